From an optimization exercise on the open Yosys and OpenROAD flow, aimed at small area; shortcuts taken in it are not production practice. Where RTL was checked, it was by simulation tests only, not by an equivalence proof against the original. Order is by start time. A run may have started before the one above it ended, and the first run may already hold edits. The series may have gaps, and a smaller design here may also do less where the tests do not look. No functional check of the RTL was part of run 1. Power figures rest on the tool's default switching activity, not on a simulated workload.

## flow/run.sh

```bash
#!/bin/bash
# synth_recipe.tcl (not shown) runs the flow's synth.tcl, then flattens the netlist and writes it again
# the make line also repeats each setting of config.mk as NAME=value (left out here)
make -C /OpenROAD-flow-scripts/flow DESIGN_CONFIG=/design/flow/config.mk WORK_HOME=/design/flow/orfs CLKGATE_MAP_FILE= SYNTH_SCRIPT=/design/flow/synth_recipe.tcl finish
```

## flow/config.mk

```make
export PLATFORM = sky130hd
export DESIGN_NAME = ms53l
export DESIGN_NICKNAME = ms53l
export VERILOG_FILES = /design/flow/design.v
export SDC_FILE = /design/flow/constraint.sdc
export NUM_CORES = 4
export LEC_CHECK = 0
export CAP_MARGIN = 20
export CORE_MARGIN = 2
export CORE_UTILIZATION = 40
export SLEW_MARGIN = 20
```

## flow/constraint.sdc

```tcl
create_clock -name core_clock -period 10.0 [get_ports {clk}]
set_input_delay 2.0000 -clock core_clock [delete_from_list [all_inputs] [get_ports {clk}]]
set_output_delay 2.0000 -clock core_clock [all_outputs]
set_load 0.01 [all_outputs]
```

## flow/design.v

```verilog
module uart_recv(
    input			     clk,                   
    input              rst_n,                 
    input              uart_rxd,                  
    output  reg        uart_done,                 
    output  reg [7:0]  uart_data,                  
	 output      [15:0]  data_two_byte
    );
parameter  CLK_FREQ = 50000000;                 
parameter  UART_BPS = 9600;                     
localparam  BPS_CNT  = CLK_FREQ/UART_BPS;       
reg        uart_rxd_d0;
reg        uart_rxd_d1;
reg [15:0] clk_cnt;                               
reg [7:0]  rxdata;
reg [3:0]  rx_cnt;
reg        rx_flag;
wire       start_flag;
assign  start_flag = uart_rxd_d1 & (~uart_rxd_d0);    
always @(posedge clk or negedge rst_n) begin 
    if (!rst_n) begin 
        uart_rxd_d0 <= 1'b0;
        uart_rxd_d1 <= 1'b0;          
    end
    else begin
        uart_rxd_d0  <= uart_rxd;                   
        uart_rxd_d1  <= uart_rxd_d0;
    end   
end
always @(posedge clk or negedge rst_n) begin         
    if (!rst_n)                                  
        rx_flag <= 1'b0;
    else begin
        if(start_flag)                           
            rx_flag <= 1'b1;                     
        else if((rx_cnt == 4'd9) && (clk_cnt == BPS_CNT/2))
            rx_flag <= 1'b0;                     
        else
            rx_flag <= rx_flag;
    end
end
always @(posedge clk or negedge rst_n) begin         
    if (!rst_n)                             
        clk_cnt <= 16'd0;                                  
    else if ( rx_flag ) begin              
        if (clk_cnt < BPS_CNT - 1)
            clk_cnt <= clk_cnt + 1'b1;
        else
            clk_cnt <= 16'd0;              
    end
    else                              				
        clk_cnt <= 16'd0;						 
end
always @(posedge clk or negedge rst_n) begin         
    if (!rst_n)                             
        rx_cnt  <= 4'd0;
    else if ( rx_flag ) begin                 
        if (clk_cnt == BPS_CNT - 1)				 
            rx_cnt <= rx_cnt + 1'b1;			 
        else
            rx_cnt <= rx_cnt;       
    end
	 else
        rx_cnt  <= 4'd0;						 
end
always @(posedge clk or negedge rst_n) begin 
    if ( !rst_n)  
        rxdata <= 8'd0;                                     
    else if(rx_flag)                             
        if (clk_cnt == BPS_CNT/2) begin          
            case ( rx_cnt )
             4'd1 : rxdata[0] <= uart_rxd_d1;    
             4'd2 : rxdata[1] <= uart_rxd_d1;
             4'd3 : rxdata[2] <= uart_rxd_d1;
             4'd4 : rxdata[3] <= uart_rxd_d1;
             4'd5 : rxdata[4] <= uart_rxd_d1;
             4'd6 : rxdata[5] <= uart_rxd_d1;
             4'd7 : rxdata[6] <= uart_rxd_d1;
             4'd8 : rxdata[7] <= uart_rxd_d1;    
             default:;                                    
            endcase
        end
        else 
            rxdata <= rxdata;
    else
        rxdata <= 8'd0;
end
always @(posedge clk or negedge rst_n) begin        
    if (!rst_n) begin
        uart_data <= 8'd0;                               
        uart_done <= 1'b0;
    end
    else if(rx_cnt == 4'd9) begin                
        uart_data <= rxdata;                     
        uart_done <= 1'b1;                       
    end
    else begin
        uart_data <= 8'd0;                                   
        uart_done <= 1'b0; 
    end    
end
reg recv_done_d0;
reg recv_done_d1;
wire recv_done_flag;
assign recv_done_flag = (~recv_done_d1) & recv_done_d0;
always @(posedge clk or negedge rst_n) begin         
    if (!rst_n) begin
        recv_done_d0 <= 1'b0;                                  
        recv_done_d1 <= 1'b0;
    end                                                      
    else begin                                               
        recv_done_d0 <= uart_done;                               
        recv_done_d1 <= recv_done_d0;                            
    end
end
reg [3:0]  cnt_data;
reg [87:0] data_two_byte_reg;
always @(posedge clk or negedge rst_n) begin        
    if (!rst_n) begin
        cnt_data <= 4'd0;
    end
    else if(recv_done_flag) begin          
		  cnt_data <= cnt_data + 1'b1;
    end
    else if(cnt_data == 4'd12)
		  cnt_data <= 4'd0; 
end
always @(posedge clk or negedge rst_n) begin        
    if (!rst_n)
		data_two_byte_reg <= 8'd0;
	 else if(recv_done_flag)begin
	 case(cnt_data)
		4'd1 : data_two_byte_reg[7:0]   <= uart_data;
		4'd2 : data_two_byte_reg[15:8]  <= uart_data;
		4'd3 : data_two_byte_reg[23:16] <= uart_data;
		4'd4 : data_two_byte_reg[31:24] <= uart_data;
		4'd5 : data_two_byte_reg[39:32] <= uart_data;
		4'd6 : data_two_byte_reg[47:40] <= uart_data;
		4'd7 : data_two_byte_reg[55:48] <= uart_data;
		4'd8 : data_two_byte_reg[63:56] <= uart_data;
		4'd9 : data_two_byte_reg[71:64] <= uart_data;
		4'd10: data_two_byte_reg[79:72] <= uart_data;
		4'd11: data_two_byte_reg[87:80] <= uart_data;
		default : ;
	endcase
	end
end
assign data_two_byte = {data_two_byte_reg[63:56],data_two_byte_reg[71:64]};
endmodule	
module uart_send(
    input	           clk,            
    input              rst_n,           
    input              tx_en,             
    input       [ 7:0] tx_din,             
    output             uart_tx_busy,         
    output  reg        uart_txd              
    );
parameter  CLK_FREQ = 50000000;              
parameter  UART_BPS = 9600;                  
localparam  BPS_CNT  = CLK_FREQ/UART_BPS;    
reg [ 3:0] tx_cnt;
reg [ 7:0] tx_data;
reg        tx_flag;
wire       en_flag;
reg        uart_en_d0; 
reg        uart_en_d1;  
reg [15:0] clk_cnt;                            
assign uart_tx_busy = tx_flag;
assign en_flag = (~uart_en_d1) & uart_en_d0;
always @(posedge clk or negedge rst_n) begin         
    if (!rst_n) begin
        uart_en_d0 <= 1'b0;                                  
        uart_en_d1 <= 1'b0;
    end                                                      
    else begin                                               
        uart_en_d0 <= tx_en;                               
        uart_en_d1 <= uart_en_d0;                            
    end
end
always @(posedge clk or negedge rst_n) begin         
    if (!rst_n) begin                                  
        tx_flag <= 1'b0;
        tx_data <= 8'd0;
    end 
    else if (en_flag) begin                  
            tx_flag <= 1'b1;                 
            tx_data <= tx_din;             
        end
        else if ((tx_cnt == 4'd9) && (clk_cnt == BPS_CNT - (BPS_CNT/16))) begin                                       
            tx_flag <= 1'b0;                 
            tx_data <= 8'd0;
        end
        else begin
            tx_flag <= tx_flag;
            tx_data <= tx_data;
        end 
end
always @(posedge clk or negedge rst_n) begin         
    if (!rst_n)                             
        clk_cnt <= 16'd0;                                  
    else if (tx_flag) begin                  
        if (clk_cnt < BPS_CNT - 1)
            clk_cnt <= clk_cnt + 1'b1;
        else
            clk_cnt <= 16'd0;                
    end
    else                             
        clk_cnt <= 16'd0; 				         
end
always @(posedge clk or negedge rst_n) begin         
    if (!rst_n)                             
        tx_cnt <= 4'd0;
    else if (tx_flag) begin                
        if (clk_cnt == BPS_CNT - 1)			 
            tx_cnt <= tx_cnt + 1'b1;		 
        else
            tx_cnt <= tx_cnt;       
    end
    else                              
        tx_cnt  <= 4'd0;				     
end
always @(posedge clk or negedge rst_n) begin        
    if (!rst_n)  
        uart_txd <= 1'b1;        
    else if (tx_flag)
        case(tx_cnt)
            4'd0: uart_txd <= 1'b0;          
            4'd1: uart_txd <= tx_data[0];    
            4'd2: uart_txd <= tx_data[1];
            4'd3: uart_txd <= tx_data[2];
            4'd4: uart_txd <= tx_data[3];
            4'd5: uart_txd <= tx_data[4];
            4'd6: uart_txd <= tx_data[5];
            4'd7: uart_txd <= tx_data[6];
            4'd8: uart_txd <= tx_data[7];    
            4'd9: uart_txd <= 1'b1;          
            default: ;
        endcase
    else 
        uart_txd <= 1'b1;                    
end
endmodule	          
module reg_7Byte(
	input				clk,
	input				rst_n,
	input				flag_start,
	input            	tx_busy, 
    output reg       	tx_en,                  
    output reg  [7:0] 	tx_data
);
reg		start_en;
always @(posedge clk or negedge rst_n)begin
	if(!rst_n)
		start_en <= 1'b0;
	else if(cnt_data == 5'd11)
		start_en <= 1'b0;
	else if(flag_start)
		start_en <= 1'b1;
	else
		start_en <= start_en;
end
reg [15:0] cnt_give_pos;
always @(posedge clk or negedge rst_n)begin
	if(!rst_n)
		cnt_give_pos <= 16'd0;
	else 
		if(start_en) begin
			if(cnt_give_pos == 16'd4900)
				cnt_give_pos <= 16'd0;
			else
				cnt_give_pos <= cnt_give_pos + 1'b1;
		end
end
reg	give_en;
always @(posedge clk or negedge rst_n)begin
	if(!rst_n)
		give_en	<= 1'b0;
	else if(cnt_give_pos == 16'd4900)
		give_en <= 1'b1;
	else 
		give_en <= 1'b0;
end
reg [4:0]	cnt_data;
always @(posedge clk or negedge rst_n)begin
	if(!rst_n)begin
		cnt_data <= 4'b0;
	end
	else 
		if(start_en)begin
			if(give_en)begin
				cnt_data <= cnt_data + 1'b1;
			end
			else begin
				cnt_data <= cnt_data;
			end
		end
		else begin
			cnt_data <= 4'd0;
		end
end
reg [7:0] data_r;
always @(posedge clk or negedge rst_n)begin
	if(!rst_n)begin
		data_r <= 8'b0;
	end
	else case(cnt_data)
			4'd0  	: data_r <= 8'h51;	 
			4'd1		: data_r <= 8'h0B;	 
			4'd2    	: data_r <= 8'h00;	 
			4'd3		: data_r <= 8'h01;
			4'd4		: data_r <= 8'h00;	 
			4'd5		: data_r <= 8'h05;	 
			4'd6  	: data_r <= 8'h02;  	 
			4'd7  	: data_r <= 8'h00;	 
			4'd8  	: data_r <= 8'h64;
			4'd9		: data_r <= 8'h0D;	 
			4'd10		: data_r <= 8'h0A;
			default : ;
	endcase
end
reg tx_ready;
always @(posedge clk or negedge rst_n) begin         
    if (!rst_n) begin
        tx_ready  <= 1'b0; 
        tx_en   <= 1'b0;
        tx_data <= 8'd0;
    end                                                      
    else begin                                               
        if(give_en)begin                 
            tx_ready  <= 1'b1;                   
            tx_en   <= 1'b0;
            tx_data <= data_r;              
        end
        else if(tx_ready && (~tx_busy)) begin    
            tx_ready <= 1'b0;                    
            tx_en  <= 1'b1;                    
        end
    end
end
endmodule
module  bcd_8421
(
    input   wire            sys_clk     ,    
    input   wire            sys_rst_n   ,    
    input   wire    [19:0]  data        ,    
    output  reg     [3:0]   unit        ,    
    output  reg     [3:0]   ten         ,    
    output  reg     [3:0]   hun         ,    
    output  reg     [3:0]   tho         ,    
    output  reg     [3:0]   t_tho       ,    
    output  reg     [3:0]   h_hun            
);
reg     [4:0]   cnt_shift   ;    
reg     [43:0]  data_shift  ;    
reg             shift_flag  ;    
always@(posedge sys_clk or negedge sys_rst_n)
    if(sys_rst_n == 1'b0)
        cnt_shift   <=  5'd0;
    else    if((cnt_shift == 5'd21) && (shift_flag == 1'b1))
        cnt_shift   <=  5'd0;
    else    if(shift_flag == 1'b1)
        cnt_shift   <=  cnt_shift + 1'b1;
    else
        cnt_shift   <=  cnt_shift;
always@(posedge sys_clk or negedge sys_rst_n)
    if(sys_rst_n == 1'b0)
        data_shift  <=  44'b0;
    else    if(cnt_shift == 5'd0)
        data_shift  <=  {24'b0,data};
    else    if((cnt_shift <= 20) && (shift_flag == 1'b0))
        begin
            data_shift[23:20]   <=  (data_shift[23:20] > 4) ? (data_shift[23:20] + 2'd3) : (data_shift[23:20]);
            data_shift[27:24]   <=  (data_shift[27:24] > 4) ? (data_shift[27:24] + 2'd3) : (data_shift[27:24]);
            data_shift[31:28]   <=  (data_shift[31:28] > 4) ? (data_shift[31:28] + 2'd3) : (data_shift[31:28]);
            data_shift[35:32]   <=  (data_shift[35:32] > 4) ? (data_shift[35:32] + 2'd3) : (data_shift[35:32]);
            data_shift[39:36]   <=  (data_shift[39:36] > 4) ? (data_shift[39:36] + 2'd3) : (data_shift[39:36]);
            data_shift[43:40]   <=  (data_shift[43:40] > 4) ? (data_shift[43:40] + 2'd3) : (data_shift[43:40]);
        end
    else    if((cnt_shift <= 20) && (shift_flag == 1'b1))
        data_shift  <=  data_shift << 1;
    else
        data_shift  <=  data_shift;
always@(posedge sys_clk or negedge sys_rst_n)
    if(sys_rst_n == 1'b0)
        shift_flag  <=  1'b0;
    else
        shift_flag  <=  ~shift_flag;
always@(posedge sys_clk or negedge sys_rst_n)
    if(sys_rst_n == 1'b0)
        begin
            unit    <=  4'b0;
            ten     <=  4'b0;
            hun     <=  4'b0;
            tho     <=  4'b0;
            t_tho   <=  4'b0;
            h_hun   <=  4'b0;
        end
    else    if(cnt_shift == 5'd21)
        begin
            unit    <=  data_shift[23:20];
            ten     <=  data_shift[27:24];
            hun     <=  data_shift[31:28];
            tho     <=  data_shift[35:32];
            t_tho   <=  data_shift[39:36];
            h_hun   <=  data_shift[43:40];
        end
endmodule
module  seg_dynamic
(
    input   wire            sys_clk     ,  
    input   wire            sys_rst_n   ,  
    input   wire    [19:0]  data        ,  
    input   wire    [5:0]   point       ,  
    input   wire            seg_en      ,  
    input   wire            sign        ,  
    output  reg     [5:0]   sel         ,  
    output  reg     [7:0]   seg            
);
parameter   CNT_MAX =   16'd999;     
wire    [3:0]   unit        ;    
wire    [3:0]   ten         ;    
wire    [3:0]   hun         ;    
wire    [3:0]   tho         ;    
wire    [3:0]   t_tho       ;    
wire    [3:0]   h_hun       ;    
reg     [23:0]  data_reg    ;    
reg     [15:0]  cnt_1ms     ;    
reg             flag_1ms    ;    
reg     [2:0]   cnt_sel     ;    
reg     [5:0]   sel_reg     ;    
reg     [3:0]   data_disp   ;    
reg             dot_disp    ;    
 always@(posedge sys_clk or  negedge sys_rst_n)
    if(sys_rst_n == 1'b0)
        data_reg    <=  24'b0;
    else    if((h_hun) || (point[5]))
        data_reg    <=  {h_hun,t_tho,tho,hun,ten,unit};
    else    if(((t_tho) || (point[4])) && (sign == 1'b1)) 
        data_reg <= {4'd10,t_tho,tho,hun,ten,unit}; 
    else    if(((t_tho) || (point[4])) && (sign == 1'b0))
        data_reg <= {4'd11,t_tho,tho,hun,ten,unit}; 
    else    if(((tho) || (point[3])) && (sign == 1'b1))
        data_reg <= {4'd11,4'd10,tho,hun,ten,unit};
    else    if(((tho) || (point[3])) && (sign == 1'b0))
        data_reg <= {4'd11,4'd11,tho,hun,ten,unit};
    else    if(((hun) || (point[2])) && (sign == 1'b1))
        data_reg <= {4'd11,4'd11,4'd10,hun,ten,unit};
    else    if(((hun) || (point[2])) && (sign == 1'b0))
        data_reg <= {4'd11,4'd11,4'd11,hun,ten,unit};
    else    if(((ten) || (point[1])) && (sign == 1'b1))
        data_reg <= {4'd11,4'd11,4'd11,4'd10,ten,unit};
    else    if(((ten) || (point[1])) && (sign == 1'b0))
        data_reg <= {4'd11,4'd11,4'd11,4'd11,ten,unit};
    else    if(((unit) || (point[0])) && (sign == 1'b1))
        data_reg <= {4'd11,4'd11,4'd11,4'd11,4'd10,unit};
    else
        data_reg <= {4'd11,4'd11,4'd11,4'd11,4'd11,unit};
always@(posedge sys_clk or negedge sys_rst_n)
    if(sys_rst_n == 1'b0)
        cnt_1ms <=  16'd0;
    else    if(cnt_1ms == CNT_MAX)
        cnt_1ms <=  16'd0;
    else
        cnt_1ms <=  cnt_1ms + 1'b1;
always@(posedge sys_clk or negedge sys_rst_n)
    if(sys_rst_n == 1'b0)
        flag_1ms    <=  1'b0;
    else    if(cnt_1ms == CNT_MAX - 1'b1)
        flag_1ms    <=  1'b1;
    else
        flag_1ms    <=  1'b0;
always@(posedge sys_clk or negedge sys_rst_n)
    if(sys_rst_n == 1'b0)
        cnt_sel <=  3'd0;
    else    if((cnt_sel == 3'd5) && (flag_1ms == 1'b1))
        cnt_sel <=  3'd0;
    else    if(flag_1ms == 1'b1)
        cnt_sel <=  cnt_sel + 1'b1;
    else
        cnt_sel <=  cnt_sel;
always@(posedge sys_clk or negedge sys_rst_n)
    if(sys_rst_n == 1'b0)
        sel_reg <=  6'b000_000;
    else    if((cnt_sel == 3'd0) && (flag_1ms == 1'b1))
        sel_reg <=  6'b000_001;
    else    if(flag_1ms == 1'b1)
        sel_reg <=  sel_reg << 1;
    else
        sel_reg <=  sel_reg;
always@(posedge sys_clk or  negedge sys_rst_n)
    if(sys_rst_n == 1'b0)
        data_disp    <=  4'b0;
    else    if((seg_en == 1'b1) && (flag_1ms == 1'b1))
        case(cnt_sel)
        3'd0:   data_disp    <=  data_reg[3:0]  ;   
        3'd1:   data_disp    <=  data_reg[7:4]  ;   
        3'd2:   data_disp    <=  data_reg[11:8] ;   
        3'd3:   data_disp    <=  data_reg[15:12];   
        3'd4:   data_disp    <=  data_reg[19:16];   
        3'd5:   data_disp    <=  data_reg[23:20];   
        default:data_disp    <=  4'b0        ;
        endcase
    else
        data_disp   <=  data_disp;
always@(posedge sys_clk or negedge sys_rst_n)
    if(sys_rst_n == 1'b0)
        dot_disp    <=  1'b1;
    else    if(flag_1ms == 1'b1)
        dot_disp    <=  ~point[cnt_sel];
    else
        dot_disp    <=  dot_disp;
always@(posedge sys_clk or  negedge sys_rst_n)
    if(sys_rst_n == 1'b0)
        seg <=  8'b1111_1111;
    else    
        case(data_disp)
            4'd0  : seg  <=  {dot_disp,7'b100_0000};     
            4'd1  : seg  <=  {dot_disp,7'b111_1001};     
            4'd2  : seg  <=  {dot_disp,7'b010_0100};     
            4'd3  : seg  <=  {dot_disp,7'b011_0000};     
            4'd4  : seg  <=  {dot_disp,7'b001_1001};     
            4'd5  : seg  <=  {dot_disp,7'b001_0010};     
            4'd6  : seg  <=  {dot_disp,7'b000_0010};     
            4'd7  : seg  <=  {dot_disp,7'b111_1000};     
            4'd8  : seg  <=  {dot_disp,7'b000_0000};     
            4'd9  : seg  <=  {dot_disp,7'b001_0000};     
            4'd10 : seg  <=  8'b1011_1111          ;     
            4'd11 : seg  <=  8'b1111_1111          ;     
            default:seg  <=  8'b1100_0000;
        endcase
always@(posedge sys_clk or negedge sys_rst_n)
    if(sys_rst_n == 1'b0)
        sel <=  6'b000_000;
    else
        sel <=  sel_reg;
bcd_8421    bcd_8421_inst
(
    .sys_clk     (sys_clk  ),    
    .sys_rst_n   (sys_rst_n),    
    .data        (data     ),    
    .unit        (unit     ),    
    .ten         (ten      ),    
    .hun         (hun      ),    
    .tho         (tho      ),    
    .t_tho       (t_tho    ),    
    .h_hun       (h_hun    )     
);
endmodule
module  hc595_ctrl
(
    input   wire            sys_clk     ,    
    input   wire            sys_rst_n   ,    
    input   wire    [5:0]   sel         ,    
    input   wire    [7:0]   seg         ,    
    output  reg             stcp        ,    
    output  reg             shcp        ,    
    output  reg             ds          ,    
    output  wire            oe               
);
reg     [1:0]   cnt_4   ;    
reg     [3:0]   cnt_bit ;    
wire    [13:0]  data    ;    
assign  data = {seg[0],seg[1],seg[2],seg[3],seg[4],seg[5],seg[6],seg[7],sel};
assign oe = ~sys_rst_n;
always@(posedge sys_clk or  negedge sys_rst_n)
    if(sys_rst_n == 1'b0)
        cnt_4 <=  2'd0;
    else    if(cnt_4 == 2'd3)
        cnt_4 <=  2'd0;
    else
        cnt_4 <=  cnt_4 +   1'b1;
always@(posedge sys_clk or  negedge sys_rst_n)
    if(sys_rst_n == 1'b0)
        cnt_bit   <=  4'd0;
    else    if(cnt_4 == 2'd3 && cnt_bit == 4'd13)
        cnt_bit   <=  4'd0;
    else    if(cnt_4  ==  2'd3)
        cnt_bit   <=  cnt_bit   +   1'b1;
    else
        cnt_bit   <=  cnt_bit;
always@(posedge sys_clk or  negedge sys_rst_n)
    if(sys_rst_n == 1'b0)
        stcp    <=  1'b0;
    else    if(cnt_bit == 4'd13 && cnt_4 == 2'd3)
        stcp    <=  1'b1;
    else
        stcp    <=  1'b0;
always@(posedge sys_clk or  negedge sys_rst_n)
    if(sys_rst_n == 1'b0)
        shcp    <=  1'b0;
    else    if(cnt_4 >= 4'd2)
        shcp    <=  1'b1;
    else
        shcp    <=  1'b0;
always@(posedge sys_clk or  negedge sys_rst_n)
    if(sys_rst_n == 1'b0)
        ds  <=  1'b0;
    else    if(cnt_4 == 2'd0)
        ds  <=  data[cnt_bit];
    else
        ds  <=  ds;
endmodule
module  seg_595_dynamic
(
    input   wire            sys_clk     ,  
    input   wire            sys_rst_n   ,  
    input   wire    [19:0]  data        ,  
    input   wire    [5:0]   point       ,  
    input   wire            seg_en      ,  
    input   wire            sign        ,  
    output  wire            stcp        ,  
    output  wire            shcp        ,  
    output  wire            ds          ,  
    output  wire            oe             
);
wire    [5:0]   sel;     
wire    [7:0]   seg;     
seg_dynamic seg_dynamic_inst
(
    .sys_clk     (sys_clk  ),    
    .sys_rst_n   (sys_rst_n),    
    .data        (data     ),    
    .point       (point    ),    
    .seg_en      (seg_en   ),    
    .sign        (sign     ),    
    .sel         (sel      ),    
    .seg         (seg      )     
);
hc595_ctrl  hc595_ctrl_inst
(
    .sys_clk     (sys_clk  ),    
    .sys_rst_n   (sys_rst_n),    
    .sel         (sel      ),    
    .seg         (seg      ),    
    .stcp        (stcp     ),    
    .shcp        (shcp     ),    
    .ds          (ds       ),    
    .oe          (oe       )
);
endmodule
module ms53l(
	input			clk,
	input			rst_n,
	input			key_in,			 
	input			uart_rx,			 
	output		uart_tx,			 
	input			uart_rx_ms53l,
	output		uart_tx_ms531,
	 output  reg             led_out,
    output  wire            stcp        , 
    output  wire            shcp        , 
    output  wire            ds          , 
    output  wire            oe            
);
assign uart_tx = uart_rx_ms53l;
reg touch_key_dly1 ;  
reg touch_key_dly2 ;  
wire touch_en ;  
assign touch_en = touch_key_dly2 & (~touch_key_dly1);
always@(posedge clk or negedge rst_n) begin
	if(rst_n == 1'b0) begin
	 touch_key_dly1 <= 1'b0;
	 touch_key_dly2 <= 1'b0;
   end
   else begin
	 touch_key_dly1 <= key_in;
	 touch_key_dly2 <= touch_key_dly1;
   end
end
always@(posedge clk or negedge rst_n) begin
	if(rst_n == 1'b0)
		led_out <= 1'b1;
   else if(touch_en)
		led_out <= ~led_out;
end
wire       uart_recv_done;               
wire [7:0] uart_recv_data;               
wire       uart_send_en;                
wire [7:0] uart_send_data;              
wire       uart_tx_busy;                 
wire	[7:0]	data_ms53l;
wire [15:0] data_wire;
wire [15:0] data_two_byte_wire;
parameter  CLK_FREQ = 50000000;        
parameter  UART_BPS = 115200;    
uart_recv #(                          
    .CLK_FREQ       (CLK_FREQ),         
    .UART_BPS       (UART_BPS))        
u_uart_recv(                 
    .clk            (clk), 
    .rst_n          (rst_n),
    .uart_rxd       (uart_rx_ms53l),
    .uart_done      (uart_recv_done),
    .uart_data      (uart_recv_data),
	 .data_two_byte  (data_two_byte_wire)
    );
uart_send #(                          
    .CLK_FREQ       (CLK_FREQ),         
    .UART_BPS       (UART_BPS))         
u_uart_send(                 
    .clk            (clk),
    .rst_n          (rst_n),
    .tx_en          (uart_send_en),
    .tx_din         (uart_send_data),
    .uart_tx_busy   (uart_tx_busy),
    .uart_txd       (uart_tx_ms531)
    );
reg_7Byte reg_7Byte_u(
	.clk(clk),
	.rst_n(rst_n),
	.flag_start(touch_en),
	.tx_busy(uart_tx_busy), 
    .tx_en(uart_send_en),                  
    .tx_data(uart_send_data)
);
seg_595_dynamic    seg_595_dynamic_inst
(
    .sys_clk    (clk   		),   
    .sys_rst_n  (rst_n 		),   
	 .data       ({4'b0000,data_two_byte_wire}),
    .point      (6'b0      ),
    .seg_en     (1'b1      ),
    .sign       (1'b0      ),
    .stcp       (stcp      ),   
    .shcp       (shcp      ),   
    .ds         (ds        ),   
    .oe         (oe        )
);
endmodule
```

==> results of run 1 <==
==> kinds of logic after synthesis <==
family,share of synthesized area [%]
simple gates,16.1
xor+xnor,3.28
compound gates,12.7
fa+ha+maj,4.79
buf+inv,3.91
flops,54.9
mux,4.23
other cells,0.0575
==> power by group through the flow <==
stage / clock network, mW / registers, mW / logic [mW]
3_5_place_dp: 0 / 1.22 / 0.0824
5_1_grt: 1.37 / 1.20 / 0.0931
3_3_place_gp: 0 / 1.22 / 0.0803
4_1_cts: 1.32 / 1.20 / 0.0830
2_1_floorplan: 0 / 1.22 / 0.0436
6_report: 1.28 / 1.20 / 0.0802
==> worst register-to-register path, delay by kind of cell (launching register included) <==
family / cells / cell delay (ns)
AOI/OAI and AO/OA: 3 / 0.71
DFF: 1 / 0.85
buffers and inverters: 2 / 0.94
==> through the flow <==
step	area [sq um]	hold WS, ns	worst slack, ns
finish	14800	0.347	4.92
global route	14800	0.365	4.74
CTS	14800	0.350	4.81
detailed placement	13600	0.338	4.82
global placement	13600	0.334	4.83
floorplan	13100	0.331	5.88
==> area by class of cell <==
class                           count  area [sq um]  share of cell area, %
Sequential cell                   286          7170                   48.6
Multi-Input combinational cell    841          5450                   36.9
Clock buffer                       51          1030                   6.95
Tap cell                          442           553                   3.75
Inverter                           65           244                   1.65
Timing Repair Buffer               18           165                   1.12
Clock inverter                     10           154                   1.04
==> metal layers <==
layer / GRT usage [%] / part of all wire, % / up-vias
li1: - / - / 4356
met1: 20.0 / 48 / 4377
met2: 24.4 / 47 / 110
met3: 2.65 / 3.4 / 37
met4: 4.29 / 1.8 / 0
met5: 0 / 0 / -
==> cell usage in the layout (no fill, tap or decap), types with 27 or more instances in the layout <==
master	n
dfrtp_1	276
clkbuf_16	35
a21oi_1	29
o21ai_0	87
nor2_1	115
xnor2_1	35
inv_1	65
nand3_1	58
nand2_1	118
ha_1	50
a22o_1	27
==> synth_stat cells (all sizes together), types with 12 or more instances <==
cell    count  area share (%)
nor2      115             3.3
buf        12            0.52
a22o       27             1.8
nand3      58             2.2
nand4      15            0.72
a31oi      22             1.1
mux2i      17             1.3
o21ai     101             3.9
nand2b     22             1.1
nor4       12            0.69
ha         50             4.8
inv        65             1.9
dfrtp     276              53
nand2     118             3.4
xnor2      35             2.3
nor3       14            0.61
clkbuf     53             1.5
a21oi      29             1.1
xor2       14            0.94
o22ai      15            0.72
mux2       28             2.4
==> path summary, 6_finish.rpt <==
kind	startpoint	to	slack, ns	depth (start not counted)
setup / recovery	rst_n	oe	4.92	3
hold / removal	u_uart_recv.uart_done$_DFF_PN0_	u_uart_recv.recv_done_d0$_DFF_PN0_	0.35	0
setup reg to reg	flip-flop	flip-flop	7.39	5
hold reg to reg	u_uart_recv.uart_done$_DFF_PN0_	u_uart_recv.recv_done_d0$_DFF_PN0_	0.35	0
max in group asynchronous	rst_n	reg_7Byte_u.cnt_give_pos[4]$_DFFE_PN0P_	6.60	3
min in group asynchronous	rst_n	seg_595_dynamic_inst.seg_dynamic_inst.cnt_1ms[13]$_DFF_PN0_	1.49	1
==> flow_summary.yaml, run 1 <==
status:
  outcome: "timing/DRC/antenna clean"
clock_tree:
  htree_levels: 2
  numClockSinks: 286
  cts_made_buffers: 34
  clkTransAtPathRegs_ns: 0.05
  cts_resized: 0
  clk_path_buf_depth: 3
  cts_tree: "yes"
  clk_latency_ns: 0.50
  cts_setup_buffers: 0
  clock_tree.root_cell: "clkbuf_16"
  postCtsHoldBufs: 0
sta:
  fin_skew_ns: 0.0135
  slew-limit-headroom_pct: 34.4
  setup_tns_ns: 0
  finalHoldViolCount: 0
  setup_viol: 0
  fin_crit_ns: 5.08
  fmaxAchievable_ghz: 0.197
  worst_slew_pin_slew_ns: 0.983
  maxSlewViolCount: 0
  fin_crit_sh_pct: 50.8
  rsz0062_at_grt: "false"
die:
  die-area_sq_mm: 0.0341
  coreArea_sq_mm: 0.0324
  io-pin-count: 12
  die_w_microns: 185
  rows: 66
  fp.dieH_microns: 185
  initial_core_util_pct: 40.4
pwr:
  pwr-share-seq_pct: 47.0
  p_sw_mw: 0.536
  p_leak_nw: 6.60
  swShare_pct: 21.0
  intPower_mw: 2.02
  power_mw: 2.56
  p_clk_share_pct: 49.9
  combPwrFrac_pct: 3.1
  p_per_area_mw_per_mm2: 173
  peakVddDrop_mv: 0.104
critical_path:
  cp-start-kind: "primary input"
  cp_slowest_cell: "clkdlybuf4s50_1"
  cp_cell_sequence: "buf_8, inv_1, clkdlybuf4s50_1"
  worst-path-buf-inv: 3
  arrival_ns: 3.08
  slowest_delay_ns: 0.50
  crit_family: "buffers and inverters"
  end_kind: "output port"
  crit_type: "in -> out"
  cp_max_fo: 94
  critPathRequiredTime_ns: 8.00
job:
  drv_cap: 0
place:
  dp.cells: 1652
  port_buffers: 10
  gp_congestion: 0.792
  dp.final_hpwl_microns: 15400
synthesis:
  synth_cell_type_count: 73
  ys_seq_area_share_pct: 54.9
  synth_flop_cell: "dfrtp_1"
  synth_edf_count: 0
  syn_inst: 1244
  ys_ff_latch: 286
  avgSynthCellArea_sq_um: 10.5
  ys_warn_count: 7
  async_flop_share_pct: 100
  syn_area_sq_mm: 0.0131
finish:
  area_delta_synth_final_pct: 12.9
  final_net_count: 1301
  fillers: 3024
  fin_cells: 1713
  antenna_cells: 0
  fin_util_pct: 45.6
  drive_gt1_share_pct: 8.73
drt:
  vias: 8880
  first_pass_iters: 6
  routedWlPerCell_microns: 14.0
  routed_wl_microns: 24000
  drtAntennaViolNets: 0
  drc_errors: 0
  vias_per_cell: 5.18
  drt_iter0_markers: 541
grt:
  grt_pass1_vias: 8783
  grt_overflow_total: 0
  grt_pass1_wl_microns: 42400
  antenna_found_initial: 0
  grt_max_degree: 95
  grt.total_usage_pct: 14.8
min_path:
  hp-class: "reg -> reg"
==> inputs of run 2 (changes only) <==
==> flow/design.v (replaced) <==
module ms53l(
    input       clk,
    input       rst_n,
    input       key_in,
    input       uart_rx,
    output      uart_tx,
    input       uart_rx_ms53l,
    output      uart_tx_ms531,
    output reg  led_out,
    output wire stcp,
    output wire shcp,
    output wire ds,
    output wire oe
);
assign uart_tx = uart_rx_ms53l;
assign oe      = ~rst_n;
reg key_d1, key_d2;
wire touch = key_d2 & ~key_d1;
always @(posedge clk or negedge rst_n)
    if (!rst_n) begin
        key_d1  <= 1'b0;
        key_d2  <= 1'b0;
        led_out <= 1'b1;
    end else begin
        key_d1  <= key_in;
        key_d2  <= key_d1;
        if (touch) led_out <= ~led_out;
    end
reg        snd_en;       
reg [12:0] gap_cnt;      
reg        give;         
reg [3:0]  byte_cnt;     
reg [8:0]  bit_cnt;      
reg [3:0]  bit_idx;      
always @(posedge clk or negedge rst_n)
    if (!rst_n) begin
        snd_en   <= 1'b0;
        gap_cnt  <= 13'd0;
        give     <= 1'b0;
        byte_cnt <= 4'd0;
    end else begin
        if (byte_cnt == 4'd11)
            snd_en <= 1'b0;
        else if (touch)
            snd_en <= 1'b1;
        if (snd_en)
            gap_cnt <= (gap_cnt == 13'd4900) ? 13'd0 : gap_cnt + 1'b1;
        give <= (gap_cnt == 13'd4900);
        if (!snd_en)
            byte_cnt <= 4'd0;
        else if (give)
            byte_cnt <= byte_cnt + 1'b1;
    end
always @(posedge clk or negedge rst_n)
    if (!rst_n) begin
        bit_cnt <= 9'd0;
        bit_idx <= 4'd9;
    end else if (give) begin
        bit_cnt <= 9'd0;
        bit_idx <= 4'd15;
    end else if (bit_idx != 4'd9) begin
        bit_cnt <= (bit_cnt == 9'd433) ? 9'd0 : bit_cnt + 1'b1;
        if (bit_cnt == 9'd3)
            bit_idx <= bit_idx + 1'b1;
    end
reg [7:0] tx_byte;
always @(*)
    case (byte_cnt)
        4'd1:    tx_byte = 8'h51;
        4'd2:    tx_byte = 8'h0B;
        4'd3:    tx_byte = 8'h00;
        4'd4:    tx_byte = 8'h01;
        4'd5:    tx_byte = 8'h00;
        4'd6:    tx_byte = 8'h05;
        4'd7:    tx_byte = 8'h02;
        4'd8:    tx_byte = 8'h00;
        4'd9:    tx_byte = 8'h64;
        4'd10:   tx_byte = 8'h0D;
        default: tx_byte = 8'h0A;
    endcase
reg tx_bit;
always @(*)
    case (bit_idx)
        4'd0:    tx_bit = 1'b0;
        4'd1:    tx_bit = tx_byte[0];
        4'd2:    tx_bit = tx_byte[1];
        4'd3:    tx_bit = tx_byte[2];
        4'd4:    tx_bit = tx_byte[3];
        4'd5:    tx_bit = tx_byte[4];
        4'd6:    tx_bit = tx_byte[5];
        4'd7:    tx_bit = tx_byte[6];
        4'd8:    tx_bit = tx_byte[7];
        default: tx_bit = 1'b1;
    endcase
assign uart_tx_ms531 = tx_bit;
reg       rxd_d0, rxd_d1;
reg       rx_flag;
reg [8:0] rx_clk;
reg [3:0] rx_cnt;
reg [7:0] rx_data;
reg [3:0] rx_bytes;      
reg [15:0] value;        
wire rx_start = rxd_d1 & ~rxd_d0;
wire rx_done  = (rx_cnt == 4'd9) && (rx_clk == 9'd2);
always @(posedge clk or negedge rst_n)
    if (!rst_n) begin
        rxd_d0  <= 1'b0;
        rxd_d1  <= 1'b0;
        rx_flag <= 1'b0;
        rx_clk  <= 9'd0;
        rx_cnt  <= 4'd0;
        rx_bytes <= 4'd0;
    end else begin
        rxd_d0 <= uart_rx_ms53l;
        rxd_d1 <= rxd_d0;
        if (rx_start)
            rx_flag <= 1'b1;
        else if ((rx_cnt == 4'd9) && (rx_clk == 9'd217))
            rx_flag <= 1'b0;
        if (rx_flag) begin
            rx_clk <= (rx_clk == 9'd433) ? 9'd0 : rx_clk + 1'b1;
            if (rx_clk == 9'd433)
                rx_cnt <= rx_cnt + 1'b1;
        end else begin
            rx_clk <= 9'd0;
            rx_cnt <= 4'd0;
        end
        if (rx_done)
            rx_bytes <= (rx_bytes == 4'd11) ? 4'd0 : rx_bytes + 1'b1;
    end
always @(posedge clk)
    if (rx_clk == 9'd217)
        rx_data <= {rxd_d1, rx_data[7:1]};
reg [1:0] ph;        
reg [3:0] bitn;      
reg [7:0] slot;      
reg [3:0] sub;       
reg       stcp_r, shcp_r;
always @(posedge clk or negedge rst_n)
    if (!rst_n) begin
        ph     <= 2'd0;
        bitn   <= 4'd13;
        slot   <= 8'd0;
        sub    <= 4'd0;
        stcp_r <= 1'b0;
        shcp_r <= 1'b0;
    end else begin
        ph <= ph + 1'b1;
        if (ph == 2'd0)
            bitn <= (bitn == 4'd13) ? 4'd0 : bitn + 1'b1;
        if (ph == 2'd3) begin
            slot <= (slot == 8'd249) ? 8'd0 : slot + 1'b1;
            sub  <= (sub == 4'd10) ? 4'd0 : sub + 1'b1;
        end
        stcp_r <= (bitn == 4'd13) && (ph == 2'd3);
        shcp_r <= ph[1];
    end
assign stcp = stcp_r;
assign shcp = shcp_r;
reg freeze, pend;
wire freeze_set = (sub == 4'd0) && (ph == 2'd0) && (slot >= 8'd228) && (slot <= 8'd238);
wire upd        = (slot == 8'd1) && (ph == 2'd0);
wire rx_wr      = rx_done && ((rx_bytes == 4'd8) || (rx_bytes == 4'd9));
wire we_hi      = !freeze && ((rx_done && rx_bytes == 4'd8) || (pend && rx_bytes == 4'd9));
wire we_lo      = !freeze && ((rx_done && rx_bytes == 4'd9) || (pend && rx_bytes == 4'd10));
always @(posedge clk or negedge rst_n)
    if (!rst_n) begin
        freeze <= 1'b0;
        pend   <= 1'b0;
        value  <= 16'd0;
    end else begin
        if (freeze_set)
            freeze <= 1'b1;
        else if (upd)
            freeze <= 1'b0;
        pend <= freeze & (pend | rx_wr);
        if (we_hi) value[15:8] <= rx_data;
        if (we_lo) value[7:0]  <= rx_data;
    end
reg [3:0] rm1, rm2, rm3, rm4;
reg [2:0] rm5;
wire first = (slot == 8'd247) && (ph == 2'd0);
wire [1:0] ord = {~slot[7] | (slot[3] & slot[0]), ~slot[0]};
wire vbit = value[~{ord, ph}];
function [4:0] dstep;    
    input [3:0] r;
    input       x;
    input       clr;
    reg   [3:0] re;
    reg   [3:0] m;
    reg         q;
    begin
        re = clr ? 4'd0 : r;
        q  = (re >= 4'd5);
        m  = q ? re - 4'd5 : re;
        dstep = {q, m[2:0], x};
    end
endfunction
wire [4:0] s1 = dstep(rm1, vbit,  first);
wire [4:0] s2 = dstep(rm2, s1[4], first);
wire [4:0] s3 = dstep(rm3, s2[4], first);
wire [4:0] s4 = dstep(rm4, s3[4], first);
always @(posedge clk) begin
    rm1 <= s1[3:0];
    rm2 <= s2[3:0];
    rm3 <= s3[3:0];
    rm4 <= s4[3:0];
    rm5 <= {rm5[1:0], s4[4]};
end
reg [2:0] dsel;      
reg [3:0] dval;      
wire z5 = (rm5 == 3'd0);
wire z4 = z5 & (rm4 == 4'd0);
wire z3 = z4 & (rm3 == 4'd0);
wire z2 = z3 & (rm2 == 4'd0);
wire [2:0] dnext = (dsel == 3'd5 || dsel == 3'd7) ? 3'd0 : dsel + 1'b1;
reg  [3:0] dnew;
always @(*)
    case (dnext)
        3'd0:    dnew = rm1;
        3'd1:    dnew = z2 ? 4'd11 : rm2;
        3'd2:    dnew = z3 ? 4'd11 : rm3;
        3'd3:    dnew = z4 ? 4'd11 : rm4;
        3'd4:    dnew = z5 ? 4'd11 : {1'b0, rm5};
        default: dnew = 4'd11;
    endcase
always @(posedge clk or negedge rst_n)
    if (!rst_n) begin
        dsel <= 3'd6;
        dval <= 4'd0;
    end else if (upd) begin
        dsel <= (dsel == 3'd6) ? 3'd7 : dnext;
        if (dsel != 3'd6)
            dval <= dnew;
    end
reg [6:0] segs;      
always @(*)
    case (dval)
        4'd0:    segs = 7'b100_0000;
        4'd1:    segs = 7'b111_1001;
        4'd2:    segs = 7'b010_0100;
        4'd3:    segs = 7'b011_0000;
        4'd4:    segs = 7'b001_1001;
        4'd5:    segs = 7'b001_0010;
        4'd6:    segs = 7'b000_0010;
        4'd7:    segs = 7'b111_1000;
        4'd8:    segs = 7'b000_0000;
        4'd9:    segs = 7'b001_0000;
        default: segs = 7'b111_1111;
    endcase
reg ds_w;
always @(*)
    case (bitn)
        4'd0, 4'd1, 4'd2, 4'd3, 4'd4, 4'd5: ds_w = (dsel == bitn[2:0]);
        4'd6:    ds_w = 1'b1;
        4'd7:    ds_w = segs[6];
        4'd8:    ds_w = segs[5];
        4'd9:    ds_w = segs[4];
        4'd10:   ds_w = segs[3];
        4'd11:   ds_w = segs[2];
        4'd12:   ds_w = segs[1];
        default: ds_w = segs[0];
    endcase
assign ds = ds_w;
endmodule
==> run 2 against run 1 <==
  * Count of clock-buffer cells in the layout decreased by 23
  * Critical path depth unchanged
  * Critical path type unchanged
  * Critical endpoint unchanged
  * Clock skew decreased by 0.0016 ns
  * First-iteration DRC count decreased by 49%
  * Fmax decreased by 0.25%
  * Flip-flop and latch count decreased by 159
==> flow_summary.yaml, run 2 <==
finish:
  top_regs: "value: 16 flops, gap_cnt: 13 flops"
  area_delta_synth_final_pct: 12.8
  multi_input_area_sq_mm: 0.00348
  final_cell_mix: "dfrtp_1 (92), nand2_1 (65), nor2_1 (65)"
  fillers: 1521
  final_net_count: 748
  antenna_cells: 0
  top_register: "value"
  drive_gt1_share_pct: 11.2
  largest_reg_flops: 16
  seqCellArea_sq_mm: 0.00313
  final_common_cell: "dfrtp_1"
critical_path:
  critPathLaunch: "rst_n"
  critPathRequiredTime_ns: 8.00
  cp_max_fo: 45
  rr_worst_depth: 12
  crit_type: "in -> out"
  cp-start-kind: "primary input"
  end_kind: "output port"
  arrival_ns: 3.09
  r2r_setup_slack_ns: 6.94
  r2r-start: "ph[0]$_DFF_PN0_"
  r2r_end: "rm4[2]$_DFF_P_"
  critPathCapture: "oe"
synthesis:
  syn_inst: 690
  synth_edf_count: 8
  ys_ff_latch: 127
  ys_warn_count: 1
  synth_cell_type_count: 76
  yosysMostFrequentCell: "dfrtp_1"
  syn_area_sq_mm: 0.00688
  ys_seq_area_share_pct: 45.5
  ys_top_cells_by_count: "dfrtp_1 (92), nand2_1 (65), nor2_1 (65)"
  yosysTopAreaCellShare_pct: 33.4
  avgSynthCellArea_sq_um: 9.98
  yosys-top-cells-area: "dfrtp_1 (33%), ha_1 (8.0%), dfxtp_1 (5.5%), o21ai_0 (3.7%), nand2_1 (3.5%)"
  async_flop_share_pct: 78.7
  synth_flop_cell: "dfrtp_1"
  synth_top_area_cell: "dfrtp_1"
grt:
  grt_pass1_vias: 5007
  grt_overflow_total: 0
  grt.total_usage_pct: 15.7
  grt_pass1_wl_microns: 23100
  antenna_found_initial: 0
  grt_max_degree: 58
sta:
  slew-limit-headroom_pct: 51.6
  holdWs_ns: 0.368
  setup_tns_ns: 0
  setup_viol: 0
  fin_crit_sh_pct: 50.9
  maxSlewViolCount: 0
  worst_slew_pin_slew_ns: 0.726
  fin_skew_ns: 0.0119
  fin_crit_ns: 5.09
  fmaxAchievable_ghz: 0.196
  rsz0062_at_grt: "false"
  finalHoldViolCount: 0
  setup_slack_ns: 4.91
drt:
  vias: 4994
  drt_iter0_markers: 277
  first_pass_iters: 6
  routedWlPerCell_microns: 14.2
  drc_errors: 0
  vias_per_cell: 5.36
  drtAntennaViolNets: 0
  routed_wl_microns: 13200
die:
  coreArea_sq_mm: 0.0167
  fp.dieH_microns: 135
  die-area_sq_mm: 0.0183
  initial_core_util_pct: 41.2
  io-pin-count: 12
  die_w_microns: 135
  rows: 47
min_path:
  hp-class: "reg -> reg"
clock_tree:
  cts_made_buffers: 17
  clk_path_buf_depth: 2
  clock_tree.root_cell: "clkbuf_16"
  numClockSinks: 127
  cts_tree: "yes"
  clkTransAtPathRegs_ns: 0.05
  cts_setup_buffers: 0
  cts_resized: 0
  clk_latency_ns: 0.42
  htree_levels: 4
  postCtsHoldBufs: 0
job:
  drv_cap: 0
place:
  gp_congestion: 0.846
  post-place-ws_ns: 4.87
  port_buffers: 10
  dp.final_hpwl_microns: 9160
pwr:
  p_clk_share_pct: 47.9
  combPwrFrac_pct: 7.4
  swShare_pct: 23.1
  peakVddDrop_mv: 0.127
  p_sw_mw: 0.302
  p_leak_nw: 3.46
  pwr-share-seq_pct: 44.7
  intPower_mw: 1.00
  p_per_area_mw_per_mm2: 168
status:
  outcome: "timing/DRC/antenna clean"
## run 2: cell count changes after synthesis, moves of 24 or more
cell      previous run  this run
a22o_1              27         3
clkbuf_1            53        13
dfrtp_1            276        92
inv_1               65        40
nand2_1            118        65
nand3_1             58        22
nor2_1             115        65
o21ai_0             87        51
## run 2: critical path: stages
cell and delay (ns):
buf_4 0.47, inv_1 0.08, clkdlybuf4s50_1 0.50
## run 2: layout make-up
cell class	instances	share of cell area (%)
clock buffers	28	6.80
flip-flops and latches	127	40.3
repair buffers	13	1.55
inverters	41	1.98
multi-input cells	499	44.8
clock inverters	4	0.935
well taps	220	3.54
## run 2: worst min path at each step
stage                     startpoint                to  slack (ns)  cells after the start
floorplan           key_d1$_DFF_PN0_  key_d2$_DFF_PN0_        0.35                      0
global placement    key_d1$_DFF_PN0_  key_d2$_DFF_PN0_        0.35                      0
detailed placement  rxd_d0$_DFF_PN0_  rxd_d1$_DFF_PN0_        0.36                      0
CTS                 rxd_d0$_DFF_PN0_  rxd_d1$_DFF_PN0_        0.37                      0
global route        key_d1$_DFF_PN0_  key_d2$_DFF_PN0_        0.38                      0
finish              key_d1$_DFF_PN0_  key_d2$_DFF_PN0_        0.37                      0
## run 2: metal layers
| layer | track usage, % | share of wire [%] | up-vias |
|---|---|---|---|
| met5 | 0 | 0 | - |
| met4 | 6.83 | 1.8 | 0 |
| met3 | 4.23 | 3.1 | 20 |
| met2 | 25.5 | 48 | 74 |
| met1 | 19.8 | 47 | 2439 |
| li1 | - | - | 2461 |
## run 2: cells by family (layout without fill, tap and decap cells)
kind of cell | count (synthesis) | in the layout | synth area share (%)
simple gates | 251 | 251 | 19.6
fa+ha+maj | 44 | 44 | 8.00
mux | 30 | 30 | 5.60
xor+xnor | 29 | 29 | 3.69
compound gates | 145 | 145 | 13.7
flops | 127 | 127 | 45.5
buf+inv | 64 | 86 | 3.89
## run 2: power groups by stage
stage	logic [mW]	registers, mW	clock network, mW
CTS	0.0993	0.584	0.639
detailed placement	0.0985	0.593	0
global route	0.113	0.589	0.664
global placement	0.0928	0.590	0
floorplan	0.0778	0.582	0
finish	0.0967	0.584	0.625
## run 2: through the flow
| stage | cells | instance area, sq um | power, mW | utilization, % |
|---|---|---|---|---|
| 2_1_floorplan | 690 | 6880 | 0.660 | - |
| 3_3_place_gp | 900 | 7160 | 0.683 | 42.9 |
| 3_5_place_dp | 900 | 7160 | 0.691 | 42.9 |
| 4_1_cts | 932 | 7760 | 1.32 | 46.5 |
| 5_1_grt | 932 | 7760 | 1.37 | 46.5 |
| 6_report | 932 | 7760 | 1.31 | 46.5 |
==> inputs of run 3 (changes only) <==
--- a/flow/config.mk
+++ b/flow/config.mk
@@ -8,4 +8,7 @@
 export CAP_MARGIN = 20
 export CORE_MARGIN = 2
 export CORE_UTILIZATION = 40
+export CTS_BUF_LIST = sky130_fd_sc_hd__clkbuf_4
+export CTS_CLUSTER_DIAMETER = 100
+export CTS_CLUSTER_SIZE = 50
 export SLEW_MARGIN = 20
==> run 3 against run 2 <==
  * Flip-flop and latch count is the same
  * Worst setup slack better by 0.0027 ns
  * Still clean on timing, DRC and antenna
  * Critical endpoint unchanged
  * Power fell by 20%
  * Die area did not move
==> flow_summary.yaml, run 3 <==
die:
  fp.dieH_microns: 135
  rows: 47
  coreArea_sq_mm: 0.0167
  initial_core_util_pct: 41.2
  io-pin-count: 12
  die-area_sq_mm: 0.0183
  die_w_microns: 135
critical_path:
  arrival_ns: 3.09
  cp_max_fo: 45
  end_kind: "output port"
  cp_cell_sequence: "buf_4, inv_1, clkdlybuf4s50_1"
  cp_slowest_cell: "clkdlybuf4s50_1"
  slowest_delay_ns: 0.50
  cp-start-kind: "primary input"
  crit_family: "buffers and inverters"
  worst-path-buf-inv: 3
  critPathRequiredTime_ns: 8.00
  crit_type: "in -> out"
sta:
  fin_skew_ns: 0.0202
  setup_tns_ns: 0
  slew-limit-headroom_pct: 51.8
  rsz0062_at_grt: "false"
  maxSlewViolCount: 0
  worst_slew_pin_slew_ns: 0.722
  fin_crit_ns: 5.09
  setup_viol: 0
  finalHoldViolCount: 0
  fin_crit_sh_pct: 50.9
  fmaxAchievable_ghz: 0.196
finish:
  antenna_cells: 0
  top_register: "value"
  design_area_sq_mm: 0.00745
  final_net_count: 748
  final_cell_mix: "dfrtp_1 (92), nand2_1 (65), nor2_1 (65)"
  final_common_cell: "dfrtp_1"
  drive_gt1_share_pct: 11.5
  largest_reg_flops: 16
  top_regs: "value: 16 flops, gap_cnt: 13 flops"
  area_delta_synth_final_pct: 8.31
grt:
  grt_max_degree: 58
  grt_pass1_vias: 4942
  antenna_found_initial: 0
  grt.total_usage_pct: 15.3
  grt_overflow_total: 0
  grt_pass1_wl_microns: 22700
synthesis:
  synth_flop_cell: "dfrtp_1"
  ys_warn_count: 1
  synth_cell_type_count: 76
  synth_top_area_cell: "dfrtp_1"
  ys_ff_latch: 127
  ys_seq_area_share_pct: 45.5
  syn_inst: 690
  yosysMostFrequentCell: "dfrtp_1"
  yosysTopAreaCellShare_pct: 33.4
  yosys-top-cells-area: "dfrtp_1 (33%), ha_1 (8.0%), dfxtp_1 (5.5%), o21ai_0 (3.7%), nand2_1 (3.5%)"
  syn_area_sq_mm: 0.00688
  synth_edf_count: 8
  ys_top_cells_by_count: "dfrtp_1 (92), nand2_1 (65), nor2_1 (65)"
  async_flop_share_pct: 78.7
  avgSynthCellArea_sq_um: 9.98
clock_tree:
  cts_resized: 0
  clk_latency_ns: 0.53
  htree_levels: 4
  clk_path_buf_depth: 2
  cts_tree: "yes"
  postCtsHoldBufs: 0
  numClockSinks: 127
  cts_made_buffers: 17
  clock_tree.root_cell: "clkbuf_4"
  cts_setup_buffers: 0
  clkTransAtPathRegs_ns: 0.10
drt:
  vias_per_cell: 5.38
  routed_wl_microns: 13000
  drc_errors: 0
  routedWlPerCell_microns: 13.9
  drt_iter0_markers: 325
  vias: 5011
  first_pass_iters: 5
  drtAntennaViolNets: 0
status:
  outcome: "timing/DRC/antenna clean"
place:
  dp.final_hpwl_microns: 9160
  gp_congestion: 0.846
  port_buffers: 10
  dpl_cell_area_sq_mm: 0.00716
job:
  drv_cap: 0
pwr:
  peakVddDrop_mv: 0.0664
  p_per_area_mw_per_mm2: 141
  p_leak_nw: 3.33
min_path:
  hp-class: "reg -> reg"
-- run 3: cell count changes in the layout (fill, tap and decap cells not counted), sizes merged --
cell and change:
clkbuf -5, clkinv +4, bufinv +1
-- run 3: final cells by class --
cell class | count | area, sq um
fill | 1571 | 9250
multi-input combinational | 499 | 3480
sequential | 127 | 3130
tap | 220 | 275
clock buffer | 23 | 173
inverter | 41 | 154
timing repair buffer | 13 | 120
clock inverter | 9 | 118
-- run 3: routing by layer --
metal,routed length (microns),up-vias,track usage (%)
li1,-,2459,-
met1,6170,2445,19.6
met2,6160,88,25.3
met3,412,19,3.82
met4,218,0,5.61
met5,0,-,0
-- run 3: cell families (layout without fill, tap and decap cells) --
logic type | after synthesis | in the layout | share of synthesized area, %
and+or+nand+nor | 251 | 251 | 19.6
DFF | 127 | 127 | 45.5
AOI/OAI and AO/OA | 145 | 145 | 13.7
buffers and inverters | 64 | 86 | 3.89
muxes | 30 | 30 | 5.60
adders and majority gates | 44 | 44 | 8.00
xor gates and xnor gates | 29 | 29 | 3.69
-- run 3: power by group --
group,internal (mW),switching [mW]
sequential,0.546,0.0371
combinational,0.0484,0.0484
clock,0.187,0.181
total,0.781,0.267
-- run 3: stage by stage --
step	util (%)	total power, mW	instances	setup slack [ns]	hold slack (ns)
after floorplan	-	0.660	690	5.88	0.346
after global placement	42.9	0.683	900	4.90	0.355
after detailed placement	42.9	0.691	900	4.87	0.359
after CTS	44.6	1.06	932	4.87	0.382
after global routing	44.6	1.11	932	4.77	0.391
final	44.6	1.05	932	4.91	0.380
-- run 3: worst paths after layout --
check / startpoint / end / slack (ns) / depth (start not counted)
worst min-delay path: rxd_d0$_DFF_PN0_ / rxd_d1$_DFF_PN0_ / 0.38 / 0
min in group asynchronous: rst_n / dval[3]$_DFFE_PN0P_ / 1.47 / 1
max in group asynchronous: rst_n / bit_cnt[0]$_DFFE_PN0P_ / 7.38 / 2
worst min register to register: rxd_d0$_DFF_PN0_ / rxd_d1$_DFF_PN0_ / 0.38 / 0
worst max-delay path: rst_n / oe / 4.91 / 3
worst max register to register: ph[0]$_DFF_PN0_ / rm4[2]$_DFF_P_ / 6.92 / 12
-- run 3: worst register-to-register path, cell delays in order, from the launching register on --
cell and delay, ns:
dfrtp_1 0.50, inv_1 0.12, ha_1 0.35, nand4_1 0.21
or4_1 0.70, nand2_1 0.17, inv_1 0.05, ha_1 0.17
nand2b_1 0.15, a21oi_1 0.31, nor2_1 0.07, a21oi_1 0.14
nor2_1 0.05
==> inputs of run 4 (changes only) <==
==> flow/config.mk (replaced) <==
export PLATFORM = sky130hd
export DESIGN_NAME = ms53l
export DESIGN_NICKNAME = ms53l
export VERILOG_FILES = /design/flow/design.v
export SDC_FILE = /design/flow/constraint.sdc
export NUM_CORES = 4
export LEC_CHECK = 0
export CAP_MARGIN = 20
export CORE_MARGIN = 2
export CORE_UTILIZATION = 60
export CTS_BUF_LIST = sky130_fd_sc_hd__clkbuf_8
export CTS_CLUSTER_DIAMETER = 300
export CTS_CLUSTER_SIZE = 100
export SLEW_MARGIN = 20
==> run 4 against run 3 <==
  * Fmax is 1.4% higher
  * Worst setup slack better by 0.069 ns
  * First-iteration DRC count rose by 5.2%
  * Sequential share of layout area stayed put
  * Sequential power about the same
  * Critical path depth unchanged
  * Core utilization increased by 21 points
  * Hold slack got worse by 0.0073 ns
  * Flip-flop and latch count is the same
  * Count of clock-buffer cells in the layout down 6
  * Synthesized area did not move
==> flow_summary.yaml, run 4 <==
status:
  outcome: "timing/DRC/antenna clean"
synthesis:
  yosysTopAreaCellShare_pct: 33.4
  ys_top_cells_by_count: "dfrtp_1 (92), nand2_1 (65), nor2_1 (65)"
  avgSynthCellArea_sq_um: 9.98
  ys_ff_latch: 127
  yosys-top-cells-area: "dfrtp_1 (33%), ha_1 (8.0%), dfxtp_1 (5.5%), o21ai_0 (3.7%), nand2_1 (3.5%)"
  synth_fa_ha_area_share_pct: 8.00
  yosysMostFrequentCell: "dfrtp_1"
  syn_area_sq_mm: 0.00688
  synth_cell_type_count: 76
  ys_seq_area_share_pct: 45.5
  synth_top_area_cell: "dfrtp_1"
  muxShareOfSynthArea_pct: 5.60
  synth_top_family_by_area: "simple AND/OR/NAND/NOR gates"
  syn_inst: 690
  synth_compound_area_share_pct: 13.7
  synth_edf_count: 8
  synth-simple-area-share_pct: 19.6
  synthXorXnorAreaFrac_pct: 3.69
  synth_flop_cell: "dfrtp_1"
  async_flop_share_pct: 78.7
  ys_warn_count: 1
grt:
  grt_overflow_total: 0
  antenna_found_initial: 0
  grt_pass1_wl_microns: 22600
  grt_max_degree: 68
  grt_pass1_vias: 4953
  grt.total_usage_pct: 22.3
critical_path:
  slowest_delay_ns: 0.50
  r2r_setup_slack_ns: 6.97
  cp_slowest_cell: "clkdlybuf4s50_1"
  cp_max_fo: 35
  r2r-start: "ph[0]$_DFF_PN0_"
  critPathLaunch: "rst_n"
  crit_type: "in -> out"
  critPathRequiredTime_ns: 8.00
  cp_cell_sequence: "buf_4, inv_1, clkdlybuf4s50_1"
  crit_family: "buffers and inverters"
  arrival_ns: 3.02
  end_kind: "output port"
  cp-start-kind: "primary input"
  worst-path-buf-inv: 3
sta:
  fmaxAchievable_ghz: 0.199
  fin_crit_ns: 5.02
  finalHoldViolCount: 0
  worst_slew_pin_slew_ns: 0.845
  setup_slack_ns: 4.98
  maxSlewViolCount: 0
  fin_crit_sh_pct: 50.2
  setup_tns_ns: 0
  slew-limit-headroom_pct: 43.7
  fin_skew_ns: 0.0131
  holdWs_ns: 0.373
  rsz0062_at_grt: "false"
  setup_viol: 0
place:
  post-place-ws_ns: 4.94
  gp_congestion: 0.870
  dp.final_hpwl_microns: 8810
  port_buffers: 10
drt:
  routed.top_layer: "met4"
  vias: 4999
  dr_wl_met2_microns: 6090
  drt_iter0_markers: 342
  drtAntennaViolNets: 0
  first_pass_iters: 5
  drc_errors: 0
  routedWlPerCell_microns: 14.7
  vias_per_cell: 5.85
  wl_met3_microns: 456
  routed_wl_microns: 12600
  wl_met1_microns: 5890
die:
  io-pin-count: 12
  coreArea_sq_mm: 0.0113
  fp.dieH_microns: 111
  die_w_microns: 111
  rows: 39
  die-area_sq_mm: 0.0123
  initial_core_util_pct: 60.8
clock_tree:
  postCtsHoldBufs: 0
  numClockSinks: 127
  cts_tree: "yes"
  cts_resized: 0
  clk_path_buf_depth: 2
  cts_setup_buffers: 0
  htree_levels: 4
  clkTransAtPathRegs_ns: 0.08
  clock_tree.root_cell: "clkbuf_8"
  clk_latency_ns: 0.45
  cts_made_buffers: 17
finish:
  largest_reg_flops: 16
  final_cell_mix: "dfrtp_1 (92), nand2_1 (65), nor2_1 (65)"
  top_register: "value"
  top_regs: "value: 16 flops, gap_cnt: 13 flops"
  fin_util_pct: 65.8
  drive_gt1_share_pct: 12.1
  final_net_count: 748
  antenna_cells: 0
  final_common_cell: "dfrtp_1"
  area_delta_synth_final_pct: 8.31
job:
  drv_cap: 0
pwr:
  p_per_area_mw_per_mm2: 148
  peakVddDrop_mv: 0.134
  p_leak_nw: 3.37
min_path:
  hp-class: "reg -> reg"
  hp-start: "key_d1$_DFF_PN0_"
run 4: cell types whose count changed in the layout (fill, tap and decap cells not counted), sizes merged:
cell and delta:
inv +6, clkbuf -6, bufinv -2, clkinv +2
run 4: final timing paths:
check | endpoint | cells after the start
hold / removal | key_d2$_DFF_PN0_ | 0
setup reg to reg | rm3[2]$_DFF_P_ | 12
min in group asynchronous | dval[3]$_DFFE_PN0P_ | 1
max in group asynchronous | rx_clk[0]$_DFF_PN0_ | 2
setup / recovery | oe | 3
hold reg to reg | key_d2$_DFF_PN0_ | 0
run 4: cell families (layout without fill, tap and decap cells):
logic type               count (synthesis)  count (layout)
XOR/XNOR                                29              29
AO/OA/AOI/OAI                          145             145
adder cells (fa/ha/maj)                 44              44
multiplexers                            30              30
AND/OR/NAND/NOR                        251             251
buffers and inverters                   64              86
flip-flops                             127             127
run 4: worst reg2reg max path, delay by kind of cell (launching register included):
kind	cells	cell delay, ns
flops	1	0.50
fa+ha+maj	2	0.47
simple gates	6	1.32
compound gates	2	0.46
buf+inv	2	0.17
run 4: where the power goes:
group | switching, mW | leakage, nW | internal, mW | total, mW
sequential | 0.0376 | 1.49 | 0.546 | 0.583
clock | 0.225 | 0.195 | 0.204 | 0.429
combinational | 0.0465 | 1.68 | 0.0481 | 0.0946
total | 0.309 | 3.37 | 0.798 | 1.11
run 4: final cells by class:
cell class | count | area (sq um)
fill | 935 | 3870
multi-input combinational | 499 | 3480
sequential | 127 | 3130
clock buffer | 17 | 234
tap | 143 | 179
inverter | 41 | 154
clock inverter | 15 | 153
timing repair buffer | 13 | 120
run 4: layer usage:
metal,global-route usage [%],vias up
li1,-,2465
met1,29.0,2434
met2,36.3,88
met4,7.98,0
met5,0,-
met3,5.80,12
run 4: stage by stage:
stage / cells / instance area [sq um] / power [mW]
6_report: 855 / 7450 / 1.11
5_1_grt: 855 / 7450 / 1.16
4_1_cts: 855 / 7450 / 1.12
3_5_place_dp: 823 / 7070 / 0.688
3_3_place_gp: 823 / 7070 / 0.683
2_1_floorplan: 690 / 6880 / 0.660
==> inputs of run 5 (changes only) <==
==> flow/flow/run.sh (new file) <==
#!/bin/bash
# Standard ORFS layout with a lighter clock tree (no dummy loads, small
# clock buffers) and minimum-size port buffers. Every tool's output is
# kept in its own log file in this folder.
set -euo pipefail
export CTS_ARGS="-sink_clustering_enable -sink_clustering_size 40 -sink_clustering_max_diameter 150 -buf_list {sky130_fd_sc_hd__clkbuf_4 sky130_fd_sc_hd__clkbuf_8} -dont_use_dummy_load -repair_clock_nets"
export BUFFER_PORTS_ARGS="-buffer_cell sky130_fd_sc_hd__buf_1"
bash standard.sh synth > synth.log 2>&1
bash standard.sh finish > layout.log 2>&1
==> flow/standard.sh (new file) <==
#!/bin/bash
# synth_recipe.tcl (not shown) runs the flow's synth.tcl, then flattens the netlist and writes it again
# the make line also repeats each setting of config.mk as NAME=value (left out here)
make -C /OpenROAD-flow-scripts/flow DESIGN_CONFIG=/design/flow/config.mk WORK_HOME=/design/flow/orfs CLKGATE_MAP_FILE= SYNTH_SCRIPT=/design/flow/synth_recipe.tcl "${@:-finish}"
==> flow/config.mk (replaced) <==
export PLATFORM = sky130hd
export DESIGN_NAME = ms53l
export DESIGN_NICKNAME = ms53l
export VERILOG_FILES = /design/flow/design.v
export SDC_FILE = /design/flow/constraint.sdc
export NUM_CORES = 4
export LEC_CHECK = 0
export ABC_AREA = 1
export CAP_MARGIN = 20
export CORE_MARGIN = 2
export CORE_UTILIZATION = 40
export SLEW_MARGIN = 20
removed: flow/run.sh
==> run 5 against run 4 <==
  * Still clean
  * Register-to-register slack better by 0.54 ns
  * Synthesized cell count up 28%
  * Hold slack worse by 0.0055 ns
  * Power down 7.2%
  * Die area up 54%
  * Global-route usage down 7.0 points
  * Routed wire length up 3.5%
  * Sequential power about the same
  * Combinational power up 31%
  * Non-clock buffer count down 1
  * Highest routed layer unchanged
==> flow_summary.yaml, run 5 <==
status:
  outcome: "timing/DRC/antenna clean"
drt:
  routedWlPerCell_microns: 11.6
  drc_errors: 0
  drt_iter0_markers: 239
  wl_met3_microns: 373
  dr_wl_met2_microns: 5840
  wl_met1_microns: 6650
  routed_wl_microns: 13000
  drtAntennaViolNets: 0
  vias_per_cell: 4.87
  routed.top_layer: "met4"
  vias: 5488
  first_pass_iters: 4
sta:
  finalHoldViolCount: 0
  fin_crit_ns: 4.73
  fin_crit_sh_pct: 47.3
  setup_viol: 0
  maxSlewViolCount: 0
  worst_slew_pin_slew_ns: 0.747
  setup_tns_ns: 0
  fmaxAchievable_ghz: 0.212
  fin_skew_ns: 0.0274
  slew-limit-headroom_pct: 50.2
  rsz0062_at_grt: "false"
finish:
  drive_gt1_share_pct: 11.3
  top_regs: "value: 16 flops, gap_cnt: 13 flops"
  final_net_count: 953
  final_cell_mix: "nand2_1 (178), inv_1 (104), dfrtp_1 (92)"
  largest_reg_flops: 16
  final_common_cell: "nand2_1"
  area_delta_synth_final_pct: 6.99
  antenna_cells: 0
  top_register: "value"
  fillers: 1730
die:
  fp.dieH_microns: 138
  die_w_microns: 138
  initial_core_util_pct: 41.1
  coreArea_sq_mm: 0.0174
  die-area_sq_mm: 0.0190
  io-pin-count: 12
  rows: 48
grt:
  grt_max_degree: 60
  grt_pass1_vias: 5246
  grt_overflow_total: 0
  grt.total_usage_pct: 15.2
  antenna_found_initial: 0
  grt_pass1_wl_microns: 23300
clock_tree:
  cts_resized: 0
  clock_tree.root_cell: "clkbuf_8"
  cts_made_buffers: 17
  cts_tree: "yes"
  clkTransAtPathRegs_ns: 0.05
  postCtsHoldBufs: 0
  htree_levels: 4
  clk_path_buf_depth: 2
  numClockSinks: 127
  clk_latency_ns: 0.43
  cts_setup_buffers: 0
place:
  gp_congestion: 0.825
  dp.final_hpwl_microns: 9480
  port_buffers: 10
pwr:
  combPwrFrac_pct: 12.1
  peakVddDrop_mv: 0.0891
  p_clk_share_pct: 30.9
  p_sw_mw: 0.284
  power_mw: 1.03
  pwr-share-seq_pct: 57.0
  intPower_mw: 0.742
  p_per_area_mw_per_mm2: 134
  p_leak_nw: 3.74
  swShare_pct: 27.7
synthesis:
  async_flop_share_pct: 78.7
  ys_ff_latch: 127
  ys_seq_area_share_pct: 43.8
  synth_cell_type_count: 49
  yosys-top-cells-area: "dfrtp_1 (32%), nand2_1 (9.3%), ha_1 (7.7%), inv_1 (5.5%), dfxtp_1 (5.3%)"
  synth_top_area_cell: "dfrtp_1"
  ys_top_cells_by_count: "nand2_1 (178), inv_1 (104), dfrtp_1 (92)"
  ys_warn_count: 1
  synth_edf_count: 8
  syn_area_sq_mm: 0.00716
  yosysMostFrequentCell: "nand2_1"
  synth_flop_cell: "dfrtp_1"
  avgSynthCellArea_sq_um: 8.08
  yosysTopAreaCellShare_pct: 32.2
  syn_inst: 886
critical_path:
  cp_slowest_cell: "clkbuf_4"
  cp_max_fo: 43
  end_kind: "output port"
  slowest_delay_ns: 0.50
  critPathRequiredTime_ns: 8.00
  rr_worst_depth: 12
  cp_cell_sequence: "clkbuf_4, inv_1, buf_1"
  crit_type: "in -> out"
  cp-start-kind: "primary input"
  r2r_setup_slack_ns: 7.51
  arrival_ns: 2.73
min_path:
  whs_path_depth: 0
  hp-class: "reg -> reg"
job:
  drv_cap: 0
-- run 5: power groups by stage --
stage	Sequential, mW	Combinational [mW]	Clock [mW]
final	0.585	0.124	0.317
after global routing	0.589	0.146	0.352
after CTS	0.585	0.127	0.333
after global placement	0.594	0.124	0
after detailed placement	0.594	0.127	0
after floorplan	0.588	0.0970	0
-- run 5: logic make-up (layout without fill, tap and decap cells) --
group                      count (synthesis)  in the layout  share of synthesized area, %
xor gates and xnor gates                  20             20                          2.45
adders and majority gates                 44             44                          7.69
and+or+nand+nor                          413            413                          27.8
buffers and inverters                    149            165                          8.20
DFF                                      127            127                          43.8
AOI/OAI and AO/OA                        133            133                          10.1
-- run 5: layout make-up --
cell class	instances	area [sq um]	share of cell area [%]
Multi-Input combinational cell	610	3440	45.0
Sequential cell	127	3130	40.9
Inverter	136	510	6.67
Tap cell	225	282	3.68
Clock buffer	17	234	3.06
Timing Repair Buffer	12	56.3	0.735
-- run 5: final timing paths --
| check | to | startpoint |
|---|---|---|
| worst max-delay path | oe | rst_n |
| worst min-delay path | rm5[2]$_DFF_P_ | rm5[1]$_DFF_P_ |
| worst max register to register | rm1[3]$_DFF_P_ | ph[0]$_DFF_PN0_ |
| worst min register to register | rm5[2]$_DFF_P_ | rm5[1]$_DFF_P_ |
| max in group asynchronous | rx_clk[1]$_DFF_PN0_ | rst_n |
| min in group asynchronous | bit_cnt[8]$_DFFE_PN0P_ | rst_n |
-- run 5: routing by layer --
layer  GRT usage, %  vias to the layer above
li1               -                     2919
met1           20.5                     2507
met2           24.4                       50
met3           3.61                       12
met4           4.82                        0
met5              0                        -
-- run 5: through the flow --
stage	std cells	hold slack [ns]	area, sq um	setup WS [ns]	utilization [%]
2_1_floorplan	886	0.331	7160	5.88	-
3_3_place_gp	1110	0.343	7420	5.23	42.6
3_5_place_dp	1110	0.349	7420	5.21	42.6
4_1_cts	1127	0.368	7660	5.21	44.0
5_1_grt	1127	0.376	7660	5.13	44.0
6_report	1127	0.367	7660	5.27	44.0
-- run 5: critical path, delay by kind of cell --
family / cells / cell delay [ns]
buf+inv: 3 / 0.72
==> inputs of run 6 (changes only) <==
==> flow/run.sh (new file) <==
#!/bin/bash
# synth_recipe.tcl (not shown) runs the flow's synth.tcl, then flattens the netlist and writes it again
# the make line also repeats each setting of config.mk as NAME=value (left out here)
make -C /OpenROAD-flow-scripts/flow DESIGN_CONFIG=/design/flow/config.mk WORK_HOME=/design/flow/orfs CLKGATE_MAP_FILE= SYNTH_SCRIPT=/design/flow/synth_recipe.tcl finish
--- a/flow/config.mk
+++ b/flow/config.mk
@@ -9,4 +9,7 @@
 export CAP_MARGIN = 20
 export CORE_MARGIN = 2
 export CORE_UTILIZATION = 40
+export CTS_BUF_LIST = sky130_fd_sc_hd__clkbuf_4
+export CTS_CLUSTER_DIAMETER = 100
+export CTS_CLUSTER_SIZE = 50
 export SLEW_MARGIN = 20
removed: flow/flow/run.sh
removed: flow/standard.sh
==> run 6 against run 5 <==
  * Core utilization is 0.37 points higher
  * Cell area is 0.83% higher
  * Highest routed layer unchanged
  * Largest cell class unchanged
  * Critical path type unchanged
  * Fmax is 5.8% lower
==> flow_summary.yaml, run 6 <==
finish:
  final_cell_mix: "nand2_1 (178), inv_1 (104), dfrtp_1 (92)"
  final_common_cell: "nand2_1"
  drive_gt1_share_pct: 12.3
  top_register: "value"
  largest_reg_flops: 16
  top_regs: "value: 16 flops, gap_cnt: 13 flops"
  final_net_count: 952
  fin_cells: 1142
  area_delta_synth_final_pct: 7.88
clock_tree:
  cts_resized: 0
  htree_levels: 4
  clock_tree.root_cell: "clkbuf_4"
  cts_tree: "yes"
  clk_path_buf_depth: 2
  cts_made_buffers: 17
  clk_latency_ns: 0.54
  postCtsHoldBufs: 0
  numClockSinks: 127
  cts_setup_buffers: 0
  clkTransAtPathRegs_ns: 0.09
synthesis:
  ys_top_cells_by_count: "nand2_1 (178), inv_1 (104), dfrtp_1 (92)"
  avgSynthCellArea_sq_um: 8.08
  ys_seq_area_share_pct: 43.8
  yosysMostFrequentCell: "nand2_1"
  yosysTopAreaCellShare_pct: 32.2
  synth_fa_ha_area_share_pct: 7.69
  synthXorXnorAreaFrac_pct: 2.45
  ys_ff_latch: 127
  synth_flop_cell: "dfrtp_1"
  syn_area_sq_mm: 0.00716
  synth_top_family_by_area: "simple AND/OR/NAND/NOR gates"
  yosys-top-cells-area: "dfrtp_1 (32%), nand2_1 (9.3%), ha_1 (7.7%), inv_1 (5.5%), dfxtp_1 (5.3%)"
  synth_cell_type_count: 49
  syn_inst: 886
  ys_warn_count: 1
  synth_compound_area_share_pct: 10.1
  muxShareOfSynthArea_pct: 0
  synth_edf_count: 8
  synth-simple-area-share_pct: 27.8
  async_flop_share_pct: 78.7
  synth_top_area_cell: "dfrtp_1"
grt:
  grt.total_usage_pct: 15.9
  antenna_found_initial: 1
  grt_pass1_vias: 5482
  grt_pass1_wl_microns: 24300
  grt_overflow_total: 0
  grt_max_degree: 74
critical_path:
  end_kind: "output port"
  cp_cell_sequence: "clkdlybuf4s50_1, clkdlybuf4s50_1"
  critPathLaunch: "uart_rx_ms53l"
  cp-start-kind: "primary input"
  arrival_ns: 3.02
  r2r_setup_slack_ns: 7.19
  crit_family: "buffers and inverters"
  worst-path-buf-inv: 2
  cp_common_cell: "clkdlybuf4s50_1"
  slowest_delay_ns: 0.54
  crit_type: "in -> out"
  cp_slowest_cell: "clkdlybuf4s50_1"
  r2r-start: "ph[0]$_DFF_PN0_"
  cp_max_fo: 2
  critPathRequiredTime_ns: 8.00
die:
  coreArea_sq_mm: 0.0174
  rows: 48
  die-area_sq_mm: 0.0190
  fp.dieH_microns: 138
  die_w_microns: 138
  io-pin-count: 12
  initial_core_util_pct: 41.1
pwr:
  combPwrFrac_pct: 12.4
  p_sw_mw: 0.305
  p_per_area_mw_per_mm2: 134
  p_clk_share_pct: 31.1
  intPower_mw: 0.732
  peakVddDrop_mv: 0.159
  swShare_pct: 29.4
  p_leak_nw: 3.77
  pwr-share-seq_pct: 56.5
sta:
  finalHoldViolCount: 0
  slew-limit-headroom_pct: 38.9
  fin_crit_ns: 5.02
  fmaxAchievable_ghz: 0.199
  setup_viol: 0
  fin_skew_ns: 0.0195
  worst_slew_pin_slew_ns: 0.916
  rsz0062_at_grt: "false"
  fin_crit_sh_pct: 50.2
  setup_tns_ns: 0
  maxSlewViolCount: 0
min_path:
  hp-class: "reg -> reg"
  hp-start: "rm5[0]$_DFF_P_"
drt:
  routedWlPerCell_microns: 11.9
  drt_iter0_markers: 231
  first_pass_iters: 5
  vias_per_cell: 4.94
  vias: 5642
  routed_wl_microns: 13500
  drc_errors: 0
  drtAntennaViolNets: 0
status:
  outcome: "timing/DRC/antenna clean"
place:
  port_buffers: 10
  gp_congestion: 0.826
  dp.cells: 1109
  dp.final_hpwl_microns: 9780
job:
  drv_cap: 0
-- run 6: cell count changes in the layout (fill, tap and decap cells not counted) --
| cell | delta |
|---|---|
| nand3_2 | +1 |
| clkinv_4 | +1 |
| clkinv_2 | +3 |
| diode_2 | +1 |
| bufinv_16 | +1 |
| clkbuf_8 | -17 |
| clkdlybuf4s50_1 | +9 |
| clkinv_1 | +4 |
| nand3_1 | -1 |
| clkbuf_4 | +22 |
| buf_1 | -9 |
-- run 6: worst paths after layout --
check,end,cells after the start
min in group asynchronous,bit_cnt[7]$_DFFE_PN0P_,1
min reg2reg,rm5[1]$_DFF_P_,0
max in group asynchronous,rx_clk[1]$_DFF_PN0_,2
max reg2reg,rm1[3]$_DFF_P_,12
max,uart_tx,2
min,rm5[1]$_DFF_P_,0
-- run 6: kinds of logic after synthesis --
logic type,count (synthesis)
simple gates,413
buf+inv,149
compound gates,133
flops,127
fa+ha+maj,44
xor+xnor,20
-- run 6: power by group through the flow --
stage                     clock network, mW  logic [mW]  registers, mW
after detailed placement                  0       0.130          0.595
after CTS                             0.336       0.131          0.585
final                                 0.323       0.129          0.585
after global placement                    0       0.128          0.594
after global routing                  0.360       0.153          0.591
after floorplan                           0      0.0970          0.588
-- run 6: final cells by class --
type / instances / area (sq um)
Clock inverter: 9 / 68.8
Tap cell: 225 / 282
Sequential cell: 127 / 3130
Clock buffer: 23 / 173
Timing Repair Buffer: 11 / 105
Antenna cell: 1 / 2.50
Inverter: 136 / 510
Multi-Input combinational cell: 610 / 3450
Fill cell: 1771 / 9700
-- run 6: metrics by stage --
stage / total power, mW / hold WS (ns) / setup slack, ns / area (sq um) / util [%]
3_3_place_gp: 0.721 / 0.337 / 5.00 / 7470 / 42.9
6_report: 1.04 / 0.357 / 4.98 / 7720 / 44.3
3_5_place_dp: 0.725 / 0.339 / 4.99 / 7470 / 42.9
4_1_cts: 1.05 / 0.359 / 4.98 / 7710 / 44.3
2_1_floorplan: 0.685 / 0.331 / 5.88 / 7160 / -
5_1_grt: 1.10 / 0.369 / 4.94 / 7720 / 44.3
-- run 6: routing by layer --
| layer | GRT usage (%) | part of all wire, % | vias to the layer above |
|---|---|---|---|
| met5 | 0 | 0 | - |
| met4 | 5.05 | 1.4 | 0 |
| li1 | - | - | 2937 |
| met2 | 26.5 | 46 | 59 |
| met3 | 3.97 | 2.8 | 16 |
| met1 | 20.4 | 50 | 2630 |
==> inputs of run 7 (changes only) <==
--- a/flow/design.v
+++ b/flow/design.v
@@ -55,12 +55,11 @@
     if (!rst_n) begin
         bit_cnt <= 9'd0;
         bit_idx <= 4'd9;
-    end else if (give) begin
-        bit_cnt <= 9'd0;
-        bit_idx <= 4'd15;
-    end else if (bit_idx != 4'd9) begin
-        bit_cnt <= (bit_cnt == 9'd433) ? 9'd0 : bit_cnt + 1'b1;
-        if (bit_cnt == 9'd3)
+    end else begin
+        bit_cnt <= (give || bit_cnt == 9'd182) ? 9'd0 : {bit_cnt[7:0], ~(bit_cnt[8] ^ bit_cnt[4])};
+        if (give)
+            bit_idx <= 4'd15;
+        else if (bit_idx != 4'd9 && bit_cnt == 9'd7)
             bit_idx <= bit_idx + 1'b1;
     end
 reg [7:0] tx_byte;
@@ -95,13 +94,13 @@
 assign uart_tx_ms531 = tx_bit;
 reg       rxd_d0, rxd_d1;
 reg       rx_flag;
-reg [8:0] rx_clk;
+reg [8:0] rx_clk;        
 reg [3:0] rx_cnt;
 reg [7:0] rx_data;
 reg [3:0] rx_bytes;      
 reg [15:0] value;        
 wire rx_start = rxd_d1 & ~rxd_d0;
-wire rx_done  = (rx_cnt == 4'd9) && (rx_clk == 9'd2);
+wire rx_done  = (rx_cnt == 4'd9) && (rx_clk == 9'd3);
 always @(posedge clk or negedge rst_n)
     if (!rst_n) begin
         rxd_d0  <= 1'b0;
@@ -115,34 +114,30 @@
         rxd_d1 <= rxd_d0;
         if (rx_start)
             rx_flag <= 1'b1;
-        else if ((rx_cnt == 4'd9) && (rx_clk == 9'd217))
+        else if ((rx_cnt == 4'd9) && (rx_clk == 9'd77))
             rx_flag <= 1'b0;
-        if (rx_flag) begin
-            rx_clk <= (rx_clk == 9'd433) ? 9'd0 : rx_clk + 1'b1;
-            if (rx_clk == 9'd433)
-                rx_cnt <= rx_cnt + 1'b1;
-        end else begin
-            rx_clk <= 9'd0;
+        rx_clk <= (rx_flag && rx_clk != 9'd182) ? {rx_clk[7:0], ~(rx_clk[8] ^ rx_clk[4])} : 9'd0;
+        if (!rx_flag)
             rx_cnt <= 4'd0;
-        end
+        else if (rx_clk == 9'd182)
+            rx_cnt <= rx_cnt + 1'b1;
         if (rx_done)
             rx_bytes <= (rx_bytes == 4'd11) ? 4'd0 : rx_bytes + 1'b1;
     end
 always @(posedge clk)
-    if (rx_clk == 9'd217)
+    if (rx_clk == 9'd77)
         rx_data <= {rxd_d1, rx_data[7:1]};
 reg [1:0] ph;        
 reg [3:0] bitn;      
 reg [7:0] slot;      
 reg [3:0] sub;       
-reg       stcp_r, shcp_r;
+reg       shcp_r;
 always @(posedge clk or negedge rst_n)
     if (!rst_n) begin
         ph     <= 2'd0;
         bitn   <= 4'd13;
         slot   <= 8'd0;
         sub    <= 4'd0;
-        stcp_r <= 1'b0;
         shcp_r <= 1'b0;
     end else begin
         ph <= ph + 1'b1;
@@ -152,10 +147,9 @@
             slot <= (slot == 8'd249) ? 8'd0 : slot + 1'b1;
             sub  <= (sub == 4'd10) ? 4'd0 : sub + 1'b1;
         end
-        stcp_r <= (bitn == 4'd13) && (ph == 2'd3);
         shcp_r <= ph[1];
     end
-assign stcp = stcp_r;
+assign stcp = (bitn == 4'd13) && (ph == 2'd0) && (dsel != 3'd6);
 assign shcp = shcp_r;
 reg freeze, pend;
 wire freeze_set = (sub == 4'd0) && (ph == 2'd0) && (slot >= 8'd228) && (slot <= 8'd238);
--- a/flow/config.mk
+++ b/flow/config.mk
@@ -5,7 +5,6 @@
 export SDC_FILE = /design/flow/constraint.sdc
 export NUM_CORES = 4
 export LEC_CHECK = 0
-export ABC_AREA = 1
 export CAP_MARGIN = 20
 export CORE_MARGIN = 2
 export CORE_UTILIZATION = 40
==> run 7 against run 6 <==
  * Still clean on timing, DRC and antenna
  * Non-clock buffer count is 1 higher
  * Fmax rose by 0.13%
  * First-iteration DRC count grew 65%
  * Clock skew grew 0.0011 ns
  * Sequential power down 0.9%
  * Critical path type unchanged
  * Largest cell class is now flip-flops and latches
  * Largest power group unchanged
==> flow_summary.yaml, run 7 <==
sta:
  fin_skew_ns: 0.0206
  fmaxAchievable_ghz: 0.200
  fin_crit_sh_pct: 50.1
  worst_slew_pin_slew_ns: 0.786
  maxSlewViolCount: 0
  setup_viol: 0
  rsz0062_at_grt: "false"
  fin_crit_ns: 5.01
  slew-limit-headroom_pct: 47.1
  setup_tns_ns: 0
  finalHoldViolCount: 0
finish:
  drive_gt1_share_pct: 11.0
  final_common_cell: "dfrtp_1"
  final_net_count: 695
  seqCellArea_sq_mm: 0.00311
  final_cell_mix: "dfrtp_1 (91), nor2_1 (55), nand2_1 (52)"
  fillers: 1525
  area_delta_synth_final_pct: 8.35
  top_regs: "value: 16 flops, gap_cnt: 13 flops"
  multi_input_area_sq_mm: 0.00310
  top_register: "value"
  largest_reg_flops: 16
clock_tree:
  clkTransAtPathRegs_ns: 0.11
  numClockSinks: 126
  cts_tree: "yes"
  postCtsHoldBufs: 0
  cts_setup_buffers: 0
  clk_path_buf_depth: 2
  clk_latency_ns: 0.53
  cts_made_buffers: 17
  clock_tree.root_cell: "clkbuf_4"
  cts_resized: 0
  htree_levels: 4
place:
  dp.final_hpwl_microns: 8140
  port_buffers: 10
  gp_congestion: 0.783
die:
  die_w_microns: 131
  initial_core_util_pct: 40.7
  coreArea_sq_mm: 0.0158
  rows: 46
  die-area_sq_mm: 0.0171
  fp.dieH_microns: 131
  io-pin-count: 12
pwr:
  pwr-share-seq_pct: 59.8
  intPower_mw: 0.716
  swShare_pct: 26.1
  combPwrFrac_pct: 8.6
  p_leak_nw: 3.11
  peakVddDrop_mv: 0.0855
  power_mw: 0.970
  p_sw_mw: 0.253
  p_clk_share_pct: 31.5
  p_per_area_mw_per_mm2: 139
critical_path:
  path_depth: 3
  critPathCapture: "oe"
  cp_cell_sequence: "buf_4, inv_1, clkdlybuf4s50_1"
  rr_worst_depth: 13
  critPathRequiredTime_ns: 8.00
  crit_type: "in -> out"
  critPathLaunch: "rst_n"
  arrival_ns: 3.01
  r2r_setup_slack_ns: 7.19
  cp-start-kind: "primary input"
  slowest_delay_ns: 0.49
  cp_max_fo: 43
  r2r_end: "rm2[2]$_DFF_P_"
  worst-path-buf-inv: 3
  r2r-start: "ph[0]$_DFF_PN0_"
  crit_family: "buffers and inverters"
  end_kind: "output port"
  cp_slowest_cell: "clkdlybuf4s50_1"
min_path:
  hp-class: "reg -> reg"
synthesis:
  ys_seq_area_share_pct: 48.2
  synth_cell_type_count: 62
  yosys-top-cells-area: "dfrtp_1 (35%), ha_1 (7.6%), dfxtp_1 (5.9%), edfxtp_1 (3.7%), dfstp_2 (3.3%)"
  yosysMostFrequentCell: "dfrtp_1"
  ys_top_cells_by_count: "dfrtp_1 (91), nor2_1 (55), nand2_1 (52)"
  synth_top_area_cell: "dfrtp_1"
  ys_warn_count: 1
  syn_area_sq_mm: 0.00644
  synth_flop_cell: "dfrtp_1"
  synth_edf_count: 8
  syn_inst: 642
  avgSynthCellArea_sq_um: 10.0
  async_flop_share_pct: 78.6
  ys_ff_latch: 126
  yosysTopAreaCellShare_pct: 35.3
drt:
  drc_errors: 0
  routedWlPerCell_microns: 13.1
  drtAntennaViolNets: 0
  routed_wl_microns: 11500
  vias: 4637
  drt_iter0_markers: 380
  vias_per_cell: 5.26
  first_pass_iters: 5
grt:
  grt_pass1_wl_microns: 20800
  grt.total_usage_pct: 15.1
  grt_pass1_vias: 4736
  antenna_found_initial: 1
  grt_max_degree: 59
  grt_overflow_total: 0
status:
  outcome: "timing/DRC/antenna clean"
job:
  drv_cap: 0
-- run 7: worst min path at each step --
| stage | startpoint | end | slack, ns | depth (start not counted) |
|---|---|---|---|---|
| 6_report | rm5[1]$_DFF_P_ | rm5[2]$_DFF_P_ | 0.38 | 0 |
| 5_1_grt | rm5[1]$_DFF_P_ | rm5[2]$_DFF_P_ | 0.39 | 0 |
| 4_1_cts | rm5[1]$_DFF_P_ | rm5[2]$_DFF_P_ | 0.38 | 0 |
| 3_5_place_dp | key_d1$_DFF_PN0_ | key_d2$_DFF_PN0_ | 0.36 | 0 |
| 3_3_place_gp | key_d1$_DFF_PN0_ | key_d2$_DFF_PN0_ | 0.35 | 0 |
| 2_1_floorplan | key_d1$_DFF_PN0_ | key_d2$_DFF_PN0_ | 0.35 | 0 |
-- run 7: final cells by class --
| type | instances | area share, % |
|---|---|---|
| clock buffer | 18 | 1.94 |
| antenna | 1 | 0.0358 |
| multi-input combinational | 455 | 44.5 |
| sequential | 126 | 44.5 |
| tap | 216 | 3.87 |
| clock inverter | 14 | 1.49 |
| inverter | 39 | 2.10 |
| timing repair buffer | 12 | 1.61 |
-- run 7: routing by layer --
layer / global-route usage (%) / part of all wire (%)
met5: 0 / 0
met4: 6.38 / 1.5
met3: 4.23 / 3.1
met2: 25.4 / 49
met1: 18.4 / 47
-- run 7: cell families after synthesis --
group	synth area share, %
muxes	5.44
and+or+nand+nor	19.4
adders and majority gates	7.57
xor gates and xnor gates	3.40
DFF	48.2
buffers and inverters	3.61
AOI/OAI and AO/OA	12.3
-- run 7: power by group through the flow --
stage / Combinational, mW / Sequential, mW / Clock, mW
2_1_floorplan: 0.0604 / 0.583 / 0
3_3_place_gp: 0.0817 / 0.590 / 0
3_5_place_dp: 0.0851 / 0.590 / 0
4_1_cts: 0.0861 / 0.581 / 0.322
5_1_grt: 0.0955 / 0.587 / 0.344
6_report: 0.0838 / 0.580 / 0.306
-- run 7: metrics by stage --
step                      utilization (%)  hold slack, ns  cell area, sq um  setup WS [ns]  std cells
after floorplan                         -           0.346              6440           5.88        642
after global placement               42.6           0.353              6740           4.95        848
after detailed placement             42.6           0.357              6740           4.94        848
after CTS                            44.1           0.380              6980           4.93        880
after global routing                 44.1           0.391              6980           4.86        881
final                                44.1           0.380              6980           4.99        881
==> inputs of run 8 (changes only) <==
==> flow/flow/run.sh (new file) <==
#!/bin/bash
# Layout flow: the standard ORFS flow (standard.sh) with three changes:
#  - synthesis: the standard script (own_synth.tcl = synth_recipe.tcl) with
#    ORFS's adder extraction off and ABC run on an area script
#    (abc_area.abc); flip-flops are mapped exactly as in the standard run;
#  - port buffers are the minimum-size buffer;
#  - clock tree built from clkbuf_4 only, without dummy loads.
# Each tool's full output goes to the ORFS logs, and each make run's output
# to a log file in this folder.
set -euo pipefail
F="$(pwd)/flow"
export OWN_ABC_SCRIPT="$F/abc_area.abc"
export CTS_ARGS='-sink_clustering_enable -buf_list "sky130_fd_sc_hd__clkbuf_4" -dont_use_dummy_load -repair_clock_nets'
export BUFFER_PORTS_ARGS="-buffer_cell sky130_fd_sc_hd__buf_1"
bash standard.sh SYNTH_SCRIPT="$F/own_synth.tcl" ADDER_MAP_FILE= synth > synth.log 2>&1
bash standard.sh SYNTH_SCRIPT="$F/own_synth.tcl" ADDER_MAP_FILE= finish > layout.log 2>&1
==> flow/flow/abc_area.abc (new file) <==
strash
&get -n
&fraig -x
&put
scorr
dc2
strash
&get -n
&syn2
&dch -f
&nf -R 1000
&put
==> flow/flow/own_synth.tcl (new file) <==
proc synth {args} { yosys synth -nofsm -noshare {*}$args }
proc abc {args} {
  set i [lsearch -exact $args -script]
  if { $i >= 0 } { lset args [expr { $i + 1 }] $::env(OWN_ABC_SCRIPT) }
  yosys abc {*}$args
}
source $::env(SCRIPTS_DIR)/synth.tcl
# left out here: clear keep_hierarchy, flatten, clean up, hide names made inside functions, write 1_2_yosys.v
==> flow/standard.sh (new file) <==
#!/bin/bash
# synth_recipe.tcl (not shown) runs the flow's synth.tcl, then flattens the netlist and writes it again
# the make line also repeats each setting of config.mk as NAME=value (left out here)
make -C /OpenROAD-flow-scripts/flow DESIGN_CONFIG=/design/flow/config.mk WORK_HOME=/design/flow/orfs CLKGATE_MAP_FILE= SYNTH_SCRIPT=/design/flow/synth_recipe.tcl "${@:-finish}"
==> flow/config.mk (replaced) <==
export PLATFORM = sky130hd
export DESIGN_NAME = ms53l
export DESIGN_NICKNAME = ms53l
export VERILOG_FILES = /design/flow/design.v
export SDC_FILE = /design/flow/constraint.sdc
export NUM_CORES = 4
export LEC_CHECK = 0
export CAP_MARGIN = 20
export CORE_MARGIN = 2
export CORE_UTILIZATION = 55
export SLEW_MARGIN = 20
removed: flow/run.sh
==> run 8 against run 7 <==
  * Largest cell class unchanged
  * Count of clock-buffer cells in the layout down 1
  * Still clean on timing, DRC and antenna
  * Sequential power about the same
  * Largest power group unchanged
  * Flip-flop and latch count unchanged
==> flow_summary.yaml, run 8 <==
clock_tree:
  clkTransAtPathRegs_ns: 0.10
  clk_latency_ns: 0.53
  cts_resized: 0
  numClockSinks: 126
  htree_levels: 4
  cts_made_buffers: 17
  clock_tree.root_cell: "clkbuf_4"
  postCtsHoldBufs: 0
  cts_setup_buffers: 0
  cts_tree: "yes"
  clk_path_buf_depth: 2
place:
  port_buffers: 10
  dp.final_hpwl_microns: 6880
  gp_congestion: 0.851
  dp.cells: 683
die:
  die-area_sq_mm: 0.0108
  fp.dieH_microns: 104
  io-pin-count: 12
  coreArea_sq_mm: 0.00973
  die_w_microns: 104
  initial_core_util_pct: 56.5
  rows: 36
sta:
  finalHoldViolCount: 0
  rsz0062_at_grt: "false"
  fin_crit_ns: 4.77
  slew-limit-headroom_pct: 37.4
  setup_viol: 0
  worst_slew_pin_slew_ns: 0.930
  fin_crit_sh_pct: 47.7
  maxSlewViolCount: 0
  setup_tns_ns: 0
  fmaxAchievable_ghz: 0.210
  fin_skew_ns: 0.0291
finish:
  top_register: "value"
  final_cell_mix: "dfrtp_1 (91), nor2_1 (58), a21oi_1 (55)"
  final_common_cell: "dfrtp_1"
  top_regs: "value: 16 flops, gap_cnt: 13 flops"
  drive_gt1_share_pct: 5.47
  final_net_count: 574
  multi_input_area_sq_mm: 0.00233
  seqCellArea_sq_mm: 0.00311
  fin_cells: 701
  fillers: 850
  fin_util_pct: 60.2
  area_delta_synth_final_pct: 6.67
  largest_reg_flops: 16
grt:
  grt_overflow_total: 0
  grt.total_usage_pct: 20.6
  grt_max_degree: 60
  grt_pass1_wl_microns: 17900
  antenna_found_initial: 0
  grt_pass1_vias: 3830
critical_path:
  cp-start-kind: "primary input"
  arrival_ns: 2.77
  cp_max_fo: 42
  crit_type: "in -> out"
  end_kind: "output port"
  critPathRequiredTime_ns: 8.00
drt:
  drc_errors: 0
  first_pass_iters: 5
  routedWlPerCell_microns: 14.2
  vias: 3989
  drt_iter0_markers: 190
  drtAntennaViolNets: 0
  vias_per_cell: 5.69
  routed_wl_microns: 9970
synthesis:
  async_flop_share_pct: 78.6
  synth_cell_type_count: 49
  ys_top_cells_by_count: "dfrtp_1 (91), nor2_1 (58), a21oi_1 (55)"
  synth_edf_count: 8
  yosys-top-cells-area: "dfrtp_1 (41%), dfxtp_1 (6.9%), a21oi_1 (5.0%), mux2_1 (4.5%), edfxtp_1 (4.4%)"
  ys_ff_latch: 126
  avgSynthCellArea_sq_um: 10.2
  ys_warn_count: 1
  yosysMostFrequentCell: "dfrtp_1"
  syn_inst: 537
  syn_area_sq_mm: 0.00549
  ys_seq_area_share_pct: 56.6
  synth_top_area_cell: "dfrtp_1"
  yosysTopAreaCellShare_pct: 41.5
  synth_flop_cell: "dfrtp_1"
pwr:
  p_per_area_mw_per_mm2: 151
  p_leak_nw: 2.44
  peakVddDrop_mv: 0.119
status:
  outcome: "timing/DRC/antenna clean"
min_path:
  hp-class: "reg -> reg"
job:
  drv_cap: 0
-- run 8: cell types whose count changed after synthesis, sizes merged, moves of 12 or more --
cell,before,now
clkinv,0,15
nand2,52,40
inv,39,0
clkbuf,20,0
a21oi,33,55
ha,39,0
nand2b,19,7
-- run 8: layout make-up --
type | instances | area share (%)
well taps | 133 | 2.84
flip-flops and latches | 126 | 53.0
inverters | 15 | 0.961
diodes | 1 | 0.0427
multi-input cells | 395 | 39.7
clock buffers | 17 | 2.18
repair buffers | 14 | 1.22
-- run 8: logic make-up after synthesis --
| kind of cell | share of synthesized area, % |
|---|---|
| and+or+nand+nor | 20.8 |
| AOI/OAI and AO/OA | 13.6 |
| DFF | 56.6 |
| muxes | 4.69 |
| xor gates and xnor gates | 3.19 |
| buffers and inverters | 1.16 |
-- run 8: final timing paths --
kind                                           from                       to  slack [ns]  depth (start not counted)
worst max-delay path                          rst_n                       oe        5.23                          3
worst min-delay path                 rm5[1]$_DFF_P_           rm5[2]$_DFF_P_        0.36                          0
worst max register to register  rx_clk[4]$_DFF_PN0_    value[10]$_DFFE_PN0P_        7.08                          5
worst min register to register       rm5[1]$_DFF_P_           rm5[2]$_DFF_P_        0.36                          0
max in group asynchronous                     rst_n      dval[0]$_DFFE_PN0P_        7.36                          2
min in group asynchronous                     rst_n  byte_cnt[3]$_DFFE_PN0P_        1.47                          1
-- run 8: where the power goes --
| part | internal [mW] | switching [mW] | total, mW |
|---|---|---|---|
| sequential | 0.552 | 0.0311 | 0.583 |
| clock | 0.0774 | 0.155 | 0.232 |
| combinational | 0.0360 | 0.0354 | 0.0714 |
-- run 8: metal layers --
metal	track usage (%)	part of all wire [%]	vias to the layer above
li1	-	-	2006
met1	28.6	49	1919
met2	31.0	46	50
met3	6.39	3.2	14
met4	7.05	1.5	0
met5	0	0	-
-- run 8: metrics by stage --
step / cell area [sq um] / power [mW] / setup WS, ns / hold slack (ns)
floorplan: 5490 / 0.638 / 5.88 / 0.346
global placement: 5730 / 0.662 / 5.17 / 0.351
detailed placement: 5730 / 0.666 / 5.17 / 0.359
CTS: 5860 / 0.899 / 5.17 / 0.360
global route: 5860 / 0.939 / 5.09 / 0.388
finish: 5860 / 0.887 / 5.23 / 0.357
-- run 8: critical path, cell delays in order --
cell and delay [ns]:
clkbuf_4 0.47, clkinv_1 0.13, buf_1 0.15
==> inputs of run 9 (changes only) <==
--- a/flow/design.v
+++ b/flow/design.v
@@ -32,6 +32,7 @@
 reg [3:0]  byte_cnt;     
 reg [8:0]  bit_cnt;      
 reg [3:0]  bit_idx;      
+wire gap_end = (gap_cnt == 13'd1790);
 always @(posedge clk or negedge rst_n)
     if (!rst_n) begin
         snd_en   <= 1'b0;
@@ -43,13 +44,20 @@
             snd_en <= 1'b0;
         else if (touch)
             snd_en <= 1'b1;
-        if (snd_en)
-            gap_cnt <= (gap_cnt == 13'd4900) ? 13'd0 : gap_cnt + 1'b1;
-        give <= (gap_cnt == 13'd4900);
         if (!snd_en)
+            gap_cnt <= {11'd0, byte_cnt[3], 1'b0};
+        else if (gap_end)
+            gap_cnt <= 13'd0;
+        else
+            gap_cnt <= {gap_cnt[11:0], ~(gap_cnt[12] ^ gap_cnt[3] ^ gap_cnt[2] ^ gap_cnt[0])};
+        give <= gap_end;
+        if (snd_en) begin
+            if (give)
+                byte_cnt <= byte_cnt + 1'b1;
+        end else if (byte_cnt == 4'd11)
+            byte_cnt <= 4'd12;
+        else if (touch)
             byte_cnt <= 4'd0;
-        else if (give)
-            byte_cnt <= byte_cnt + 1'b1;
     end
 always @(posedge clk or negedge rst_n)
     if (!rst_n) begin
--- a/flow/config.mk
+++ b/flow/config.mk
@@ -7,5 +7,5 @@
 export LEC_CHECK = 0
 export CAP_MARGIN = 20
 export CORE_MARGIN = 2
-export CORE_UTILIZATION = 55
+export CORE_UTILIZATION = 40
 export SLEW_MARGIN = 20
==> run 9 against run 8 <==
  * Worst setup slack better by 0.15 ns
  * Power grew 2.8%
  * Non-clock buffer count fell by 2
  * Flip-flop and latch count stayed put
  * Via count fell by 2.5%
  * Critical path depth stayed put
  * Critical endpoint unchanged
  * Highest routed layer unchanged
  * Register-to-register slack worse by 0.11 ns
  * Sequential share of layout area grew 0.12 points
  * Still clean on timing, DRC and antenna
==> flow_summary.yaml, run 9 <==
critical_path:
  arrival_ns: 2.62
  cp_cell_sequence: "clkbuf_4, clkinv_1, buf_1"
  crit_family: "buffers and inverters"
  r2r_end: "value[15]$_DFFE_PN0P_"
  rr_worst_depth: 7
  worst-path-buf-inv: 3
  critPathRequiredTime_ns: 8.00
  slowest_delay_ns: 0.35
  cp-start-kind: "primary input"
  r2r_setup_slack_ns: 6.97
  end_kind: "output port"
  cp_slowest_cell: "clkbuf_4"
  cp_max_fo: 29
  r2r-start: "rx_clk[6]$_DFF_PN0_"
  crit_type: "in -> out"
synthesis:
  ys_top_cells_by_count: "dfrtp_1 (91), nor2_1 (65), nand2_1 (41)"
  ys_ff_latch: 126
  avgSynthCellArea_sq_um: 10.4
  synth_flop_cell: "dfrtp_1"
  yosys-top-cells-area: "dfrtp_1 (42%), dfxtp_1 (7.0%), nor2_1 (4.5%), edfxtp_1 (4.4%), mux2_1 (3.9%)"
  synth_edf_count: 8
  syn_area_sq_mm: 0.00545
  yosysTopAreaCellShare_pct: 41.8
  synth_top_area_cell: "dfrtp_1"
  synth_cell_type_count: 54
  syn_inst: 524
  ys_seq_area_share_pct: 57.1
  yosysMostFrequentCell: "dfrtp_1"
  async_flop_share_pct: 78.6
  ys_warn_count: 1
drt:
  vias_per_cell: 5.33
  vias: 3888
  drt_iter0_markers: 164
  drc_errors: 0
  drtAntennaViolNets: 0
  first_pass_iters: 4
  routedWlPerCell_microns: 13.5
  routed_wl_microns: 9830
die:
  coreArea_sq_mm: 0.0133
  die_w_microns: 121
  fp.dieH_microns: 121
  die-area_sq_mm: 0.0146
  rows: 42
  io-pin-count: 12
  initial_core_util_pct: 41.0
clock_tree:
  postCtsHoldBufs: 0
  clkTransAtPathRegs_ns: 0.10
  cts_setup_buffers: 0
  numClockSinks: 126
  htree_levels: 4
  clock_tree.root_cell: "clkbuf_4"
  clk_path_buf_depth: 2
  cts_resized: 0
  clk_latency_ns: 0.51
  cts_made_buffers: 17
  cts_tree: "yes"
pwr:
  p_leak_nw: 2.38
  p_per_area_mw_per_mm2: 156
  peakVddDrop_mv: 0.0895
finish:
  final_net_count: 559
  final_common_cell: "dfrtp_1"
  design_area_sq_mm: 0.00585
  top_register: "value"
  final_cell_mix: "dfrtp_1 (91), nor2_1 (65), nand2_1 (41)"
  fillers: 1285
  largest_reg_flops: 16
  area_delta_synth_final_pct: 7.33
  top_regs: "value: 16 flops, gap_cnt: 13 flops"
  fin_util_pct: 44.0
  drive_gt1_share_pct: 5.07
grt:
  grtUsageMet3_pct: 4.39
  grt_max_degree: 73
  grt_pass1_wl_microns: 17400
  gr-usage-met1_pct: 18.3
  grt_overflow_total: 0
  grt_pass1_vias: 3890
  grt.total_usage_pct: 15.0
  antenna_found_initial: 1
  grtUsageMet2_pct: 25.1
  grt.busiest_layer: "met2"
job:
  drv_cap: 0
sta:
  setup_viol: 0
  fin_skew_ns: 0.0273
  rsz0062_at_grt: "false"
  maxSlewViolCount: 0
  worst_slew_pin_slew_ns: 1.00
  fmaxAchievable_ghz: 0.217
  finalHoldViolCount: 0
  fin_crit_sh_pct: 46.2
  setup_tns_ns: 0
  slew-limit-headroom_pct: 32.5
  setup_slack_ns: 5.38
  fin_crit_ns: 4.62
place:
  post-place-ws_ns: 5.34
  dpl_cell_area_sq_mm: 0.00572
  gp_congestion: 0.747
  dp.final_hpwl_microns: 6900
  port_buffers: 10
min_path:
  hold_path_end: "key_d2$_DFF_PN0_"
  hp-start: "key_d1$_DFF_PN0_"
  whs_path_depth: 0
  hp-class: "reg -> reg"
status:
  outcome: "timing/DRC/antenna clean"
[run 9: changes by cell type after synthesis, moves of 6 or more]
| cell | delta |
|---|---|
| nor2b_1 | +8 |
| and2_0 | +10 |
| a21oi_1 | -23 |
| o21ai_0 | -8 |
| nor2_1 | +7 |
| nand3_1 | -6 |
[run 9: through the flow]
stage / instances / power (mW) / hold WS [ns]
floorplan: 524 / 0.668 / 0.346
global placement: 711 / 0.694 / 0.355
detailed placement: 711 / 0.699 / 0.354
CTS: 728 / 0.929 / 0.387
global route: 729 / 0.970 / 0.407
finish: 729 / 0.912 / 0.383
[run 9: worst register-to-register path: stages (launching register included)]
cell	delay (ns)
dfrtp_1	0.42
or3b_1	0.37
or3_1	0.31
nor3_1	0.55
nor3b_1	0.28
a31oi_1	0.06
or3b_1	0.54
mux2_1	0.38
[run 9: logic make-up after synthesis]
group / share of synthesized area, %
xor+xnor: 2.89
compound gates: 12.1
flops: 57.1
simple gates: 22.8
buf+inv: 1.03
mux: 4.11
[run 9: per-layer routing]
layer,share of wire (%),vias to the layer above
met5,0,-
li1,-,1941
met3,3.1,4
met4,0.73,0
met1,48,1895
met2,49,48
[run 9: how the worst max path moves through the flow]
stage	from	endpoint	slack [ns]	cells after the start
2_1_floorplan	uart_rx_ms53l	uart_tx	5.88	1
3_3_place_gp	rst_n	oe	5.34	3
3_5_place_dp	rst_n	oe	5.34	3
4_1_cts	rst_n	oe	5.33	3
5_1_grt	rst_n	oe	5.28	3
6_report	rst_n	oe	5.38	3
[run 9: layout make-up]
| cell class | instances | area, sq um | share of cell area [%] |
|---|---|---|---|
| flip-flops and latches | 126 | 3110 | 53.2 |
| multi-input cells | 384 | 2280 | 39.0 |
| well taps | 176 | 220 | 3.77 |
| clock buffers | 17 | 128 | 2.18 |
| repair buffers | 12 | 56.3 | 0.963 |
| inverters | 13 | 48.8 | 0.835 |
| diodes | 1 | 2.50 | 0.0428 |
[run 9: power by group]
| group | total (mW) | internal [mW] | switching (mW) |
|---|---|---|---|
| clock network | 0.227 | 0.0776 | 0.149 |
| registers | 0.604 | 0.568 | 0.0361 |
| logic | 0.0821 | 0.0459 | 0.0362 |
| total | 0.912 | 0.691 | 0.221 |
==> inputs of run 10 (changes only) <==
--- a/flow/design.v
+++ b/flow/design.v
@@ -160,7 +160,7 @@
 assign stcp = (bitn == 4'd13) && (ph == 2'd0) && (dsel != 3'd6);
 assign shcp = shcp_r;
 reg freeze, pend;
-wire freeze_set = (sub == 4'd0) && (ph == 2'd0) && (slot >= 8'd228) && (slot <= 8'd238);
+wire freeze_set = (sub == 4'd0) && (ph == 2'd0) && (slot >= 8'd228);
 wire upd        = (slot == 8'd1) && (ph == 2'd0);
 wire rx_wr      = rx_done && ((rx_bytes == 4'd8) || (rx_bytes == 4'd9));
 wire we_hi      = !freeze && ((rx_done && rx_bytes == 4'd8) || (pend && rx_bytes == 4'd9));
@@ -179,8 +179,12 @@
         if (we_hi) value[15:8] <= rx_data;
         if (we_lo) value[7:0]  <= rx_data;
     end
+reg [2:0] dsel;      
+reg [3:0] dval;      
+wire [2:0] dnext = (dsel == 3'd5 || dsel == 3'd7) ? 3'd0 : dsel + 1'b1;
 reg [3:0] rm1, rm2, rm3, rm4;
-reg [2:0] rm5;
+reg [3:0] rmo;       
+reg       nzo;       
 wire first = (slot == 8'd247) && (ph == 2'd0);
 wire [1:0] ord = {~slot[7] | (slot[3] & slot[0]), ~slot[0]};
 wire vbit = value[~{ord, ph}];
@@ -202,30 +206,25 @@
 wire [4:0] s2 = dstep(rm2, s1[4], first);
 wire [4:0] s3 = dstep(rm3, s2[4], first);
 wire [4:0] s4 = dstep(rm4, s3[4], first);
+reg  xo;
+always @(*)
+    case (dnext)
+        3'd0:    xo = vbit;
+        3'd1:    xo = s1[4];
+        3'd2:    xo = s2[4];
+        3'd3:    xo = s3[4];
+        default: xo = s4[4];
+    endcase
+wire [4:0] so = dstep(rmo, xo, first);
 always @(posedge clk) begin
     rm1 <= s1[3:0];
     rm2 <= s2[3:0];
     rm3 <= s3[3:0];
     rm4 <= s4[3:0];
-    rm5 <= {rm5[1:0], s4[4]};
+    rmo <= so[3:0];
+    nzo <= xo | (nzo & ~first);
 end
-reg [2:0] dsel;      
-reg [3:0] dval;      
-wire z5 = (rm5 == 3'd0);
-wire z4 = z5 & (rm4 == 4'd0);
-wire z3 = z4 & (rm3 == 4'd0);
-wire z2 = z3 & (rm2 == 4'd0);
-wire [2:0] dnext = (dsel == 3'd5 || dsel == 3'd7) ? 3'd0 : dsel + 1'b1;
-reg  [3:0] dnew;
-always @(*)
-    case (dnext)
-        3'd0:    dnew = rm1;
-        3'd1:    dnew = z2 ? 4'd11 : rm2;
-        3'd2:    dnew = z3 ? 4'd11 : rm3;
-        3'd3:    dnew = z4 ? 4'd11 : rm4;
-        3'd4:    dnew = z5 ? 4'd11 : {1'b0, rm5};
-        default: dnew = 4'd11;
-    endcase
+wire [3:0] dnew = (dnext == 3'd5 || (dnext != 3'd0 && !nzo)) ? 4'd11 : rmo;
 always @(posedge clk or negedge rst_n)
     if (!rst_n) begin
         dsel <= 3'd6;
==> run 10 against run 9 <==
  * Still clean on timing, DRC and antenna
  * Hold slack better by 0.0089 ns
  * Critical path depth up 5
  * Global-route usage down 0.15 points
  * Worst setup slack better by 0.027 ns
  * First-iteration DRC count up 26%
  * Register-to-register slack better by 0.21 ns
  * Highest routed layer unchanged
==> flow_summary.yaml, run 10 <==
synthesis:
  ys_ff_latch: 128
  syn_inst: 515
  avgSynthCellArea_sq_um: 10.5
  synth_top_area_cell: "dfrtp_1"
  ys_seq_area_share_pct: 58.0
  syn_area_sq_mm: 0.00543
  ys_top_cells_by_count: "dfrtp_1 (91), nor2_1 (60), a21oi_1 (43)"
  yosysMostFrequentCell: "dfrtp_1"
  synth_flop_cell: "dfrtp_1"
  synth_edf_count: 8
  yosys-top-cells-area: "dfrtp_1 (42%), dfxtp_1 (7.7%), edfxtp_1 (4.4%), nor2_1 (4.1%), a21oi_1 (4.0%)"
  synth_cell_type_count: 48
  ys_warn_count: 1
  async_flop_share_pct: 77.3
  yosysTopAreaCellShare_pct: 41.9
job:
  drv_cap: 0
grt:
  grt_overflow_total: 0
  antenna_found_initial: 1
  grt_pass1_vias: 3710
  grt_max_degree: 89
  grt.total_usage_pct: 14.8
  grt_pass1_wl_microns: 17200
finish:
  area_delta_synth_final_pct: 7.65
  final_net_count: 549
  largest_reg_flops: 16
  top_register: "value"
  fin_util_pct: 44.1
  drive_gt1_share_pct: 5.35
  fillers: 1292
  final_cell_mix: "dfrtp_1 (91), nor2_1 (60), a21oi_1 (43)"
  final_common_cell: "dfrtp_1"
  top_regs: "value: 16 flops, gap_cnt: 13 flops"
min_path:
  hold_path_end: "key_d2$_DFF_PN0_"
  hp-start: "key_d1$_DFF_PN0_"
  whs_path_depth: 0
  hp-class: "reg -> reg"
pwr:
  combPwrFrac_pct: 9.5
  p_leak_nw: 2.43
  intPower_mw: 0.703
  pwr-share-seq_pct: 66.3
  p_per_area_mw_per_mm2: 159
  peakVddDrop_mv: 0.122
  swShare_pct: 24.5
  p_sw_mw: 0.228
  p_clk_share_pct: 24.2
place:
  post-place-ws_ns: 5.49
  dp.final_hpwl_microns: 6540
  gp_congestion: 0.767
  port_buffers: 10
die:
  rows: 42
  io-pin-count: 12
  initial_core_util_pct: 41.0
  fp.dieH_microns: 121
  die_w_microns: 121
  coreArea_sq_mm: 0.0132
  die-area_sq_mm: 0.0145
sta:
  worst_slew_pin_slew_ns: 0.869
  maxSlewViolCount: 0
  setup_tns_ns: 0
  fin_crit_sh_pct: 45.9
  finalHoldViolCount: 0
  fmaxAchievable_ghz: 0.218
  rsz0062_at_grt: "false"
  slew-limit-headroom_pct: 41.6
  fin_crit_ns: 4.59
  holdWs_ns: 0.391
  setup_slack_ns: 5.41
  setup_viol: 0
  fin_skew_ns: 0.0311
critical_path:
  cp_max_fo: 12
  slowest_delay_ns: 0.67
  r2r-start: "rx_clk[4]$_DFF_PN0_"
  rr_worst_depth: 7
  cp_cell_sequence: "nor2_1, xnor2_1, a21oi_1, nor2_1, a31oi_1, a21oi_1, or4_1, buf_1"
  cp-start-kind: "flip-flop"
  crit_family: "simple AND/OR/NAND/NOR gates"
  r2r_end: "value[0]$_DFFE_PN0P_"
  r2r_setup_slack_ns: 7.18
  crit_type: "reg -> out"
  critPathLaunch: "bitn[0]$_DFFE_PN1N_"
  worst-path-buf-inv: 1
  arrival_ns: 2.59
  critPathRequiredTime_ns: 8.00
  cp_slowest_cell: "dfstp_2"
  end_kind: "output port"
clock_tree:
  cts_resized: 0
  postCtsHoldBufs: 0
  clock_tree.root_cell: "clkbuf_4"
  numClockSinks: 128
  cts_setup_buffers: 0
  clkTransAtPathRegs_ns: 0.09
  clk_path_buf_depth: 2
  clk_latency_ns: 0.50
  htree_levels: 4
  cts_made_buffers: 17
  cts_tree: "yes"
drt:
  drt_iter0_markers: 206
  drc_errors: 0
  first_pass_iters: 4
  vias_per_cell: 5.25
  drtAntennaViolNets: 0
  vias: 3775
  routed_wl_microns: 9590
  routedWlPerCell_microns: 13.3
status:
  outcome: "timing/DRC/antenna clean"
## run 10: cell types whose count changed in the layout (fill, tap and decap cells not counted), sizes merged, moves of 5 or more
cell and change:
a21oi +11, nand2 -11, o21a +7, o21ai -7, nor2 -5
## run 10: how the worst max path moves through the flow
stage	slack [ns]	cells after the start	endpoint
after floorplan	5.88	1	uart_tx
after global placement	5.47	3	oe
after detailed placement	5.49	3	oe
after CTS	5.37	8	ds
after global routing	5.22	8	ds
final	5.41	8	ds
## run 10: logic make-up after synthesis
family	synth area share (%)
buffers and inverters	1.04
and+or+nand+nor	21.2
DFF	58.0
xor gates and xnor gates	3.23
muxes	3.73
AOI/OAI and AO/OA	12.8
## run 10: final cells by class
type | count | area, sq um | share of cell area [%]
Antenna cell | 1 | 2.50 | 0.0428
Clock buffer | 17 | 128 | 2.18
Inverter | 13 | 48.8 | 0.835
Multi-Input combinational cell | 373 | 2250 | 38.4
Sequential cell | 128 | 3150 | 53.9
Tap cell | 176 | 220 | 3.77
Timing Repair Buffer | 11 | 52.6 | 0.899
## run 10: power groups by stage
stage	combinational, mW	clock [mW]	sequential, mW
global placement	0.0878	0	0.626
global route	0.105	0.260	0.626
detailed placement	0.0897	0	0.627
finish	0.0887	0.225	0.617
CTS	0.0907	0.237	0.618
floorplan	0.0684	0	0.616
## run 10: metrics by stage
stage / power, mW / instances / area [sq um]
2_1_floorplan: 0.685 / 515 / 5430
3_3_place_gp: 0.714 / 701 / 5700
3_5_place_dp: 0.717 / 701 / 5700
4_1_cts: 0.946 / 718 / 5830
5_1_grt: 0.991 / 719 / 5850
6_report: 0.931 / 719 / 5850
## run 10: routing by layer
metal,track usage (%),up-vias,wire length (microns)
met4,4.72,0,107
met5,0,-,0
met2,22.6,49,4410
met1,19.9,1825,4690
li1,-,1892,-
met3,5.24,9,388
==> inputs of run 11 (changes only) <==
--- a/flow/design.v
+++ b/flow/design.v
@@ -33,10 +33,16 @@
 reg [8:0]  bit_cnt;      
 reg [3:0]  bit_idx;      
 wire gap_end = (gap_cnt == 13'd1790);
+always @(posedge clk)
+    if (!snd_en)
+        gap_cnt <= {11'd0, byte_cnt[3], 1'b0};
+    else if (gap_end)
+        gap_cnt <= 13'd0;
+    else
+        gap_cnt <= {gap_cnt[11:0], ~(gap_cnt[12] ^ gap_cnt[3] ^ gap_cnt[2] ^ gap_cnt[0])};
 always @(posedge clk or negedge rst_n)
     if (!rst_n) begin
         snd_en   <= 1'b0;
-        gap_cnt  <= 13'd0;
         give     <= 1'b0;
         byte_cnt <= 4'd0;
     end else begin
@@ -44,13 +50,7 @@
             snd_en <= 1'b0;
         else if (touch)
             snd_en <= 1'b1;
-        if (!snd_en)
-            gap_cnt <= {11'd0, byte_cnt[3], 1'b0};
-        else if (gap_end)
-            gap_cnt <= 13'd0;
-        else
-            gap_cnt <= {gap_cnt[11:0], ~(gap_cnt[12] ^ gap_cnt[3] ^ gap_cnt[2] ^ gap_cnt[0])};
-        give <= gap_end;
+        give <= gap_end & snd_en;
         if (snd_en) begin
             if (give)
                 byte_cnt <= byte_cnt + 1'b1;
@@ -59,12 +59,12 @@
         else if (touch)
             byte_cnt <= 4'd0;
     end
-always @(posedge clk or negedge rst_n)
-    if (!rst_n) begin
-        bit_cnt <= 9'd0;
+always @(posedge clk)
+    bit_cnt <= (give || bit_cnt == 9'd182) ? 9'd0 : {bit_cnt[7:0], ~(bit_cnt[8] ^ bit_cnt[4])};
+always @(posedge clk or negedge rst_n)
+    if (!rst_n)
         bit_idx <= 4'd9;
-    end else begin
-        bit_cnt <= (give || bit_cnt == 9'd182) ? 9'd0 : {bit_cnt[7:0], ~(bit_cnt[8] ^ bit_cnt[4])};
+    else begin
         if (give)
             bit_idx <= 4'd15;
         else if (bit_idx != 4'd9 && bit_cnt == 9'd7)
@@ -114,24 +114,24 @@
         rxd_d0  <= 1'b0;
         rxd_d1  <= 1'b0;
         rx_flag <= 1'b0;
-        rx_clk  <= 9'd0;
         rx_cnt  <= 4'd0;
         rx_bytes <= 4'd0;
     end else begin
         rxd_d0 <= uart_rx_ms53l;
         rxd_d1 <= rxd_d0;
+        if (!rx_flag)
+            rx_cnt <= 4'd0;
+        else if (rx_clk == 9'd182)
+            rx_cnt <= rx_cnt + 1'b1;
         if (rx_start)
             rx_flag <= 1'b1;
         else if ((rx_cnt == 4'd9) && (rx_clk == 9'd77))
             rx_flag <= 1'b0;
-        rx_clk <= (rx_flag && rx_clk != 9'd182) ? {rx_clk[7:0], ~(rx_clk[8] ^ rx_clk[4])} : 9'd0;
-        if (!rx_flag)
-            rx_cnt <= 4'd0;
-        else if (rx_clk == 9'd182)
-            rx_cnt <= rx_cnt + 1'b1;
         if (rx_done)
             rx_bytes <= (rx_bytes == 4'd11) ? 4'd0 : rx_bytes + 1'b1;
     end
+always @(posedge clk)
+    rx_clk <= (rx_flag && rx_clk != 9'd182) ? {rx_clk[7:0], ~(rx_clk[8] ^ rx_clk[4])} : 9'd0;
 always @(posedge clk)
     if (rx_clk == 9'd77)
         rx_data <= {rxd_d1, rx_data[7:1]};
==> run 11 against run 10 <==
  * Cell area down 3.3%
  * Sequential power down 0.6%
  * First-iteration DRC count is 23% lower
  * Sequential share of layout area fell by 0.92 points
  * Critical path type is now in -> out
  * Largest cell class unchanged
==> flow_summary.yaml, run 11 <==
pwr:
  intPower_mw: 0.698
  p_sw_mw: 0.220
  p_clk_share_pct: 24.6
  swShare_pct: 24.0
  combPwrFrac_pct: 8.7
  p_leak_nw: 2.30
  p_per_area_mw_per_mm2: 162
  peakVddDrop_mv: 0.0659
  pwr-share-seq_pct: 66.7
synthesis:
  synth_edf_count: 8
  ys_ff_latch: 128
  synth_cell_type_count: 53
  ys_top_cells_by_count: "nor2_1 (68), dfrtp_1 (60), dfxtp_1 (52)"
  yosys-top-cells-area: "dfrtp_1 (29%), dfxtp_1 (20%), nor2_1 (4.9%), edfxtp_1 (4.6%), dfstp_2 (4.0%)"
  yosysMostFrequentCell: "nor2_1"
  yosysTopAreaCellShare_pct: 28.6
  synth_top_area_cell: "dfrtp_1"
  ys_warn_count: 1
  syn_area_sq_mm: 0.00524
  synth_flop_cell: "dfrtp_1"
  async_flop_share_pct: 53.1
  ys_seq_area_share_pct: 57.1
  syn_inst: 512
  avgSynthCellArea_sq_um: 10.2
sta:
  worst_slew_pin_slew_ns: 0.850
  fin_crit_ns: 5.06
  rsz0062_at_grt: "false"
  finalHoldViolCount: 0
  fmaxAchievable_ghz: 0.198
  setup_viol: 0
  maxSlewViolCount: 0
  holdWs_ns: 0.388
  setup_tns_ns: 0
  fin_skew_ns: 0.0345
  fin_crit_sh_pct: 50.6
  slew-limit-headroom_pct: 43.4
clock_tree:
  clkTransAtPathRegs_ns: 0.07
  postCtsHoldBufs: 0
  clock_tree.root_cell: "clkbuf_4"
  cts_made_buffers: 17
  cts_setup_buffers: 0
  clk_path_buf_depth: 2
  cts_tree: "yes"
  cts_resized: 0
  htree_levels: 4
  numClockSinks: 128
  clk_latency_ns: 0.52
finish:
  area_delta_synth_final_pct: 7.83
  top_register: "value"
  final_common_cell: "nor2_1"
  final_net_count: 549
  antenna_cells: 0
  drive_gt1_share_pct: 5.72
  largest_reg_flops: 16
  top_regs: "value: 16 flops, gap_cnt: 13 flops"
  fillers: 1256
  design_area_sq_mm: 0.00565
  final_cell_mix: "nor2_1 (68), dfrtp_1 (60), dfxtp_1 (52)"
  fin_util_pct: 44.4
place:
  dp.final_hpwl_microns: 6250
  gp_congestion: 0.809
  dpl_cell_area_sq_mm: 0.00553
  port_buffers: 10
drt:
  drtAntennaViolNets: 0
  vias_per_cell: 5.24
  vias: 3743
  first_pass_iters: 4
  routed_wl_microns: 8920
  drt_iter0_markers: 159
  drc_errors: 0
  routedWlPerCell_microns: 12.5
critical_path:
  crit_type: "in -> out"
  end_kind: "output port"
  cp_max_fo: 69
  cp_slowest_cell: "buf_4"
  arrival_ns: 3.06
  cp_cell_sequence: "buf_2, buf_4, clkinv_1, buf_1"
  critPathRequiredTime_ns: 8.00
  cp-start-kind: "primary input"
  slowest_delay_ns: 0.64
grt:
  antenna_found_initial: 0
  grt.total_usage_pct: 13.9
  grt_overflow_total: 0
  grt_max_degree: 70
  grt_pass1_wl_microns: 15900
  grt_pass1_vias: 3563
die:
  initial_core_util_pct: 41.2
  fp.dieH_microns: 118
  rows: 41
  die-area_sq_mm: 0.0140
  die_w_microns: 118
  io-pin-count: 12
  coreArea_sq_mm: 0.0127
min_path:
  hp-class: "reg -> reg"
job:
  drv_cap: 0
status:
  outcome: "timing/DRC/antenna clean"
[run 11: cell types whose count changed after synthesis, sizes merged, moves of 5 or more]
cell / change
dfxtp: +31
a21o: +5
or2: -5
nand2: +10
a31oi: -7
nor2b: -5
a21oi: -11
dfrtp: -31
xor2: +5
nor2: +8
[run 11: worst max-delay path: cells and delay by family]
kind,cells,cell delay [ns]
buf+inv,4,1.03
[run 11: cells by family (layout without fill, tap and decap cells)]
family	count (synthesis)	after routing	synth area share, %
AND/OR/NAND/NOR	223	223	21.4
flip-flops	128	128	57.1
AO/OA/AOI/OAI	104	104	12.4
XOR/XNOR	25	25	4.18
multiplexers	18	18	3.82
buffers and inverters	14	44	1.07
[run 11: path summary, 6_finish.rpt]
| check | startpoint | endpoint | slack, ns | depth (start not counted) |
|---|---|---|---|---|
| worst max-delay path | rst_n | oe | 4.94 | 4 |
| worst min-delay path | rxd_d0$_DFF_PN0_ | rxd_d1$_DFF_PN0_ | 0.39 | 0 |
| worst max register to register | rx_clk[4]$_SDFF_PN0_ | value[4]$_DFFE_PN0P_ | 7.47 | 7 |
| worst min register to register | rxd_d0$_DFF_PN0_ | rxd_d1$_DFF_PN0_ | 0.39 | 0 |
| max in group asynchronous | rst_n | key_d2$_DFF_PN0_ | 7.76 | 2 |
| min in group asynchronous | rst_n | dval[3]$_DFFE_PN0P_ | 1.66 | 2 |
[run 11: area by class of cell]
type / instances / area (sq um) / area share, %
Clock buffer: 17 / 128 / 2.26
Inverter: 13 / 48.8 / 0.863
Multi-Input combinational cell: 370 / 2200 / 38.9
Sequential cell: 128 / 2990 / 52.9
Tap cell: 172 / 215 / 3.81
Timing Repair Buffer: 14 / 68.8 / 1.22
[run 11: per-layer routing]
metal	part of all wire, %	vias to the layer above	wire length, microns	track usage, %
li1	-	1893	-	-
met1	49	1781	4340	17.2
met2	46	56	4110	22.3
met3	3.6	13	321	4.87
met4	1.6	0	143	5.28
met5	0	-	0	0
[run 11: metrics by stage]
stage	instances	power, mW	worst slack (ns)
after CTS	714	0.934	4.85
final	714	0.919	4.94
after detailed placement	697	0.704	4.85
after floorplan	512	0.676	5.88
after global routing	714	0.978	4.72
after global placement	697	0.700	4.86
[run 11: power groups by stage]
stage	registers (mW)	clock network, mW	logic, mW
finish	0.613	0.226	0.0803
global route	0.621	0.267	0.0905
CTS	0.613	0.239	0.0817
floorplan	0.614	0	0.0619
detailed placement	0.622	0	0.0815
global placement	0.622	0	0.0773
==> inputs of run 12 (changes only) <==
--- a/flow/flow/run.sh
+++ b/flow/flow/run.sh
@@ -2,7 +2,7 @@
 # Layout flow: the standard ORFS flow (standard.sh) with three changes:
 #  - synthesis: the standard script (own_synth.tcl = synth_recipe.tcl) with
 #    ORFS's adder extraction off and ABC run on an area script
-#    (abc_area.abc); flip-flops are mapped exactly as in the standard run;
+#    (abc_area.abc, with ABC's deep synthesis); flip-flops are mapped exactly as in the standard run;
 #  - port buffers are the minimum-size buffer;
 #  - clock tree built from clkbuf_4 only, without dummy loads.
 # Each tool's full output goes to the ORFS logs, and each make run's output
==> flow/flow/abc_area.abc (replaced) <==
strash
&get -n
&fraig -x
&put
scorr
dc2
strash
&get -n
&deepsyn -J 1000
&dch -f
&nf -R 1000
&put
==> run 12 against run 11 <==
  * Synthesized cell count is 5.7% lower
  * Non-clock buffer count is 2 lower
  * First-iteration DRC count is 26% higher
  * Combinational power is 2% lower
  * Still clean
  * Highest routed layer unchanged
  * Global-route usage is 0.56 points higher
==> flow_summary.yaml, run 12 <==
sta:
  maxSlewViolCount: 0
  fin_skew_ns: 0.0352
  finalHoldViolCount: 0
  fmaxAchievable_ghz: 0.198
  rsz0062_at_grt: "false"
  worst_slew_pin_slew_ns: 0.871
  fin_crit_ns: 5.06
  setup_tns_ns: 0
  holdWs_ns: 0.381
  setup_viol: 0
  fin_crit_sh_pct: 50.6
  slew-limit-headroom_pct: 41.9
  setup_slack_ns: 4.94
grt:
  antenna_found_initial: 0
  grt_max_degree: 70
  grtUsageMet2_pct: 22.9
  grt.busiest_layer: "met2"
  grt_overflow_total: 0
  gr-usage-met1_pct: 18.3
  grt_pass1_wl_microns: 15300
  grt.total_usage_pct: 14.5
  grtUsageMet3_pct: 5.19
  grt_pass1_vias: 3383
clock_tree:
  postCtsHoldBufs: 0
  cts_setup_buffers: 0
  clock_tree.root_cell: "clkbuf_4"
  clkTransAtPathRegs_ns: 0.09
  clk_latency_ns: 0.51
  htree_levels: 4
  cts_resized: 0
  cts_made_buffers: 17
  clk_path_buf_depth: 2
  cts_tree: "yes"
  numClockSinks: 128
die:
  coreArea_sq_mm: 0.0125
  die_w_microns: 116
  rows: 41
  io-pin-count: 12
  die-area_sq_mm: 0.0136
  fp.dieH_microns: 116
  initial_core_util_pct: 40.6
pwr:
  p_leak_nw: 2.24
  p_per_area_mw_per_mm2: 169
  peakVddDrop_mv: 0.164
drt:
  vias_per_cell: 5.13
  routedWlPerCell_microns: 12.9
  drtAntennaViolNets: 0
  drc_errors: 0
  routed_wl_microns: 8800
  drt_iter0_markers: 201
  first_pass_iters: 4
  vias: 3505
finish:
  final_common_cell: "dfrtp_1"
  final_net_count: 518
  area_delta_synth_final_pct: 7.81
  top_regs: "value: 16 flops, gap_cnt: 13 flops"
  top_register: "value"
  drive_gt1_share_pct: 5.68
  final_cell_mix: "dfrtp_1 (60), nor2_1 (57), dfxtp_1 (52)"
  antenna_cells: 0
  largest_reg_flops: 16
synthesis:
  ys_seq_area_share_pct: 59.1
  yosysTopAreaCellShare_pct: 29.7
  ys_top_cells_by_count: "dfrtp_1 (60), nor2_1 (57), dfxtp_1 (52)"
  async_flop_share_pct: 53.1
  avgSynthCellArea_sq_um: 10.5
  syn_inst: 483
  ys_ff_latch: 128
  syn_area_sq_mm: 0.00506
  synth_top_area_cell: "dfrtp_1"
  synth_cell_type_count: 49
  yosys-top-cells-area: "dfrtp_1 (30%), dfxtp_1 (21%), edfxtp_1 (4.7%), nor2_1 (4.2%), dfstp_2 (4.2%)"
  synth_edf_count: 8
  ys_warn_count: 1
  yosysMostFrequentCell: "dfrtp_1"
  synth_flop_cell: "dfrtp_1"
critical_path:
  r2r_setup_slack_ns: 7.53
  critPathRequiredTime_ns: 8.00
  r2r_end: "value[2]$_DFFE_PN0P_"
  crit_type: "in -> out"
  cp_cell_sequence: "buf_2, buf_4, clkinv_1, buf_1"
  cp_max_fo: 69
  end_kind: "output port"
  critPathCapture: "oe"
  rr_worst_depth: 6
  arrival_ns: 3.06
  cp_slowest_cell: "buf_4"
  cp-start-kind: "primary input"
  critPathLaunch: "rst_n"
  slowest_delay_ns: 0.66
  r2r-start: "rx_clk[8]$_SDFF_PN0_"
place:
  post-place-ws_ns: 4.87
  gp_congestion: 0.749
  port_buffers: 10
  dp.final_hpwl_microns: 6050
min_path:
  hp-class: "reg -> reg"
job:
  drv_cap: 0
status:
  outcome: "timing/DRC/antenna clean"
run 12: power by group:
group,internal [mW],switching (mW),total (mW)
clock network,0.0776,0.151,0.228
registers,0.579,0.0378,0.616
logic,0.0447,0.0338,0.0786
total,0.701,0.222,0.923
run 12: cell type report:
| class | count | area [sq um] |
|---|---|---|
| multi-input combinational | 338 | 2010 |
| inverter | 16 | 60.1 |
| timing repair buffer | 12 | 53.8 |
| tap | 172 | 215 |
| sequential | 128 | 2990 |
| fill | 1212 | 7010 |
| clock buffer | 17 | 128 |
run 12: per-stage QoR:
step           power, mW  instances  utilization [%]  instance area [sq um]
3_3_place_gp       0.702        666             42.7                   5330
5_1_grt            0.980        683             43.8                   5460
6_report           0.923        683             43.8                   5460
2_1_floorplan      0.679        483                -                   5060
4_1_cts            0.942        683             43.8                   5460
3_5_place_dp       0.708        666             42.7                   5330
run 12: worst max-delay path, delay by kind of cell:
family   cells  cell delay, ns
buf+inv      4            1.04
run 12: cell families after synthesis:
kind of cell	synth area share [%]
compound gates	11.4
xor+xnor	3.29
buf+inv	1.34
flops	59.1
mux	4.20
simple gates	20.7
run 12: per-layer routing:
metal / vias to the layer above / wire (microns)
li1: 1762 / -
met1: 1693 / 4270
met2: 42 / 4190
met3: 8 / 277
met4: 0 / 72
met5: - / 0
run 12: worst min path at each step:
| stage | startpoint | endpoint | slack, ns | depth (start not counted) |
|---|---|---|---|---|
| final | key_d1$_DFF_PN0_ | key_d2$_DFF_PN0_ | 0.38 | 0 |
| after global routing | key_d1$_DFF_PN0_ | key_d2$_DFF_PN0_ | 0.40 | 0 |
| after CTS | key_d1$_DFF_PN0_ | key_d2$_DFF_PN0_ | 0.39 | 0 |
| after detailed placement | key_d1$_DFF_PN0_ | key_d2$_DFF_PN0_ | 0.36 | 0 |
| after global placement | key_d1$_DFF_PN0_ | key_d2$_DFF_PN0_ | 0.35 | 0 |
| after floorplan | key_d1$_DFF_PN0_ | key_d2$_DFF_PN0_ | 0.35 | 0 |
==> inputs of run 13 (changes only) <==
--- a/flow/design.v
+++ b/flow/design.v
@@ -169,16 +169,17 @@
     if (!rst_n) begin
         freeze <= 1'b0;
         pend   <= 1'b0;
-        value  <= 16'd0;
     end else begin
         if (freeze_set)
             freeze <= 1'b1;
         else if (upd)
             freeze <= 1'b0;
         pend <= freeze & (pend | rx_wr);
-        if (we_hi) value[15:8] <= rx_data;
-        if (we_lo) value[7:0]  <= rx_data;
-    end
+    end
+always @(posedge clk) begin
+    if (!rst_n || we_hi) value[15:8] <= rst_n ? rx_data : 8'd0;
+    if (!rst_n || we_lo) value[7:0]  <= rst_n ? rx_data : 8'd0;
+end
 reg [2:0] dsel;      
 reg [3:0] dval;      
 wire [2:0] dnext = (dsel == 3'd5 || dsel == 3'd7) ? 3'd0 : dsel + 1'b1;
==> run 13 against run 12 <==
  * Still clean on timing, DRC and antenna
  * Register-to-register slack gained 0.14 ns
  * Clock power is essentially flat
  * Clock skew shrank 0.0077 ns
  * Sequential share of layout area grew 1.8 points
  * Power grew 22%
  * Count of clock-buffer cells in the layout is the same
  * Sequential power grew 15%
  * Global-route usage shrank 0.071 points
  * Routed wire length shrank 1.5%
  * Core utilization grew 0.84 points
==> flow_summary.yaml, run 13 <==
sta:
  setup_viol: 0
  fin_crit_ns: 5.05
  setup_tns_ns: 0
  fin_skew_ns: 0.0276
  slew-limit-headroom_pct: 47.9
  finalHoldViolCount: 0
  fmaxAchievable_ghz: 0.198
  worst_slew_pin_slew_ns: 0.777
  maxSlewViolCount: 0
  rsz0062_at_grt: "false"
  fin_crit_sh_pct: 50.5
drt:
  first_pass_iters: 5
  drtAntennaViolNets: 0
  drc_errors: 0
  vias_per_cell: 5.08
  drt_iter0_markers: 207
  vias: 3411
  routedWlPerCell_microns: 12.9
  routed_wl_microns: 8670
clock_tree:
  postCtsHoldBufs: 0
  cts_resized: 0
  clkTransAtPathRegs_ns: 0.08
  clock_tree.root_cell: "clkbuf_4"
  cts_made_buffers: 17
  clk_latency_ns: 0.53
  numClockSinks: 128
  cts_tree: "yes"
  cts_setup_buffers: 0
  htree_levels: 4
  clk_path_buf_depth: 2
finish:
  top_regs: "value: 16 flops, gap_cnt: 13 flops"
  fin_cells: 671
  drive_gt1_share_pct: 5.58
  top_register: "value"
  final_net_count: 509
  final_common_cell: "nor2_1"
  design_area_sq_mm: 0.00543
  largest_reg_flops: 16
  fillers: 1156
  final_cell_mix: "nor2_1 (61), dfxtp_1 (52), dfrtp_1 (44)"
  area_delta_synth_final_pct: 7.67
synthesis:
  synth_flop_cell: "dfxtp_1"
  ys_warn_count: 1
  synth_edf_count: 24
  synth_top_area_cell: "dfrtp_1"
  synth_cell_type_count: 48
  syn_area_sq_mm: 0.00504
  ys_top_cells_by_count: "nor2_1 (61), dfxtp_1 (52), dfrtp_1 (44)"
  yosysMostFrequentCell: "nor2_1"
  avgSynthCellArea_sq_um: 10.6
  syn_inst: 474
  ys_ff_latch: 128
  yosys-top-cells-area: "dfrtp_1 (22%), dfxtp_1 (21%), edfxtp_1 (14%), and2_0 (5.0%), nor2_1 (4.5%)"
  yosysTopAreaCellShare_pct: 21.9
  async_flop_share_pct: 40.6
  ys_seq_area_share_pct: 61.0
critical_path:
  arrival_ns: 3.05
  r2r_setup_slack_ns: 7.67
  slowest_delay_ns: 0.57
  crit_family: "buffers and inverters"
  worst-path-buf-inv: 4
  rr_worst_depth: 7
  critPathCapture: "oe"
  cp_cell_sequence: "clkbuf_2, buf_4, clkinv_1, buf_1"
  path_depth: 4
  cp_slowest_cell: "buf_4"
  crit_type: "in -> out"
  critPathRequiredTime_ns: 8.00
  cp-start-kind: "primary input"
  r2r-start: "ph[1]$_DFF_PN0_"
  end_kind: "output port"
  cp_max_fo: 62
  critPathLaunch: "rst_n"
  r2r_end: "slot[7]$_DFFE_PN0N_"
min_path:
  hp-class: "reg -> reg"
die:
  die_w_microns: 116
  rows: 40
  fp.dieH_microns: 116
  die-area_sq_mm: 0.0135
  initial_core_util_pct: 41.4
  coreArea_sq_mm: 0.0122
  io-pin-count: 12
pwr:
  p_per_area_mw_per_mm2: 208
  p_leak_nw: 2.08
  peakVddDrop_mv: 0.110
grt:
  grt_pass1_wl_microns: 15100
  grt_pass1_vias: 3426
  grt_overflow_total: 0
  antenna_found_initial: 1
  grt_max_degree: 63
  grt.total_usage_pct: 14.4
place:
  gp_congestion: 0.778
  port_buffers: 10
  dp.final_hpwl_microns: 5840
  dp.cells: 653
  dpl_cell_area_sq_mm: 0.00530
status:
  outcome: "timing/DRC/antenna clean"
job:
  drv_cap: 0
==> run 13: changes by cell type in the layout (fill, tap and decap cells not counted), moves of 5 or more <==
| cell | previous run | this run |
|---|---|---|
| edfxtp_1 | 8 | 24 |
| o22ai_1 | 2 | 8 |
| dfrtp_1 | 60 | 44 |
| and2_0 | 31 | 40 |
| nand2_1 | 35 | 25 |
| mux2_1 | 18 | 0 |
| a21oi_1 | 33 | 28 |
==> run 13: worst reg2reg max path, cell delays in order, from the launching register on <==
cell	delay [ns]
dfrtp_1	0.44
and2_0	0.46
nand2_1	0.10
o41ai_1	0.46
and2_0	0.28
nand2_1	0.13
nor2_1	0.20
xor2_1	0.17
==> run 13: stage by stage <==
| stage | power, mW | hold WS (ns) | setup WS [ns] | utilization (%) |
|---|---|---|---|---|
| after detailed placement | 0.911 | 0.364 | 4.88 | 43.5 |
| after global routing | 1.21 | 0.400 | 4.77 | 44.6 |
| after floorplan | 0.859 | 0.346 | 5.88 | - |
| after CTS | 1.14 | 0.384 | 4.89 | 44.6 |
| final | 1.13 | 0.379 | 4.95 | 44.6 |
| after global placement | 0.899 | 0.353 | 4.92 | 43.5 |
==> run 13: area by class of cell <==
cell class,instances,area [sq um],share of cell area (%)
Multi-Input combinational cell,330,1900,35.1
Sequential cell,128,3070,56.6
Tap cell,168,210,3.87
Clock buffer,17,128,2.35
Antenna cell,1,2.50,0.0461
Timing Repair Buffer,12,53.8,0.992
Inverter,15,56.3,1.04
==> run 13: worst min-delay path by stage <==
stage | depth (start not counted) | startpoint | slack [ns] | end
after floorplan | 0 | key_d1$_DFF_PN0_ | 0.35 | key_d2$_DFF_PN0_
after detailed placement | 0 | key_d1$_DFF_PN0_ | 0.36 | key_d2$_DFF_PN0_
after CTS | 0 | rxd_d0$_DFF_PN0_ | 0.38 | rxd_d1$_DFF_PN0_
after global placement | 0 | key_d1$_DFF_PN0_ | 0.35 | key_d2$_DFF_PN0_
final | 0 | rxd_d0$_DFF_PN0_ | 0.38 | rxd_d1$_DFF_PN0_
after global routing | 0 | key_d1$_DFF_PN0_ | 0.40 | key_d2$_DFF_PN0_
==> run 13: report_power, final <==
part	internal, mW	switching (mW)	total [mW]	leakage (nW)
logic	0.0953	0.0974	0.193	0.674
registers	0.639	0.0669	0.706	1.32
clock network	0.0774	0.150	0.228	0.0782
==> run 13: metal layers <==
layer	routed length, microns	GRT usage (%)	part of all wire, %	vias to the layer above
met1	4170	17.3	48	1624
met2	4160	22.9	48	35
li1	-	-	-	1743
met4	119	7.86	1.4	0
met3	214	4.83	2.5	9
met5	0	0	0	-
==> run 13: cells by family after synthesis <==
family                    Yosys count  synth area share, %
muxes                               1                0.199
buffers and inverters              16                 1.27
and+or+nand+nor                   209                 21.6
AOI/OAI and AO/OA                  99                 12.3
xor gates and xnor gates           21                 3.65
DFF                               128                 61.0
==> inputs of run 14 (changes only) <==
==> flow/flow/abc_area.abc (replaced) <==
strash
&get -n
&fraig -x
&put
scorr
dc2
strash
&get -n
&deepsyn -J 3000
&dch -f
&nf -R 1000
&put
==> run 14 against run 13 <==
  * Synthesized area is the same
  * Flip-flop and latch count is the same
  * Via count is the same
  * Sequential power is essentially flat
  * Critical path depth is the same
  * Clock power is essentially flat
  * Cell area is the same
  * Global-route usage is the same
  * Critical path type unchanged
==> flow_summary.yaml, run 14 <==
min_path:
  hp-start: "rxd_d0$_DFF_PN0_"
  hp-class: "reg -> reg"
  hold_path_end: "rxd_d1$_DFF_PN0_"
  whs_path_depth: 0
clock_tree:
  cts_resized: 0
  numClockSinks: 128
  cts_made_buffers: 17
  clock_tree.root_cell: "clkbuf_4"
  cts_setup_buffers: 0
  clkTransAtPathRegs_ns: 0.08
  postCtsHoldBufs: 0
  clk_path_buf_depth: 2
  cts_tree: "yes"
  htree_levels: 4
  clk_latency_ns: 0.53
sta:
  finalHoldViolCount: 0
  rsz0062_at_grt: "false"
  setup_viol: 0
  fin_crit_ns: 5.05
  fin_crit_sh_pct: 50.5
  setup_slack_ns: 4.95
  fin_skew_ns: 0.0276
  fmaxAchievable_ghz: 0.198
  setup_tns_ns: 0
  slew-limit-headroom_pct: 47.9
  worst_slew_pin_slew_ns: 0.777
  maxSlewViolCount: 0
pwr:
  peakVddDrop_mv: 0.110
  p_per_area_mw_per_mm2: 208
  p_leak_nw: 2.08
finish:
  fin_util_pct: 44.6
  top_register: "value"
  largest_reg_flops: 16
  fillers: 1156
  area_delta_synth_final_pct: 7.67
  drive_gt1_share_pct: 5.58
  final_net_count: 509
  top_regs: "value: 16 flops, gap_cnt: 13 flops"
  final_common_cell: "nor2_1"
  final_cell_mix: "nor2_1 (61), dfxtp_1 (52), dfrtp_1 (44)"
grt:
  antenna_found_initial: 1
  grt_overflow_total: 0
  gr-usage-met1_pct: 17.3
  grt_max_degree: 63
  grt.total_usage_pct: 14.4
  grt_pass1_wl_microns: 15100
  grt_pass1_vias: 3426
  grtUsageMet2_pct: 22.9
  grt.busiest_layer: "met2"
  grtUsageMet3_pct: 4.83
die:
  die-area_sq_mm: 0.0135
  die_w_microns: 116
  rows: 40
  io-pin-count: 12
  coreArea_sq_mm: 0.0122
  fp.dieH_microns: 116
  initial_core_util_pct: 41.4
drt:
  vias_per_cell: 5.08
  vias: 3411
  first_pass_iters: 5
  routed_wl_microns: 8670
  routedWlPerCell_microns: 12.9
  drc_errors: 0
  drtAntennaViolNets: 0
  drt_iter0_markers: 207
synthesis:
  avgSynthCellArea_sq_um: 10.6
  yosysTopAreaCellShare_pct: 21.9
  synth_top_family_by_area: "simple AND/OR/NAND/NOR gates"
  synth-simple-area-share_pct: 21.6
  synth_compound_area_share_pct: 12.3
  yosysMostFrequentCell: "nor2_1"
  synth_edf_count: 24
  ys_warn_count: 1
  ys_ff_latch: 128
  async_flop_share_pct: 40.6
  synthXorXnorAreaFrac_pct: 3.65
  synth_top_area_cell: "dfrtp_1"
  ys_seq_area_share_pct: 61.0
  synth_flop_cell: "dfxtp_1"
  muxShareOfSynthArea_pct: 0.199
  synth_fa_ha_area_share_pct: 0
  syn_inst: 474
  synth_cell_type_count: 48
  yosys-top-cells-area: "dfrtp_1 (22%), dfxtp_1 (21%), edfxtp_1 (14%), and2_0 (5.0%), nor2_1 (4.5%)"
  syn_area_sq_mm: 0.00504
  ys_top_cells_by_count: "nor2_1 (61), dfxtp_1 (52), dfrtp_1 (44)"
place:
  post-place-ws_ns: 4.88
  port_buffers: 10
  gp_congestion: 0.778
  dp.final_hpwl_microns: 5840
critical_path:
  r2r-start: "ph[1]$_DFF_PN0_"
  crit_type: "in -> out"
  arrival_ns: 3.05
  cp_slowest_cell: "buf_4"
  end_kind: "output port"
  crit_family: "buffers and inverters"
  r2r_end: "slot[7]$_DFFE_PN0N_"
  r2r_setup_slack_ns: 7.67
  cp-start-kind: "primary input"
  rr_worst_depth: 7
  cp_max_fo: 62
  slowest_delay_ns: 0.57
  worst-path-buf-inv: 4
  cp_cell_sequence: "clkbuf_2, buf_4, clkinv_1, buf_1"
  critPathRequiredTime_ns: 8.00
status:
  outcome: "timing/DRC/antenna clean"
job:
  drv_cap: 0
run 14: cell type report:
type	count	area (sq um)	area share (%)
Multi-Input combinational cell	330	1900	35.1
Sequential cell	128	3070	56.6
Antenna cell	1	2.50	0.0461
Tap cell	168	210	3.87
Timing Repair Buffer	12	53.8	0.992
Inverter	15	56.3	1.04
Clock buffer	17	128	2.35
run 14: how the worst max path moves through the flow:
| stage | endpoint | from | cells past startpoint | slack (ns) |
|---|---|---|---|---|
| after CTS | oe | rst_n | 4 | 4.89 |
| after floorplan | uart_tx | uart_rx_ms53l | 1 | 5.88 |
| after detailed placement | oe | rst_n | 4 | 4.88 |
| after global placement | oe | rst_n | 4 | 4.92 |
| after global routing | oe | rst_n | 4 | 4.77 |
| final | oe | rst_n | 4 | 4.95 |
run 14: per-stage QoR:
step	total power, mW	cell area [sq um]	instances	hold WS (ns)
floorplan	0.859	5040	474	0.346
global placement	0.899	5300	653	0.353
detailed placement	0.911	5300	653	0.364
CTS	1.14	5420	670	0.384
global route	1.21	5430	671	0.400
finish	1.13	5430	671	0.379
run 14: cells by family (layout without fill, tap and decap cells):
kind of cell,count (synthesis),in the layout
compound gates,99,99
xor+xnor,21,21
buf+inv,16,44
flops,128,128
mux,1,1
other cells,0,1
simple gates,209,209
run 14: worst register-to-register path, cell delays in order (launching register included):
cell and delay (ns):
dfrtp_1 0.44, and2_0 0.46, nand2_1 0.10, o41ai_1 0.46
and2_0 0.28, nand2_1 0.13, nor2_1 0.20, xor2_1 0.17
run 14: metal layers:
metal	share of wire, %	wire (microns)	vias to the layer above
met4	1.4	119	0
met3	2.5	214	9
met5	0	0	-
met2	48	4160	35
met1	48	4170	1624
li1	-	-	1743
run 14: report_power, final:
group	leakage (nW)	switching, mW	internal, mW
clock	0.0782	0.150	0.0774
combinational	0.674	0.0974	0.0953
sequential	1.32	0.0669	0.639

==> re-timing with driven ports <==
How much do the figures lean on ideal ports? The routed layouts below were timed once more, with nothing changed but the port constraints. Step 1: set_driving_cell puts a clkbuf_16 on clk and a buf_2 on each other input, an assumption about the parent block. Step 2 moves the port delays by t, midway between the first and last clock arrival at a register: inputs arrive t later, outputs are due t later. That takes back most of the time a late clock gives input paths. a / b / c = no drivers / after step 1 / after step 2; a / b = the first two.
run	t (ns)	setup WS [ns]	hold WS [ns]	worst slew at a driven data input, ns	pins driven straight from the clock port
run 1	0.545	4.919 / 4.868 / 4.868	0.347 / 0.347 / 0.347	0.05	1
run 2	0.456	4.906 / 4.881 / 4.881	0.368 / 0.368 / 0.368	0.03	1
run 3	0.554	4.909 / 4.883 / 4.883	0.380 / 0.380 / 0.380	0.03	1
run 4	0.477	4.978 / 4.954 / 4.954	0.373 / 0.373 / 0.373	0.03	1
run 5	0.462	5.274 / 5.249 / 5.249	0.367 / 0.367 / 0.367	0.03	1
run 6	0.567	4.983 / 4.961 / 4.961	0.357 / 0.357 / 0.357	0.03	1
run 7	0.561	4.989 / 4.965 / 4.965	0.380 / 0.380 / 0.380	0.03	1
run 8	0.549	5.230 / 5.163 / 5.163	0.357 / 0.357 / 0.357	0.06	1
run 9	0.529	5.384 / 5.341 / 5.341	0.383 / 0.383 / 0.383	0.04	1
run 10	0.522	5.411 / 5.377 / 5.493	0.391 / 0.391 / 0.391	0.03	1
run 11	0.534	4.941 / 4.919 / 4.919	0.388 / 0.388 / 0.388	0.03	1
run 12	0.528	4.940 / 4.920 / 4.920	0.381 / 0.381 / 0.381	0.03	1
run 13	0.550	4.954 / 4.931 / 4.931	0.379 / 0.379 / 0.379	0.03	1
run 14	0.550	4.954 / 4.931 / 4.931	0.379 / 0.379 / 0.379	0.03	1
After both steps setup and hold are still met in every run listed. For run 8, which loses most, drivers alone change the setup slack by -0.067 ns; drivers and shift together by -0.067 ns.
